Source: an optimization exercise on an open RTL-to-GDS flow (aim: small area). Production flows keep margins and buffers that such runs may drop. At most, simulation tests tie the RTL to the original design; equivalence was not proved. The runs stand in the order in which they began. Some may have run side by side, so a run need not build on the results above it, and the first need not be the original design. The series may have gaps, and a smaller design here may also do less where the tests do not look. The RTL of run 2 was laid out without a check of its function. Power and IR drop assume default switching activity.

**flow/run.sh**
```bash
#!/bin/bash
# synth_recipe.tcl (not shown) runs the flow's synth.tcl, then flattens the netlist and writes it again
# the make line also repeats each setting of config.mk as NAME=value (left out here)
make -C /OpenROAD-flow-scripts/flow DESIGN_CONFIG=/design/flow/config.mk WORK_HOME=/design/flow/orfs CLKGATE_MAP_FILE= SYNTH_SCRIPT=/design/flow/synth_recipe.tcl finish
```
**flow/config.mk**
```make
export PLATFORM = sky130hd
export DESIGN_NAME = datapath
export DESIGN_NICKNAME = datapath
export VERILOG_FILES = /design/flow/design.v
export SDC_FILE = /design/flow/constraint.sdc
export NUM_CORES = 4
export LEC_CHECK = 0
export CAP_MARGIN = 20
export CORE_MARGIN = 2
export CORE_UTILIZATION = 40
export SLEW_MARGIN = 20
```
**flow/constraint.sdc**
```tcl
create_clock -name core_clock -period 150.0 [get_ports {clock}]
set_input_delay 30.0000 -clock core_clock [delete_from_list [all_inputs] [get_ports {clock}]]
set_output_delay 30.0000 -clock core_clock [all_outputs]
set_load 0.01 [all_outputs]
```
**flow/design.v**
```verilog
module mux (data0, data1, sel, out);
  parameter WIDTH = 32;
  input [WIDTH-1:0] data0, data1;
  input sel;
  output [WIDTH-1:0] out;
  assign out = (sel == 1) ? data1 : data0;
endmodule
module adder(a, b,  out);
   input[31:0] a, b;
   output[31:0] out;
   assign out = OUT(a, b);
   function [31:0] OUT;
       input [31:0] a, b;
       begin
       casex(b[31])
           1'b1:   begin
                   b = ~b;
                   b = b + 1'b1;
                   OUT = a - b;
                   end
           default: OUT = a + b;
       endcase
     end
   endfunction
endmodule
module FFD_resettable(clock, reset_, d, q);
   parameter WIDTH = 32;
   input  [WIDTH-1:0] d;
   input clock, reset_;
   output [WIDTH-1:0] q;
   reg [WIDTH-1:0] q;
   always @(posedge clock)
      if (!reset_) q <= 0;
      else q <= d;
endmodule
module regfile(clock, regWrite, readReg1, readReg2, regDest, writeData, readData1, readData2);
   input clock, regWrite;
   input[4:0] readReg1, readReg2, regDest;
   input[31:0] writeData;
   output[31:0] readData1, readData2;
   reg[31:0] regFile[0:31];
   always @(posedge clock) if (regWrite == 1) regFile[regDest] <= writeData;
   assign readData1 = (readReg1 != 0) ? regFile[readReg1] : 0;
   assign readData2 = (readReg2 != 0) ? regFile[readReg2] : 0;
endmodule
module immGenerator(instruction, immOut);
   input [31:0] instruction;
   output[31:0] immOut;
   reg[31:0] IMM_OUT;
   wire[6:0] opcode;
   wire[2:0] funct3;
   assign immOut = IMM_OUT;
   assign opcode = instruction[6:0];
   assign funct3 = instruction[14:12];
   always @(*)
   casex(opcode)
        7'b0010011: IMM_OUT <= { {21{instruction[31]}}, instruction[30:25], instruction[24:21], instruction[20]};
        7'b0100011: IMM_OUT <= { {21{instruction[31]}}, instruction[30:25], instruction[11:8], instruction[7]};
        7'b0010111: IMM_OUT <= { instruction[31], instruction[30:20], instruction[19:12], {12{1'b0}} };
        7'b0000011: IMM_OUT <= { {21{instruction[31]}}, instruction[30:25], instruction[24:21], instruction[20]};
        7'b1101111: IMM_OUT <= { {12{instruction[31]}}, instruction[19:12], instruction[20], instruction[30:25], instruction[24:21], {1{1'b0}}};
        7'b1100011: IMM_OUT <= { {20{instruction[31]}}, instruction[7], instruction[30:25], instruction[11:8], {1{1'b0}}};
        default: IMM_OUT <= 32'b0;
    endcase
endmodule
module alu(a, b, aluctrl,  aluOut, zero, LSb_aluresult);
   input  [31:0] a, b;
   input  [3:0] aluctrl;
   output[31:0] aluOut;
   output zero, LSb_aluresult;
   reg[31:0] aluOut;
   assign zero = (aluOut==0) ? 1 : 0;
   assign LSb_aluresult = aluOut[0];
   always @(*)
      casex (aluctrl)
         0: aluOut <= a & b;
         1: aluOut <= a | b;
         2: aluOut <= OUT(a, b);
         4: aluOut <= a * b;
         5: aluOut <= (b == 0) ? 32'hFFFFFFFF : a / b;
         10: aluOut <= a - b;
         11: aluOut <= (a < b) ? 1:0;
         default: aluOut<=0;
      endcase
      function [31:0] OUT;
          input [31:0] a, b;
          begin
          casex(b[31])
              1'b1:   begin
                      b = ~b;
                      b = b + 1'b1;
                      OUT = a - b;
                      end
              default: OUT = a + b;
          endcase
          end
      endfunction
endmodule
module datapath(clock, reset_, memtoreg, regwrite, aluControl, instr, readDataDMem, zero, pc, aluOut, readData2, selBranch, alusrcA, alusrcB, jump, LSb_aluresult);
   input clock, reset_, memtoreg, selBranch, alusrcA, alusrcB, regwrite, jump;
   input[3:0] aluControl;
   input[31:0] instr, readDataDMem;
   output zero, LSb_aluresult;
   output[31:0] pc, aluOut, readData2;
   wire[4:0] writereg;
   wire[31:0] pcnext, pcplus4, pcbranch, pcMux;
   wire[31:0] immOut, aluinA, aluinB, writeDataRegFile, readData1;
   assign writereg = instr[11:7];
   FFD_resettable #(32) pcreg(clock, reset_, pcnext, pc);
   adder                pcaddStart(pc, 32'b100, pcplus4);
   adder       pcaddBranch(pc, immOut, pcbranch);
   mux #(32)   pcBranchMux(pcplus4, pcbranch, selBranch, pcMux);
   mux #(32)   pcJumpMux(pcMux, aluOut, jump, pcnext);
   regfile     rf(clock, regwrite, instr[19:15], instr[24:20], instr[11:7], writeDataRegFile, readData1, readData2);
   mux #(32)   muxToWrite(aluOut, readDataDMem, memtoreg, writeDataRegFile);
   immGenerator immg(instr, immOut);
   mux #(32)  muxsrcB(readData2, immOut, alusrcB, aluinB);
   mux #(32)  muxsrcA(pc, readData1, alusrcA, aluinA);
   alu        alu(aluinA, aluinB, aluControl, aluOut, zero, LSb_aluresult);
endmodule
```
==> run_results.csv, run 1 <==
group,metric,value,unit
run_status,outcome,"no timing/DRC/antenna violations",
job,cap_violations,0,
setup_path,reg2reg_to,"rf.regFile[16][0]",
setup_path,start_kind,"input pin",
floorplan,die_area,0.253,mm2
floorplan,top_level_ports,174,
clocking,h-tree-depth,3,
routing,drc_errors,0,
clocking,cts_tree,"yes",
routing,dr.pass1.iters,6,
setup_path,cp.buffers_inverters,36,
timing,setup_viol,0,
clocking,clkLatencyLatePin,710,ps
worst_hold_path,hold_start,"pcreg.q[0]",
logic_synthesis,syn_inst,9488,
clocking,cts.reportedPaths.clkPinSlew,70,ps
setup_path,critPathMaxStageDelay,680,ps
floorplan,placeableCoreArea,0.248,mm2
timing,slew_viol_final,0,
final_layout,areaGrowthSynthToFinish,11.6,%
logic_synthesis,synth_nets,10800,
routing,viasPerCell,6.40,
worst_hold_path,holdPathStages,2,
logic_synthesis,synthArstFlopShare,0,
logic_synthesis,ys_ff_latch,1056,
setup_path,required,120000,ps
final_layout,instances_no_fill,13100,
place,hpwlAfterDp,313000,um
logic_synthesis,yosysSeqAreaShare,0.315,
timing,hold_viol,0,
timing,max_freq,6.92,MHz
routing,vias,84100,
routing,routed_wl,433000,um
final_layout,drive_above_1_share,0.153,
setup_path,r2r-start,"rf.regFile[25][25]",
global_route,grt_pass1_wl,607000,um
global_route,overflow,0,
worst_hold_path,holdPathEnd,"pcreg.q[0]",
logic_synthesis,synth_area,0.0997,mm2
place,io_buffers,173,
global_route,antenna_found_initial,30,
routing,antenna_left,0,
logic_synthesis,synthFlopType,"edfxtp_1",
clocking,postCtsHoldBufs,0,
global_route,grt_use_total,0.335,
floorplan,start_util,0.402,
logic_synthesis,synth_cell_types,116,
final_layout,fillers,23300,
timing,period_minus_slack,144580,ps
place,place_congestion,1.03,
logic_synthesis,yosys_warnings,5,
global_route,grt_max_degree,102,
setup_path,worst-setup-path-type,"in2out",
final_layout,final_common_cell,"edfxtp_1",
place,place_inst,12900,
final_layout,finalNetCount,11000,
worst_hold_path,hp-class,"reg2reg",
timing,post-route-period-util,0.964,
clocking,root_buffer,"clkbuf_16",
logic_synthesis,synth_enable_flop_cells,1024,
routing,routedWlPerCell,32.9,um
setup_path,worst-endpoint-arrival,114580,ps
clocking,clkSinkCount,1056,
global_route,grt_pass1_vias,83100,
setup_path,critPathCaptureType,"primary output",
setup_path,r2r_slack,66240,ps
routing,drt_iter0_markers,9399,
timing,worst_clock_skew,32.9,ps
floorplan,fp.dieW,503,um
clocking,clk_path_buf_depth,3,
logic_synthesis,syn_area_per_cell,10.5,um2
floorplan,rows,183,
setup_path,crit_path_max_fanout,34,
setup_path,slowest_stage,"or4_1",
timing,slew_headroom,0.151,
timing,tightest_slew,1260,ps
clocking,cts-buffers-inserted,103,
setup_path,cp_common_cell,"ha_1",
floorplan,die_y,503,um
final_layout,layout_common_cells,"edfxtp_1 (1024), nand2_1 (899), ha_1 (782), inv_1 (736), nor2_1 (708)",
setup_path,reg2reg_depth,357,
setup_path,critPathTopFamily,"compound AO/OA/AOI/OAI gates",
worst register-to-register path: cells and delay by family (launching register included):
family          cells  cell delay, ps
compound gates    194           45340
fa+ha+maj          31            9330
buf+inv            32            6570
flops               1             390
mux                 5            2270
simple gates       95           19310
state kept, by name (all words and copies together), names as in the netlist:
register and flops:
rf.regFile 1024, pcreg.q 32
final cells by class:
class                      count  area [um2]  share of cell area
inverter                     755        2840              0.0255
sequential                  1056       31400               0.282
multi-input combinational   7217       64500               0.580
antenna                       22        55.1            0.000495
clock buffer                 130        2760              0.0248
clock inverter                62         527             0.00473
timing repair buffer         571        5010              0.0450
tap                         3330        4170              0.0374
synthesized netlist by cell type, drive strengths merged (64+ instances only):
cell type	n	area share
a211oi	99	0.0078
a21o	200	0.015
a21oi	463	0.023
a31oi	97	0.0063
and3	64	0.0040
buf	175	0.011
clkbuf	286	0.011
edfxtp	1024	0.31
fa	411	0.082
ha	782	0.098
inv	748	0.028
mux2	124	0.014
mux2i	190	0.019
mux4	505	0.11
nand2	903	0.034
nand2b	74	0.0046
nand3	167	0.0085
nor2	756	0.029
nor2b	80	0.0050
nor3	219	0.011
o211ai	74	0.0059
o21a	161	0.012
o21ai	354	0.018
o22ai	78	0.0049
or3	76	0.0048
xnor2	329	0.029
xor2	156	0.014
kinds of logic (layout without fill, tap and decap cells):
family          Yosys count  after routing  synth area share
fa+ha+maj              1193           1193             0.181
compound gates         2093           2093             0.144
buf+inv                1216           1518            0.0500
flops                  1056           1056             0.315
xor+xnor                485            485            0.0426
simple gates           2626           2627             0.121
other cells               0             22                 0
mux                     819            819             0.147
metrics by stage:
| stage | hold slack [ps] | util | TNS, ps | instance area (um2) | setup WS [ps] |
|---|---|---|---|---|---|
| after floorplan | 593 | - | 0 | 99700 | 10400 |
| after global placement | 656 | 0.431 | 0 | 107000 | 1090 |
| after detailed placement | 661 | 0.432 | 0 | 107000 | 278 |
| after CTS | 675 | 0.445 | 0 | 110000 | 161 |
| after global routing | 712 | 0.448 | -52.3 | 111000 | -52.3 |
| final | 663 | 0.448 | 0 | 111000 | 5420 |
per-layer routing:
layer  global-route usage  vias up  routed length [um]
met1                0.394    42300              156000
met4                0.248       18               38300
li1                     -    35800                   -
met5                    0        -                 113
met3               0.0672     1287               37700
met2                0.542     4685              201000
worst max path at each step:
stage,startpoint,end,slack [ps],cells after the start
after floorplan,instr[20],zero,10400,382
after global placement,instr[20],zero,1090,359
after detailed placement,instr[20],zero,280,352
after CTS,instr[20],zero,160,353
after global routing,instr[21],zero,-50,363
final,instr[24],zero,5420,361
timing repair:
item | 4_1_cts | 5_1_grt
endpoints found under the setup margin | 1 | 5
setup buffers | 0 | 21
gates cloned | 0 | 4
resized for setup | 3 | 140
pin swaps | 0 | 11
Power of run 1 is not shown: default switching activity piles up to over one toggle a cycle in this logic, so the estimate is an artifact.
==> run 2, diff against run 1 <==
==> flow/design.v (replaced) <==
module mux (data0, data1, sel, out);
  parameter WIDTH = 32;
  input [WIDTH-1:0] data0, data1;
  input sel;
  output [WIDTH-1:0] out;
  assign out = (sel == 1) ? data1 : data0;
endmodule
module adder(a, b, cin, out);
   input  [31:0] a, b;
   input  cin;
   output [31:0] out;
   wire   [32:0] c;
   assign c[0] = cin;
   assign out = a ^ b ^ c[31:0];
   assign c[32:1] = (a & b) | (c[31:0] & (a ^ b));
endmodule
module FFD_resettable(clock, reset_, d, q);
   parameter WIDTH = 32;
   input  [WIDTH-1:0] d;
   input clock, reset_;
   output [WIDTH-1:0] q;
   reg [WIDTH-1:0] q;
   always @(posedge clock)
      if (!reset_) q <= 0;
      else q <= d;
endmodule
module regfile(clock, regWrite, readReg1, readReg2, regDest, writeData, readData1, readData2);
   input clock, regWrite;
   input [4:0] readReg1, readReg2, regDest;
   input [31:0] writeData;
   output [31:0] readData1, readData2;
   reg [31:0] rd1, rd2;
   genvar k;
   generate for (k = 1; k < 32; k = k + 1) begin : g_reg
      reg [31:0] x;
      always @(posedge clock)
         if (regWrite && regDest == k) x <= writeData;
   end endgenerate
   always @(*) begin
      rd1 = 32'd0;
      rd2 = 32'd0;
      if (readReg1 == 5'd1) rd1 = rd1 | g_reg[1].x;
      if (readReg2 == 5'd1) rd2 = rd2 | g_reg[1].x;
      if (readReg1 == 5'd2) rd1 = rd1 | g_reg[2].x;
      if (readReg2 == 5'd2) rd2 = rd2 | g_reg[2].x;
      if (readReg1 == 5'd3) rd1 = rd1 | g_reg[3].x;
      if (readReg2 == 5'd3) rd2 = rd2 | g_reg[3].x;
      if (readReg1 == 5'd4) rd1 = rd1 | g_reg[4].x;
      if (readReg2 == 5'd4) rd2 = rd2 | g_reg[4].x;
      if (readReg1 == 5'd5) rd1 = rd1 | g_reg[5].x;
      if (readReg2 == 5'd5) rd2 = rd2 | g_reg[5].x;
      if (readReg1 == 5'd6) rd1 = rd1 | g_reg[6].x;
      if (readReg2 == 5'd6) rd2 = rd2 | g_reg[6].x;
      if (readReg1 == 5'd7) rd1 = rd1 | g_reg[7].x;
      if (readReg2 == 5'd7) rd2 = rd2 | g_reg[7].x;
      if (readReg1 == 5'd8) rd1 = rd1 | g_reg[8].x;
      if (readReg2 == 5'd8) rd2 = rd2 | g_reg[8].x;
      if (readReg1 == 5'd9) rd1 = rd1 | g_reg[9].x;
      if (readReg2 == 5'd9) rd2 = rd2 | g_reg[9].x;
      if (readReg1 == 5'd10) rd1 = rd1 | g_reg[10].x;
      if (readReg2 == 5'd10) rd2 = rd2 | g_reg[10].x;
      if (readReg1 == 5'd11) rd1 = rd1 | g_reg[11].x;
      if (readReg2 == 5'd11) rd2 = rd2 | g_reg[11].x;
      if (readReg1 == 5'd12) rd1 = rd1 | g_reg[12].x;
      if (readReg2 == 5'd12) rd2 = rd2 | g_reg[12].x;
      if (readReg1 == 5'd13) rd1 = rd1 | g_reg[13].x;
      if (readReg2 == 5'd13) rd2 = rd2 | g_reg[13].x;
      if (readReg1 == 5'd14) rd1 = rd1 | g_reg[14].x;
      if (readReg2 == 5'd14) rd2 = rd2 | g_reg[14].x;
      if (readReg1 == 5'd15) rd1 = rd1 | g_reg[15].x;
      if (readReg2 == 5'd15) rd2 = rd2 | g_reg[15].x;
      if (readReg1 == 5'd16) rd1 = rd1 | g_reg[16].x;
      if (readReg2 == 5'd16) rd2 = rd2 | g_reg[16].x;
      if (readReg1 == 5'd17) rd1 = rd1 | g_reg[17].x;
      if (readReg2 == 5'd17) rd2 = rd2 | g_reg[17].x;
      if (readReg1 == 5'd18) rd1 = rd1 | g_reg[18].x;
      if (readReg2 == 5'd18) rd2 = rd2 | g_reg[18].x;
      if (readReg1 == 5'd19) rd1 = rd1 | g_reg[19].x;
      if (readReg2 == 5'd19) rd2 = rd2 | g_reg[19].x;
      if (readReg1 == 5'd20) rd1 = rd1 | g_reg[20].x;
      if (readReg2 == 5'd20) rd2 = rd2 | g_reg[20].x;
      if (readReg1 == 5'd21) rd1 = rd1 | g_reg[21].x;
      if (readReg2 == 5'd21) rd2 = rd2 | g_reg[21].x;
      if (readReg1 == 5'd22) rd1 = rd1 | g_reg[22].x;
      if (readReg2 == 5'd22) rd2 = rd2 | g_reg[22].x;
      if (readReg1 == 5'd23) rd1 = rd1 | g_reg[23].x;
      if (readReg2 == 5'd23) rd2 = rd2 | g_reg[23].x;
      if (readReg1 == 5'd24) rd1 = rd1 | g_reg[24].x;
      if (readReg2 == 5'd24) rd2 = rd2 | g_reg[24].x;
      if (readReg1 == 5'd25) rd1 = rd1 | g_reg[25].x;
      if (readReg2 == 5'd25) rd2 = rd2 | g_reg[25].x;
      if (readReg1 == 5'd26) rd1 = rd1 | g_reg[26].x;
      if (readReg2 == 5'd26) rd2 = rd2 | g_reg[26].x;
      if (readReg1 == 5'd27) rd1 = rd1 | g_reg[27].x;
      if (readReg2 == 5'd27) rd2 = rd2 | g_reg[27].x;
      if (readReg1 == 5'd28) rd1 = rd1 | g_reg[28].x;
      if (readReg2 == 5'd28) rd2 = rd2 | g_reg[28].x;
      if (readReg1 == 5'd29) rd1 = rd1 | g_reg[29].x;
      if (readReg2 == 5'd29) rd2 = rd2 | g_reg[29].x;
      if (readReg1 == 5'd30) rd1 = rd1 | g_reg[30].x;
      if (readReg2 == 5'd30) rd2 = rd2 | g_reg[30].x;
      if (readReg1 == 5'd31) rd1 = rd1 | g_reg[31].x;
      if (readReg2 == 5'd31) rd2 = rd2 | g_reg[31].x;
   end
   assign readData1 = rd1;
   assign readData2 = rd2;
endmodule
module immGenerator(instruction, immOut);
   input [31:0] instruction;
   output [31:0] immOut;
   reg [31:0] IMM_OUT;
   wire [6:0] opcode = instruction[6:0];
   assign immOut = IMM_OUT;
   always @(*)
      case (opcode)
         7'b0010011, 7'b0000011: IMM_OUT = {{21{instruction[31]}}, instruction[30:20]};
         7'b0100011: IMM_OUT = {{21{instruction[31]}}, instruction[30:25], instruction[11:7]};
         7'b0010111: IMM_OUT = {instruction[31:12], 12'b0};
         7'b1101111: IMM_OUT = {{12{instruction[31]}}, instruction[19:12], instruction[20], instruction[30:21], 1'b0};
         7'b1100011: IMM_OUT = {{20{instruction[31]}}, instruction[7], instruction[30:25], instruction[11:8], 1'b0};
         default: IMM_OUT = 32'b0;
      endcase
endmodule
module alu(a, b, aluctrl, aluOut, zero, LSb_aluresult);
   input  [31:0] a, b;
   input  [3:0] aluctrl;
   output [31:0] aluOut;
   output zero, LSb_aluresult;
   wire is_and = (aluctrl == 4'd0);
   wire is_or  = (aluctrl == 4'd1);
   wire is_add = (aluctrl == 4'd2);
   wire is_mul = (aluctrl == 4'd4);
   wire is_div = (aluctrl == 4'd5);
   wire is_sub = (aluctrl == 4'd10);
   wire is_slt = (aluctrl == 4'd11);
   wire negb   = is_div | is_sub | is_slt;
   wire arith  = is_add | is_sub | is_mul;
   wire [31:0] y  = is_mul ? a : (b ^ {32{negb}});
   wire [31:0] r0 = is_mul ? 32'd0 : a;
   wire [32:0] bhz;
   assign bhz[32] = 1'b1;
   genvar n;
   generate for (n = 31; n >= 0; n = n - 1) begin : g_bhz
      assign bhz[n] = bhz[n+1] & ~b[n];
   end endgenerate
   wire [31:0] q;
   wire [0:0] r31_r, r31_g, r31_t, r31_x, r31_o;
   wire [1:0] r31_c;
   wire r31_sel;
   assign r31_r[0] = r0[31];
   assign r31_g = r31_r & y[0:0];
   assign r31_t = r31_r | y[0:0];
   assign r31_c[0] = negb;
   assign r31_c[1:1] = r31_g | (r31_t & r31_c[0:0]);
   assign q[31] = r31_c[1] & bhz[1];
   assign r31_sel = is_div ? q[31] : (is_mul & b[31]);
   assign r31_x = y[0:0] ^ r31_c[0:0];
   assign r31_o = r31_r ^ ({1{r31_sel}} & r31_x);
   wire [1:0] r30_r, r30_g, r30_t, r30_x, r30_o;
   wire [2:0] r30_c;
   wire r30_sel;
   assign r30_r[0] = r0[30];
   assign r30_r[1] = r31_o[0];
   assign r30_g = r30_r & y[1:0];
   assign r30_t = r30_r | y[1:0];
   assign r30_c[0] = negb;
   assign r30_c[2:1] = r30_g | (r30_t & r30_c[1:0]);
   assign q[30] = r30_c[2] & bhz[2];
   assign r30_sel = is_div ? q[30] : (is_mul & b[30]);
   assign r30_x = y[1:0] ^ r30_c[1:0];
   assign r30_o = r30_r ^ ({2{r30_sel}} & r30_x);
   wire [2:0] r29_r, r29_g, r29_t, r29_x, r29_o;
   wire [3:0] r29_c;
   wire r29_sel;
   assign r29_r[0] = r0[29];
   assign r29_r[1] = r30_o[0];
   assign r29_r[2] = r30_o[1];
   assign r29_g = r29_r & y[2:0];
   assign r29_t = r29_r | y[2:0];
   assign r29_c[0] = negb;
   assign r29_c[3:1] = r29_g | (r29_t & r29_c[2:0]);
   assign q[29] = r29_c[3] & bhz[3];
   assign r29_sel = is_div ? q[29] : (is_mul & b[29]);
   assign r29_x = y[2:0] ^ r29_c[2:0];
   assign r29_o = r29_r ^ ({3{r29_sel}} & r29_x);
   wire [3:0] r28_r, r28_g, r28_t, r28_x, r28_o;
   wire [4:0] r28_c;
   wire r28_sel;
   assign r28_r[0] = r0[28];
   assign r28_r[1] = r29_o[0];
   assign r28_r[2] = r29_o[1];
   assign r28_r[3] = r29_o[2];
   assign r28_g = r28_r & y[3:0];
   assign r28_t = r28_r | y[3:0];
   assign r28_c[0] = negb;
   assign r28_c[4:1] = r28_g | (r28_t & r28_c[3:0]);
   assign q[28] = r28_c[4] & bhz[4];
   assign r28_sel = is_div ? q[28] : (is_mul & b[28]);
   assign r28_x = y[3:0] ^ r28_c[3:0];
   assign r28_o = r28_r ^ ({4{r28_sel}} & r28_x);
   wire [4:0] r27_r, r27_g, r27_t, r27_x, r27_o;
   wire [5:0] r27_c;
   wire r27_sel;
   assign r27_r[0] = r0[27];
   assign r27_r[1] = r28_o[0];
   assign r27_r[2] = r28_o[1];
   assign r27_r[3] = r28_o[2];
   assign r27_r[4] = r28_o[3];
   assign r27_g = r27_r & y[4:0];
   assign r27_t = r27_r | y[4:0];
   assign r27_c[0] = negb;
   assign r27_c[5:1] = r27_g | (r27_t & r27_c[4:0]);
   assign q[27] = r27_c[5] & bhz[5];
   assign r27_sel = is_div ? q[27] : (is_mul & b[27]);
   assign r27_x = y[4:0] ^ r27_c[4:0];
   assign r27_o = r27_r ^ ({5{r27_sel}} & r27_x);
   wire [5:0] r26_r, r26_g, r26_t, r26_x, r26_o;
   wire [6:0] r26_c;
   wire r26_sel;
   assign r26_r[0] = r0[26];
   assign r26_r[1] = r27_o[0];
   assign r26_r[2] = r27_o[1];
   assign r26_r[3] = r27_o[2];
   assign r26_r[4] = r27_o[3];
   assign r26_r[5] = r27_o[4];
   assign r26_g = r26_r & y[5:0];
   assign r26_t = r26_r | y[5:0];
   assign r26_c[0] = negb;
   assign r26_c[6:1] = r26_g | (r26_t & r26_c[5:0]);
   assign q[26] = r26_c[6] & bhz[6];
   assign r26_sel = is_div ? q[26] : (is_mul & b[26]);
   assign r26_x = y[5:0] ^ r26_c[5:0];
   assign r26_o = r26_r ^ ({6{r26_sel}} & r26_x);
   wire [6:0] r25_r, r25_g, r25_t, r25_x, r25_o;
   wire [7:0] r25_c;
   wire r25_sel;
   assign r25_r[0] = r0[25];
   assign r25_r[1] = r26_o[0];
   assign r25_r[2] = r26_o[1];
   assign r25_r[3] = r26_o[2];
   assign r25_r[4] = r26_o[3];
   assign r25_r[5] = r26_o[4];
   assign r25_r[6] = r26_o[5];
   assign r25_g = r25_r & y[6:0];
   assign r25_t = r25_r | y[6:0];
   assign r25_c[0] = negb;
   assign r25_c[7:1] = r25_g | (r25_t & r25_c[6:0]);
   assign q[25] = r25_c[7] & bhz[7];
   assign r25_sel = is_div ? q[25] : (is_mul & b[25]);
   assign r25_x = y[6:0] ^ r25_c[6:0];
   assign r25_o = r25_r ^ ({7{r25_sel}} & r25_x);
   wire [7:0] r24_r, r24_g, r24_t, r24_x, r24_o;
   wire [8:0] r24_c;
   wire r24_sel;
   assign r24_r[0] = r0[24];
   assign r24_r[1] = r25_o[0];
   assign r24_r[2] = r25_o[1];
   assign r24_r[3] = r25_o[2];
   assign r24_r[4] = r25_o[3];
   assign r24_r[5] = r25_o[4];
   assign r24_r[6] = r25_o[5];
   assign r24_r[7] = r25_o[6];
   assign r24_g = r24_r & y[7:0];
   assign r24_t = r24_r | y[7:0];
   assign r24_c[0] = negb;
   assign r24_c[8:1] = r24_g | (r24_t & r24_c[7:0]);
   assign q[24] = r24_c[8] & bhz[8];
   assign r24_sel = is_div ? q[24] : (is_mul & b[24]);
   assign r24_x = y[7:0] ^ r24_c[7:0];
   assign r24_o = r24_r ^ ({8{r24_sel}} & r24_x);
   wire [8:0] r23_r, r23_g, r23_t, r23_x, r23_o;
   wire [9:0] r23_c;
   wire r23_sel;
   assign r23_r[0] = r0[23];
   assign r23_r[1] = r24_o[0];
   assign r23_r[2] = r24_o[1];
   assign r23_r[3] = r24_o[2];
   assign r23_r[4] = r24_o[3];
   assign r23_r[5] = r24_o[4];
   assign r23_r[6] = r24_o[5];
   assign r23_r[7] = r24_o[6];
   assign r23_r[8] = r24_o[7];
   assign r23_g = r23_r & y[8:0];
   assign r23_t = r23_r | y[8:0];
   assign r23_c[0] = negb;
   assign r23_c[9:1] = r23_g | (r23_t & r23_c[8:0]);
   assign q[23] = r23_c[9] & bhz[9];
   assign r23_sel = is_div ? q[23] : (is_mul & b[23]);
   assign r23_x = y[8:0] ^ r23_c[8:0];
   assign r23_o = r23_r ^ ({9{r23_sel}} & r23_x);
   wire [9:0] r22_r, r22_g, r22_t, r22_x, r22_o;
   wire [10:0] r22_c;
   wire r22_sel;
   assign r22_r[0] = r0[22];
   assign r22_r[1] = r23_o[0];
   assign r22_r[2] = r23_o[1];
   assign r22_r[3] = r23_o[2];
   assign r22_r[4] = r23_o[3];
   assign r22_r[5] = r23_o[4];
   assign r22_r[6] = r23_o[5];
   assign r22_r[7] = r23_o[6];
   assign r22_r[8] = r23_o[7];
   assign r22_r[9] = r23_o[8];
   assign r22_g = r22_r & y[9:0];
   assign r22_t = r22_r | y[9:0];
   assign r22_c[0] = negb;
   assign r22_c[10:1] = r22_g | (r22_t & r22_c[9:0]);
   assign q[22] = r22_c[10] & bhz[10];
   assign r22_sel = is_div ? q[22] : (is_mul & b[22]);
   assign r22_x = y[9:0] ^ r22_c[9:0];
   assign r22_o = r22_r ^ ({10{r22_sel}} & r22_x);
   wire [10:0] r21_r, r21_g, r21_t, r21_x, r21_o;
   wire [11:0] r21_c;
   wire r21_sel;
   assign r21_r[0] = r0[21];
   assign r21_r[1] = r22_o[0];
   assign r21_r[2] = r22_o[1];
   assign r21_r[3] = r22_o[2];
   assign r21_r[4] = r22_o[3];
   assign r21_r[5] = r22_o[4];
   assign r21_r[6] = r22_o[5];
   assign r21_r[7] = r22_o[6];
   assign r21_r[8] = r22_o[7];
   assign r21_r[9] = r22_o[8];
   assign r21_r[10] = r22_o[9];
   assign r21_g = r21_r & y[10:0];
   assign r21_t = r21_r | y[10:0];
   assign r21_c[0] = negb;
   assign r21_c[11:1] = r21_g | (r21_t & r21_c[10:0]);
   assign q[21] = r21_c[11] & bhz[11];
   assign r21_sel = is_div ? q[21] : (is_mul & b[21]);
   assign r21_x = y[10:0] ^ r21_c[10:0];
   assign r21_o = r21_r ^ ({11{r21_sel}} & r21_x);
   wire [11:0] r20_r, r20_g, r20_t, r20_x, r20_o;
   wire [12:0] r20_c;
   wire r20_sel;
   assign r20_r[0] = r0[20];
   assign r20_r[1] = r21_o[0];
   assign r20_r[2] = r21_o[1];
   assign r20_r[3] = r21_o[2];
   assign r20_r[4] = r21_o[3];
   assign r20_r[5] = r21_o[4];
   assign r20_r[6] = r21_o[5];
   assign r20_r[7] = r21_o[6];
   assign r20_r[8] = r21_o[7];
   assign r20_r[9] = r21_o[8];
   assign r20_r[10] = r21_o[9];
   assign r20_r[11] = r21_o[10];
   assign r20_g = r20_r & y[11:0];
   assign r20_t = r20_r | y[11:0];
   assign r20_c[0] = negb;
   assign r20_c[12:1] = r20_g | (r20_t & r20_c[11:0]);
   assign q[20] = r20_c[12] & bhz[12];
   assign r20_sel = is_div ? q[20] : (is_mul & b[20]);
   assign r20_x = y[11:0] ^ r20_c[11:0];
   assign r20_o = r20_r ^ ({12{r20_sel}} & r20_x);
   wire [12:0] r19_r, r19_g, r19_t, r19_x, r19_o;
   wire [13:0] r19_c;
   wire r19_sel;
   assign r19_r[0] = r0[19];
   assign r19_r[1] = r20_o[0];
   assign r19_r[2] = r20_o[1];
   assign r19_r[3] = r20_o[2];
   assign r19_r[4] = r20_o[3];
   assign r19_r[5] = r20_o[4];
   assign r19_r[6] = r20_o[5];
   assign r19_r[7] = r20_o[6];
   assign r19_r[8] = r20_o[7];
   assign r19_r[9] = r20_o[8];
   assign r19_r[10] = r20_o[9];
   assign r19_r[11] = r20_o[10];
   assign r19_r[12] = r20_o[11];
   assign r19_g = r19_r & y[12:0];
   assign r19_t = r19_r | y[12:0];
   assign r19_c[0] = negb;
   assign r19_c[13:1] = r19_g | (r19_t & r19_c[12:0]);
   assign q[19] = r19_c[13] & bhz[13];
   assign r19_sel = is_div ? q[19] : (is_mul & b[19]);
   assign r19_x = y[12:0] ^ r19_c[12:0];
   assign r19_o = r19_r ^ ({13{r19_sel}} & r19_x);
   wire [13:0] r18_r, r18_g, r18_t, r18_x, r18_o;
   wire [14:0] r18_c;
   wire r18_sel;
   assign r18_r[0] = r0[18];
   assign r18_r[1] = r19_o[0];
   assign r18_r[2] = r19_o[1];
   assign r18_r[3] = r19_o[2];
   assign r18_r[4] = r19_o[3];
   assign r18_r[5] = r19_o[4];
   assign r18_r[6] = r19_o[5];
   assign r18_r[7] = r19_o[6];
   assign r18_r[8] = r19_o[7];
   assign r18_r[9] = r19_o[8];
   assign r18_r[10] = r19_o[9];
   assign r18_r[11] = r19_o[10];
   assign r18_r[12] = r19_o[11];
   assign r18_r[13] = r19_o[12];
   assign r18_g = r18_r & y[13:0];
   assign r18_t = r18_r | y[13:0];
   assign r18_c[0] = negb;
   assign r18_c[14:1] = r18_g | (r18_t & r18_c[13:0]);
   assign q[18] = r18_c[14] & bhz[14];
   assign r18_sel = is_div ? q[18] : (is_mul & b[18]);
   assign r18_x = y[13:0] ^ r18_c[13:0];
   assign r18_o = r18_r ^ ({14{r18_sel}} & r18_x);
   wire [14:0] r17_r, r17_g, r17_t, r17_x, r17_o;
   wire [15:0] r17_c;
   wire r17_sel;
   assign r17_r[0] = r0[17];
   assign r17_r[1] = r18_o[0];
   assign r17_r[2] = r18_o[1];
   assign r17_r[3] = r18_o[2];
   assign r17_r[4] = r18_o[3];
   assign r17_r[5] = r18_o[4];
   assign r17_r[6] = r18_o[5];
   assign r17_r[7] = r18_o[6];
   assign r17_r[8] = r18_o[7];
   assign r17_r[9] = r18_o[8];
   assign r17_r[10] = r18_o[9];
   assign r17_r[11] = r18_o[10];
   assign r17_r[12] = r18_o[11];
   assign r17_r[13] = r18_o[12];
   assign r17_r[14] = r18_o[13];
   assign r17_g = r17_r & y[14:0];
   assign r17_t = r17_r | y[14:0];
   assign r17_c[0] = negb;
   assign r17_c[15:1] = r17_g | (r17_t & r17_c[14:0]);
   assign q[17] = r17_c[15] & bhz[15];
   assign r17_sel = is_div ? q[17] : (is_mul & b[17]);
   assign r17_x = y[14:0] ^ r17_c[14:0];
   assign r17_o = r17_r ^ ({15{r17_sel}} & r17_x);
   wire [15:0] r16_r, r16_g, r16_t, r16_x, r16_o;
   wire [16:0] r16_c;
   wire r16_sel;
   assign r16_r[0] = r0[16];
   assign r16_r[1] = r17_o[0];
   assign r16_r[2] = r17_o[1];
   assign r16_r[3] = r17_o[2];
   assign r16_r[4] = r17_o[3];
   assign r16_r[5] = r17_o[4];
   assign r16_r[6] = r17_o[5];
   assign r16_r[7] = r17_o[6];
   assign r16_r[8] = r17_o[7];
   assign r16_r[9] = r17_o[8];
   assign r16_r[10] = r17_o[9];
   assign r16_r[11] = r17_o[10];
   assign r16_r[12] = r17_o[11];
   assign r16_r[13] = r17_o[12];
   assign r16_r[14] = r17_o[13];
   assign r16_r[15] = r17_o[14];
   assign r16_g = r16_r & y[15:0];
   assign r16_t = r16_r | y[15:0];
   assign r16_c[0] = negb;
   assign r16_c[16:1] = r16_g | (r16_t & r16_c[15:0]);
   assign q[16] = r16_c[16] & bhz[16];
   assign r16_sel = is_div ? q[16] : (is_mul & b[16]);
   assign r16_x = y[15:0] ^ r16_c[15:0];
   assign r16_o = r16_r ^ ({16{r16_sel}} & r16_x);
   wire [16:0] r15_r, r15_g, r15_t, r15_x, r15_o;
   wire [17:0] r15_c;
   wire r15_sel;
   assign r15_r[0] = r0[15];
   assign r15_r[1] = r16_o[0];
   assign r15_r[2] = r16_o[1];
   assign r15_r[3] = r16_o[2];
   assign r15_r[4] = r16_o[3];
   assign r15_r[5] = r16_o[4];
   assign r15_r[6] = r16_o[5];
   assign r15_r[7] = r16_o[6];
   assign r15_r[8] = r16_o[7];
   assign r15_r[9] = r16_o[8];
   assign r15_r[10] = r16_o[9];
   assign r15_r[11] = r16_o[10];
   assign r15_r[12] = r16_o[11];
   assign r15_r[13] = r16_o[12];
   assign r15_r[14] = r16_o[13];
   assign r15_r[15] = r16_o[14];
   assign r15_r[16] = r16_o[15];
   assign r15_g = r15_r & y[16:0];
   assign r15_t = r15_r | y[16:0];
   assign r15_c[0] = negb;
   wire [4:0] r15_G, r15_P;
   assign r15_G[0] = r15_g[3] | (r15_t[3] & (r15_g[2] | (r15_t[2] & (r15_g[1] | (r15_t[1] & (r15_g[0]))))));
   assign r15_P[0] = &r15_t[3:0];
   assign r15_c[1] = r15_g[0] | (r15_t[0] & r15_c[0]);
   assign r15_c[2] = r15_g[1] | (r15_t[1] & r15_c[1]);
   assign r15_c[3] = r15_g[2] | (r15_t[2] & r15_c[2]);
   assign r15_c[4] = r15_G[0] | (r15_P[0] & r15_c[0]);
   assign r15_G[1] = r15_g[7] | (r15_t[7] & (r15_g[6] | (r15_t[6] & (r15_g[5] | (r15_t[5] & (r15_g[4]))))));
   assign r15_P[1] = &r15_t[7:4];
   assign r15_c[5] = r15_g[4] | (r15_t[4] & r15_c[4]);
   assign r15_c[6] = r15_g[5] | (r15_t[5] & r15_c[5]);
   assign r15_c[7] = r15_g[6] | (r15_t[6] & r15_c[6]);
   assign r15_c[8] = r15_G[1] | (r15_P[1] & r15_c[4]);
   assign r15_G[2] = r15_g[11] | (r15_t[11] & (r15_g[10] | (r15_t[10] & (r15_g[9] | (r15_t[9] & (r15_g[8]))))));
   assign r15_P[2] = &r15_t[11:8];
   assign r15_c[9] = r15_g[8] | (r15_t[8] & r15_c[8]);
   assign r15_c[10] = r15_g[9] | (r15_t[9] & r15_c[9]);
   assign r15_c[11] = r15_g[10] | (r15_t[10] & r15_c[10]);
   assign r15_c[12] = r15_G[2] | (r15_P[2] & r15_c[8]);
   assign r15_G[3] = r15_g[15] | (r15_t[15] & (r15_g[14] | (r15_t[14] & (r15_g[13] | (r15_t[13] & (r15_g[12]))))));
   assign r15_P[3] = &r15_t[15:12];
   assign r15_c[13] = r15_g[12] | (r15_t[12] & r15_c[12]);
   assign r15_c[14] = r15_g[13] | (r15_t[13] & r15_c[13]);
   assign r15_c[15] = r15_g[14] | (r15_t[14] & r15_c[14]);
   assign r15_c[16] = r15_G[3] | (r15_P[3] & r15_c[12]);
   assign r15_G[4] = r15_g[16];
   assign r15_P[4] = &r15_t[16:16];
   assign r15_c[17] = r15_G[4] | (r15_P[4] & r15_c[16]);
   assign q[15] = r15_c[17] & bhz[17];
   assign r15_sel = is_div ? q[15] : (is_mul & b[15]);
   assign r15_x = y[16:0] ^ r15_c[16:0];
   assign r15_o = r15_r ^ ({17{r15_sel}} & r15_x);
   wire [17:0] r14_r, r14_g, r14_t, r14_x, r14_o;
   wire [18:0] r14_c;
   wire r14_sel;
   assign r14_r[0] = r0[14];
   assign r14_r[1] = r15_o[0];
   assign r14_r[2] = r15_o[1];
   assign r14_r[3] = r15_o[2];
   assign r14_r[4] = r15_o[3];
   assign r14_r[5] = r15_o[4];
   assign r14_r[6] = r15_o[5];
   assign r14_r[7] = r15_o[6];
   assign r14_r[8] = r15_o[7];
   assign r14_r[9] = r15_o[8];
   assign r14_r[10] = r15_o[9];
   assign r14_r[11] = r15_o[10];
   assign r14_r[12] = r15_o[11];
   assign r14_r[13] = r15_o[12];
   assign r14_r[14] = r15_o[13];
   assign r14_r[15] = r15_o[14];
   assign r14_r[16] = r15_o[15];
   assign r14_r[17] = r15_o[16];
   assign r14_g = r14_r & y[17:0];
   assign r14_t = r14_r | y[17:0];
   assign r14_c[0] = negb;
   wire [4:0] r14_G, r14_P;
   assign r14_G[0] = r14_g[3] | (r14_t[3] & (r14_g[2] | (r14_t[2] & (r14_g[1] | (r14_t[1] & (r14_g[0]))))));
   assign r14_P[0] = &r14_t[3:0];
   assign r14_c[1] = r14_g[0] | (r14_t[0] & r14_c[0]);
   assign r14_c[2] = r14_g[1] | (r14_t[1] & r14_c[1]);
   assign r14_c[3] = r14_g[2] | (r14_t[2] & r14_c[2]);
   assign r14_c[4] = r14_G[0] | (r14_P[0] & r14_c[0]);
   assign r14_G[1] = r14_g[7] | (r14_t[7] & (r14_g[6] | (r14_t[6] & (r14_g[5] | (r14_t[5] & (r14_g[4]))))));
   assign r14_P[1] = &r14_t[7:4];
   assign r14_c[5] = r14_g[4] | (r14_t[4] & r14_c[4]);
   assign r14_c[6] = r14_g[5] | (r14_t[5] & r14_c[5]);
   assign r14_c[7] = r14_g[6] | (r14_t[6] & r14_c[6]);
   assign r14_c[8] = r14_G[1] | (r14_P[1] & r14_c[4]);
   assign r14_G[2] = r14_g[11] | (r14_t[11] & (r14_g[10] | (r14_t[10] & (r14_g[9] | (r14_t[9] & (r14_g[8]))))));
   assign r14_P[2] = &r14_t[11:8];
   assign r14_c[9] = r14_g[8] | (r14_t[8] & r14_c[8]);
   assign r14_c[10] = r14_g[9] | (r14_t[9] & r14_c[9]);
   assign r14_c[11] = r14_g[10] | (r14_t[10] & r14_c[10]);
   assign r14_c[12] = r14_G[2] | (r14_P[2] & r14_c[8]);
   assign r14_G[3] = r14_g[15] | (r14_t[15] & (r14_g[14] | (r14_t[14] & (r14_g[13] | (r14_t[13] & (r14_g[12]))))));
   assign r14_P[3] = &r14_t[15:12];
   assign r14_c[13] = r14_g[12] | (r14_t[12] & r14_c[12]);
   assign r14_c[14] = r14_g[13] | (r14_t[13] & r14_c[13]);
   assign r14_c[15] = r14_g[14] | (r14_t[14] & r14_c[14]);
   assign r14_c[16] = r14_G[3] | (r14_P[3] & r14_c[12]);
   assign r14_G[4] = r14_g[17] | (r14_t[17] & (r14_g[16]));
   assign r14_P[4] = &r14_t[17:16];
   assign r14_c[17] = r14_g[16] | (r14_t[16] & r14_c[16]);
   assign r14_c[18] = r14_G[4] | (r14_P[4] & r14_c[16]);
   assign q[14] = r14_c[18] & bhz[18];
   assign r14_sel = is_div ? q[14] : (is_mul & b[14]);
   assign r14_x = y[17:0] ^ r14_c[17:0];
   assign r14_o = r14_r ^ ({18{r14_sel}} & r14_x);
   wire [18:0] r13_r, r13_g, r13_t, r13_x, r13_o;
   wire [19:0] r13_c;
   wire r13_sel;
   assign r13_r[0] = r0[13];
   assign r13_r[1] = r14_o[0];
   assign r13_r[2] = r14_o[1];
   assign r13_r[3] = r14_o[2];
   assign r13_r[4] = r14_o[3];
   assign r13_r[5] = r14_o[4];
   assign r13_r[6] = r14_o[5];
   assign r13_r[7] = r14_o[6];
   assign r13_r[8] = r14_o[7];
   assign r13_r[9] = r14_o[8];
   assign r13_r[10] = r14_o[9];
   assign r13_r[11] = r14_o[10];
   assign r13_r[12] = r14_o[11];
   assign r13_r[13] = r14_o[12];
   assign r13_r[14] = r14_o[13];
   assign r13_r[15] = r14_o[14];
   assign r13_r[16] = r14_o[15];
   assign r13_r[17] = r14_o[16];
   assign r13_r[18] = r14_o[17];
   assign r13_g = r13_r & y[18:0];
   assign r13_t = r13_r | y[18:0];
   assign r13_c[0] = negb;
   wire [4:0] r13_G, r13_P;
   assign r13_G[0] = r13_g[3] | (r13_t[3] & (r13_g[2] | (r13_t[2] & (r13_g[1] | (r13_t[1] & (r13_g[0]))))));
   assign r13_P[0] = &r13_t[3:0];
   assign r13_c[1] = r13_g[0] | (r13_t[0] & r13_c[0]);
   assign r13_c[2] = r13_g[1] | (r13_t[1] & r13_c[1]);
   assign r13_c[3] = r13_g[2] | (r13_t[2] & r13_c[2]);
   assign r13_c[4] = r13_G[0] | (r13_P[0] & r13_c[0]);
   assign r13_G[1] = r13_g[7] | (r13_t[7] & (r13_g[6] | (r13_t[6] & (r13_g[5] | (r13_t[5] & (r13_g[4]))))));
   assign r13_P[1] = &r13_t[7:4];
   assign r13_c[5] = r13_g[4] | (r13_t[4] & r13_c[4]);
   assign r13_c[6] = r13_g[5] | (r13_t[5] & r13_c[5]);
   assign r13_c[7] = r13_g[6] | (r13_t[6] & r13_c[6]);
   assign r13_c[8] = r13_G[1] | (r13_P[1] & r13_c[4]);
   assign r13_G[2] = r13_g[11] | (r13_t[11] & (r13_g[10] | (r13_t[10] & (r13_g[9] | (r13_t[9] & (r13_g[8]))))));
   assign r13_P[2] = &r13_t[11:8];
   assign r13_c[9] = r13_g[8] | (r13_t[8] & r13_c[8]);
   assign r13_c[10] = r13_g[9] | (r13_t[9] & r13_c[9]);
   assign r13_c[11] = r13_g[10] | (r13_t[10] & r13_c[10]);
   assign r13_c[12] = r13_G[2] | (r13_P[2] & r13_c[8]);
   assign r13_G[3] = r13_g[15] | (r13_t[15] & (r13_g[14] | (r13_t[14] & (r13_g[13] | (r13_t[13] & (r13_g[12]))))));
   assign r13_P[3] = &r13_t[15:12];
   assign r13_c[13] = r13_g[12] | (r13_t[12] & r13_c[12]);
   assign r13_c[14] = r13_g[13] | (r13_t[13] & r13_c[13]);
   assign r13_c[15] = r13_g[14] | (r13_t[14] & r13_c[14]);
   assign r13_c[16] = r13_G[3] | (r13_P[3] & r13_c[12]);
   assign r13_G[4] = r13_g[18] | (r13_t[18] & (r13_g[17] | (r13_t[17] & (r13_g[16]))));
   assign r13_P[4] = &r13_t[18:16];
   assign r13_c[17] = r13_g[16] | (r13_t[16] & r13_c[16]);
   assign r13_c[18] = r13_g[17] | (r13_t[17] & r13_c[17]);
   assign r13_c[19] = r13_G[4] | (r13_P[4] & r13_c[16]);
   assign q[13] = r13_c[19] & bhz[19];
   assign r13_sel = is_div ? q[13] : (is_mul & b[13]);
   assign r13_x = y[18:0] ^ r13_c[18:0];
   assign r13_o = r13_r ^ ({19{r13_sel}} & r13_x);
   wire [19:0] r12_r, r12_g, r12_t, r12_x, r12_o;
   wire [20:0] r12_c;
   wire r12_sel;
   assign r12_r[0] = r0[12];
   assign r12_r[1] = r13_o[0];
   assign r12_r[2] = r13_o[1];
   assign r12_r[3] = r13_o[2];
   assign r12_r[4] = r13_o[3];
   assign r12_r[5] = r13_o[4];
   assign r12_r[6] = r13_o[5];
   assign r12_r[7] = r13_o[6];
   assign r12_r[8] = r13_o[7];
   assign r12_r[9] = r13_o[8];
   assign r12_r[10] = r13_o[9];
   assign r12_r[11] = r13_o[10];
   assign r12_r[12] = r13_o[11];
   assign r12_r[13] = r13_o[12];
   assign r12_r[14] = r13_o[13];
   assign r12_r[15] = r13_o[14];
   assign r12_r[16] = r13_o[15];
   assign r12_r[17] = r13_o[16];
   assign r12_r[18] = r13_o[17];
   assign r12_r[19] = r13_o[18];
   assign r12_g = r12_r & y[19:0];
   assign r12_t = r12_r | y[19:0];
   assign r12_c[0] = negb;
   wire [4:0] r12_G, r12_P;
   assign r12_G[0] = r12_g[3] | (r12_t[3] & (r12_g[2] | (r12_t[2] & (r12_g[1] | (r12_t[1] & (r12_g[0]))))));
   assign r12_P[0] = &r12_t[3:0];
   assign r12_c[1] = r12_g[0] | (r12_t[0] & r12_c[0]);
   assign r12_c[2] = r12_g[1] | (r12_t[1] & r12_c[1]);
   assign r12_c[3] = r12_g[2] | (r12_t[2] & r12_c[2]);
   assign r12_c[4] = r12_G[0] | (r12_P[0] & r12_c[0]);
   assign r12_G[1] = r12_g[7] | (r12_t[7] & (r12_g[6] | (r12_t[6] & (r12_g[5] | (r12_t[5] & (r12_g[4]))))));
   assign r12_P[1] = &r12_t[7:4];
   assign r12_c[5] = r12_g[4] | (r12_t[4] & r12_c[4]);
   assign r12_c[6] = r12_g[5] | (r12_t[5] & r12_c[5]);
   assign r12_c[7] = r12_g[6] | (r12_t[6] & r12_c[6]);
   assign r12_c[8] = r12_G[1] | (r12_P[1] & r12_c[4]);
   assign r12_G[2] = r12_g[11] | (r12_t[11] & (r12_g[10] | (r12_t[10] & (r12_g[9] | (r12_t[9] & (r12_g[8]))))));
   assign r12_P[2] = &r12_t[11:8];
   assign r12_c[9] = r12_g[8] | (r12_t[8] & r12_c[8]);
   assign r12_c[10] = r12_g[9] | (r12_t[9] & r12_c[9]);
   assign r12_c[11] = r12_g[10] | (r12_t[10] & r12_c[10]);
   assign r12_c[12] = r12_G[2] | (r12_P[2] & r12_c[8]);
   assign r12_G[3] = r12_g[15] | (r12_t[15] & (r12_g[14] | (r12_t[14] & (r12_g[13] | (r12_t[13] & (r12_g[12]))))));
   assign r12_P[3] = &r12_t[15:12];
   assign r12_c[13] = r12_g[12] | (r12_t[12] & r12_c[12]);
   assign r12_c[14] = r12_g[13] | (r12_t[13] & r12_c[13]);
   assign r12_c[15] = r12_g[14] | (r12_t[14] & r12_c[14]);
   assign r12_c[16] = r12_G[3] | (r12_P[3] & r12_c[12]);
   assign r12_G[4] = r12_g[19] | (r12_t[19] & (r12_g[18] | (r12_t[18] & (r12_g[17] | (r12_t[17] & (r12_g[16]))))));
   assign r12_P[4] = &r12_t[19:16];
   assign r12_c[17] = r12_g[16] | (r12_t[16] & r12_c[16]);
   assign r12_c[18] = r12_g[17] | (r12_t[17] & r12_c[17]);
   assign r12_c[19] = r12_g[18] | (r12_t[18] & r12_c[18]);
   assign r12_c[20] = r12_G[4] | (r12_P[4] & r12_c[16]);
   assign q[12] = r12_c[20] & bhz[20];
   assign r12_sel = is_div ? q[12] : (is_mul & b[12]);
   assign r12_x = y[19:0] ^ r12_c[19:0];
   assign r12_o = r12_r ^ ({20{r12_sel}} & r12_x);
   wire [20:0] r11_r, r11_g, r11_t, r11_x, r11_o;
   wire [21:0] r11_c;
   wire r11_sel;
   assign r11_r[0] = r0[11];
   assign r11_r[1] = r12_o[0];
   assign r11_r[2] = r12_o[1];
   assign r11_r[3] = r12_o[2];
   assign r11_r[4] = r12_o[3];
   assign r11_r[5] = r12_o[4];
   assign r11_r[6] = r12_o[5];
   assign r11_r[7] = r12_o[6];
   assign r11_r[8] = r12_o[7];
   assign r11_r[9] = r12_o[8];
   assign r11_r[10] = r12_o[9];
   assign r11_r[11] = r12_o[10];
   assign r11_r[12] = r12_o[11];
   assign r11_r[13] = r12_o[12];
   assign r11_r[14] = r12_o[13];
   assign r11_r[15] = r12_o[14];
   assign r11_r[16] = r12_o[15];
   assign r11_r[17] = r12_o[16];
   assign r11_r[18] = r12_o[17];
   assign r11_r[19] = r12_o[18];
   assign r11_r[20] = r12_o[19];
   assign r11_g = r11_r & y[20:0];
   assign r11_t = r11_r | y[20:0];
   assign r11_c[0] = negb;
   wire [5:0] r11_G, r11_P;
   assign r11_G[0] = r11_g[3] | (r11_t[3] & (r11_g[2] | (r11_t[2] & (r11_g[1] | (r11_t[1] & (r11_g[0]))))));
   assign r11_P[0] = &r11_t[3:0];
   assign r11_c[1] = r11_g[0] | (r11_t[0] & r11_c[0]);
   assign r11_c[2] = r11_g[1] | (r11_t[1] & r11_c[1]);
   assign r11_c[3] = r11_g[2] | (r11_t[2] & r11_c[2]);
   assign r11_c[4] = r11_G[0] | (r11_P[0] & r11_c[0]);
   assign r11_G[1] = r11_g[7] | (r11_t[7] & (r11_g[6] | (r11_t[6] & (r11_g[5] | (r11_t[5] & (r11_g[4]))))));
   assign r11_P[1] = &r11_t[7:4];
   assign r11_c[5] = r11_g[4] | (r11_t[4] & r11_c[4]);
   assign r11_c[6] = r11_g[5] | (r11_t[5] & r11_c[5]);
   assign r11_c[7] = r11_g[6] | (r11_t[6] & r11_c[6]);
   assign r11_c[8] = r11_G[1] | (r11_P[1] & r11_c[4]);
   assign r11_G[2] = r11_g[11] | (r11_t[11] & (r11_g[10] | (r11_t[10] & (r11_g[9] | (r11_t[9] & (r11_g[8]))))));
   assign r11_P[2] = &r11_t[11:8];
   assign r11_c[9] = r11_g[8] | (r11_t[8] & r11_c[8]);
   assign r11_c[10] = r11_g[9] | (r11_t[9] & r11_c[9]);
   assign r11_c[11] = r11_g[10] | (r11_t[10] & r11_c[10]);
   assign r11_c[12] = r11_G[2] | (r11_P[2] & r11_c[8]);
   assign r11_G[3] = r11_g[15] | (r11_t[15] & (r11_g[14] | (r11_t[14] & (r11_g[13] | (r11_t[13] & (r11_g[12]))))));
   assign r11_P[3] = &r11_t[15:12];
   assign r11_c[13] = r11_g[12] | (r11_t[12] & r11_c[12]);
   assign r11_c[14] = r11_g[13] | (r11_t[13] & r11_c[13]);
   assign r11_c[15] = r11_g[14] | (r11_t[14] & r11_c[14]);
   assign r11_c[16] = r11_G[3] | (r11_P[3] & r11_c[12]);
   assign r11_G[4] = r11_g[19] | (r11_t[19] & (r11_g[18] | (r11_t[18] & (r11_g[17] | (r11_t[17] & (r11_g[16]))))));
   assign r11_P[4] = &r11_t[19:16];
   assign r11_c[17] = r11_g[16] | (r11_t[16] & r11_c[16]);
   assign r11_c[18] = r11_g[17] | (r11_t[17] & r11_c[17]);
   assign r11_c[19] = r11_g[18] | (r11_t[18] & r11_c[18]);
   assign r11_c[20] = r11_G[4] | (r11_P[4] & r11_c[16]);
   assign r11_G[5] = r11_g[20];
   assign r11_P[5] = &r11_t[20:20];
   assign r11_c[21] = r11_G[5] | (r11_P[5] & r11_c[20]);
   assign q[11] = r11_c[21] & bhz[21];
   assign r11_sel = is_div ? q[11] : (is_mul & b[11]);
   assign r11_x = y[20:0] ^ r11_c[20:0];
   assign r11_o = r11_r ^ ({21{r11_sel}} & r11_x);
   wire [21:0] r10_r, r10_g, r10_t, r10_x, r10_o;
   wire [22:0] r10_c;
   wire r10_sel;
   assign r10_r[0] = r0[10];
   assign r10_r[1] = r11_o[0];
   assign r10_r[2] = r11_o[1];
   assign r10_r[3] = r11_o[2];
   assign r10_r[4] = r11_o[3];
   assign r10_r[5] = r11_o[4];
   assign r10_r[6] = r11_o[5];
   assign r10_r[7] = r11_o[6];
   assign r10_r[8] = r11_o[7];
   assign r10_r[9] = r11_o[8];
   assign r10_r[10] = r11_o[9];
   assign r10_r[11] = r11_o[10];
   assign r10_r[12] = r11_o[11];
   assign r10_r[13] = r11_o[12];
   assign r10_r[14] = r11_o[13];
   assign r10_r[15] = r11_o[14];
   assign r10_r[16] = r11_o[15];
   assign r10_r[17] = r11_o[16];
   assign r10_r[18] = r11_o[17];
   assign r10_r[19] = r11_o[18];
   assign r10_r[20] = r11_o[19];
   assign r10_r[21] = r11_o[20];
   assign r10_g = r10_r & y[21:0];
   assign r10_t = r10_r | y[21:0];
   assign r10_c[0] = negb;
   wire [5:0] r10_G, r10_P;
   assign r10_G[0] = r10_g[3] | (r10_t[3] & (r10_g[2] | (r10_t[2] & (r10_g[1] | (r10_t[1] & (r10_g[0]))))));
   assign r10_P[0] = &r10_t[3:0];
   assign r10_c[1] = r10_g[0] | (r10_t[0] & r10_c[0]);
   assign r10_c[2] = r10_g[1] | (r10_t[1] & r10_c[1]);
   assign r10_c[3] = r10_g[2] | (r10_t[2] & r10_c[2]);
   assign r10_c[4] = r10_G[0] | (r10_P[0] & r10_c[0]);
   assign r10_G[1] = r10_g[7] | (r10_t[7] & (r10_g[6] | (r10_t[6] & (r10_g[5] | (r10_t[5] & (r10_g[4]))))));
   assign r10_P[1] = &r10_t[7:4];
   assign r10_c[5] = r10_g[4] | (r10_t[4] & r10_c[4]);
   assign r10_c[6] = r10_g[5] | (r10_t[5] & r10_c[5]);
   assign r10_c[7] = r10_g[6] | (r10_t[6] & r10_c[6]);
   assign r10_c[8] = r10_G[1] | (r10_P[1] & r10_c[4]);
   assign r10_G[2] = r10_g[11] | (r10_t[11] & (r10_g[10] | (r10_t[10] & (r10_g[9] | (r10_t[9] & (r10_g[8]))))));
   assign r10_P[2] = &r10_t[11:8];
   assign r10_c[9] = r10_g[8] | (r10_t[8] & r10_c[8]);
   assign r10_c[10] = r10_g[9] | (r10_t[9] & r10_c[9]);
   assign r10_c[11] = r10_g[10] | (r10_t[10] & r10_c[10]);
   assign r10_c[12] = r10_G[2] | (r10_P[2] & r10_c[8]);
   assign r10_G[3] = r10_g[15] | (r10_t[15] & (r10_g[14] | (r10_t[14] & (r10_g[13] | (r10_t[13] & (r10_g[12]))))));
   assign r10_P[3] = &r10_t[15:12];
   assign r10_c[13] = r10_g[12] | (r10_t[12] & r10_c[12]);
   assign r10_c[14] = r10_g[13] | (r10_t[13] & r10_c[13]);
   assign r10_c[15] = r10_g[14] | (r10_t[14] & r10_c[14]);
   assign r10_c[16] = r10_G[3] | (r10_P[3] & r10_c[12]);
   assign r10_G[4] = r10_g[19] | (r10_t[19] & (r10_g[18] | (r10_t[18] & (r10_g[17] | (r10_t[17] & (r10_g[16]))))));
   assign r10_P[4] = &r10_t[19:16];
   assign r10_c[17] = r10_g[16] | (r10_t[16] & r10_c[16]);
   assign r10_c[18] = r10_g[17] | (r10_t[17] & r10_c[17]);
   assign r10_c[19] = r10_g[18] | (r10_t[18] & r10_c[18]);
   assign r10_c[20] = r10_G[4] | (r10_P[4] & r10_c[16]);
   assign r10_G[5] = r10_g[21] | (r10_t[21] & (r10_g[20]));
   assign r10_P[5] = &r10_t[21:20];
   assign r10_c[21] = r10_g[20] | (r10_t[20] & r10_c[20]);
   assign r10_c[22] = r10_G[5] | (r10_P[5] & r10_c[20]);
   assign q[10] = r10_c[22] & bhz[22];
   assign r10_sel = is_div ? q[10] : (is_mul & b[10]);
   assign r10_x = y[21:0] ^ r10_c[21:0];
   assign r10_o = r10_r ^ ({22{r10_sel}} & r10_x);
   wire [22:0] r9_r, r9_g, r9_t, r9_x, r9_o;
   wire [23:0] r9_c;
   wire r9_sel;
   assign r9_r[0] = r0[9];
   assign r9_r[1] = r10_o[0];
   assign r9_r[2] = r10_o[1];
   assign r9_r[3] = r10_o[2];
   assign r9_r[4] = r10_o[3];
   assign r9_r[5] = r10_o[4];
   assign r9_r[6] = r10_o[5];
   assign r9_r[7] = r10_o[6];
   assign r9_r[8] = r10_o[7];
   assign r9_r[9] = r10_o[8];
   assign r9_r[10] = r10_o[9];
   assign r9_r[11] = r10_o[10];
   assign r9_r[12] = r10_o[11];
   assign r9_r[13] = r10_o[12];
   assign r9_r[14] = r10_o[13];
   assign r9_r[15] = r10_o[14];
   assign r9_r[16] = r10_o[15];
   assign r9_r[17] = r10_o[16];
   assign r9_r[18] = r10_o[17];
   assign r9_r[19] = r10_o[18];
   assign r9_r[20] = r10_o[19];
   assign r9_r[21] = r10_o[20];
   assign r9_r[22] = r10_o[21];
   assign r9_g = r9_r & y[22:0];
   assign r9_t = r9_r | y[22:0];
   assign r9_c[0] = negb;
   wire [5:0] r9_G, r9_P;
   assign r9_G[0] = r9_g[3] | (r9_t[3] & (r9_g[2] | (r9_t[2] & (r9_g[1] | (r9_t[1] & (r9_g[0]))))));
   assign r9_P[0] = &r9_t[3:0];
   assign r9_c[1] = r9_g[0] | (r9_t[0] & r9_c[0]);
   assign r9_c[2] = r9_g[1] | (r9_t[1] & r9_c[1]);
   assign r9_c[3] = r9_g[2] | (r9_t[2] & r9_c[2]);
   assign r9_c[4] = r9_G[0] | (r9_P[0] & r9_c[0]);
   assign r9_G[1] = r9_g[7] | (r9_t[7] & (r9_g[6] | (r9_t[6] & (r9_g[5] | (r9_t[5] & (r9_g[4]))))));
   assign r9_P[1] = &r9_t[7:4];
   assign r9_c[5] = r9_g[4] | (r9_t[4] & r9_c[4]);
   assign r9_c[6] = r9_g[5] | (r9_t[5] & r9_c[5]);
   assign r9_c[7] = r9_g[6] | (r9_t[6] & r9_c[6]);
   assign r9_c[8] = r9_G[1] | (r9_P[1] & r9_c[4]);
   assign r9_G[2] = r9_g[11] | (r9_t[11] & (r9_g[10] | (r9_t[10] & (r9_g[9] | (r9_t[9] & (r9_g[8]))))));
   assign r9_P[2] = &r9_t[11:8];
   assign r9_c[9] = r9_g[8] | (r9_t[8] & r9_c[8]);
   assign r9_c[10] = r9_g[9] | (r9_t[9] & r9_c[9]);
   assign r9_c[11] = r9_g[10] | (r9_t[10] & r9_c[10]);
   assign r9_c[12] = r9_G[2] | (r9_P[2] & r9_c[8]);
   assign r9_G[3] = r9_g[15] | (r9_t[15] & (r9_g[14] | (r9_t[14] & (r9_g[13] | (r9_t[13] & (r9_g[12]))))));
   assign r9_P[3] = &r9_t[15:12];
   assign r9_c[13] = r9_g[12] | (r9_t[12] & r9_c[12]);
   assign r9_c[14] = r9_g[13] | (r9_t[13] & r9_c[13]);
   assign r9_c[15] = r9_g[14] | (r9_t[14] & r9_c[14]);
   assign r9_c[16] = r9_G[3] | (r9_P[3] & r9_c[12]);
   assign r9_G[4] = r9_g[19] | (r9_t[19] & (r9_g[18] | (r9_t[18] & (r9_g[17] | (r9_t[17] & (r9_g[16]))))));
   assign r9_P[4] = &r9_t[19:16];
   assign r9_c[17] = r9_g[16] | (r9_t[16] & r9_c[16]);
   assign r9_c[18] = r9_g[17] | (r9_t[17] & r9_c[17]);
   assign r9_c[19] = r9_g[18] | (r9_t[18] & r9_c[18]);
   assign r9_c[20] = r9_G[4] | (r9_P[4] & r9_c[16]);
   assign r9_G[5] = r9_g[22] | (r9_t[22] & (r9_g[21] | (r9_t[21] & (r9_g[20]))));
   assign r9_P[5] = &r9_t[22:20];
   assign r9_c[21] = r9_g[20] | (r9_t[20] & r9_c[20]);
   assign r9_c[22] = r9_g[21] | (r9_t[21] & r9_c[21]);
   assign r9_c[23] = r9_G[5] | (r9_P[5] & r9_c[20]);
   assign q[9] = r9_c[23] & bhz[23];
   assign r9_sel = is_div ? q[9] : (is_mul & b[9]);
   assign r9_x = y[22:0] ^ r9_c[22:0];
   assign r9_o = r9_r ^ ({23{r9_sel}} & r9_x);
   wire [23:0] r8_r, r8_g, r8_t, r8_x, r8_o;
   wire [24:0] r8_c;
   wire r8_sel;
   assign r8_r[0] = r0[8];
   assign r8_r[1] = r9_o[0];
   assign r8_r[2] = r9_o[1];
   assign r8_r[3] = r9_o[2];
   assign r8_r[4] = r9_o[3];
   assign r8_r[5] = r9_o[4];
   assign r8_r[6] = r9_o[5];
   assign r8_r[7] = r9_o[6];
   assign r8_r[8] = r9_o[7];
   assign r8_r[9] = r9_o[8];
   assign r8_r[10] = r9_o[9];
   assign r8_r[11] = r9_o[10];
   assign r8_r[12] = r9_o[11];
   assign r8_r[13] = r9_o[12];
   assign r8_r[14] = r9_o[13];
   assign r8_r[15] = r9_o[14];
   assign r8_r[16] = r9_o[15];
   assign r8_r[17] = r9_o[16];
   assign r8_r[18] = r9_o[17];
   assign r8_r[19] = r9_o[18];
   assign r8_r[20] = r9_o[19];
   assign r8_r[21] = r9_o[20];
   assign r8_r[22] = r9_o[21];
   assign r8_r[23] = r9_o[22];
   assign r8_g = r8_r & y[23:0];
   assign r8_t = r8_r | y[23:0];
   assign r8_c[0] = negb;
   wire [5:0] r8_G, r8_P;
   assign r8_G[0] = r8_g[3] | (r8_t[3] & (r8_g[2] | (r8_t[2] & (r8_g[1] | (r8_t[1] & (r8_g[0]))))));
   assign r8_P[0] = &r8_t[3:0];
   assign r8_c[1] = r8_g[0] | (r8_t[0] & r8_c[0]);
   assign r8_c[2] = r8_g[1] | (r8_t[1] & r8_c[1]);
   assign r8_c[3] = r8_g[2] | (r8_t[2] & r8_c[2]);
   assign r8_c[4] = r8_G[0] | (r8_P[0] & r8_c[0]);
   assign r8_G[1] = r8_g[7] | (r8_t[7] & (r8_g[6] | (r8_t[6] & (r8_g[5] | (r8_t[5] & (r8_g[4]))))));
   assign r8_P[1] = &r8_t[7:4];
   assign r8_c[5] = r8_g[4] | (r8_t[4] & r8_c[4]);
   assign r8_c[6] = r8_g[5] | (r8_t[5] & r8_c[5]);
   assign r8_c[7] = r8_g[6] | (r8_t[6] & r8_c[6]);
   assign r8_c[8] = r8_G[1] | (r8_P[1] & r8_c[4]);
   assign r8_G[2] = r8_g[11] | (r8_t[11] & (r8_g[10] | (r8_t[10] & (r8_g[9] | (r8_t[9] & (r8_g[8]))))));
   assign r8_P[2] = &r8_t[11:8];
   assign r8_c[9] = r8_g[8] | (r8_t[8] & r8_c[8]);
   assign r8_c[10] = r8_g[9] | (r8_t[9] & r8_c[9]);
   assign r8_c[11] = r8_g[10] | (r8_t[10] & r8_c[10]);
   assign r8_c[12] = r8_G[2] | (r8_P[2] & r8_c[8]);
   assign r8_G[3] = r8_g[15] | (r8_t[15] & (r8_g[14] | (r8_t[14] & (r8_g[13] | (r8_t[13] & (r8_g[12]))))));
   assign r8_P[3] = &r8_t[15:12];
   assign r8_c[13] = r8_g[12] | (r8_t[12] & r8_c[12]);
   assign r8_c[14] = r8_g[13] | (r8_t[13] & r8_c[13]);
   assign r8_c[15] = r8_g[14] | (r8_t[14] & r8_c[14]);
   assign r8_c[16] = r8_G[3] | (r8_P[3] & r8_c[12]);
   assign r8_G[4] = r8_g[19] | (r8_t[19] & (r8_g[18] | (r8_t[18] & (r8_g[17] | (r8_t[17] & (r8_g[16]))))));
   assign r8_P[4] = &r8_t[19:16];
   assign r8_c[17] = r8_g[16] | (r8_t[16] & r8_c[16]);
   assign r8_c[18] = r8_g[17] | (r8_t[17] & r8_c[17]);
   assign r8_c[19] = r8_g[18] | (r8_t[18] & r8_c[18]);
   assign r8_c[20] = r8_G[4] | (r8_P[4] & r8_c[16]);
   assign r8_G[5] = r8_g[23] | (r8_t[23] & (r8_g[22] | (r8_t[22] & (r8_g[21] | (r8_t[21] & (r8_g[20]))))));
   assign r8_P[5] = &r8_t[23:20];
   assign r8_c[21] = r8_g[20] | (r8_t[20] & r8_c[20]);
   assign r8_c[22] = r8_g[21] | (r8_t[21] & r8_c[21]);
   assign r8_c[23] = r8_g[22] | (r8_t[22] & r8_c[22]);
   assign r8_c[24] = r8_G[5] | (r8_P[5] & r8_c[20]);
   assign q[8] = r8_c[24] & bhz[24];
   assign r8_sel = is_div ? q[8] : (is_mul & b[8]);
   assign r8_x = y[23:0] ^ r8_c[23:0];
   assign r8_o = r8_r ^ ({24{r8_sel}} & r8_x);
   wire [24:0] r7_r, r7_g, r7_t, r7_x, r7_o;
   wire [25:0] r7_c;
   wire r7_sel;
   assign r7_r[0] = r0[7];
   assign r7_r[1] = r8_o[0];
   assign r7_r[2] = r8_o[1];
   assign r7_r[3] = r8_o[2];
   assign r7_r[4] = r8_o[3];
   assign r7_r[5] = r8_o[4];
   assign r7_r[6] = r8_o[5];
   assign r7_r[7] = r8_o[6];
   assign r7_r[8] = r8_o[7];
   assign r7_r[9] = r8_o[8];
   assign r7_r[10] = r8_o[9];
   assign r7_r[11] = r8_o[10];
   assign r7_r[12] = r8_o[11];
   assign r7_r[13] = r8_o[12];
   assign r7_r[14] = r8_o[13];
   assign r7_r[15] = r8_o[14];
   assign r7_r[16] = r8_o[15];
   assign r7_r[17] = r8_o[16];
   assign r7_r[18] = r8_o[17];
   assign r7_r[19] = r8_o[18];
   assign r7_r[20] = r8_o[19];
   assign r7_r[21] = r8_o[20];
   assign r7_r[22] = r8_o[21];
   assign r7_r[23] = r8_o[22];
   assign r7_r[24] = r8_o[23];
   assign r7_g = r7_r & y[24:0];
   assign r7_t = r7_r | y[24:0];
   assign r7_c[0] = negb;
   wire [6:0] r7_G, r7_P;
   assign r7_G[0] = r7_g[3] | (r7_t[3] & (r7_g[2] | (r7_t[2] & (r7_g[1] | (r7_t[1] & (r7_g[0]))))));
   assign r7_P[0] = &r7_t[3:0];
   assign r7_c[1] = r7_g[0] | (r7_t[0] & r7_c[0]);
   assign r7_c[2] = r7_g[1] | (r7_t[1] & r7_c[1]);
   assign r7_c[3] = r7_g[2] | (r7_t[2] & r7_c[2]);
   assign r7_c[4] = r7_G[0] | (r7_P[0] & r7_c[0]);
   assign r7_G[1] = r7_g[7] | (r7_t[7] & (r7_g[6] | (r7_t[6] & (r7_g[5] | (r7_t[5] & (r7_g[4]))))));
   assign r7_P[1] = &r7_t[7:4];
   assign r7_c[5] = r7_g[4] | (r7_t[4] & r7_c[4]);
   assign r7_c[6] = r7_g[5] | (r7_t[5] & r7_c[5]);
   assign r7_c[7] = r7_g[6] | (r7_t[6] & r7_c[6]);
   assign r7_c[8] = r7_G[1] | (r7_P[1] & r7_c[4]);
   assign r7_G[2] = r7_g[11] | (r7_t[11] & (r7_g[10] | (r7_t[10] & (r7_g[9] | (r7_t[9] & (r7_g[8]))))));
   assign r7_P[2] = &r7_t[11:8];
   assign r7_c[9] = r7_g[8] | (r7_t[8] & r7_c[8]);
   assign r7_c[10] = r7_g[9] | (r7_t[9] & r7_c[9]);
   assign r7_c[11] = r7_g[10] | (r7_t[10] & r7_c[10]);
   assign r7_c[12] = r7_G[2] | (r7_P[2] & r7_c[8]);
   assign r7_G[3] = r7_g[15] | (r7_t[15] & (r7_g[14] | (r7_t[14] & (r7_g[13] | (r7_t[13] & (r7_g[12]))))));
   assign r7_P[3] = &r7_t[15:12];
   assign r7_c[13] = r7_g[12] | (r7_t[12] & r7_c[12]);
   assign r7_c[14] = r7_g[13] | (r7_t[13] & r7_c[13]);
   assign r7_c[15] = r7_g[14] | (r7_t[14] & r7_c[14]);
   assign r7_c[16] = r7_G[3] | (r7_P[3] & r7_c[12]);
   assign r7_G[4] = r7_g[19] | (r7_t[19] & (r7_g[18] | (r7_t[18] & (r7_g[17] | (r7_t[17] & (r7_g[16]))))));
   assign r7_P[4] = &r7_t[19:16];
   assign r7_c[17] = r7_g[16] | (r7_t[16] & r7_c[16]);
   assign r7_c[18] = r7_g[17] | (r7_t[17] & r7_c[17]);
   assign r7_c[19] = r7_g[18] | (r7_t[18] & r7_c[18]);
   assign r7_c[20] = r7_G[4] | (r7_P[4] & r7_c[16]);
   assign r7_G[5] = r7_g[23] | (r7_t[23] & (r7_g[22] | (r7_t[22] & (r7_g[21] | (r7_t[21] & (r7_g[20]))))));
   assign r7_P[5] = &r7_t[23:20];
   assign r7_c[21] = r7_g[20] | (r7_t[20] & r7_c[20]);
   assign r7_c[22] = r7_g[21] | (r7_t[21] & r7_c[21]);
   assign r7_c[23] = r7_g[22] | (r7_t[22] & r7_c[22]);
   assign r7_c[24] = r7_G[5] | (r7_P[5] & r7_c[20]);
   assign r7_G[6] = r7_g[24];
   assign r7_P[6] = &r7_t[24:24];
   assign r7_c[25] = r7_G[6] | (r7_P[6] & r7_c[24]);
   assign q[7] = r7_c[25] & bhz[25];
   assign r7_sel = is_div ? q[7] : (is_mul & b[7]);
   assign r7_x = y[24:0] ^ r7_c[24:0];
   assign r7_o = r7_r ^ ({25{r7_sel}} & r7_x);
   wire [25:0] r6_r, r6_g, r6_t, r6_x, r6_o;
   wire [26:0] r6_c;
   wire r6_sel;
   assign r6_r[0] = r0[6];
   assign r6_r[1] = r7_o[0];
   assign r6_r[2] = r7_o[1];
   assign r6_r[3] = r7_o[2];
   assign r6_r[4] = r7_o[3];
   assign r6_r[5] = r7_o[4];
   assign r6_r[6] = r7_o[5];
   assign r6_r[7] = r7_o[6];
   assign r6_r[8] = r7_o[7];
   assign r6_r[9] = r7_o[8];
   assign r6_r[10] = r7_o[9];
   assign r6_r[11] = r7_o[10];
   assign r6_r[12] = r7_o[11];
   assign r6_r[13] = r7_o[12];
   assign r6_r[14] = r7_o[13];
   assign r6_r[15] = r7_o[14];
   assign r6_r[16] = r7_o[15];
   assign r6_r[17] = r7_o[16];
   assign r6_r[18] = r7_o[17];
   assign r6_r[19] = r7_o[18];
   assign r6_r[20] = r7_o[19];
   assign r6_r[21] = r7_o[20];
   assign r6_r[22] = r7_o[21];
   assign r6_r[23] = r7_o[22];
   assign r6_r[24] = r7_o[23];
   assign r6_r[25] = r7_o[24];
   assign r6_g = r6_r & y[25:0];
   assign r6_t = r6_r | y[25:0];
   assign r6_c[0] = negb;
   wire [6:0] r6_G, r6_P;
   assign r6_G[0] = r6_g[3] | (r6_t[3] & (r6_g[2] | (r6_t[2] & (r6_g[1] | (r6_t[1] & (r6_g[0]))))));
   assign r6_P[0] = &r6_t[3:0];
   assign r6_c[1] = r6_g[0] | (r6_t[0] & r6_c[0]);
   assign r6_c[2] = r6_g[1] | (r6_t[1] & r6_c[1]);
   assign r6_c[3] = r6_g[2] | (r6_t[2] & r6_c[2]);
   assign r6_c[4] = r6_G[0] | (r6_P[0] & r6_c[0]);
   assign r6_G[1] = r6_g[7] | (r6_t[7] & (r6_g[6] | (r6_t[6] & (r6_g[5] | (r6_t[5] & (r6_g[4]))))));
   assign r6_P[1] = &r6_t[7:4];
   assign r6_c[5] = r6_g[4] | (r6_t[4] & r6_c[4]);
   assign r6_c[6] = r6_g[5] | (r6_t[5] & r6_c[5]);
   assign r6_c[7] = r6_g[6] | (r6_t[6] & r6_c[6]);
   assign r6_c[8] = r6_G[1] | (r6_P[1] & r6_c[4]);
   assign r6_G[2] = r6_g[11] | (r6_t[11] & (r6_g[10] | (r6_t[10] & (r6_g[9] | (r6_t[9] & (r6_g[8]))))));
   assign r6_P[2] = &r6_t[11:8];
   assign r6_c[9] = r6_g[8] | (r6_t[8] & r6_c[8]);
   assign r6_c[10] = r6_g[9] | (r6_t[9] & r6_c[9]);
   assign r6_c[11] = r6_g[10] | (r6_t[10] & r6_c[10]);
   assign r6_c[12] = r6_G[2] | (r6_P[2] & r6_c[8]);
   assign r6_G[3] = r6_g[15] | (r6_t[15] & (r6_g[14] | (r6_t[14] & (r6_g[13] | (r6_t[13] & (r6_g[12]))))));
   assign r6_P[3] = &r6_t[15:12];
   assign r6_c[13] = r6_g[12] | (r6_t[12] & r6_c[12]);
   assign r6_c[14] = r6_g[13] | (r6_t[13] & r6_c[13]);
   assign r6_c[15] = r6_g[14] | (r6_t[14] & r6_c[14]);
   assign r6_c[16] = r6_G[3] | (r6_P[3] & r6_c[12]);
   assign r6_G[4] = r6_g[19] | (r6_t[19] & (r6_g[18] | (r6_t[18] & (r6_g[17] | (r6_t[17] & (r6_g[16]))))));
   assign r6_P[4] = &r6_t[19:16];
   assign r6_c[17] = r6_g[16] | (r6_t[16] & r6_c[16]);
   assign r6_c[18] = r6_g[17] | (r6_t[17] & r6_c[17]);
   assign r6_c[19] = r6_g[18] | (r6_t[18] & r6_c[18]);
   assign r6_c[20] = r6_G[4] | (r6_P[4] & r6_c[16]);
   assign r6_G[5] = r6_g[23] | (r6_t[23] & (r6_g[22] | (r6_t[22] & (r6_g[21] | (r6_t[21] & (r6_g[20]))))));
   assign r6_P[5] = &r6_t[23:20];
   assign r6_c[21] = r6_g[20] | (r6_t[20] & r6_c[20]);
   assign r6_c[22] = r6_g[21] | (r6_t[21] & r6_c[21]);
   assign r6_c[23] = r6_g[22] | (r6_t[22] & r6_c[22]);
   assign r6_c[24] = r6_G[5] | (r6_P[5] & r6_c[20]);
   assign r6_G[6] = r6_g[25] | (r6_t[25] & (r6_g[24]));
   assign r6_P[6] = &r6_t[25:24];
   assign r6_c[25] = r6_g[24] | (r6_t[24] & r6_c[24]);
   assign r6_c[26] = r6_G[6] | (r6_P[6] & r6_c[24]);
   assign q[6] = r6_c[26] & bhz[26];
   assign r6_sel = is_div ? q[6] : (is_mul & b[6]);
   assign r6_x = y[25:0] ^ r6_c[25:0];
   assign r6_o = r6_r ^ ({26{r6_sel}} & r6_x);
   wire [26:0] r5_r, r5_g, r5_t, r5_x, r5_o;
   wire [27:0] r5_c;
   wire r5_sel;
   assign r5_r[0] = r0[5];
   assign r5_r[1] = r6_o[0];
   assign r5_r[2] = r6_o[1];
   assign r5_r[3] = r6_o[2];
   assign r5_r[4] = r6_o[3];
   assign r5_r[5] = r6_o[4];
   assign r5_r[6] = r6_o[5];
   assign r5_r[7] = r6_o[6];
   assign r5_r[8] = r6_o[7];
   assign r5_r[9] = r6_o[8];
   assign r5_r[10] = r6_o[9];
   assign r5_r[11] = r6_o[10];
   assign r5_r[12] = r6_o[11];
   assign r5_r[13] = r6_o[12];
   assign r5_r[14] = r6_o[13];
   assign r5_r[15] = r6_o[14];
   assign r5_r[16] = r6_o[15];
   assign r5_r[17] = r6_o[16];
   assign r5_r[18] = r6_o[17];
   assign r5_r[19] = r6_o[18];
   assign r5_r[20] = r6_o[19];
   assign r5_r[21] = r6_o[20];
   assign r5_r[22] = r6_o[21];
   assign r5_r[23] = r6_o[22];
   assign r5_r[24] = r6_o[23];
   assign r5_r[25] = r6_o[24];
   assign r5_r[26] = r6_o[25];
   assign r5_g = r5_r & y[26:0];
   assign r5_t = r5_r | y[26:0];
   assign r5_c[0] = negb;
   wire [6:0] r5_G, r5_P;
   assign r5_G[0] = r5_g[3] | (r5_t[3] & (r5_g[2] | (r5_t[2] & (r5_g[1] | (r5_t[1] & (r5_g[0]))))));
   assign r5_P[0] = &r5_t[3:0];
   assign r5_c[1] = r5_g[0] | (r5_t[0] & r5_c[0]);
   assign r5_c[2] = r5_g[1] | (r5_t[1] & r5_c[1]);
   assign r5_c[3] = r5_g[2] | (r5_t[2] & r5_c[2]);
   assign r5_c[4] = r5_G[0] | (r5_P[0] & r5_c[0]);
   assign r5_G[1] = r5_g[7] | (r5_t[7] & (r5_g[6] | (r5_t[6] & (r5_g[5] | (r5_t[5] & (r5_g[4]))))));
   assign r5_P[1] = &r5_t[7:4];
   assign r5_c[5] = r5_g[4] | (r5_t[4] & r5_c[4]);
   assign r5_c[6] = r5_g[5] | (r5_t[5] & r5_c[5]);
   assign r5_c[7] = r5_g[6] | (r5_t[6] & r5_c[6]);
   assign r5_c[8] = r5_G[1] | (r5_P[1] & r5_c[4]);
   assign r5_G[2] = r5_g[11] | (r5_t[11] & (r5_g[10] | (r5_t[10] & (r5_g[9] | (r5_t[9] & (r5_g[8]))))));
   assign r5_P[2] = &r5_t[11:8];
   assign r5_c[9] = r5_g[8] | (r5_t[8] & r5_c[8]);
   assign r5_c[10] = r5_g[9] | (r5_t[9] & r5_c[9]);
   assign r5_c[11] = r5_g[10] | (r5_t[10] & r5_c[10]);
   assign r5_c[12] = r5_G[2] | (r5_P[2] & r5_c[8]);
   assign r5_G[3] = r5_g[15] | (r5_t[15] & (r5_g[14] | (r5_t[14] & (r5_g[13] | (r5_t[13] & (r5_g[12]))))));
   assign r5_P[3] = &r5_t[15:12];
   assign r5_c[13] = r5_g[12] | (r5_t[12] & r5_c[12]);
   assign r5_c[14] = r5_g[13] | (r5_t[13] & r5_c[13]);
   assign r5_c[15] = r5_g[14] | (r5_t[14] & r5_c[14]);
   assign r5_c[16] = r5_G[3] | (r5_P[3] & r5_c[12]);
   assign r5_G[4] = r5_g[19] | (r5_t[19] & (r5_g[18] | (r5_t[18] & (r5_g[17] | (r5_t[17] & (r5_g[16]))))));
   assign r5_P[4] = &r5_t[19:16];
   assign r5_c[17] = r5_g[16] | (r5_t[16] & r5_c[16]);
   assign r5_c[18] = r5_g[17] | (r5_t[17] & r5_c[17]);
   assign r5_c[19] = r5_g[18] | (r5_t[18] & r5_c[18]);
   assign r5_c[20] = r5_G[4] | (r5_P[4] & r5_c[16]);
   assign r5_G[5] = r5_g[23] | (r5_t[23] & (r5_g[22] | (r5_t[22] & (r5_g[21] | (r5_t[21] & (r5_g[20]))))));
   assign r5_P[5] = &r5_t[23:20];
   assign r5_c[21] = r5_g[20] | (r5_t[20] & r5_c[20]);
   assign r5_c[22] = r5_g[21] | (r5_t[21] & r5_c[21]);
   assign r5_c[23] = r5_g[22] | (r5_t[22] & r5_c[22]);
   assign r5_c[24] = r5_G[5] | (r5_P[5] & r5_c[20]);
   assign r5_G[6] = r5_g[26] | (r5_t[26] & (r5_g[25] | (r5_t[25] & (r5_g[24]))));
   assign r5_P[6] = &r5_t[26:24];
   assign r5_c[25] = r5_g[24] | (r5_t[24] & r5_c[24]);
   assign r5_c[26] = r5_g[25] | (r5_t[25] & r5_c[25]);
   assign r5_c[27] = r5_G[6] | (r5_P[6] & r5_c[24]);
   assign q[5] = r5_c[27] & bhz[27];
   assign r5_sel = is_div ? q[5] : (is_mul & b[5]);
   assign r5_x = y[26:0] ^ r5_c[26:0];
   assign r5_o = r5_r ^ ({27{r5_sel}} & r5_x);
   wire [27:0] r4_r, r4_g, r4_t, r4_x, r4_o;
   wire [28:0] r4_c;
   wire r4_sel;
   assign r4_r[0] = r0[4];
   assign r4_r[1] = r5_o[0];
   assign r4_r[2] = r5_o[1];
   assign r4_r[3] = r5_o[2];
   assign r4_r[4] = r5_o[3];
   assign r4_r[5] = r5_o[4];
   assign r4_r[6] = r5_o[5];
   assign r4_r[7] = r5_o[6];
   assign r4_r[8] = r5_o[7];
   assign r4_r[9] = r5_o[8];
   assign r4_r[10] = r5_o[9];
   assign r4_r[11] = r5_o[10];
   assign r4_r[12] = r5_o[11];
   assign r4_r[13] = r5_o[12];
   assign r4_r[14] = r5_o[13];
   assign r4_r[15] = r5_o[14];
   assign r4_r[16] = r5_o[15];
   assign r4_r[17] = r5_o[16];
   assign r4_r[18] = r5_o[17];
   assign r4_r[19] = r5_o[18];
   assign r4_r[20] = r5_o[19];
   assign r4_r[21] = r5_o[20];
   assign r4_r[22] = r5_o[21];
   assign r4_r[23] = r5_o[22];
   assign r4_r[24] = r5_o[23];
   assign r4_r[25] = r5_o[24];
   assign r4_r[26] = r5_o[25];
   assign r4_r[27] = r5_o[26];
   assign r4_g = r4_r & y[27:0];
   assign r4_t = r4_r | y[27:0];
   assign r4_c[0] = negb;
   wire [6:0] r4_G, r4_P;
   assign r4_G[0] = r4_g[3] | (r4_t[3] & (r4_g[2] | (r4_t[2] & (r4_g[1] | (r4_t[1] & (r4_g[0]))))));
   assign r4_P[0] = &r4_t[3:0];
   assign r4_c[1] = r4_g[0] | (r4_t[0] & r4_c[0]);
   assign r4_c[2] = r4_g[1] | (r4_t[1] & r4_c[1]);
   assign r4_c[3] = r4_g[2] | (r4_t[2] & r4_c[2]);
   assign r4_c[4] = r4_G[0] | (r4_P[0] & r4_c[0]);
   assign r4_G[1] = r4_g[7] | (r4_t[7] & (r4_g[6] | (r4_t[6] & (r4_g[5] | (r4_t[5] & (r4_g[4]))))));
   assign r4_P[1] = &r4_t[7:4];
   assign r4_c[5] = r4_g[4] | (r4_t[4] & r4_c[4]);
   assign r4_c[6] = r4_g[5] | (r4_t[5] & r4_c[5]);
   assign r4_c[7] = r4_g[6] | (r4_t[6] & r4_c[6]);
   assign r4_c[8] = r4_G[1] | (r4_P[1] & r4_c[4]);
   assign r4_G[2] = r4_g[11] | (r4_t[11] & (r4_g[10] | (r4_t[10] & (r4_g[9] | (r4_t[9] & (r4_g[8]))))));
   assign r4_P[2] = &r4_t[11:8];
   assign r4_c[9] = r4_g[8] | (r4_t[8] & r4_c[8]);
   assign r4_c[10] = r4_g[9] | (r4_t[9] & r4_c[9]);
   assign r4_c[11] = r4_g[10] | (r4_t[10] & r4_c[10]);
   assign r4_c[12] = r4_G[2] | (r4_P[2] & r4_c[8]);
   assign r4_G[3] = r4_g[15] | (r4_t[15] & (r4_g[14] | (r4_t[14] & (r4_g[13] | (r4_t[13] & (r4_g[12]))))));
   assign r4_P[3] = &r4_t[15:12];
   assign r4_c[13] = r4_g[12] | (r4_t[12] & r4_c[12]);
   assign r4_c[14] = r4_g[13] | (r4_t[13] & r4_c[13]);
   assign r4_c[15] = r4_g[14] | (r4_t[14] & r4_c[14]);
   assign r4_c[16] = r4_G[3] | (r4_P[3] & r4_c[12]);
   assign r4_G[4] = r4_g[19] | (r4_t[19] & (r4_g[18] | (r4_t[18] & (r4_g[17] | (r4_t[17] & (r4_g[16]))))));
   assign r4_P[4] = &r4_t[19:16];
   assign r4_c[17] = r4_g[16] | (r4_t[16] & r4_c[16]);
   assign r4_c[18] = r4_g[17] | (r4_t[17] & r4_c[17]);
   assign r4_c[19] = r4_g[18] | (r4_t[18] & r4_c[18]);
   assign r4_c[20] = r4_G[4] | (r4_P[4] & r4_c[16]);
   assign r4_G[5] = r4_g[23] | (r4_t[23] & (r4_g[22] | (r4_t[22] & (r4_g[21] | (r4_t[21] & (r4_g[20]))))));
   assign r4_P[5] = &r4_t[23:20];
   assign r4_c[21] = r4_g[20] | (r4_t[20] & r4_c[20]);
   assign r4_c[22] = r4_g[21] | (r4_t[21] & r4_c[21]);
   assign r4_c[23] = r4_g[22] | (r4_t[22] & r4_c[22]);
   assign r4_c[24] = r4_G[5] | (r4_P[5] & r4_c[20]);
   assign r4_G[6] = r4_g[27] | (r4_t[27] & (r4_g[26] | (r4_t[26] & (r4_g[25] | (r4_t[25] & (r4_g[24]))))));
   assign r4_P[6] = &r4_t[27:24];
   assign r4_c[25] = r4_g[24] | (r4_t[24] & r4_c[24]);
   assign r4_c[26] = r4_g[25] | (r4_t[25] & r4_c[25]);
   assign r4_c[27] = r4_g[26] | (r4_t[26] & r4_c[26]);
   assign r4_c[28] = r4_G[6] | (r4_P[6] & r4_c[24]);
   assign q[4] = r4_c[28] & bhz[28];
   assign r4_sel = is_div ? q[4] : (is_mul & b[4]);
   assign r4_x = y[27:0] ^ r4_c[27:0];
   assign r4_o = r4_r ^ ({28{r4_sel}} & r4_x);
   wire [28:0] r3_r, r3_g, r3_t, r3_x, r3_o;
   wire [29:0] r3_c;
   wire r3_sel;
   assign r3_r[0] = r0[3];
   assign r3_r[1] = r4_o[0];
   assign r3_r[2] = r4_o[1];
   assign r3_r[3] = r4_o[2];
   assign r3_r[4] = r4_o[3];
   assign r3_r[5] = r4_o[4];
   assign r3_r[6] = r4_o[5];
   assign r3_r[7] = r4_o[6];
   assign r3_r[8] = r4_o[7];
   assign r3_r[9] = r4_o[8];
   assign r3_r[10] = r4_o[9];
   assign r3_r[11] = r4_o[10];
   assign r3_r[12] = r4_o[11];
   assign r3_r[13] = r4_o[12];
   assign r3_r[14] = r4_o[13];
   assign r3_r[15] = r4_o[14];
   assign r3_r[16] = r4_o[15];
   assign r3_r[17] = r4_o[16];
   assign r3_r[18] = r4_o[17];
   assign r3_r[19] = r4_o[18];
   assign r3_r[20] = r4_o[19];
   assign r3_r[21] = r4_o[20];
   assign r3_r[22] = r4_o[21];
   assign r3_r[23] = r4_o[22];
   assign r3_r[24] = r4_o[23];
   assign r3_r[25] = r4_o[24];
   assign r3_r[26] = r4_o[25];
   assign r3_r[27] = r4_o[26];
   assign r3_r[28] = r4_o[27];
   assign r3_g = r3_r & y[28:0];
   assign r3_t = r3_r | y[28:0];
   assign r3_c[0] = negb;
   wire [7:0] r3_G, r3_P;
   assign r3_G[0] = r3_g[3] | (r3_t[3] & (r3_g[2] | (r3_t[2] & (r3_g[1] | (r3_t[1] & (r3_g[0]))))));
   assign r3_P[0] = &r3_t[3:0];
   assign r3_c[1] = r3_g[0] | (r3_t[0] & r3_c[0]);
   assign r3_c[2] = r3_g[1] | (r3_t[1] & r3_c[1]);
   assign r3_c[3] = r3_g[2] | (r3_t[2] & r3_c[2]);
   assign r3_c[4] = r3_G[0] | (r3_P[0] & r3_c[0]);
   assign r3_G[1] = r3_g[7] | (r3_t[7] & (r3_g[6] | (r3_t[6] & (r3_g[5] | (r3_t[5] & (r3_g[4]))))));
   assign r3_P[1] = &r3_t[7:4];
   assign r3_c[5] = r3_g[4] | (r3_t[4] & r3_c[4]);
   assign r3_c[6] = r3_g[5] | (r3_t[5] & r3_c[5]);
   assign r3_c[7] = r3_g[6] | (r3_t[6] & r3_c[6]);
   assign r3_c[8] = r3_G[1] | (r3_P[1] & r3_c[4]);
   assign r3_G[2] = r3_g[11] | (r3_t[11] & (r3_g[10] | (r3_t[10] & (r3_g[9] | (r3_t[9] & (r3_g[8]))))));
   assign r3_P[2] = &r3_t[11:8];
   assign r3_c[9] = r3_g[8] | (r3_t[8] & r3_c[8]);
   assign r3_c[10] = r3_g[9] | (r3_t[9] & r3_c[9]);
   assign r3_c[11] = r3_g[10] | (r3_t[10] & r3_c[10]);
   assign r3_c[12] = r3_G[2] | (r3_P[2] & r3_c[8]);
   assign r3_G[3] = r3_g[15] | (r3_t[15] & (r3_g[14] | (r3_t[14] & (r3_g[13] | (r3_t[13] & (r3_g[12]))))));
   assign r3_P[3] = &r3_t[15:12];
   assign r3_c[13] = r3_g[12] | (r3_t[12] & r3_c[12]);
   assign r3_c[14] = r3_g[13] | (r3_t[13] & r3_c[13]);
   assign r3_c[15] = r3_g[14] | (r3_t[14] & r3_c[14]);
   assign r3_c[16] = r3_G[3] | (r3_P[3] & r3_c[12]);
   assign r3_G[4] = r3_g[19] | (r3_t[19] & (r3_g[18] | (r3_t[18] & (r3_g[17] | (r3_t[17] & (r3_g[16]))))));
   assign r3_P[4] = &r3_t[19:16];
   assign r3_c[17] = r3_g[16] | (r3_t[16] & r3_c[16]);
   assign r3_c[18] = r3_g[17] | (r3_t[17] & r3_c[17]);
   assign r3_c[19] = r3_g[18] | (r3_t[18] & r3_c[18]);
   assign r3_c[20] = r3_G[4] | (r3_P[4] & r3_c[16]);
   assign r3_G[5] = r3_g[23] | (r3_t[23] & (r3_g[22] | (r3_t[22] & (r3_g[21] | (r3_t[21] & (r3_g[20]))))));
   assign r3_P[5] = &r3_t[23:20];
   assign r3_c[21] = r3_g[20] | (r3_t[20] & r3_c[20]);
   assign r3_c[22] = r3_g[21] | (r3_t[21] & r3_c[21]);
   assign r3_c[23] = r3_g[22] | (r3_t[22] & r3_c[22]);
   assign r3_c[24] = r3_G[5] | (r3_P[5] & r3_c[20]);
   assign r3_G[6] = r3_g[27] | (r3_t[27] & (r3_g[26] | (r3_t[26] & (r3_g[25] | (r3_t[25] & (r3_g[24]))))));
   assign r3_P[6] = &r3_t[27:24];
   assign r3_c[25] = r3_g[24] | (r3_t[24] & r3_c[24]);
   assign r3_c[26] = r3_g[25] | (r3_t[25] & r3_c[25]);
   assign r3_c[27] = r3_g[26] | (r3_t[26] & r3_c[26]);
   assign r3_c[28] = r3_G[6] | (r3_P[6] & r3_c[24]);
   assign r3_G[7] = r3_g[28];
   assign r3_P[7] = &r3_t[28:28];
   assign r3_c[29] = r3_G[7] | (r3_P[7] & r3_c[28]);
   assign q[3] = r3_c[29] & bhz[29];
   assign r3_sel = is_div ? q[3] : (is_mul & b[3]);
   assign r3_x = y[28:0] ^ r3_c[28:0];
   assign r3_o = r3_r ^ ({29{r3_sel}} & r3_x);
   wire [29:0] r2_r, r2_g, r2_t, r2_x, r2_o;
   wire [30:0] r2_c;
   wire r2_sel;
   assign r2_r[0] = r0[2];
   assign r2_r[1] = r3_o[0];
   assign r2_r[2] = r3_o[1];
   assign r2_r[3] = r3_o[2];
   assign r2_r[4] = r3_o[3];
   assign r2_r[5] = r3_o[4];
   assign r2_r[6] = r3_o[5];
   assign r2_r[7] = r3_o[6];
   assign r2_r[8] = r3_o[7];
   assign r2_r[9] = r3_o[8];
   assign r2_r[10] = r3_o[9];
   assign r2_r[11] = r3_o[10];
   assign r2_r[12] = r3_o[11];
   assign r2_r[13] = r3_o[12];
   assign r2_r[14] = r3_o[13];
   assign r2_r[15] = r3_o[14];
   assign r2_r[16] = r3_o[15];
   assign r2_r[17] = r3_o[16];
   assign r2_r[18] = r3_o[17];
   assign r2_r[19] = r3_o[18];
   assign r2_r[20] = r3_o[19];
   assign r2_r[21] = r3_o[20];
   assign r2_r[22] = r3_o[21];
   assign r2_r[23] = r3_o[22];
   assign r2_r[24] = r3_o[23];
   assign r2_r[25] = r3_o[24];
   assign r2_r[26] = r3_o[25];
   assign r2_r[27] = r3_o[26];
   assign r2_r[28] = r3_o[27];
   assign r2_r[29] = r3_o[28];
   assign r2_g = r2_r & y[29:0];
   assign r2_t = r2_r | y[29:0];
   assign r2_c[0] = negb;
   wire [7:0] r2_G, r2_P;
   assign r2_G[0] = r2_g[3] | (r2_t[3] & (r2_g[2] | (r2_t[2] & (r2_g[1] | (r2_t[1] & (r2_g[0]))))));
   assign r2_P[0] = &r2_t[3:0];
   assign r2_c[1] = r2_g[0] | (r2_t[0] & r2_c[0]);
   assign r2_c[2] = r2_g[1] | (r2_t[1] & r2_c[1]);
   assign r2_c[3] = r2_g[2] | (r2_t[2] & r2_c[2]);
   assign r2_c[4] = r2_G[0] | (r2_P[0] & r2_c[0]);
   assign r2_G[1] = r2_g[7] | (r2_t[7] & (r2_g[6] | (r2_t[6] & (r2_g[5] | (r2_t[5] & (r2_g[4]))))));
   assign r2_P[1] = &r2_t[7:4];
   assign r2_c[5] = r2_g[4] | (r2_t[4] & r2_c[4]);
   assign r2_c[6] = r2_g[5] | (r2_t[5] & r2_c[5]);
   assign r2_c[7] = r2_g[6] | (r2_t[6] & r2_c[6]);
   assign r2_c[8] = r2_G[1] | (r2_P[1] & r2_c[4]);
   assign r2_G[2] = r2_g[11] | (r2_t[11] & (r2_g[10] | (r2_t[10] & (r2_g[9] | (r2_t[9] & (r2_g[8]))))));
   assign r2_P[2] = &r2_t[11:8];
   assign r2_c[9] = r2_g[8] | (r2_t[8] & r2_c[8]);
   assign r2_c[10] = r2_g[9] | (r2_t[9] & r2_c[9]);
   assign r2_c[11] = r2_g[10] | (r2_t[10] & r2_c[10]);
   assign r2_c[12] = r2_G[2] | (r2_P[2] & r2_c[8]);
   assign r2_G[3] = r2_g[15] | (r2_t[15] & (r2_g[14] | (r2_t[14] & (r2_g[13] | (r2_t[13] & (r2_g[12]))))));
   assign r2_P[3] = &r2_t[15:12];
   assign r2_c[13] = r2_g[12] | (r2_t[12] & r2_c[12]);
   assign r2_c[14] = r2_g[13] | (r2_t[13] & r2_c[13]);
   assign r2_c[15] = r2_g[14] | (r2_t[14] & r2_c[14]);
   assign r2_c[16] = r2_G[3] | (r2_P[3] & r2_c[12]);
   assign r2_G[4] = r2_g[19] | (r2_t[19] & (r2_g[18] | (r2_t[18] & (r2_g[17] | (r2_t[17] & (r2_g[16]))))));
   assign r2_P[4] = &r2_t[19:16];
   assign r2_c[17] = r2_g[16] | (r2_t[16] & r2_c[16]);
   assign r2_c[18] = r2_g[17] | (r2_t[17] & r2_c[17]);
   assign r2_c[19] = r2_g[18] | (r2_t[18] & r2_c[18]);
   assign r2_c[20] = r2_G[4] | (r2_P[4] & r2_c[16]);
   assign r2_G[5] = r2_g[23] | (r2_t[23] & (r2_g[22] | (r2_t[22] & (r2_g[21] | (r2_t[21] & (r2_g[20]))))));
   assign r2_P[5] = &r2_t[23:20];
   assign r2_c[21] = r2_g[20] | (r2_t[20] & r2_c[20]);
   assign r2_c[22] = r2_g[21] | (r2_t[21] & r2_c[21]);
   assign r2_c[23] = r2_g[22] | (r2_t[22] & r2_c[22]);
   assign r2_c[24] = r2_G[5] | (r2_P[5] & r2_c[20]);
   assign r2_G[6] = r2_g[27] | (r2_t[27] & (r2_g[26] | (r2_t[26] & (r2_g[25] | (r2_t[25] & (r2_g[24]))))));
   assign r2_P[6] = &r2_t[27:24];
   assign r2_c[25] = r2_g[24] | (r2_t[24] & r2_c[24]);
   assign r2_c[26] = r2_g[25] | (r2_t[25] & r2_c[25]);
   assign r2_c[27] = r2_g[26] | (r2_t[26] & r2_c[26]);
   assign r2_c[28] = r2_G[6] | (r2_P[6] & r2_c[24]);
   assign r2_G[7] = r2_g[29] | (r2_t[29] & (r2_g[28]));
   assign r2_P[7] = &r2_t[29:28];
   assign r2_c[29] = r2_g[28] | (r2_t[28] & r2_c[28]);
   assign r2_c[30] = r2_G[7] | (r2_P[7] & r2_c[28]);
   assign q[2] = r2_c[30] & bhz[30];
   assign r2_sel = is_div ? q[2] : (is_mul & b[2]);
   assign r2_x = y[29:0] ^ r2_c[29:0];
   assign r2_o = r2_r ^ ({30{r2_sel}} & r2_x);
   wire [30:0] r1_r, r1_g, r1_t, r1_x, r1_o;
   wire [31:0] r1_c;
   wire r1_sel;
   assign r1_r[0] = r0[1];
   assign r1_r[1] = r2_o[0];
   assign r1_r[2] = r2_o[1];
   assign r1_r[3] = r2_o[2];
   assign r1_r[4] = r2_o[3];
   assign r1_r[5] = r2_o[4];
   assign r1_r[6] = r2_o[5];
   assign r1_r[7] = r2_o[6];
   assign r1_r[8] = r2_o[7];
   assign r1_r[9] = r2_o[8];
   assign r1_r[10] = r2_o[9];
   assign r1_r[11] = r2_o[10];
   assign r1_r[12] = r2_o[11];
   assign r1_r[13] = r2_o[12];
   assign r1_r[14] = r2_o[13];
   assign r1_r[15] = r2_o[14];
   assign r1_r[16] = r2_o[15];
   assign r1_r[17] = r2_o[16];
   assign r1_r[18] = r2_o[17];
   assign r1_r[19] = r2_o[18];
   assign r1_r[20] = r2_o[19];
   assign r1_r[21] = r2_o[20];
   assign r1_r[22] = r2_o[21];
   assign r1_r[23] = r2_o[22];
   assign r1_r[24] = r2_o[23];
   assign r1_r[25] = r2_o[24];
   assign r1_r[26] = r2_o[25];
   assign r1_r[27] = r2_o[26];
   assign r1_r[28] = r2_o[27];
   assign r1_r[29] = r2_o[28];
   assign r1_r[30] = r2_o[29];
   assign r1_g = r1_r & y[30:0];
   assign r1_t = r1_r | y[30:0];
   assign r1_c[0] = negb;
   wire [7:0] r1_G, r1_P;
   assign r1_G[0] = r1_g[3] | (r1_t[3] & (r1_g[2] | (r1_t[2] & (r1_g[1] | (r1_t[1] & (r1_g[0]))))));
   assign r1_P[0] = &r1_t[3:0];
   assign r1_c[1] = r1_g[0] | (r1_t[0] & r1_c[0]);
   assign r1_c[2] = r1_g[1] | (r1_t[1] & r1_c[1]);
   assign r1_c[3] = r1_g[2] | (r1_t[2] & r1_c[2]);
   assign r1_c[4] = r1_G[0] | (r1_P[0] & r1_c[0]);
   assign r1_G[1] = r1_g[7] | (r1_t[7] & (r1_g[6] | (r1_t[6] & (r1_g[5] | (r1_t[5] & (r1_g[4]))))));
   assign r1_P[1] = &r1_t[7:4];
   assign r1_c[5] = r1_g[4] | (r1_t[4] & r1_c[4]);
   assign r1_c[6] = r1_g[5] | (r1_t[5] & r1_c[5]);
   assign r1_c[7] = r1_g[6] | (r1_t[6] & r1_c[6]);
   assign r1_c[8] = r1_G[1] | (r1_P[1] & r1_c[4]);
   assign r1_G[2] = r1_g[11] | (r1_t[11] & (r1_g[10] | (r1_t[10] & (r1_g[9] | (r1_t[9] & (r1_g[8]))))));
   assign r1_P[2] = &r1_t[11:8];
   assign r1_c[9] = r1_g[8] | (r1_t[8] & r1_c[8]);
   assign r1_c[10] = r1_g[9] | (r1_t[9] & r1_c[9]);
   assign r1_c[11] = r1_g[10] | (r1_t[10] & r1_c[10]);
   assign r1_c[12] = r1_G[2] | (r1_P[2] & r1_c[8]);
   assign r1_G[3] = r1_g[15] | (r1_t[15] & (r1_g[14] | (r1_t[14] & (r1_g[13] | (r1_t[13] & (r1_g[12]))))));
   assign r1_P[3] = &r1_t[15:12];
   assign r1_c[13] = r1_g[12] | (r1_t[12] & r1_c[12]);
   assign r1_c[14] = r1_g[13] | (r1_t[13] & r1_c[13]);
   assign r1_c[15] = r1_g[14] | (r1_t[14] & r1_c[14]);
   assign r1_c[16] = r1_G[3] | (r1_P[3] & r1_c[12]);
   assign r1_G[4] = r1_g[19] | (r1_t[19] & (r1_g[18] | (r1_t[18] & (r1_g[17] | (r1_t[17] & (r1_g[16]))))));
   assign r1_P[4] = &r1_t[19:16];
   assign r1_c[17] = r1_g[16] | (r1_t[16] & r1_c[16]);
   assign r1_c[18] = r1_g[17] | (r1_t[17] & r1_c[17]);
   assign r1_c[19] = r1_g[18] | (r1_t[18] & r1_c[18]);
   assign r1_c[20] = r1_G[4] | (r1_P[4] & r1_c[16]);
   assign r1_G[5] = r1_g[23] | (r1_t[23] & (r1_g[22] | (r1_t[22] & (r1_g[21] | (r1_t[21] & (r1_g[20]))))));
   assign r1_P[5] = &r1_t[23:20];
   assign r1_c[21] = r1_g[20] | (r1_t[20] & r1_c[20]);
   assign r1_c[22] = r1_g[21] | (r1_t[21] & r1_c[21]);
   assign r1_c[23] = r1_g[22] | (r1_t[22] & r1_c[22]);
   assign r1_c[24] = r1_G[5] | (r1_P[5] & r1_c[20]);
   assign r1_G[6] = r1_g[27] | (r1_t[27] & (r1_g[26] | (r1_t[26] & (r1_g[25] | (r1_t[25] & (r1_g[24]))))));
   assign r1_P[6] = &r1_t[27:24];
   assign r1_c[25] = r1_g[24] | (r1_t[24] & r1_c[24]);
   assign r1_c[26] = r1_g[25] | (r1_t[25] & r1_c[25]);
   assign r1_c[27] = r1_g[26] | (r1_t[26] & r1_c[26]);
   assign r1_c[28] = r1_G[6] | (r1_P[6] & r1_c[24]);
   assign r1_G[7] = r1_g[30] | (r1_t[30] & (r1_g[29] | (r1_t[29] & (r1_g[28]))));
   assign r1_P[7] = &r1_t[30:28];
   assign r1_c[29] = r1_g[28] | (r1_t[28] & r1_c[28]);
   assign r1_c[30] = r1_g[29] | (r1_t[29] & r1_c[29]);
   assign r1_c[31] = r1_G[7] | (r1_P[7] & r1_c[28]);
   assign q[1] = r1_c[31] & bhz[31];
   assign r1_sel = is_div ? q[1] : (is_mul & b[1]);
   assign r1_x = y[30:0] ^ r1_c[30:0];
   assign r1_o = r1_r ^ ({31{r1_sel}} & r1_x);
   wire [31:0] r0_r, r0_g, r0_t, r0_x, r0_o;
   wire [32:0] r0_c;
   wire r0_sel;
   assign r0_r[0] = r0[0];
   assign r0_r[1] = r1_o[0];
   assign r0_r[2] = r1_o[1];
   assign r0_r[3] = r1_o[2];
   assign r0_r[4] = r1_o[3];
   assign r0_r[5] = r1_o[4];
   assign r0_r[6] = r1_o[5];
   assign r0_r[7] = r1_o[6];
   assign r0_r[8] = r1_o[7];
   assign r0_r[9] = r1_o[8];
   assign r0_r[10] = r1_o[9];
   assign r0_r[11] = r1_o[10];
   assign r0_r[12] = r1_o[11];
   assign r0_r[13] = r1_o[12];
   assign r0_r[14] = r1_o[13];
   assign r0_r[15] = r1_o[14];
   assign r0_r[16] = r1_o[15];
   assign r0_r[17] = r1_o[16];
   assign r0_r[18] = r1_o[17];
   assign r0_r[19] = r1_o[18];
   assign r0_r[20] = r1_o[19];
   assign r0_r[21] = r1_o[20];
   assign r0_r[22] = r1_o[21];
   assign r0_r[23] = r1_o[22];
   assign r0_r[24] = r1_o[23];
   assign r0_r[25] = r1_o[24];
   assign r0_r[26] = r1_o[25];
   assign r0_r[27] = r1_o[26];
   assign r0_r[28] = r1_o[27];
   assign r0_r[29] = r1_o[28];
   assign r0_r[30] = r1_o[29];
   assign r0_r[31] = r1_o[30];
   assign r0_g = r0_r & y[31:0];
   assign r0_t = r0_r | y[31:0];
   assign r0_c[0] = negb;
   wire [7:0] r0_G, r0_P;
   assign r0_G[0] = r0_g[3] | (r0_t[3] & (r0_g[2] | (r0_t[2] & (r0_g[1] | (r0_t[1] & (r0_g[0]))))));
   assign r0_P[0] = &r0_t[3:0];
   assign r0_c[1] = r0_g[0] | (r0_t[0] & r0_c[0]);
   assign r0_c[2] = r0_g[1] | (r0_t[1] & r0_c[1]);
   assign r0_c[3] = r0_g[2] | (r0_t[2] & r0_c[2]);
   assign r0_c[4] = r0_G[0] | (r0_P[0] & r0_c[0]);
   assign r0_G[1] = r0_g[7] | (r0_t[7] & (r0_g[6] | (r0_t[6] & (r0_g[5] | (r0_t[5] & (r0_g[4]))))));
   assign r0_P[1] = &r0_t[7:4];
   assign r0_c[5] = r0_g[4] | (r0_t[4] & r0_c[4]);
   assign r0_c[6] = r0_g[5] | (r0_t[5] & r0_c[5]);
   assign r0_c[7] = r0_g[6] | (r0_t[6] & r0_c[6]);
   assign r0_c[8] = r0_G[1] | (r0_P[1] & r0_c[4]);
   assign r0_G[2] = r0_g[11] | (r0_t[11] & (r0_g[10] | (r0_t[10] & (r0_g[9] | (r0_t[9] & (r0_g[8]))))));
   assign r0_P[2] = &r0_t[11:8];
   assign r0_c[9] = r0_g[8] | (r0_t[8] & r0_c[8]);
   assign r0_c[10] = r0_g[9] | (r0_t[9] & r0_c[9]);
   assign r0_c[11] = r0_g[10] | (r0_t[10] & r0_c[10]);
   assign r0_c[12] = r0_G[2] | (r0_P[2] & r0_c[8]);
   assign r0_G[3] = r0_g[15] | (r0_t[15] & (r0_g[14] | (r0_t[14] & (r0_g[13] | (r0_t[13] & (r0_g[12]))))));
   assign r0_P[3] = &r0_t[15:12];
   assign r0_c[13] = r0_g[12] | (r0_t[12] & r0_c[12]);
   assign r0_c[14] = r0_g[13] | (r0_t[13] & r0_c[13]);
   assign r0_c[15] = r0_g[14] | (r0_t[14] & r0_c[14]);
   assign r0_c[16] = r0_G[3] | (r0_P[3] & r0_c[12]);
   assign r0_G[4] = r0_g[19] | (r0_t[19] & (r0_g[18] | (r0_t[18] & (r0_g[17] | (r0_t[17] & (r0_g[16]))))));
   assign r0_P[4] = &r0_t[19:16];
   assign r0_c[17] = r0_g[16] | (r0_t[16] & r0_c[16]);
   assign r0_c[18] = r0_g[17] | (r0_t[17] & r0_c[17]);
   assign r0_c[19] = r0_g[18] | (r0_t[18] & r0_c[18]);
   assign r0_c[20] = r0_G[4] | (r0_P[4] & r0_c[16]);
   assign r0_G[5] = r0_g[23] | (r0_t[23] & (r0_g[22] | (r0_t[22] & (r0_g[21] | (r0_t[21] & (r0_g[20]))))));
   assign r0_P[5] = &r0_t[23:20];
   assign r0_c[21] = r0_g[20] | (r0_t[20] & r0_c[20]);
   assign r0_c[22] = r0_g[21] | (r0_t[21] & r0_c[21]);
   assign r0_c[23] = r0_g[22] | (r0_t[22] & r0_c[22]);
   assign r0_c[24] = r0_G[5] | (r0_P[5] & r0_c[20]);
   assign r0_G[6] = r0_g[27] | (r0_t[27] & (r0_g[26] | (r0_t[26] & (r0_g[25] | (r0_t[25] & (r0_g[24]))))));
   assign r0_P[6] = &r0_t[27:24];
   assign r0_c[25] = r0_g[24] | (r0_t[24] & r0_c[24]);
   assign r0_c[26] = r0_g[25] | (r0_t[25] & r0_c[25]);
   assign r0_c[27] = r0_g[26] | (r0_t[26] & r0_c[26]);
   assign r0_c[28] = r0_G[6] | (r0_P[6] & r0_c[24]);
   assign r0_G[7] = r0_g[31] | (r0_t[31] & (r0_g[30] | (r0_t[30] & (r0_g[29] | (r0_t[29] & (r0_g[28]))))));
   assign r0_P[7] = &r0_t[31:28];
   assign r0_c[29] = r0_g[28] | (r0_t[28] & r0_c[28]);
   assign r0_c[30] = r0_g[29] | (r0_t[29] & r0_c[29]);
   assign r0_c[31] = r0_g[30] | (r0_t[30] & r0_c[30]);
   assign r0_c[32] = r0_G[7] | (r0_P[7] & r0_c[28]);
   assign q[0] = r0_c[32] & bhz[32];
   assign r0_sel = is_div ? q[0] : (is_mul ? b[0] : (is_add | is_sub | is_slt));
   assign r0_x = y[31:0] ^ r0_c[31:0];
   assign r0_o = r0_r ^ ({32{r0_sel}} & r0_x);
   assign aluOut = ({32{is_and}} & r0_g) | ({32{is_or}} & r0_t) |
                   ({32{arith}} & r0_o) | ({32{is_div}} & q) |
                   {31'd0, is_slt & ~r0_c[32]};
   assign zero = ~|aluOut;
   assign LSb_aluresult = aluOut[0];
endmodule
module datapath(clock, reset_, memtoreg, regwrite, aluControl, instr, readDataDMem, zero, pc, aluOut, readData2, selBranch, alusrcA, alusrcB, jump, LSb_aluresult);
   input clock, reset_, memtoreg, selBranch, alusrcA, alusrcB, regwrite, jump;
   input [3:0] aluControl;
   input [31:0] instr, readDataDMem;
   output zero, LSb_aluresult;
   output [31:0] pc, aluOut, readData2;
   wire [31:0] pcnext, pcMux, pcInc;
   wire [31:0] immOut, aluinA, aluinB, writeDataRegFile, readData1;
   FFD_resettable #(32) pcreg(clock, reset_, pcnext, pc);
   mux #(32)   pcIncMux(32'd4, immOut, selBranch, pcInc);
   adder       pcadd(pc, pcInc, 1'b0, pcMux);
   mux #(32)   pcJumpMux(pcMux, aluOut, jump, pcnext);
   regfile     rf(clock, regwrite, instr[19:15], instr[24:20], instr[11:7], writeDataRegFile, readData1, readData2);
   mux #(32)   muxToWrite(aluOut, readDataDMem, memtoreg, writeDataRegFile);
   immGenerator immg(instr, immOut);
   mux #(32)  muxsrcB(readData2, immOut, alusrcB, aluinB);
   mux #(32)  muxsrcA(pc, readData1, alusrcA, aluinA);
   alu        alu(aluinA, aluinB, aluControl, aluOut, zero, LSb_aluresult);
endmodule
==> flow/flow/run.sh (new file) <==
#!/bin/bash
# Own layout flow: the standard flow, except that the synthesis maps the
# combinational logic with the ABC script in flow/my.abc (area-oriented
# mapping without ABC's buffering and upsizing; OpenROAD repairs timing later).
# Registers are untouched by ABC, so they match the standard synthesis.
set -euo pipefail
W=$(pwd)
cp flow/my.abc "$W/my.abc"
cat > "$W/mysynth.tcl" <<EOT
proc abc {args} {
  set i [lsearch \$args -script]
  if {\$i >= 0} { lset args [expr {\$i+1}] $W/my.abc }
  set i [lsearch \$args -D]
  if {\$i >= 0} { set args [lreplace \$args \$i [expr {\$i+1}]] }
  yosys abc {*}\$args
}
source $W/synth_recipe.tcl
EOT
make -C "$FLOW_HOME" DESIGN_CONFIG="$W/config.mk" WORK_HOME="$W/orfs" CLKGATE_MAP_FILE= \
  SYNTH_SCRIPT="$W/mysynth.tcl" synth > "$W/synth.log" 2>&1
bash standard.sh > "$W/layout.log" 2>&1
==> flow/flow/my.abc (new file) <==
strash
&get -n
&dch
&nf -R 1000 -p
&put
==> flow/standard.sh (new file) <==
#!/bin/bash
# synth_recipe.tcl (not shown) runs the flow's synth.tcl, then flattens the netlist and writes it again
# the make line also repeats each setting of config.mk as NAME=value (left out here)
make -C /OpenROAD-flow-scripts/flow DESIGN_CONFIG=/design/flow/config.mk WORK_HOME=/design/flow/orfs CLKGATE_MAP_FILE= SYNTH_SCRIPT=/design/flow/synth_recipe.tcl "${@:-finish}"
removed: flow/run.sh
==> run 2 against run 1 <==
Net effect:
- the layout now fails its checks (negative setup slack)
- cell area fell by 16%
- count of clock-buffer cells in the layout fell by 14
- first-iteration DRC count up 6.3%
- flip-flop and latch count fell by 32
- sequential share of layout area increased by 4.3 points
- die area down 33%
- critical path type unchanged
==> run_results.csv, run 2 <==
group,metric,value,unit
job,cap_violations,0,
logic_synthesis,synth.top_cell.area_share,0.450,
setup_path,required,120000,ps
setup_path,crit_start,"instr[23]",
place,place_congestion,1.07,
logic_synthesis,synth_xor_xnor_area_share,0.137,
clocking,cts_tree,"yes",
logic_synthesis,synth_compound_area_frac,0.194,
final_layout,drive_above_1_share,0.322,
global_route,grt_pass1_vias,68000,
final_layout,instances_no_fill,11300,
routing,vias,72200,
global_route,overflow,0,
global_route,antenna_found_initial,35,
timing,post-route-period-util,1.03,
global_route,grt_use_total,0.407,
timing,slew_viol_final,0,
clocking,clkSinkCount,1024,
setup_path,critPathTopFamily,"compound AO/OA/AOI/OAI gates",
setup_path,reg2reg_depth,523,
place,dp_slack,-12450,ps
logic_synthesis,synth_enable_flop_cells,992,
timing,setup_ws,-4480,ps
final_layout,biggestRegsByFlops,"rf.g.x: 992 flops, pcreg.q: 32 flops",
setup_path,cp_common_cell,"maj3_2",
timing,hold_viol,0,
routing,drt_iter0_markers,9992,
floorplan,rows,149,
final_layout,areaGrowthSynthToFinish,41.4,%
timing,tightest_slew,1310,ps
final_layout,regMostFlops,"rf.g.x",
global_route,grt_max_degree,65,
logic_synthesis,syn_inst,6699,
timing,max_freq,6.47,MHz
logic_synthesis,synth_fa_ha_area_frac,0.0292,
setup_path,critPathCaptureType,"primary output",
setup_path,worst-endpoint-arrival,124480,ps
routing,antenna_left,0,
setup_path,reg2reg_to,"rf.g_reg[11].x[16]",
clocking,cts-buffers-inserted,96,
routing,dr.pass1.iters,10,
timing,setup_viol,34,
timing,rsz0062_at_grt,"yes",
logic_synthesis,synthTopCellsByArea,"edfxtp_1 (45%), xnor2_1 (11%), a221o_1 (5.2%), nand2_1 (5.0%), nor2_1 (4.6%)",
setup_path,r2r-start,"rf.g_reg[1].x[30]",
logic_synthesis,ys_ff_latch,1024,
final_layout,largest_reg_flops,992,
clocking,clk_path_buf_depth,3,
logic_synthesis,yosys.area_share.simple,0.160,
routing,drc_errors,0,
timing,worst_clock_skew,45.4,ps
worst_hold_path,holdPathEnd,"pcreg.q[1]",
logic_synthesis,yosysSeqAreaShare,0.459,
setup_path,crit_cells,530,
timing,finalHoldWorstSlack,900,ps
logic_synthesis,synth_area,0.0662,mm2
routing,routedWlPerCell,31.9,um
logic_synthesis,synth_top_area_cell,"edfxtp_1",
logic_synthesis,synthMuxAreaShare,0.00353,
logic_synthesis,syn_area_per_cell,9.89,um2
logic_synthesis,yosys_warnings,3,
logic_synthesis,synth_nets,6806,
logic_synthesis,synthArstFlopShare,0,
routing,viasPerCell,6.40,
place,dpl_cell_area,0.0858,mm2
clocking,cts.reportedPaths.clkPinSlew,70,ps
logic_synthesis,synth_commonest_cells,"edfxtp_1 (992), nand2_1 (881), nor2_1 (815)",
global_route,grt_pass1_wl,489000,um
setup_path,r2r_slack,55170,ps
final_layout,final_common_cell,"buf_4",
setup_path,critPathMaxStageDelay,590,ps
clocking,clkLatencyLatePin,750,ps
logic_synthesis,synth_top_family_by_area,"compound AO/OA/AOI/OAI gates",
floorplan,die_area,0.169,mm2
logic_synthesis,synth_cell_types,69,
final_layout,finalNetCount,9100,
place,place_inst,10800,
setup_path,start_kind,"input pin",
setup_path,crit_path_max_fanout,13,
floorplan,die_y,411,um
worst_hold_path,hold_start,"pcreg.q[1]",
floorplan,placeableCoreArea,0.165,mm2
clocking,h-tree-depth,3,
timing,period_minus_slack,154480,ps
floorplan,top_level_ports,174,
setup_path,crit_path_end,"zero",
clocking,root_buffer,"clkbuf_16",
run_status,outcome,"failed layout checks",
place,hpwlAfterDp,245000,um
timing,slew_headroom,0.126,
setup_path,slowest_stage,"or4_4",
floorplan,start_util,0.402,
final_layout,fin_area,0.0937,mm2
worst_hold_path,holdPathStages,3,
setup_path,worst-setup-path-type,"in2out",
logic_synthesis,synth.most_common_cell,"edfxtp_1",
setup_path,cp.buffers_inverters,22,
routing,routed_wl,360000,um
worst_hold_path,hp-class,"reg2reg",
place,io_buffers,173,
logic_synthesis,synthFlopType,"edfxtp_1",
run_status,failed_checks,"negative setup slack",
floorplan,fp.dieW,411,um
final_layout,layout_common_cells,"buf_4 (1939), edfxtp_1 (992), nand2_1 (848), xnor2_1 (775), nor2_1 (694)",
==> run 2: kinds of logic after synthesis <==
group                    Yosys count
AO/OA/AOI/OAI                   1783
XOR/XNOR                        1035
adder cells (fa/ha/maj)          163
buffers and inverters            302
flip-flops                      1024
multiplexers                      21
AND/OR/NAND/NOR                 2371
==> run 2: worst max-delay path by stage <==
stage | start | to | slack [ps] | cells after the start
after floorplan | instr[18] | zero | -18920 | 495
after global placement | instr[21] | zero | -10510 | 532
==> run 2: final cells by class <==
cell class,count,area (um2)
well taps,2189,2740
clock buffers,116,2540
fillers,14200,70900
inverters,301,1140
flip-flops and latches,1024,30400
clock inverters,64,708
diodes,26,65.1
multi-input cells,5373,38400
repair buffers,2197,17600
==> run 2: routing by layer <==
| metal | wire (um) | vias up | track usage | part of all wire |
|---|---|---|---|---|
| li1 | - | 29800 | - | - |
| met1 | 119000 | 34700 | 0.453 | 0.33 |
| met2 | 154000 | 5668 | 0.621 | 0.43 |
| met3 | 47000 | 2015 | 0.145 | 0.13 |
| met4 | 38700 | 35 | 0.347 | 0.11 |
| met5 | 518 | - | 0.00876 | 0.0014 |
==> run 2: timing repair <==
| action | 4_1_cts | 5_1_grt |
|---|---|---|
| buffers inserted | 90 | 190 |
| pin swaps | 80 | 464 |
| hold endpoints to repair | 0 | 0 |
| cloned | 0 | 3 |
| hold buffers | 0 | 0 |
| setup endpoints to repair | 34 | 34 |
| resized for setup | 114 | 636 |
==> run 2: through the flow <==
step                 util  setup TNS, ps
detailed placement  0.521        -394240
CTS                 0.547        -333370
global placement    0.521        -327690
global route        0.569        -293360
floorplan               -        -607100
finish              0.569        -123910
Power of run 2 is not shown: the default activity estimate is doubtful for this run.
--- run 3: outline of the changes from run 2 ---
flow/design.v: 1651 -> 7899 lines; modules unchanged: 3
  g_inv: new, 5 lines
  g_nand2: new, 5 lines
  g_nor2: new, 5 lines
  g_and2: new, 5 lines
  g_or2: new, 5 lines
  g_or3: new, 5 lines
  g_xor2: new, 5 lines
  g_xnor2: new, 5 lines
  g_aoi21: new, 5 lines
  g_oai21: new, 5 lines
  g_ao21: new, 5 lines
  g_oa21: new, 5 lines
  g_ao22: new, 5 lines
  g_aoi222: new, 5 lines
  g_aoi22: new, 5 lines
  g_mux2: new, 5 lines
  adder: edited, 9 -> 8 lines
  regfile: edited, 81 -> 35 lines
  alu: edited, 1509 -> 7724 lines, shown in part
  datapath: edited, 19 -> 19 lines
==> module g_inv as of run 3 <==
module g_inv(a, y);
   input a;
   output y;
   assign y = ~a;
endmodule
==> module g_nand2 as of run 3 <==
module g_nand2(a, b, y);
   input a, b;
   output y;
   assign y = ~(a & b);
endmodule
==> module g_nor2 as of run 3 <==
module g_nor2(a, b, y);
   input a, b;
   output y;
   assign y = ~(a | b);
endmodule
==> module g_and2 as of run 3 <==
module g_and2(a, b, y);
   input a, b;
   output y;
   assign y = a & b;
endmodule
==> module g_or2 as of run 3 <==
module g_or2(a, b, y);
   input a, b;
   output y;
   assign y = a | b;
endmodule
==> module g_or3 as of run 3 <==
module g_or3(a, b, c, y);
   input a, b, c;
   output y;
   assign y = a | b | c;
endmodule
==> module g_xor2 as of run 3 <==
module g_xor2(a, b, y);
   input a, b;
   output y;
   assign y = a ^ b;
endmodule
==> module g_xnor2 as of run 3 <==
module g_xnor2(a, b, y);
   input a, b;
   output y;
   assign y = ~(a ^ b);
endmodule
==> module g_aoi21 as of run 3 <==
module g_aoi21(a1, a2, b, y);
   input a1, a2, b;
   output y;
   assign y = ~((a1 & a2) | b);
endmodule
==> module g_oai21 as of run 3 <==
module g_oai21(a1, a2, b, y);
   input a1, a2, b;
   output y;
   assign y = ~((a1 | a2) & b);
endmodule
==> module g_ao21 as of run 3 <==
module g_ao21(a1, a2, b, y);
   input a1, a2, b;
   output y;
   assign y = (a1 & a2) | b;
endmodule
==> module g_oa21 as of run 3 <==
module g_oa21(a1, a2, b, y);
   input a1, a2, b;
   output y;
   assign y = (a1 | a2) & b;
endmodule
==> module g_ao22 as of run 3 <==
module g_ao22(a1, a2, b1, b2, y);
   input a1, a2, b1, b2;
   output y;
   assign y = (a1 & a2) | (b1 & b2);
endmodule
==> module g_aoi222 as of run 3 <==
module g_aoi222(a1, a2, b1, b2, c1, c2, y);
   input a1, a2, b1, b2, c1, c2;
   output y;
   assign y = ~((a1 & a2) | (b1 & b2) | (c1 & c2));
endmodule
==> module g_aoi22 as of run 3 <==
module g_aoi22(a1, a2, b1, b2, y);
   input a1, a2, b1, b2;
   output y;
   assign y = ~((a1 & a2) | (b1 & b2));
endmodule
==> module g_mux2 as of run 3 <==
module g_mux2(a0, a1, s, y);
   input a0, a1, s;
   output y;
   assign y = s ? a1 : a0;
endmodule
==> module adder as of run 3 <==
module adder(a, b, out);
   input  [31:0] a, b;
   output [31:0] out;
   wire   [32:0] c;
   assign c[0] = 1'b0;
   assign out = a ^ b ^ c[31:0];
   assign c[32:1] = (a & b) | (c[31:0] & (a ^ b));
endmodule
==> module regfile as of run 3 <==
module regfile(clock, regWrite, readReg1, readReg2, regDest, writeData, readData1, readData2);
   input clock, regWrite;
   input [4:0] readReg1, readReg2, regDest;
   input [31:0] writeData;
   output [31:0] readData1, readData2;
   wire [31:1] we, s1, s2;
   wire [31:0] x [1:31];
   genvar k, b;
   generate for (k = 1; k < 32; k = k + 1) begin : g_dec
      assign we[k] = regWrite & (regDest == k);
      assign s1[k] = (readReg1 == k);
      assign s2[k] = (readReg2 == k);
   end endgenerate
   generate for (k = 1; k < 32; k = k + 1) begin : g_reg
      reg  [31:0] r;
      wire [31:0] d;
      wire wen = ~we[k];
      for (b = 0; b < 32; b = b + 1) begin : g_b
         g_ao22 u(we[k], writeData[b], wen, r[b], d[b]);
      end
      always @(posedge clock) r <= d;
      assign x[k] = r;
   end endgenerate
   generate for (b = 0; b < 32; b = b + 1) begin : g_rd
      wire [10:0] t1, t2;
      for (k = 0; k < 10; k = k + 1) begin : g_t
         g_aoi222 u1(s1[3*k+1], x[3*k+1][b], s1[3*k+2], x[3*k+2][b], s1[3*k+3], x[3*k+3][b], t1[k]);
         g_aoi222 u2(s2[3*k+1], x[3*k+1][b], s2[3*k+2], x[3*k+2][b], s2[3*k+3], x[3*k+3][b], t2[k]);
      end
      g_nand2 u1(s1[31], x[31][b], t1[10]);
      g_nand2 u2(s2[31], x[31][b], t2[10]);
      assign readData1[b] = ~&t1;
      assign readData2[b] = ~&t2;
   end endgenerate
endmodule
==> module alu, changes in run 3, first 50 of 9202 lines <==
@@ -13,1497 +13,7712 @@
    wire negb   = is_div | is_sub | is_slt;
    wire arith  = is_add | is_sub | is_mul;
    wire [31:0] y  = is_mul ? a : (b ^ {32{negb}});
-   wire [31:0] r0 = is_mul ? 32'd0 : a;
+   wire [31:0] yn = ~y;
+   wire [31:0] r0  = is_mul ? 32'd0 : a;
+   wire [31:0] r0n = ~r0;
    wire [32:0] bhz;
+   wire [31:1] bor;             
    assign bhz[32] = 1'b1;
+   assign bor[31] = b[31];
    genvar n;
-   generate for (n = 31; n >= 0; n = n - 1) begin : g_bhz
-      assign bhz[n] = bhz[n+1] & ~b[n];
+   generate for (n = 30; n >= 9; n = n - 1) begin : g_bor
+      g_or2 u(bor[n+1], b[n], bor[n]);
    end endgenerate
-   wire [31:0] q;
-   wire [0:0] r31_r, r31_g, r31_t, r31_x, r31_o;
-   wire [1:0] r31_c;
-   wire r31_sel;
-   assign r31_r[0] = r0[31];
-   assign r31_g = r31_r & y[0:0];
-   assign r31_t = r31_r | y[0:0];
-   assign r31_c[0] = negb;
-   assign r31_c[1:1] = r31_g | (r31_t & r31_c[0:0]);
-   assign q[31] = r31_c[1] & bhz[1];
-   assign r31_sel = is_div ? q[31] : (is_mul & b[31]);
-   assign r31_x = y[0:0] ^ r31_c[0:0];
-   assign r31_o = r31_r ^ ({1{r31_sel}} & r31_x);
-   wire [1:0] r30_r, r30_g, r30_t, r30_x, r30_o;
-   wire [2:0] r30_c;
-   wire r30_sel;
-   assign r30_r[0] = r0[30];
-   assign r30_r[1] = r31_o[0];
-   assign r30_g = r30_r & y[1:0];
-   assign r30_t = r30_r | y[1:0];
-   assign r30_c[0] = negb;
-   assign r30_c[2:1] = r30_g | (r30_t & r30_c[1:0]);
-   assign q[30] = r30_c[2] & bhz[2];
-   assign r30_sel = is_div ? q[30] : (is_mul & b[30]);
-   assign r30_x = y[1:0] ^ r30_c[1:0];
-   assign r30_o = r30_r ^ ({2{r30_sel}} & r30_x);
-   wire [2:0] r29_r, r29_g, r29_t, r29_x, r29_o;
-   wire [3:0] r29_c;
-   wire r29_sel;
-   assign r29_r[0] = r0[29];
-   assign r29_r[1] = r30_o[0];
-   assign r29_r[2] = r30_o[1];
==> module datapath as of run 3 <==
module datapath(clock, reset_, memtoreg, regwrite, aluControl, instr, readDataDMem, zero, pc, aluOut, readData2, selBranch, alusrcA, alusrcB, jump, LSb_aluresult);
   input clock, reset_, memtoreg, selBranch, alusrcA, alusrcB, regwrite, jump;
   input [3:0] aluControl;
   input [31:0] instr, readDataDMem;
   output zero, LSb_aluresult;
   output [31:0] pc, aluOut, readData2;
   wire [31:0] pcnext, pcMux, pcInc;
   wire [31:0] immOut, aluinA, aluinB, writeDataRegFile, readData1;
   FFD_resettable #(32) pcreg(clock, reset_, pcnext, pc);
   assign pcInc = selBranch ? immOut : 32'd4;
   adder       pcadd(pc, pcInc, pcMux);
   assign pcnext = jump ? aluOut : pcMux;
   regfile     rf(clock, regwrite, instr[19:15], instr[24:20], instr[11:7], writeDataRegFile, readData1, readData2);
   assign writeDataRegFile = memtoreg ? readDataDMem : aluOut;
   immGenerator immg(instr, immOut);
   assign aluinB = alusrcB ? immOut : readData2;
   assign aluinA = alusrcA ? readData1 : pc;
   alu        alu(aluinA, aluinB, aluControl, aluOut, zero, LSb_aluresult);
endmodule
--- a/flow/flow/run.sh
+++ b/flow/flow/run.sh
@@ -12,10 +12,12 @@
   if {\$i >= 0} { lset args [expr {\$i+1}] $W/my.abc }
   set i [lsearch \$args -D]
   if {\$i >= 0} { set args [lreplace \$args \$i [expr {\$i+1}]] }
+  foreach c {and2_0 or2_0 o21ai_0 a21boi_0} { lappend args -dont_use sky130_fd_sc_hd__\$c }
   yosys abc {*}\$args
 }
 source $W/synth_recipe.tcl
 EOT
+export BUFFER_PORTS_ARGS="-buffer_cell sky130_fd_sc_hd__buf_2"
 make -C "$FLOW_HOME" DESIGN_CONFIG="$W/config.mk" WORK_HOME="$W/orfs" CLKGATE_MAP_FILE= \
   SYNTH_SCRIPT="$W/mysynth.tcl" synth > "$W/synth.log" 2>&1
-bash standard.sh > "$W/layout.log" 2>&1
+bash standard.sh ${FLOW_LOCAL_TARGETS:-} > "$W/layout.log" 2>&1
--- a/flow/config.mk
+++ b/flow/config.mk
@@ -8,4 +8,6 @@
 export CAP_MARGIN = 20
 export CORE_MARGIN = 2
 export CORE_UTILIZATION = 40
+export SETUP_SLACK_MARGIN = 1.0
 export SLEW_MARGIN = 20
+export SYNTH_HIERARCHICAL = 1
==> run 3 against run 2 <==
Net effect:
- the run now finishes clean
- fmax rose by 8.3%
- first-iteration DRC count rose by 53%
- synthesized cell count rose by 13%
- critical endpoint unchanged
- largest cell class unchanged
==> run_results.csv, run 3 <==
group,metric,value,unit
clocking,root_buffer,"clkbuf_16",
clocking,clkLatencyLatePin,710,ps
timing,hold_viol,0,
final_layout,layout_common_cells,"dfxtp_1 (1024), nand2_1 (1008), a22o_1 (997), nor2_1 (924), a222oi_1 (642)",
setup_path,r2r-start,"rf.g_reg[1].r[2]",
timing,setup_ws,7410,ps
timing,post-route-period-util,0.951,
logic_synthesis,synthArstFlopShare,0,
logic_synthesis,syn_area_per_cell,8.57,um2
clocking,postCtsHoldBufs,0,
routing,routed_wl,325000,um
pwr,power_leakage,32.1,nW
final_layout,final_common_cell,"dfxtp_1",
run_status,outcome,"no timing/DRC/antenna violations",
setup_path,start_kind,"input pin",
routing,viasPerCell,6.80,
place,place_inst,10400,
setup_path,cp.buffers_inverters,20,
logic_synthesis,synth_commonest_cells,"dfxtp_1 (1024), nand2_1 (1011), a22o_1 (997)",
final_layout,fillers,15400,
floorplan,fp.dieW,407,um
logic_synthesis,synth.most_common_cell,"dfxtp_1",
timing,slew_viol_final,0,
setup_path,cp_common_cell,"o21ai_2",
clocking,cts_tree,"yes",
clocking,clk_path_buf_depth,3,
floorplan,placeableCoreArea,0.161,mm2
final_layout,areaGrowthSynthToFinish,19.0,%
final_layout,largest_reg_flops,992,
global_route,grt_max_degree,64,
routing,vias,71800,
global_route,grt_pass1_vias,65000,
floorplan,top_level_ports,174,
clocking,h-tree-depth,3,
timing,setup_viol,0,
place,place_congestion,0.999,
clocking,cts-buffers-inserted,99,
routing,drc_errors,0,
setup_path,worst-setup-path-type,"in2out",
place,dp_slack,-3100,ps
logic_synthesis,synth_nets,7694,
clocking,cts.reportedPaths.clkPinSlew,60,ps
setup_path,slowest_stage,"a222oi_1",
logic_synthesis,ys_ff_latch,1024,
setup_path,worst-endpoint-arrival,112590,ps
setup_path,required,120000,ps
routing,antenna_left,0,
final_layout,instances_no_fill,10600,
timing,worst_clock_skew,25.0,ps
pwr,cellPowerDensity,11.2,mW/mm2
final_layout,finalNetCount,8425,
logic_synthesis,yosys_warnings,9,
setup_path,critPathCaptureType,"primary output",
timing,max_freq,7.01,MHz
setup_path,critPathMaxStageDelay,500,ps
job,cap_violations,0,
place,io_buffers,173,
worst_hold_path,hold_start,"rf.g_reg[20].r[28]",
logic_synthesis,synth_cell_types,34,
global_route,grt_use_total,0.367,
logic_synthesis,synth.top_cell.area_share,0.315,
clocking,clkSinkCount,1024,
timing,tightest_slew,1320,ps
logic_synthesis,synthTopCellsByArea,"dfxtp_1 (32%), a22o_1 (13%), a222oi_1 (9.9%), xnor2_1 (7.4%), xor2_1 (7.2%)",
logic_synthesis,synth_area,0.0650,mm2
final_layout,biggestRegsByFlops,"rf.g.r: 992 flops, pcreg.q: 32 flops",
routing,dr.pass1.iters,15,
logic_synthesis,synthFlopType,"dfxtp_1",
global_route,overflow,0,
timing,rsz0062_at_grt,"no",
timing,period_minus_slack,142590,ps
floorplan,die_y,407,um
logic_synthesis,synth_top_area_cell,"dfxtp_1",
pwr,ir_drop,0.00770,mV
floorplan,start_util,0.404,
final_layout,regMostFlops,"rf.g.r",
routing,drt_iter0_markers,15300,
global_route,antenna_found_initial,25,
place,hpwlAfterDp,220000,um
timing,slew_headroom,0.115,
setup_path,crit_start,"instr[20]",
global_route,grt_pass1_wl,458000,um
final_layout,drive_above_1_share,0.131,
floorplan,die_area,0.166,mm2
setup_path,critPathTopFamily,"compound AO/OA/AOI/OAI gates",
worst_hold_path,hp-class,"reg2reg",
setup_path,crit_path_max_fanout,18,
logic_synthesis,syn_inst,7587,
logic_synthesis,synth_enable_flop_cells,0,
floorplan,rows,147,
timing,tns,0,ps
logic_synthesis,yosysSeqAreaShare,0.315,
routing,routedWlPerCell,30.8,um
-- run 3: Yosys stat by module (local to each module, per instance), excerpt --
module        flops+latches  cells inside  cell area (um2)  times used
g_ao21                    0             1             7.51         297
adder                     0            38              649           1
datapath                  0           160             1640           1
g_aoi21                   0             1             5.00          32
g_oa21                    0             1             7.51         119
g_nor2                    0             1             3.75         796
immGenerator              0            61              354           1
g_or2                     0             1             6.26         166
g_aoi222                  0             1             10.0         640
g_xor2                    0             1             8.76         537
regfile                 992          1417            22100           1
g_oai21                   0             1             5.00         560
g_or3                     0             1             6.26           1
alu                       0           304             1630           1
g_mux2                    0             1             11.3           1
g_ao22                    0             1             8.76         992
-- run 3: final cells by class --
| class | instances | area [um2] | share of cell area |
|---|---|---|---|
| Antenna cell | 9 | 22.5 | 0.000291 |
| Clock buffer | 135 | 2790 | 0.0361 |
| Clock inverter | 44 | 761 | 0.00983 |
| Inverter | 54 | 203 | 0.00262 |
| Multi-Input combinational cell | 6508 | 46000 | 0.594 |
| Sequential cell | 1024 | 20500 | 0.265 |
| Tap cell | 2160 | 2700 | 0.0349 |
| Timing Repair Buffer | 631 | 4410 | 0.0569 |
-- run 3: report_power, final --
part,internal (W),switching [W],leakage (nW)
Combinational,0.0000894,0.000154,22.0
Clock,0.000165,0.000115,1.74
Sequential,0.000310,0.0000307,8.42
Total,0.000564,0.000300,32.1
-- run 3: through the flow --
stage	area, um2	hold slack [ps]	total power (W)	util
final	77400	498	0.000864	0.481
after global routing	77400	507	0.000893	0.481
after CTS	76400	497	0.000849	0.475
after detailed placement	72600	477	0.000573	0.451
after global placement	72600	472	0.000569	0.451
after floorplan	65200	460	0.000490	-
-- run 3: worst paths after layout --
path	end	slack [ps]	cells after the start
worst max-delay path	zero	7410	449
worst max register to register	rf.g_reg[9].r[31]	67690	440
worst min-delay path	rf.g_reg[20].r[28]	500	1
worst min register to register	rf.g_reg[20].r[28]	500	1
-- run 3: logic make-up after synthesis --
group           after synthesis  share of synthesized area
mux                         129                     0.0223
buf+inv                      55                    0.00323
simple gates               2521                      0.167
xor+xnor                   1090                      0.147
fa+ha+maj                    31                    0.00943
compound gates             2737                      0.336
flops                      1024                      0.315
-- run 3: timing repair --
action                                  in CTS  in global routing
cloned                                       0                  0
pin swaps                                   11                 10
setup buffers                                7                 11
gates resized for setup                     43                181
endpoints found under the setup margin      33                 34
-- run 3: worst reg2reg max path, delay by kind of cell, from the launching register on --
| kind | cells | cell delay (ps) |
|---|---|---|
| AO/OA/AOI/OAI | 307 | 57420 |
| XOR/XNOR | 33 | 8110 |
| buffers and inverters | 15 | 2830 |
| flip-flops | 1 | 330 |
| multiplexers | 2 | 1290 |
| AND/OR/NAND/NOR | 83 | 12230 |
-- run 3: metal layers --
layer	up-vias	GRT usage	share of wire
met5	-	0.00402	0.00060
met4	18	0.161	0.050
met3	911	0.148	0.16
met2	5336	0.504	0.39
met1	34600	0.499	0.40
li1	30900	-	-
==> run 4, diff against run 3 <==
--- a/flow/design.v
+++ b/flow/design.v
@@ -103,25 +103,51 @@
       if (!reset_) q <= 0;
       else q <= d;
 endmodule
-module regfile(clock, regWrite, readReg1, readReg2, regDest, writeData, readData1, readData2);
+module regfile(clock, regWrite, readReg1, readReg2, regDest, writeData, readData1, readData2, selA, pc);
    input clock, regWrite;
    input [4:0] readReg1, readReg2, regDest;
    input [31:0] writeData;
    output [31:0] readData1, readData2;
-   wire [31:1] we, s1, s2;
+   input selA;
+   input [31:0] pc;
+   wire [3:0] hw, h1, h2;
+   wire [7:0] lw, l1, l2;
+   genvar k, b, q;
+   generate for (k = 0; k < 4; k = k + 1) begin : g_hi
+      assign hw[k] = regWrite & (regDest[4:3] == k);
+      assign h1[k] = selA & (readReg1[4:3] == k);
+      assign h2[k] = (readReg2[4:3] == k);
+   end endgenerate
+   generate for (k = 0; k < 8; k = k + 1) begin : g_lo
+      assign lw[k] = (regDest[2:0] == k);
+      assign l1[k] = (readReg1[2:0] == k);
+      assign l2[k] = (readReg2[2:0] == k);
+   end endgenerate
+   wire [3:0] hwn = ~hw, h1n = ~h1, h2n = ~h2;
+   wire [7:0] lwn = ~lw, l1n = ~l1, l2n = ~l2;
+   localparam NCP = 1;
+   wire [31:1] we [0:NCP-1];
+   wire [31:1] wen [0:NCP-1];
+   wire [31:1] s1 [0:NCP-1];
+   wire [31:1] s2 [0:NCP-1];
    wire [31:0] x [1:31];
-   genvar k, b;
+   wire [NCP-1:0] pcs;
+   generate for (q = 0; q < NCP; q = q + 1) begin : g_pcs
+      g_inv u(selA, pcs[q]);
+   end endgenerate
    generate for (k = 1; k < 32; k = k + 1) begin : g_dec
-      assign we[k] = regWrite & (regDest == k);
-      assign s1[k] = (readReg1 == k);
-      assign s2[k] = (readReg2 == k);
+      for (q = 0; q < NCP; q = q + 1) begin : g_cp
+         g_nor2  uwe(hwn[k/8], lwn[k%8], we[q][k]);
+         g_nand2 uwn(hw[k/8], lw[k%8], wen[q][k]);
+         g_nor2  us1(h1n[k/8], l1n[k%8], s1[q][k]);
+         g_nor2  us2(h2n[k/8], l2n[k%8], s2[q][k]);
+      end
    end endgenerate
    generate for (k = 1; k < 32; k = k + 1) begin : g_reg
       reg  [31:0] r;
       wire [31:0] d;
-      wire wen = ~we[k];
       for (b = 0; b < 32; b = b + 1) begin : g_b
-         g_ao22 u(we[k], writeData[b], wen, r[b], d[b]);
+         g_ao22 u(we[b*NCP/32][k], writeData[b], wen[b*NCP/32][k], r[b], d[b]);
       end
       always @(posedge clock) r <= d;
       assign x[k] = r;
@@ -129,11 +155,11 @@
    generate for (b = 0; b < 32; b = b + 1) begin : g_rd
       wire [10:0] t1, t2;
       for (k = 0; k < 10; k = k + 1) begin : g_t
-         g_aoi222 u1(s1[3*k+1], x[3*k+1][b], s1[3*k+2], x[3*k+2][b], s1[3*k+3], x[3*k+3][b], t1[k]);
-         g_aoi222 u2(s2[3*k+1], x[3*k+1][b], s2[3*k+2], x[3*k+2][b], s2[3*k+3], x[3*k+3][b], t2[k]);
+         g_aoi222 u1(s1[b*NCP/32][3*k+1], x[3*k+1][b], s1[b*NCP/32][3*k+2], x[3*k+2][b], s1[b*NCP/32][3*k+3], x[3*k+3][b], t1[k]);
+         g_aoi222 u2(s2[b*NCP/32][3*k+1], x[3*k+1][b], s2[b*NCP/32][3*k+2], x[3*k+2][b], s2[b*NCP/32][3*k+3], x[3*k+3][b], t2[k]);
       end
-      g_nand2 u1(s1[31], x[31][b], t1[10]);
-      g_nand2 u2(s2[31], x[31][b], t2[10]);
+      g_aoi22 u1(s1[b*NCP/32][31], x[31][b], pcs[b*NCP/32], pc[b], t1[10]);
+      g_nand2 u2(s2[b*NCP/32][31], x[31][b], t2[10]);
       assign readData1[b] = ~&t1;
       assign readData2[b] = ~&t2;
    end endgenerate
@@ -7885,15 +7911,22 @@
    output zero, LSb_aluresult;
    output [31:0] pc, aluOut, readData2;
    wire [31:0] pcnext, pcMux, pcInc;
-   wire [31:0] immOut, aluinA, aluinB, writeDataRegFile, readData1;
-   FFD_resettable #(32) pcreg(clock, reset_, pcnext, pc);
+   wire [31:0] immOut, aluinA, aluinB, writeDataRegFile;
+   reg [31:0] pc;
+   always @(posedge clock) pc <= pcnext;
+   wire pj  = reset_ & jump;
+   wire pnj = reset_ & ~jump;
    assign pcInc = selBranch ? immOut : 32'd4;
    adder       pcadd(pc, pcInc, pcMux);
-   assign pcnext = jump ? aluOut : pcMux;
-   regfile     rf(clock, regwrite, instr[19:15], instr[24:20], instr[11:7], writeDataRegFile, readData1, readData2);
-   assign writeDataRegFile = memtoreg ? readDataDMem : aluOut;
+   regfile     rf(clock, regwrite, instr[19:15], instr[24:20], instr[11:7], writeDataRegFile, aluinA, readData2, alusrcA, pc);
    immGenerator immg(instr, immOut);
-   assign aluinB = alusrcB ? immOut : readData2;
-   assign aluinA = alusrcA ? readData1 : pc;
+   wire m2r = memtoreg, m2rn = ~memtoreg;
+   wire sb = alusrcB, sbn = ~alusrcB;
+   genvar b;
+   generate for (b = 0; b < 32; b = b + 1) begin : g_mx
+      g_ao22 upc(pj, aluOut[b], pnj, pcMux[b], pcnext[b]);
+      g_ao22 uwd(m2r, readDataDMem[b], m2rn, aluOut[b], writeDataRegFile[b]);
+      g_ao22 usb(sb, immOut[b], sbn, readData2[b], aluinB[b]);
+   end endgenerate
    alu        alu(aluinA, aluinB, aluControl, aluOut, zero, LSb_aluresult);
 endmodule
==> run 4 against run 3 <==
Net effect:
- flip-flop and latch count unchanged
- utilization grew 0.15 points
- area after synthesis shrank 1.1%
- wire length rose by 2.9%
- clock power increased by 4%
- via count grew 1.7%
==> run_results.csv, run 4 <==
group,metric,value,unit
routing,routedWlPerCell,31.9,um
floorplan,die_area,0.164,mm2
clocking,clk_path_buf_depth,3,
setup_path,critPathMaxStageDelay,700,ps
setup_path,worst-setup-path-type,"in2out",
setup_path,start_kind,"input pin",
timing,slew_headroom,0.136,
clocking,h-tree-depth,3,
logic_synthesis,synth_commonest_cells,"a22o_1 (1093), dfxtp_1 (1024), nor2_1 (1010)",
global_route,grt_pass1_wl,468000,um
timing,period_minus_slack,142520,ps
clocking,clkLatencyLatePin,750,ps
floorplan,fp.dieW,405,um
logic_synthesis,yosysSeqAreaShare,0.319,
pwr,cellPowerDensity,11.2,mW/mm2
timing,slew_viol_final,0,
logic_synthesis,synth_area,0.0643,mm2
global_route,grtUsageMet1,0.482,
floorplan,start_util,0.401,
routing,viasPerCell,6.95,
final_layout,finalNetCount,8348,
logic_synthesis,synth_xor_xnor_area_share,0.148,
clocking,cts-buffers-inserted,108,
logic_synthesis,synthTopCellsByArea,"dfxtp_1 (32%), a22o_1 (15%), a222oi_1 (10%), xnor2_1 (7.5%), xor2_1 (7.3%)",
routing,routed_wl,335000,um
logic_synthesis,yosys_warnings,9,
final_layout,biggestRegsByFlops,"rf.g.r: 992 flops, pc: 32 flops",
clocking,root_buffer,"clkbuf_16",
clocking,postCtsHoldBufs,0,
clocking,cts_tree,"yes",
pwr,ir_drop,0.0104,mV
logic_synthesis,synth.top_cell.area_share,0.319,
floorplan,top_level_ports,174,
place,place_congestion,1.00,
setup_path,required,120000,ps
setup_path,cp_common_cell,"o21ai_2",
final_layout,final_common_cell,"a22o_1",
timing,setup_viol,0,
routing,vias,73100,
place,io_buffers,173,
floorplan,rows,147,
logic_synthesis,synthArstFlopShare,0,
routing,antenna_left,0,
logic_synthesis,yosys.area_share.simple,0.165,
setup_path,critPathCaptureType,"primary output",
logic_synthesis,synth_cell_types,33,
timing,tns,0,ps
timing,worst_clock_skew,59.5,ps
logic_synthesis,synthFlopType,"dfxtp_1",
final_layout,layout_common_cells,"a22o_1 (1089), dfxtp_1 (1024), nand2_1 (979), nor2_1 (916), a222oi_1 (642)",
routing,dr.pass1.iters,14,
global_route,grt_use_total,0.385,
logic_synthesis,ys_ff_latch,1024,
setup_path,worst-endpoint-arrival,112520,ps
final_layout,areaGrowthSynthToFinish,20.2,%
global_route,grt_pass1_vias,66700,
final_layout,regArea,0.0205,mm2
timing,rsz0062_at_grt,"no",
global_route,grtUsageMet2,0.549,
clocking,cts.reportedPaths.clkPinSlew,60,ps
floorplan,placeableCoreArea,0.160,mm2
logic_synthesis,syn_inst,7539,
clocking,clkSinkCount,1024,
setup_path,slowest_stage,"nand4_1",
place,dpl_cell_area,0.0721,mm2
pwr,power_leakage,31.5,nW
logic_synthesis,synth_top_area_cell,"dfxtp_1",
timing,max_freq,7.02,MHz
pwr,power.total,0.000864,W
logic_synthesis,syn_area_per_cell,8.53,um2
final_layout,drive_above_1_share,0.134,
worst_hold_path,hp-class,"reg2reg",
logic_synthesis,synth_top_family_by_area,"compound AO/OA/AOI/OAI gates",
setup_path,crit_path_max_fanout,12,
global_route,grt_busiest_layer,"met2",
timing,tightest_slew,1290,ps
run_status,outcome,"no timing/DRC/antenna violations",
floorplan,die_y,405,um
final_layout,regMostFlops,"rf.g.r",
final_layout,largest_reg_flops,992,
final_layout,fillers,15400,
place,hpwlAfterDp,227000,um
logic_synthesis,synth_enable_flop_cells,0,
logic_synthesis,synth_compound_area_frac,0.356,
logic_synthesis,synth_nets,7646,
routing,drt_iter0_markers,16100,
logic_synthesis,synth.most_common_cell,"a22o_1",
global_route,antenna_found_initial,36,
timing,hold_viol,0,
final_layout,fin_area,0.0773,mm2
job,cap_violations,0,
routing,drc_errors,0,
global_route,grt_max_degree,84,
logic_synthesis,synth_fa_ha_area_frac,0.00953,
logic_synthesis,synthMuxAreaShare,0.000175,
global_route,grt_use_met3,0.141,
timing,post-route-period-util,0.950,
final_layout,multi_input_comb_area,0.0455,mm2
global_route,overflow,0,
## run 4: cell types whose count changed in the layout (fill, tap and decap cells not counted), sizes merged, moves of 17 or more
cell    change
and2       -32
nor3       -26
nor3b      -18
nor2       +71
mux2      -128
a22o       +96
buf        -38
a22oi      +32
nand2      -30
clkbuf     +17
## run 4: repair_timing
action	in CTS	in global routing
setup endpoints to repair	34	34
gates resized for setup	47	172
buffers inserted	6	14
pin swaps	8	12
cloned	0	0
## run 4: logic make-up after synthesis
group                    Yosys count
XOR/XNOR                        1090
flip-flops                      1024
multiplexers                       1
AND/OR/NAND/NOR                 2489
adder cells (fa/ha/maj)           31
buffers and inverters             39
AO/OA/AOI/OAI                   2865
## run 4: final cells by class
cell class              count  share of cell area
repair buffers            593              0.0596
flip-flops and latches   1024               0.265
clock inverters            49             0.00844
diodes                     16            0.000518
clock buffers             152              0.0411
inverters                  38             0.00186
multi-input cells        6476               0.588
well taps                2160              0.0350
## run 4: final timing paths
path | start | end | slack, ps | cells after the start
setup / recovery | instr[20] | zero | 7480 | 443
hold / removal | rf.g_reg[8].r[11] | rf.g_reg[8].r[11] | 500 | 1
setup reg to reg | rf.g_reg[13].r[16] | rf.g_reg[28].r[26] | 67780 | 434
hold reg to reg | rf.g_reg[8].r[11] | rf.g_reg[8].r[11] | 500 | 1
## run 4: layer usage
| metal | up-vias | wire length, um | share of wire |
|---|---|---|---|
| li1 | 30800 | - | - |
| met1 | 35200 | 124000 | 0.37 |
| met2 | 5768 | 135000 | 0.40 |
| met3 | 1234 | 50000 | 0.15 |
| met4 | 36 | 25500 | 0.076 |
| met5 | - | 230 | 0.00069 |
## run 4: worst max-delay path: cells and delay by family
kind,cells,cell delay [ps]
AOI/OAI and AO/OA,310,58950
and+or+nand+nor,88,12970
xor gates and xnor gates,33,8050
buffers and inverters,12,2360
## run 4: power breakdown
part           internal, W  leakage (nW)  switching (W)
Sequential        0.000309          8.41      0.0000303
Clock             0.000169          1.91       0.000122
Combinational    0.0000851          21.2       0.000148
Total             0.000563          31.5       0.000301
## run 4: per-stage QoR
| step | std cells | worst slack, ps | hold slack [ps] | utilization |
|---|---|---|---|---|
| floorplan | 7539 | 1120 | 460 | - |
| global placement | 10200 | -841 | 472 | 0.446 |
| detailed placement | 10300 | -3720 | 477 | 0.450 |
| CTS | 10500 | 1080 | 496 | 0.475 |
| global route | 10500 | 492 | 509 | 0.482 |
| finish | 10500 | 7480 | 496 | 0.482 |
## run 4: per-module statistics from Yosys (local to each module, per instance), a selection
module / flip-flops and latches / cells / copies in the design / cell area, um2
g_nand2: 0 / 1 / 882 / 3.75
g_nor2: 0 / 1 / 889 / 3.75
adder: 0 / 38 / 1 / 649
g_mux2: 0 / 1 / 1 / 11.3
g_ao21: 0 / 1 / 297 / 7.51
regfile: 992 / 1304 / 1 / 21600
g_or2: 0 / 1 / 166 / 6.26
g_aoi22: 0 / 1 / 32 / 7.51
g_xnor2: 0 / 1 / 519 / 8.76
datapath: 32 / 68 / 1 / 861
g_aoi222: 0 / 1 / 640 / 10.0
g_or3: 0 / 1 / 1 / 6.26
g_ao22: 0 / 1 / 1088 / 8.76
g_oai21: 0 / 1 / 560 / 5.00

==> port drivers added, routing unchanged <==
The flow's constraints put no driver on any port. The routed layouts listed below were extracted and timed again, unchanged, in two steps.
Step 1 assumes that a clkbuf_16 drives the clock port and a buf_2 every other input.
Step 2 adds t to the input delays and takes it off the output delays; t is the mean of the earliest and latest rising clock arrival at the registers after step 1. Input paths then give back, and output paths get back, about the clock's delay inside the block.
Three values: no drivers, after step 1, after step 2; two values: the first two.
| run | t, ns | slack for setup (ns) | latest minus earliest clock arrival (ns) | pins driven straight from the clock port |
|---|---|---|---|---|
| run 1 | 0.774 | 5.420 / 5.261 / 5.261 | 0.033 / 0.033 | 1 |
| run 2 | 0.801 | -4.477 / -4.518 / -4.518 | 0.045 / 0.046 | 1 |
| run 3 | 0.766 | 7.410 / 7.375 / 7.375 | 0.025 / 0.025 | 1 |
| run 4 | 0.801 | 7.479 / 7.386 / 7.386 | 0.059 / 0.060 | 1 |
The setup slack of run 1, which loses most, moves by -0.159 ns with the drivers and by -0.159 ns with both steps.
